From an optimization exercise on the open Yosys and OpenROAD flow, aimed at small area; shortcuts taken in it are not production practice.
RTL that was checked went through simulation tests only; none was proved equivalent to the original.
The runs stand in the order in which they began. Some may have run side by side, so a run need not build on the results above it, and the first need not be the original design.
The series may have gaps, and a smaller design here may also do less where the tests do not look.
For runs 4, 5 and 10, only the layout was checked, not whether the RTL still works.
Power is estimated from default activity; no workload was simulated.

$ cat flow/design.v
module ButtonShaper(B_in, B_out, Clk, Rst);
    input B_in, Clk, Rst;
    output reg B_out;
    reg down, was_down;
    always @(posedge Clk)
        if (Rst == 0) begin
            down <= 0; was_down <= 0; B_out <= 0;
        end else begin
            down <= ~B_in;
            was_down <= down;
            B_out <= down & ~was_down;
        end
endmodule
module Authentication(clk, reset, gs, user_cred, submit, s_update, ucls);
    input clk, reset, submit;
    input [2:0] gs;
    input [7:0] user_cred;
    output reg [1:0] s_update;
    output reg [2:0] ucls;
    localparam Init = 2'd0, Compare = 2'd1, Next_id = 2'd2;
    reg [1:0] st;
    reg flag;
    reg [2:0] rom_a;
    wire [2:0] cls;
    ROM_Sim Credentials(user_cred, cls);
    wire [2:0] hit = (rom_a == 3'd0) ? 3'd1 : rom_a;
    always @(posedge clk)
        if (reset == 0) begin
            st <= Init; flag <= 0; rom_a <= 0; ucls <= 0; s_update <= 0;
        end else if (gs == 3'd0) begin
            case (st)
                Init:
                    if (submit) begin ucls <= cls; st <= Compare; end
                    else if (flag) st <= Compare;
                    else s_update <= 2'b00;
                Compare: begin
                    st <= Next_id;
                    if (ucls == hit) begin s_update <= 2'b01; flag <= 0; end
                    else if (rom_a == 3'd5) begin s_update <= 2'b10; flag <= 0; end
                    else flag <= 1;
                end
                Next_id: begin
                    st <= Init;
                    rom_a <= flag ? rom_a + 3'd1 : 3'd0;
                end
                default: ;
            endcase
        end
endmodule
module ROM_Sim(cred, cls);
    input  [7:0] cred;
    output reg [2:0] cls;
    always @(*)
        case (cred)
            8'hCC:   cls = 3'd1;
            8'h33:   cls = 3'd2;
            8'hD1:   cls = 3'd3;
            8'h4E:   cls = 3'd4;
            8'hFF:   cls = 3'd5;
            default: cls = 3'd0;
        endcase
endmodule
module GameController(s_auth, cur_time, s_results, clk, rst, timeout, gs, gs_prev);
    input [1:0] s_auth, s_results;
    input clk, rst, timeout;
    input [11:0] cur_time;
    output reg [2:0] gs, gs_prev;
    reg [1:0] counter;
    always @(posedge clk)
        if (rst == 0) begin
            gs <= 3'd0; gs_prev <= 3'd0;
        end else begin
            gs_prev <= gs;
            case (gs)
                3'd0, 3'd2:
                    case (s_auth)
                        2'b00: gs <= 3'd0;
                        2'b01: gs <= 3'd1;
                        2'b10: gs <= 3'd2;
                        default: ;
                    endcase
                3'd1, 3'd3:
                    if (cur_time == 12'd0) gs <= 3'd5;
                    else if (s_results == 2'b01) begin gs <= 3'd4; counter <= 0; end
                    else if (s_results == 2'b10) begin gs <= 3'd5; counter <= 0; end
                    else gs <= 3'd3;
                3'd4:
                    if (counter == 2'd3) gs <= 3'd3;
                    else if (timeout) counter <= counter + 2'd1;
                default: ;
            endcase
        end
endmodule
module OneSec_Timer(clk, reset, timeout);
    input clk, reset;
    output reg timeout;
    reg [9:0] cnt;
    always @(posedge clk)
        if (reset == 0) begin cnt <= 10'd1000; timeout <= 1'b0; end
        else if (cnt == 0) begin timeout <= 1'b1; cnt <= 10'd1000; end
        else begin cnt <= cnt - 10'd1; timeout <= 1'b0; end
endmodule
module Countdown(init_time, gs, sec_timer, reset, clk, value_three, value_two, value_one);
    input [2:0] gs;
    input sec_timer, reset, clk;
    input [11:0] init_time;
    output reg [3:0] value_three, value_two, value_one;
    reg state;
    wire in_game = (gs == 3'd3);
    always @(posedge clk)
        if (reset == 0) begin
            state <= 0; value_one <= 9; value_two <= 9; value_three <= 9;
        end else if (state == 0) begin
            if (in_game) begin
                state <= 1;
                value_one <= init_time[3:0]; value_two <= init_time[7:4]; value_three <= init_time[11:8];
            end else begin
                value_one <= 9; value_two <= 9; value_three <= 9;
            end
        end else begin
            if (sec_timer && in_game) begin
                if (value_one != 0) value_one <= value_one - 4'd1;
                else if (value_two != 0 || value_three != 0) begin
                    value_one <= 4'd9;
                    if (value_two == 0) begin value_three <= value_three - 4'd1; value_two <= 4'd9; end
                    else value_two <= value_two - 4'd1;
                end else state <= 0;
            end else if (gs == 3'd4 || gs == 3'd5) state <= 0;
        end
endmodule
module SevSegTimer(digit_reg, segment_output);
	input [3:0] digit_reg;
	output [6:0] segment_output;
	reg [6:0] segment_output;
	always@(digit_reg)
	begin
		case(digit_reg)
			4'b0000 : begin segment_output = 7'b1000000; end
			4'b0001 : begin segment_output = 7'b1111001; end
			4'b0010 : begin segment_output = 7'b0100100; end
			4'b0011 : begin segment_output = 7'b0110000; end
			4'b0100 : begin segment_output = 7'b0011001; end
			4'b0101 : begin segment_output = 7'b0010010; end
			4'b0110 : begin segment_output = 7'b0000010; end
			4'b0111 : begin segment_output = 7'b1111000; end
			4'b1000 : begin segment_output = 7'b0000000; end
			4'b1001 : begin segment_output = 7'b0011000; end
			default : begin segment_output = 7'b0100001; end
		endcase
	end
endmodule
module LFSR8bit(reset, clk, output_sequence);
    input reset, clk;
    output [7:0] output_sequence;
    reg [7:0] LFSR;
    reg top;
    always @(posedge clk) begin
        top <= LFSR[7];
        if (reset == 0) LFSR <= 8'hFF;
        else LFSR <= {LFSR[6:0], LFSR[1] ^ LFSR[2] ^ LFSR[3] ^ LFSR[7]};
    end
    assign output_sequence = {top, LFSR[7:1]};
endmodule
module SequenceKeyBuilder(gs, level_state, data_in, clk, rst, key, transmit);
    input [2:0] gs;
    input [1:0] level_state;
    input [7:0] data_in;
    input clk, rst;
    output reg [7:0] key;
    output reg transmit;
    always @(posedge clk)
        if (rst == 0) begin key <= 0; transmit <= 0; end
        else if (transmit) transmit <= 0;
        else if (gs == 3'd3 && level_state == 2'b11) begin key <= data_in; transmit <= 1; end
endmodule
module SequenceKeyGenerator(gs, level_state, lfsr, clk, rst, key, transmit);
    input [2:0] gs;
    input [1:0] level_state;
    input [7:0] lfsr;
    input clk, rst;
    output [7:0] key;
    output transmit;
    SequenceKeyBuilder SequenceKeyBuilder1(gs, level_state, lfsr, clk, rst, key, transmit);
endmodule
module SequenceVerifier(gs, key, valid_key, seq_in, verify, clk, rst, result);
    input [2:0] gs;
    input [7:0] key;
    input [1:0] seq_in;
    input valid_key, verify, clk, rst;
    output reg [1:0] result;
    localparam stage0 = 3'd0, stage1 = 3'd1, stage2 = 3'd2, stage3 = 3'd3,
               stage_fail = 3'd5, level_success = 3'd6;
    reg [2:0] level_stage;
    reg sv, tv;             
    reg [1:0] sc, tc;       
    reg [1:0] cnt;
    wire [1:0] n0 = key[1:0], n1 = key[3:2], n2 = key[5:4], n3 = key[7:6];
    reg [1:0] load, tgt;
    always @(*) begin
        case (level_stage)
            stage1:  load = n2;
            stage2:  load = n0;
            default: load = n3;
        endcase
        case (level_stage)
            stage1: tgt = sc ^ 2'd2;
            stage2: tgt = (sc == 2'd1) ? n2 : (sc == 2'd2) ? n1 : n3;
            default:
                case ({sc, cnt})
                    4'b00_00: tgt = n0; 4'b00_01: tgt = n1; 4'b00_10: tgt = n2; 4'b00_11: tgt = n3;
                    4'b01_00: tgt = n3; 4'b01_01: tgt = n2; 4'b01_10: tgt = n1; 4'b01_11: tgt = n0;
                    4'b10_00: tgt = n0; 4'b10_01: tgt = n3; 4'b10_10: tgt = n2; 4'b10_11: tgt = n1;
                    4'b11_00: tgt = n2; 4'b11_01: tgt = n1; 4'b11_10: tgt = n0; default: tgt = n3;
                endcase
        endcase
    end
    always @(posedge clk)
        if (rst == 0) begin
            level_stage <= stage0; result <= 2'b11;
            sv <= 0; tv <= 0; sc <= 0; tc <= 0; cnt <= 0;
        end else
            case (level_stage)
                stage0: begin
                    sv <= 0; tv <= 0; cnt <= 0;
                    if (gs == 3'd3) begin level_stage <= stage1; result <= 2'b11; end
                    else result <= 2'b00;
                end
                stage1, stage2, stage3: begin
                    if (valid_key) begin sv <= 1; sc <= load; end
                    if (sv) begin
                        tv <= 1; tc <= tgt;
                        if (verify) begin
                            if (tv && seq_in == tc) begin
                                if (cnt != 2'd3) begin cnt <= cnt + 2'd1; result <= 2'b00; end
                                else begin
                                    cnt <= 0; sv <= 0; tv <= 0;
                                    if (level_stage == stage3) begin level_stage <= level_success; result <= 2'b01; end
                                    else begin level_stage <= level_stage + 3'd1; result <= 2'b11; end
                                end
                            end else begin result <= 2'b10; level_stage <= stage_fail; end
                        end else result <= 2'b00;
                    end
                end
                level_success, stage_fail:
                    if (gs == 3'd0 || gs == 3'd3) begin level_stage <= stage0; result <= 2'b00; end
                    else if (gs == 3'd4) result <= (level_stage == level_success) ? 2'b01 : 2'b10;
                default: ;
            endcase
endmodule
module SSD_Sequence(key, gs, one_sec, button_move, button_next, clk, reset, sequence_out,
                    sevseg_1, sevseg_2, sevseg_3, sevseg_4);
    input [7:0] key;
    input [2:0] gs;
    input one_sec, button_move, button_next, clk, reset;
    output reg [1:0] sequence_out;
    output [6:0] sevseg_1, sevseg_2, sevseg_3, sevseg_4;
    localparam init = 3'd0, show2Sec = 3'd1, initialStart = 3'd2, firstSeg = 3'd3,
               secondSeg = 3'd4, thirdSeg = 3'd5, fourthSeg = 3'd6;
    reg [2:0] state;
    reg [1:0] visabity, wait_start;
    reg [3:0] on;
    reg [1:0] c1, c2, c3, c4;
    function [6:0] seg;
        input o;
        input [1:0] c;
        seg = {1'b1, ~(o & c == 2'd3), ~(o & c == 2'd3), ~(o & c == 2'd2),
               ~(o & c == 2'd1), ~(o & c == 2'd1), ~(o & c == 2'd0)};
    endfunction
    assign sevseg_1 = seg(on[0], c1);
    assign sevseg_2 = seg(on[1], c2);
    assign sevseg_3 = seg(on[2], c3);
    assign sevseg_4 = seg(on[3], c4);
    always @(posedge clk)
        if (reset == 0) begin
            on <= 4'b0000; visabity <= 0; wait_start <= 0; sequence_out <= 2'd0; state <= init;
        end else
            case (state)
                init: begin
                    on <= 4'b0000;
                    visabity <= 0;
                    if (gs == 3'd3) begin
                        if (wait_start == 3) state <= show2Sec;
                        else wait_start <= wait_start + 2'd1;
                    end
                end
                show2Sec: begin
                    if (visabity == 3) state <= initialStart;
                    else if (one_sec) visabity <= visabity + 2'd1;
                    on <= 4'b1111;
                    c1 <= key[1:0]; c2 <= key[3:2]; c3 <= key[5:4]; c4 <= key[7:6];
                end
                initialStart: begin
                    on <= 4'b1111;
                    c1 <= 0; c2 <= 0; c3 <= 0; c4 <= 0;
                    sequence_out <= 2'd0;
                    visabity <= 0; wait_start <= 0;
                    state <= firstSeg;
                end
                firstSeg:
                    if (button_next) state <= secondSeg;
                    else if (button_move) begin c4 <= c4 + 2'd1; sequence_out <= c4 + 2'd1; end
                secondSeg:
                    if (button_next) state <= thirdSeg;
                    else if (button_move) begin c3 <= c3 + 2'd1; sequence_out <= c3 + 2'd1; end
                thirdSeg:
                    if (button_next) state <= fourthSeg;
                    else if (button_move) begin c2 <= c2 + 2'd1; sequence_out <= c2 + 2'd1; end
                fourthSeg:
                    if (button_next) state <= init;
                    else if (button_move) begin c1 <= c1 + 2'd1; sequence_out <= c1 + 2'd1; end
                default: ;
            endcase
endmodule
module LCDController(clk, reset, gs_prev, ucls, level, lcd_on, lcd_en, lcd_flag);
    input clk, reset;
    input [2:0] gs_prev, ucls;
    input [7:0] level;
    output lcd_on, lcd_en;
    output reg [9:0] lcd_flag;
    reg [1:0] ph;      
    reg [5:0] step;    
    reg [2:0] cap;     
    always @(posedge clk)
        if (reset == 0) begin
            ph <= 2'd3; step <= 6'd63;
        end else begin
            ph <= ph + 2'd1;
            if (ph == 2'd3) begin
                step <= (step == 6'd41) ? 6'd6 : step + 6'd1;
                cap <= gs_prev;
            end
        end
    assign lcd_on = 1'b1;
    assign lcd_en = (ph != 2'd2);
    reg [127:0] l1, l2;
    reg [47:0] uname;
    reg [15:0] score;
    reg [7:0] ch;
    integer i;
    always @(*) begin
        case (ucls)
            3'd1: uname = "KAT   ";
            3'd2: uname = "SERGIO";
            3'd3: uname = "DANIEL";
            3'd4: uname = "RAFAEL";
            default: uname = "ERROR!";
        endcase
        case (level)
            8'd0: score = "00"; 8'd1: score = "01"; 8'd2: score = "02"; 8'd3: score = "03";
            8'd4: score = "04"; 8'd5: score = "05"; 8'd6: score = "06"; 8'd7: score = "07";
            8'd8: score = "08"; 8'd9: score = "09"; 8'd10: score = "10";
            default: score = "XX";
        endcase
        case (cap)
            3'd0: begin l1 = "   BOMB SQUAD   "; l2 = "ENTER CREDENTIAL"; end
            3'd1: begin l1 = " ACCESS GRANTED "; l2 = "    WELCOME!    "; end
            3'd2: begin l1 = "     ACCESS     "; l2 = "     DENIED     "; end
            3'd3: begin l1 = "BOMB ACTIVATED  "; l2 = {"OPERATIVE:", uname}; end
            3'd4: begin l1 = "BOMB DEACTIVATED"; l2 = "  SUCCESSFULLY  "; end
            default: begin l1 = " BOMB DETONATED "; l2 = {" YOUR SCORE: ", score, " "}; end
        endcase
        ch = 8'h00;
        for (i = 0; i < 16; i = i + 1) begin
            if (step == 6 + i)  ch = l1[8*(15-i) +: 8];
            if (step == 24 + i) ch = l2[8*(15-i) +: 8];
        end
        case (step)
            6'd0, 6'd1: lcd_flag = 10'b00_0011_1000;
            6'd2:       lcd_flag = 10'b00_0000_1000;
            6'd3:       lcd_flag = 10'b00_0000_0001;
            6'd4:       lcd_flag = 10'b00_0000_1100;
            6'd5:       lcd_flag = 10'b00_0000_0110;
            6'd22, 6'd23: lcd_flag = 10'b00_1100_0000;
            6'd40, 6'd41: lcd_flag = 10'b00_1000_0000;
            default:    lcd_flag = {2'b10, ch};
        endcase
    end
endmodule
module LEDDriver(clk, reset, gs, gs_prev, rnd, led_g, led_r);
    input clk, reset;
    input [2:0] gs, gs_prev;
    input [7:0] rnd;
    output reg [7:0] led_g;
    output reg [17:0] led_r;
    reg [21:0] counter;
    localparam C_45MS = 45, C_1SAN = 56;
    always @(posedge clk)
        if (reset == 0) begin
            led_g <= 0; led_r <= 0; counter <= 0;
        end else
            case (gs)
                3'd3: begin
                    led_g <= 0;
                    if (gs_prev != 3'd3) led_r <= 18'd1;
                    else if (counter == C_1SAN) begin counter <= 0; led_r <= {led_r[16:0], led_r[17]}; end
                    else counter <= counter + 22'd1;
                end
                3'd4: begin
                    led_r <= 0;
                    if (counter == C_45MS) begin counter <= 0; led_g <= rnd; end
                    else counter <= counter + 22'd1;
                end
                3'd5: begin
                    led_g <= 0;
                    if (counter == C_45MS) begin counter <= 0; led_r <= {rnd[4:1], rnd[7:1], rnd[7:1]}; end
                    else counter <= counter + 22'd1;
                end
                default: begin led_g <= 0; led_r <= 0; counter <= 0; end
            endcase
endmodule
module RAMController(ucls, gs_prev, clk, reset, level);
    input [2:0] ucls, gs_prev;
    input clk, reset;
    output reg [7:0] level;
    wire known = (ucls != 3'd0) && (ucls != 3'd5) && (ucls[2:1] != 2'b11);
    always @(posedge clk)
        if (reset == 0) level <= 0;
        else if (gs_prev == 3'd4 && known) level <= level + 8'd1;
endmodule
module RAM_sim;
endmodule
module TimeAssignment(game_level, value_three, value_two, value_one);
    input [7:0] game_level;
    output reg [3:0] value_three, value_two, value_one;
    always @(*)
        case (game_level)
            8'd0:  {value_three, value_two, value_one} = 12'h200;
            8'd1:  {value_three, value_two, value_one} = 12'h100;
            8'd2:  {value_three, value_two, value_one} = 12'h060;
            8'd3:  {value_three, value_two, value_one} = 12'h055;
            8'd4:  {value_three, value_two, value_one} = 12'h050;
            8'd5:  {value_three, value_two, value_one} = 12'h045;
            8'd6:  {value_three, value_two, value_one} = 12'h035;
            8'd7:  {value_three, value_two, value_one} = 12'h030;
            8'd8:  {value_three, value_two, value_one} = 12'h025;
            8'd9:  {value_three, value_two, value_one} = 12'h020;
            8'd10: {value_three, value_two, value_one} = 12'h015;
            default: {value_three, value_two, value_one} = 12'h010;
        endcase
endmodule
module BombSquad(user_cred, submit_button, rotate_button, verify_button, clk, rst,
                 timer_sevseg1, timer_sevseg2, timer_sevseg3,
                 puzzle_sevseg1, puzzle_sevseg2, puzzle_sevseg3, puzzle_sevseg4,
                 lcd_on, lcd_en, lcd_flag, led_g, led_r);
    input [7:0] user_cred;
    input submit_button, rotate_button, verify_button, clk, rst;
    output lcd_on, lcd_en;
    output [9:0] lcd_flag;
    output [6:0] puzzle_sevseg1, puzzle_sevseg2, puzzle_sevseg3, puzzle_sevseg4;
    output [6:0] timer_sevseg1, timer_sevseg2, timer_sevseg3;
    output [7:0] led_g;
    output [17:0] led_r;
    wire submit, rotate, verify;
    wire [1:0] s_auth, verifier_result;
    wire [2:0] ucls;            
    wire [2:0] gs, gs_prev;     
    wire one_sec;
    wire [3:0] cur_time3, cur_time2, cur_time1;
    wire [3:0] value_three, value_two, value_one;
    wire [7:0] lfsr_out;
    wire [7:0] key;             
    wire valid_key;
    wire [1:0] seq_in;          
    wire [7:0] level;
    ButtonShaper RotateButton(rotate_button, rotate, clk, rst);
    ButtonShaper VerifyButton(verify_button, verify, clk, rst);
    ButtonShaper SubmitButton(submit_button, submit, clk, rst);
    Authentication UserAuthentication(clk, rst, gs, user_cred, submit, s_auth, ucls);
    GameController MainGameController(s_auth, {cur_time3, cur_time2, cur_time1}, verifier_result,
                                      clk, rst, one_sec, gs, gs_prev);
    OneSec_Timer OneSecondTimer(clk, rst, one_sec);
    Countdown CountdownTimer({value_three, value_two, value_one}, gs, one_sec, rst, clk,
                             cur_time3, cur_time2, cur_time1);
    SevSegTimer SevSegTimer1(cur_time3, timer_sevseg3);
    SevSegTimer SevSegTimer2(cur_time2, timer_sevseg2);
    SevSegTimer SevSegTimer3(cur_time1, timer_sevseg1);
    LFSR8bit LFSR(rst, clk, lfsr_out);
    SequenceKeyGenerator PuzzleSequenceKeyGenerator(gs, verifier_result, lfsr_out, clk, rst, key, valid_key);
    SequenceVerifier UserSequenceVerifier(gs, key, valid_key, seq_in, verify, clk, rst, verifier_result);
    SSD_Sequence SSD_Sequence1(key, gs, one_sec, rotate, verify, clk, rst, seq_in,
                               puzzle_sevseg1, puzzle_sevseg2, puzzle_sevseg3, puzzle_sevseg4);
    RAMController RAMController1(ucls, gs_prev, clk, rst, level);
    TimeAssignment TimeAssignment1(level, value_three, value_two, value_one);
    LCDController LCDController1(clk, rst, gs_prev, ucls, level, lcd_on, lcd_en, lcd_flag);
    LEDDriver LEDDriver1(clk, rst, gs, gs_prev, lfsr_out, led_g, led_r);
endmodule
$ cat flow/run.sh
#!/bin/bash
# synth_recipe.tcl (not shown) runs the flow's synth.tcl, then flattens the netlist and writes it again
# the make line also repeats each setting of config.mk as NAME=value (left out here)
make -C /OpenROAD-flow-scripts/flow DESIGN_CONFIG=/design/flow/config.mk WORK_HOME=/design/flow/orfs CLKGATE_MAP_FILE= SYNTH_SCRIPT=/design/flow/synth_recipe.tcl finish
$ cat flow/config.mk
export PLATFORM = sky130hd
export DESIGN_NAME = BombSquad
export DESIGN_NICKNAME = BombSquad
export VERILOG_FILES = /design/flow/design.v
export SDC_FILE = /design/flow/constraint.sdc
export NUM_CORES = 4
export LEC_CHECK = 0
export CAP_MARGIN = 20
export CORE_MARGIN = 2
export CORE_UTILIZATION = 40
export SLEW_MARGIN = 20
$ cat flow/constraint.sdc
create_clock -name core_clock -period 10.0 [get_ports {clk}]
set_input_delay 2.0000 -clock core_clock [delete_from_list [all_inputs] [get_ports {clk}]]
set_output_delay 2.0000 -clock core_clock [all_outputs]
set_load 0.01 [all_outputs]
==> notes.md, run 1 <==
* Status: finished clean
* GRT Residual Overflow at 0
* Final Skew at 0.0263 ns
* Worst Path Arrival at 4.64 ns
* Antenna violation net count after detailed routing at 0
* Fillcell total at 3264
* Core Area at 0.0325 sq mm
* Ys async rst share at 0%
* # hold bufs at CTS at 0
* Vias in the first global route at 12400
* Mapped cell area at 0.0132 sq mm
* R2R Path Start: MainGameController.gs[0]
* Antenna diodes at 0
* Post-synth top area cell: dfxtp_1
* Main synth FF type: dfxtp_1
* Max Fclk at 151 MHz
* Cell Rows at 66
* WL final at 42.8 mm
* H-tree depth at 1
* Syn Area/Cell at 7.66 sq um
* Clk root buf: clkbuf_16
* Post-synth top area share at 28.6%
* Cts bufs inserted at 24
* Drt drc at 0
* Post-CTS Resized at 0
* Peak supply drop at 124 uV
* Worst-path maximum fanout at 24
* Number of flops mapped to enable cells by yosys at 13
* TritonCTS clock tree: built
* Setup TNS at 0 ns
* # setup viols final at 0
* Post-CTS Setup Bufs at 0
* Library cells used by synthesis at 97
* Clk latency of the worst-skew pair at 0.54 ns
* Half-perimeter wire length after placement at 30.6 mm
* HP Start: RotateButton.was_down
* Syn-to-layout area delta at 13.7%
* Starting Density at 40.7%
* Fin cells at 2197
* Detailed Routing Iterations Pass 1 at 5
* Register area share after synthesis at 31.5%
* Worst Setup Start Kind: flip-flop
* Minimum clock period at 6.64 ns
* Clock Pin Slew Worst Setup and Hold Paths at 0.06 ns
* #FFs+latches synth at 202
* Rel. slew slack at 31.6%
* Max-slew violation total from the final report at 0
* Fin crit share at 66.4%
* Routability congestion estimate at 0.971
* Leak at 0.00556 uW
* Register area at 0.00418 sq mm
* Largest net degree at the start of global routing at 73
* Area contributors post-synth: dfxtp_1, ha_1, nor2_1, nand2_1, a21oi_1
* Fin nets at 1831
* Die Height at 186 microns
* First-pass GRT wire length at 68.1 mm
* Clock Sinks at 202
* CP required at 8.00 ns
* Tightest Pin Transition at 1.02 ns
* Total placed cells including tap cells at 2157
* Synth warn at 15
* Layout cell share with drive strength beyond 1 at 5.30%
* Die width at 186 microns
* Commonest cells after routing, fill and taps aside: nor2_1, nand2_1, dfxtp_1, a21oi_1, o21ai_0
* Min-Delay Path Class: flip-flop to flip-flop
* Max cap viols at 0
* Most common cell after layout, fill and taps aside: nor2_1
* RSZ-0062 raised after global routing: false
* Critical path class: flip-flop to primary output
* Fin. Hold Viols at 0
* Multi-input combinational cell area at 0.00819 sq mm
* CP Capture Type: primary output
* Total die area at 0.0346 sq mm
* Clk buf depth at 3
* PD cells at 140 mW/mm^2
* Critical path origin: LCDController1.step[2]
* Drt first-iter violations at 1145
* Via count at 13000
* Max FFs per register at 22
* Port bufs at 93
* Top Ports at 100
* Detailed-route vias per instance at 5.91
* Initial antenna violation count at 0
* Avg WL per Cell at 19.5 microns
* GRT Total Usage at 24.6%
* Cell count after synthesis at 1728
-- critical path: stages (launching register included) --
cell and delay, ns:
dfxtp_1 0.88, nor2b_1 0.78, nand2_1 0.41, a221o_1 0.44, o2111ai_1 0.08, o211ai_1 0.15
a311oi_1 0.31, o2111ai_1 0.21, a41oi_1 0.27, clkdlybuf4s50_1 0.57
-- synth_stat cells (21+ instances only) --
cell type and instances:
inv_1 79, xnor2_1 23, nand2_1 195, nor2_1 204, nand4_1 23, mux2i_1 30
buf_2 22, buf_4 21, o21ai_0 108, nor4_1 24, clkbuf_1 70, a21oi_1 140
nor3_1 49, dfxtp_1 189, nand2b_1 28, a31oi_1 21, o211ai_1 24, ha_1 77
nand3_1 47
-- metal layers --
| metal | vias up | global-route usage [%] | wire, microns |
|---|---|---|---|
| met2 | 498 | 39.9 | 19300 |
| li1 | 6195 | - | - |
| met5 | - | 0 | 0 |
| met3 | 116 | 4.09 | 2870 |
| met4 | 0 | 10.2 | 1830 |
| met1 | 6167 | 32.5 | 18800 |
-- stage by stage --
step                utilization [%]  worst slack, ns  hold WS (ns)  total power [uW]  area [sq um]
floorplan                         -             5.49         0.367              1140         13300
global placement               43.8             3.93         0.374              1240         14200
detailed placement             43.8             3.97         0.381              1250         14200
CTS                            46.2             3.41         0.390              2130         15000
global route                   46.2             3.18         0.402              2200         15000
finish                         46.2             3.36         0.385              2110         15000
-- cells by family (layout without fill, tap and decap cells) --
kind of cell               Yosys count  in the layout  synth area share [%]
and+or+nand+nor                    691            691                  25.5
AOI/OAI and AO/OA                  480            480                  23.7
buffers and inverters              203            226                  6.74
DFF                                202            202                  31.5
adders and majority gates           77             77                  7.28
xor gates and xnor gates            41             41                  2.71
muxes                               32             32                  2.44
other                                2              6                0.0567
-- layout make-up --
class,instances,area share (%)
inverters,80,2.00
clock buffers,29,4.32
clock inverters,11,0.990
well taps,442,3.68
repair buffers,106,6.80
multi-input cells,1327,54.5
flip-flops and latches,202,27.8
-- final timing paths --
| check | end | slack (ns) | depth (start not counted) |
|---|---|---|---|
| worst max-delay path | lcd_flag[3] | 3.36 | 9 |
| worst max register to register | timer_sevseg2[5] | 6.70 | 11 |
| worst min register to register | RotateButton.B_out | 0.38 | 1 |
| worst min-delay path | RotateButton.B_out | 0.38 | 1 |
-- where the power goes --
group	internal, uW	leakage (uW)	switching [uW]
clock	518	0.000388	357
sequential	836	0.00165	48.7
combinational	122	0.00352	229
total	1480	0.00556	635
==> inputs of run 2 (changes only) <==
--- a/flow/design.v
+++ b/flow/design.v
@@ -49,16 +49,12 @@
 endmodule
 module ROM_Sim(cred, cls);
     input  [7:0] cred;
-    output reg [2:0] cls;
-    always @(*)
-        case (cred)
-            8'hCC:   cls = 3'd1;
-            8'h33:   cls = 3'd2;
-            8'hD1:   cls = 3'd3;
-            8'h4E:   cls = 3'd4;
-            8'hFF:   cls = 3'd5;
-            default: cls = 3'd0;
-        endcase
+    output [2:0] cls;
+    assign cls = (cred == 8'hCC) ? 3'd1 :
+                 (cred == 8'h33) ? 3'd2 :
+                 (cred == 8'hD1) ? 3'd3 :
+                 (cred == 8'h4E) ? 3'd4 :
+                 (cred == 8'hFF) ? 3'd5 : 3'd0;
 endmodule
 module GameController(s_auth, cur_time, s_results, clk, rst, timeout, gs, gs_prev);
     input [1:0] s_auth, s_results;
@@ -131,23 +127,17 @@
 module SevSegTimer(digit_reg, segment_output);
 	input [3:0] digit_reg;
 	output [6:0] segment_output;
-	reg [6:0] segment_output;
-	always@(digit_reg)
-	begin
-		case(digit_reg)
-			4'b0000 : begin segment_output = 7'b1000000; end
-			4'b0001 : begin segment_output = 7'b1111001; end
-			4'b0010 : begin segment_output = 7'b0100100; end
-			4'b0011 : begin segment_output = 7'b0110000; end
-			4'b0100 : begin segment_output = 7'b0011001; end
-			4'b0101 : begin segment_output = 7'b0010010; end
-			4'b0110 : begin segment_output = 7'b0000010; end
-			4'b0111 : begin segment_output = 7'b1111000; end
-			4'b1000 : begin segment_output = 7'b0000000; end
-			4'b1001 : begin segment_output = 7'b0011000; end
-			default : begin segment_output = 7'b0100001; end
-		endcase
-	end
+	assign segment_output =
+		(digit_reg == 4'd0) ? 7'b1000000 :
+		(digit_reg == 4'd1) ? 7'b1111001 :
+		(digit_reg == 4'd2) ? 7'b0100100 :
+		(digit_reg == 4'd3) ? 7'b0110000 :
+		(digit_reg == 4'd4) ? 7'b0011001 :
+		(digit_reg == 4'd5) ? 7'b0010010 :
+		(digit_reg == 4'd6) ? 7'b0000010 :
+		(digit_reg == 4'd7) ? 7'b1111000 :
+		(digit_reg == 4'd8) ? 7'b0000000 :
+		(digit_reg == 4'd9) ? 7'b0011000 : 7'b0100001;
 endmodule
 module LFSR8bit(reset, clk, output_sequence);
     input reset, clk;
@@ -318,16 +308,21 @@
     output lcd_on, lcd_en;
     output reg [9:0] lcd_flag;
     reg [1:0] ph;      
-    reg [5:0] step;    
+    reg init;          
+    reg [1:0] sec;     
+    reg [3:0] pos;     
     reg [2:0] cap;     
+    wire last = init ? (pos == 4'd5) : sec[0] ? (pos == 4'd1) : (pos == 4'd15);
     always @(posedge clk)
         if (reset == 0) begin
-            ph <= 2'd3; step <= 6'd63;
+            ph <= 2'd3; init <= 1; sec <= 2'd3; pos <= 4'd15;
         end else begin
             ph <= ph + 2'd1;
             if (ph == 2'd3) begin
-                step <= (step == 6'd41) ? 6'd6 : step + 6'd1;
                 cap <= gs_prev;
+                if (pos == 4'd15 && sec == 2'd3) pos <= 4'd0;    
+                else if (last) begin pos <= 4'd0; init <= 0; if (!init) sec <= sec + 2'd1; else sec <= 2'd0; end
+                else pos <= pos + 4'd1;
             end
         end
     assign lcd_on = 1'b1;
@@ -335,45 +330,34 @@
     reg [127:0] l1, l2;
     reg [47:0] uname;
     reg [15:0] score;
+    reg [127:0] ln;
     reg [7:0] ch;
-    integer i;
     always @(*) begin
-        case (ucls)
-            3'd1: uname = "KAT   ";
-            3'd2: uname = "SERGIO";
-            3'd3: uname = "DANIEL";
-            3'd4: uname = "RAFAEL";
-            default: uname = "ERROR!";
-        endcase
-        case (level)
-            8'd0: score = "00"; 8'd1: score = "01"; 8'd2: score = "02"; 8'd3: score = "03";
-            8'd4: score = "04"; 8'd5: score = "05"; 8'd6: score = "06"; 8'd7: score = "07";
-            8'd8: score = "08"; 8'd9: score = "09"; 8'd10: score = "10";
-            default: score = "XX";
-        endcase
-        case (cap)
-            3'd0: begin l1 = "   BOMB SQUAD   "; l2 = "ENTER CREDENTIAL"; end
-            3'd1: begin l1 = " ACCESS GRANTED "; l2 = "    WELCOME!    "; end
-            3'd2: begin l1 = "     ACCESS     "; l2 = "     DENIED     "; end
-            3'd3: begin l1 = "BOMB ACTIVATED  "; l2 = {"OPERATIVE:", uname}; end
-            3'd4: begin l1 = "BOMB DEACTIVATED"; l2 = "  SUCCESSFULLY  "; end
-            default: begin l1 = " BOMB DETONATED "; l2 = {" YOUR SCORE: ", score, " "}; end
-        endcase
-        ch = 8'h00;
-        for (i = 0; i < 16; i = i + 1) begin
-            if (step == 6 + i)  ch = l1[8*(15-i) +: 8];
-            if (step == 24 + i) ch = l2[8*(15-i) +: 8];
-        end
-        case (step)
-            6'd0, 6'd1: lcd_flag = 10'b00_0011_1000;
-            6'd2:       lcd_flag = 10'b00_0000_1000;
-            6'd3:       lcd_flag = 10'b00_0000_0001;
-            6'd4:       lcd_flag = 10'b00_0000_1100;
-            6'd5:       lcd_flag = 10'b00_0000_0110;
-            6'd22, 6'd23: lcd_flag = 10'b00_1100_0000;
-            6'd40, 6'd41: lcd_flag = 10'b00_1000_0000;
-            default:    lcd_flag = {2'b10, ch};
-        endcase
+        uname = (ucls == 3'd1) ? "KAT   " :
+                (ucls == 3'd2) ? "SERGIO" :
+                (ucls == 3'd3) ? "DANIEL" :
+                (ucls == 3'd4) ? "RAFAEL" : "ERROR!";
+        score = (level > 8'd10) ? "XX" :
+                (level == 8'd10) ? "10" : {"0", 4'h3, level[3:0]};
+        l1 = (cap == 3'd0) ? "   BOMB SQUAD   " :
+             (cap == 3'd1) ? " ACCESS GRANTED " :
+             (cap == 3'd2) ? "     ACCESS     " :
+             (cap == 3'd3) ? "BOMB ACTIVATED  " :
+             (cap == 3'd4) ? "BOMB DEACTIVATED" : " BOMB DETONATED ";
+        l2 = (cap == 3'd0) ? "ENTER CREDENTIAL" :
+             (cap == 3'd1) ? "    WELCOME!    " :
+             (cap == 3'd2) ? "     DENIED     " :
+             (cap == 3'd3) ? {"OPERATIVE:", uname} :
+             (cap == 3'd4) ? "  SUCCESSFULLY  " : {" YOUR SCORE: ", score, " "};
+        ln = sec[1] ? l2 : l1;
+        ch = ln[8*(15-pos) +: 8];
+        if (init)
+            lcd_flag = (pos[2:1] == 2'd0) ? 10'b00_0011_1000 :
+                       (pos == 4'd2) ? 10'b00_0000_1000 :
+                       (pos == 4'd3) ? 10'b00_0000_0001 :
+                       (pos == 4'd4) ? 10'b00_0000_1100 : 10'b00_0000_0110;
+        else if (sec[0]) lcd_flag = {3'b001, ~sec[1], 6'b000000};
+        else lcd_flag = {2'b10, ch};
     end
 endmodule
 module LEDDriver(clk, reset, gs, gs_prev, rnd, led_g, led_r);
@@ -420,23 +404,20 @@
 module RAM_sim;
 endmodule
 module TimeAssignment(game_level, value_three, value_two, value_one);
-    input [7:0] game_level;
-    output reg [3:0] value_three, value_two, value_one;
-    always @(*)
-        case (game_level)
-            8'd0:  {value_three, value_two, value_one} = 12'h200;
-            8'd1:  {value_three, value_two, value_one} = 12'h100;
-            8'd2:  {value_three, value_two, value_one} = 12'h060;
-            8'd3:  {value_three, value_two, value_one} = 12'h055;
-            8'd4:  {value_three, value_two, value_one} = 12'h050;
-            8'd5:  {value_three, value_two, value_one} = 12'h045;
-            8'd6:  {value_three, value_two, value_one} = 12'h035;
-            8'd7:  {value_three, value_two, value_one} = 12'h030;
-            8'd8:  {value_three, value_two, value_one} = 12'h025;
-            8'd9:  {value_three, value_two, value_one} = 12'h020;
-            8'd10: {value_three, value_two, value_one} = 12'h015;
-            default: {value_three, value_two, value_one} = 12'h010;
-        endcase
+	input [7:0] game_level;
+	output [3:0] value_three, value_two, value_one;
+	assign {value_three, value_two, value_one} =
+		(game_level == 8'd0)  ? 12'h200 :
+		(game_level == 8'd1)  ? 12'h100 :
+		(game_level == 8'd2)  ? 12'h060 :
+		(game_level == 8'd3)  ? 12'h055 :
+		(game_level == 8'd4)  ? 12'h050 :
+		(game_level == 8'd5)  ? 12'h045 :
+		(game_level == 8'd6)  ? 12'h035 :
+		(game_level == 8'd7)  ? 12'h030 :
+		(game_level == 8'd8)  ? 12'h025 :
+		(game_level == 8'd9)  ? 12'h020 :
+		(game_level == 8'd10) ? 12'h015 : 12'h010;
 endmodule
 module BombSquad(user_cred, submit_button, rotate_button, verify_button, clk, rst,
                  timer_sevseg1, timer_sevseg2, timer_sevseg3,
--- a/flow/config.mk
+++ b/flow/config.mk
@@ -5,6 +5,7 @@
 export SDC_FILE = /design/flow/constraint.sdc
 export NUM_CORES = 4
 export LEC_CHECK = 0
+export ABC_AREA = 1
 export CAP_MARGIN = 20
 export CORE_MARGIN = 2
 export CORE_UTILIZATION = 40
==> notes.md, run 2 <==
* Status: finished clean
* Clock Sinks at 169
* Fin. Hold Viols at 0
* Worst Path Arrival at 3.31 ns
* Cells on worst reg2reg path at 8
* Max FFs per register at 22
* Die Height at 172 microns
* Synth top cells by count: nand2_1, inv_1, nor2_1
* #FFs+latches synth at 169
* Clk buf depth at 2
* Starting Density at 40.6%
* Total placed cells including tap cells at 2185
* Peak supply drop at 102 uV
* Fin nets at 1900
* GRT Residual Overflow at 0
* Fin crit share at 53.1%
* Routability congestion estimate at 1.03
* H-tree depth at 4
* Cell Rows at 61
* Worst-path maximum fanout at 11
* Drt first-iter violations at 1036
* Antenna diodes at 0
* CP Capture Type: primary output
* Leak at 0.00587 uW
* Worst stage delay on the critical path at 0.57 ns
* Critical path class: flip-flop to primary output
* GRT Total Usage at 23.0%
* Half-perimeter wire length after placement at 24.9 mm
* Register area share after synthesis at 31.0%
* Worst reg-to-reg setup slack at 7.50 ns
* Most common cell after layout, fill and taps aside: nand2_1
* Setup TNS at 0 ns
* Tightest Pin Transition at 1.01 ns
* Syn Area/Cell at 6.43 sq um
* # setup viols final at 0
* Main synth FF type: dfxtp_1
* Worst Setup Start Kind: flip-flop
* Clk root buf: clkbuf_16
* TritonCTS clock tree: built
* Syn-to-layout area delta at 15.2%
* First-pass GRT wire length at 54.7 mm
* Chain of cells forming the critical path: inv_1, nand3_2, inv_1, nand2_1, nand3b_1, nand3_1, nand2_1, a21oi_1, nand2_1, nand2_1, nand2_1, nand2_1, clkdlybuf4s50_1
* RSZ-0062 raised after global routing: false
* Max cap viols at 0
* Initial antenna violation count at 0
* Avg WL per Cell at 15.2 microns
* Cell count after synthesis at 1761
* Mapped cell area at 0.0113 sq mm
* Number of flops mapped to enable cells by yosys at 13
* Clk latency of the worst-skew pair at 0.44 ns
* Area contributors post-synth: dfxtp_1, nand2_1, inv_1, nor2_1, ha_1
* Most frequent cell after synthesis: nand2_1
* WL final at 33.7 mm
* Max-slew violation total from the final report at 0
* Fin cells at 2217
* Vias in the first global route at 10700
* Library cells used by synthesis at 60
* Ys async rst share at 0%
* Detailed Routing Iterations Pass 1 at 5
* Synth warn at 12
* Clock Pin Slew Worst Setup and Hold Paths at 0.07 ns
* Core Area at 0.0279 sq mm
* Rel. slew slack at 32.9%
* Top Ports at 100
* Total die area at 0.0297 sq mm
* Slowest cell on the critical path: edfxtp_1
* Detailed-route vias per instance at 5.25
* Commonest cells after routing, fill and taps aside: nand2_1, inv_1, nor2_1, dfxtp_1, o21ai_0
* Via count at 11600
* Max Fclk at 188 MHz
* Minimum clock period at 5.31 ns
* Layout cell share with drive strength beyond 1 at 5.44%
* FF-to-FF End: LEDDriver1.counter[9]
* WHS at 0.385 ns
* Largest net degree at the start of global routing at 85
* R2R Path Start: MainGameController.gs[1]
* CP required at 8.00 ns
* Worst setup path endpoint: lcd_flag[2]
* Critical path origin: LCDController1.cap[2]
* Post-synth top area cell: dfxtp_1
* Cts bufs inserted at 17
* Post-CTS Resized at 0
* Min-Delay Path Class: flip-flop to flip-flop
* Die width at 172 microns
* Antenna violation net count after detailed routing at 0
* Most used cell, CP: nand2_1
* Post-synth top area share at 27.6%
* Final Skew at 0.0121 ns
* PD cells at 139 mW/mm^2
* Port bufs at 93
* # hold bufs at CTS at 0
* Drt drc at 0
* Post-CTS Setup Bufs at 0
-- run 2: changes by cell type in the layout (fill, tap and decap cells not counted), sizes merged, moves of 16 or more --
cell,previous run,this run
nand2,195,421
inv,83,260
nand3,47,109
nor2,204,248
dfxtp,189,156
mux2i,30,0
nand2b,28,0
a21oi,141,116
and2,21,1
xnor2,23,4
nor4,25,7
or3,17,0
ha,77,61
nor2b,16,0
-- run 2: cell families (layout without fill, tap and decap cells) --
logic type               count (synthesis)  count (layout)  share of synthesized area, %
flip-flops                             169             169                          31.0
buffers and inverters                  307             381                          11.1
adder cells (fa/ha/maj)                 61              61                          6.74
other                                    2               6                        0.0663
XOR/XNOR                                14              14                          1.08
AO/OA/AOI/OAI                          331             331                          16.5
AND/OR/NAND/NOR                        877             877                          33.5
-- run 2: worst min-delay path by stage --
stage | startpoint | end | slack, ns | cells after the start
6_report | RotateButton.was_down | RotateButton.B_out | 0.38 | 1
3_3_place_gp | RotateButton.was_down | RotateButton.B_out | 0.37 | 1
4_1_cts | RotateButton.was_down | RotateButton.B_out | 0.39 | 1
5_1_grt | LFSR.LFSR[7] | LFSR.top | 0.40 | 0
3_5_place_dp | VerifyButton.was_down | VerifyButton.B_out | 0.38 | 1
2_1_floorplan | RotateButton.was_down | RotateButton.B_out | 0.37 | 1
-- run 2: critical path, delay by kind of cell, from the launching register on --
family	cells	cell delay (ns)
DFF	1	0.57
AOI/OAI and AO/OA	1	0.14
and+or+nand+nor	9	1.04
buffers and inverters	3	1.11
-- run 2: stage by stage --
stage               utilization (%)  total power (uW)  worst slack (ns)  cell area, sq um
floorplan                         -              1050              6.36             11300
global placement               44.8              1170              5.15             12500
detailed placement             44.8              1160              5.24             12500
CTS                            46.8              1820              4.77             13000
global route                   46.8              1920              4.42             13000
finish                         46.8              1810              4.69             13000
-- run 2: report_power, final --
group          switching [uW]  leakage, uW  internal [uW]
logic                     279      0.00419            135
clock network             309     0.000289            344
registers                32.0      0.00139            712
total                     620      0.00587           1190
-- run 2: layer usage --
| metal | share of wire (%) | global-route usage, % | up-vias |
|---|---|---|---|
| met5 | 0 | 0 | - |
| li1 | - | - | 5856 |
| met4 | 2.7 | 8.22 | 0 |
| met2 | 43 | 35.9 | 409 |
| met3 | 6.0 | 3.85 | 73 |
| met1 | 48 | 32.0 | 5306 |
-- run 2: final cells by class --
class                      instances  area, sq um
fill                            2817        14800
multi-input combinational       1289         6570
sequential                       169         3510
timing repair buffer              99          971
inverter                         250          943
tap                              378          473
clock buffer                      19          453
clock inverter                    13          120
==> inputs of run 3 (changes only) <==
--- a/flow/config.mk
+++ b/flow/config.mk
@@ -8,5 +8,7 @@
 export ABC_AREA = 1
 export CAP_MARGIN = 20
 export CORE_MARGIN = 2
-export CORE_UTILIZATION = 40
+export CORE_UTILIZATION = 60
+export CTS_CLUSTER_DIAMETER = 100
+export CTS_CLUSTER_SIZE = 50
 export SLEW_MARGIN = 20
==> notes.md, run 3 <==
* Status: finished clean
* Worst stage delay on the critical path at 0.77 ns
* Area contributors post-synth: dfxtp_1, nand2_1, inv_1, nor2_1, ha_1
* Port bufs at 93
* Clk latency of the worst-skew pair at 0.44 ns
* Post-CTS Resized at 0
* Most common cell after layout, fill and taps aside: nand2_1
* TritonCTS clock tree: built
* RSZ-0062 raised after global routing: false
* Fin crit share at 54.2%
* Commonest cells after routing, fill and taps aside: nand2_1, inv_1, nor2_1, dfxtp_1, o21ai_0
* Cell Rows at 50
* CP required at 8.00 ns
* # hold bufs at CTS at 0
* Total die area at 0.0200 sq mm
* H-tree depth at 4
* Fin nets at 1899
* Slowest cell on the critical path: inv_1
* Worst Path Arrival at 3.42 ns
* Max-slew violation total from the final report at 0
* Routability congestion estimate at 1.09
* Drt first-iter violations at 1388
* Initial antenna violation count at 0
* Number of flops mapped to enable cells by yosys at 13
* First-pass GRT wire length at 53.6 mm
* GRT Residual Overflow at 0
* Syn-to-layout area delta at 13.6%
* Minimum clock period at 5.42 ns
* Half-perimeter wire length after placement at 24.0 mm
* Max FFs per register at 22
* Leak at 0.00586 uW
* Final core utilization at 69.2%
* CP Capture Type: primary output
* Largest net degree at the start of global routing at 58
* Post-synth top area share at 27.6%
* Clock Pin Slew Worst Setup and Hold Paths at 0.07 ns
* Min-Delay Path Class: flip-flop to flip-flop
* Finished layout cell area at 0.0129 sq mm
* Max Fclk at 184 MHz
* PD cells at 141 mW/mm^2
* Vias in the first global route at 11000
* # setup viols final at 0
* Critical path class: flip-flop to primary output
* Via count at 12100
* Synth warn at 12
* Cell count after synthesis at 1761
* Delay-heaviest family, CP: buffers and inverters
* Antenna diodes at 0
* Clock Sinks at 169
* Core Area at 0.0186 sq mm
* Cts bufs inserted at 17
* Die width at 141 microns
* Library cells used by synthesis at 60
* Clk buf depth at 2
* Ys async rst share at 0%
* Synth top cells by count: nand2_1, inv_1, nor2_1
* Total power at 1820 uW
* Rel. slew slack at 27.9%
* Max cap viols at 0
* Final Skew at 0.0167 ns
* Critical path buffer and inverter count at 2
* Detailed Routing Iterations Pass 1 at 7
* Chain of cells forming the critical path: inv_1, nor2_1, nand2_1, nand2_1, o21ai_0, o21ai_0, nand2_1, nand2_1, nor2_1, nand2_1, nand2_1, clkdlybuf4s50_1
* Antenna violation net count after detailed routing at 0
* Mapped cell area at 0.0113 sq mm
* WL final at 33.5 mm
* Fin. Hold Viols at 0
* #FFs+latches synth at 169
* Post-synth top area cell: dfxtp_1
* Drt drc at 0
* Main synth FF type: dfxtp_1
* Syn Area/Cell at 6.43 sq um
* Starting Density at 60.9%
* Worst-path maximum fanout at 30
* Setup TNS at 0 ns
* Area after DPL at 0.0123 sq mm
* Most used cell, CP: nand2_1
* Detailed-route vias per instance at 5.82
* Tightest Pin Transition at 1.08 ns
* Most frequent cell after synthesis: nand2_1
* Avg WL per Cell at 16.2 microns
* WHS at 0.386 ns
* Clk root buf: clkbuf_16
* Worst Setup Start Kind: flip-flop
* Post-CTS Setup Bufs at 0
* Die Height at 141 microns
* Register area share after synthesis at 31.0%
* Layout cell share with drive strength beyond 1 at 5.33%
* GRT Total Usage at 33.0%
* Top Ports at 100
* Peak supply drop at 186 uV
==> run 3: cell types whose count changed in the layout (fill, tap and decap cells not counted), moves of 2 or more <==
| cell | previous run | this run |
|---|---|---|
| inv_8 | 5 | 3 |
| inv_12 | 0 | 2 |
| inv_6 | 6 | 4 |
| clkbuf_8 | 2 | 0 |
| clkinv_4 | 1 | 3 |
==> run 3: routing by layer <==
metal | global-route usage, % | share of wire [%]
met3 | 6.04 | 8.5
met5 | 0 | 0
met4 | 11.6 | 2.9
met2 | 55.5 | 46
met1 | 42.7 | 43
==> run 3: through the flow <==
stage	setup WS, ns	cells
finish	4.58	2072
global route	4.50	2072
CTS	4.69	2072
detailed placement	5.16	2040
global placement	5.00	2040
floorplan	6.36	1765
==> run 3: cell type report <==
class,count,area [sq um]
multi-input cells,1289,6570
fillers,1597,5720
flip-flops and latches,169,3510
repair buffers,98,963
inverters,250,943
clock buffers,18,429
well taps,234,293
clock inverters,14,149
==> run 3: worst register-to-register path: cells and delay by family, from the launching register on <==
| kind | cells | cell delay, ns |
|---|---|---|
| and+or+nand+nor | 6 | 1.42 |
| buffers and inverters | 2 | 0.53 |
| DFF | 1 | 0.44 |
==> run 3: logic make-up after synthesis <==
family | Yosys count | synth area share [%]
flops | 169 | 31.0
other cells | 2 | 0.0663
simple gates | 877 | 33.5
xor+xnor | 14 | 1.08
buf+inv | 307 | 11.1
compound gates | 331 | 16.5
fa+ha+maj | 61 | 6.74
==> run 3: worst paths after layout <==
check                           slack (ns)                      from                      to  depth (start not counted)
worst min-delay path                  0.39     VerifyButton.was_down      VerifyButton.B_out                          1
worst min register to register        0.39     VerifyButton.was_down      VerifyButton.B_out                          1
worst max-delay path                  4.58     LCDController1.sec[1]             lcd_flag[3]                         12
worst max register to register        7.55  MainGameController.gs[1]  LEDDriver1.counter[10]                          8
==> run 3: power by group <==
part	internal [uW]	leakage, uW	switching (uW)	total (uW)
Clock	335	0.000281	317	652
Sequential	712	0.00139	33.5	746
Combinational	134	0.00418	285	419
Total	1180	0.00586	635	1820
--- run 4: outline of the changes from run 3 ---
flow/design.v: 467 -> 2948 lines; modules unchanged: 0
  BombSquad: edited, 46 -> 2948 lines, shown in part
  removed: ButtonShaper, Authentication, ROM_Sim, GameController, OneSec_Timer, Countdown, SevSegTimer, LFSR8bit, SequenceKeyBuilder, SequenceKeyGenerator, SequenceVerifier, SSD_Sequence, LCDController, LEDDriver, RAMController, RAM_sim, TimeAssignment
==> module BombSquad as of run 4, first 85 of 2948 lines <==
module BombSquad(user_cred, submit_button, rotate_button, verify_button, clk, rst, timer_sevseg1, timer_sevseg2, timer_sevseg3, puzzle_sevseg1, puzzle_sevseg2, puzzle_sevseg3, puzzle_sevseg4, lcd_on, lcd_en, lcd_flag, led_g, led_r);
  input [7:0] user_cred;
  wire [7:0] user_cred;
  input submit_button;
  wire submit_button;
  input rotate_button;
  wire rotate_button;
  input verify_button;
  wire verify_button;
  input clk;
  wire clk;
  input rst;
  wire rst;
  output [6:0] timer_sevseg1;
  wire [6:0] timer_sevseg1;
  output [6:0] timer_sevseg2;
  wire [6:0] timer_sevseg2;
  output [6:0] timer_sevseg3;
  wire [6:0] timer_sevseg3;
  output [6:0] puzzle_sevseg1;
  wire [6:0] puzzle_sevseg1;
  output [6:0] puzzle_sevseg2;
  wire [6:0] puzzle_sevseg2;
  output [6:0] puzzle_sevseg3;
  wire [6:0] puzzle_sevseg3;
  output [6:0] puzzle_sevseg4;
  wire [6:0] puzzle_sevseg4;
  output lcd_on;
  wire lcd_on;
  output lcd_en;
  wire lcd_en;
  output [9:0] lcd_flag;
  wire [9:0] lcd_flag;
  output [7:0] led_g;
  reg [7:0] led_g;
  output [17:0] led_r;
  reg [17:0] led_r;
  wire _0000_;
  wire _0001_;
  wire _0002_;
  wire _0003_;
  wire _0004_;
  wire _0005_;
  wire _0006_;
  wire _0007_;
  wire _0008_;
  wire _0009_;
  wire _0010_;
  wire _0011_;
  wire _0012_;
  wire _0013_;
  wire _0014_;
  wire _0015_;
  wire _0016_;
  wire _0017_;
  wire _0018_;
  wire _0019_;
  wire _0020_;
  wire _0021_;
  wire _0022_;
  wire _0023_;
  wire _0024_;
  wire _0025_;
  wire _0026_;
  wire _0027_;
  wire _0028_;
  wire _0029_;
  wire _0030_;
  wire _0031_;
  wire _0032_;
  wire _0033_;
  wire _0034_;
  wire _0035_;
  wire _0036_;
  wire _0037_;
  wire _0038_;
  wire _0039_;
  wire _0040_;
  wire _0041_;
  wire _0042_;
  wire _0043_;
  wire _0044_;
  wire _0045_;
  wire _0046_;
  wire _0047_;
--- a/flow/config.mk
+++ b/flow/config.mk
@@ -9,6 +9,5 @@
 export CAP_MARGIN = 20
 export CORE_MARGIN = 2
 export CORE_UTILIZATION = 60
-export CTS_CLUSTER_DIAMETER = 100
-export CTS_CLUSTER_SIZE = 50
+export CTS_BUF_LIST = sky130_fd_sc_hd__clkbuf_8
 export SLEW_MARGIN = 20
==> notes.md, run 4 <==
* Total power at 1900 uW
* # setup viols final at 0
* Tightest Pin Transition at 0.867 ns
* GRT Total Usage at 32.7%
* Mapped cell area at 0.00998 sq mm
* Multi-input combinational cell area at 0.00547 sq mm
* Cell count after synthesis at 1487
* Antenna diodes at 0
* Worst stage delay on the critical path at 0.81 ns
* Cell Rows at 47
* # hold bufs at CTS at 0
* Synth top cells by count: nand2_1, nor2_1, inv_1
* Pre-CTS WS at 4.70 ns
* Min-Delay Path Class: flip-flop to flip-flop
* Hold path endpoint: SSD_Sequence1.button_next
* Routability congestion estimate at 1.03
* Leak at 0.00512 uW
* Clock Sinks at 169
* Post-synth top area share at 31.3%
* Rel. slew slack at 40.7%
* CP Capture Type: primary output
* Clock Pin Slew Worst Setup and Hold Paths at 0.09 ns
* #FFs+latches synth at 169
* Register area share after synthesis at 35.2%
* Library cells used by synthesis at 53
* Initial antenna violation count at 0
* Main synth FF type: dfxtp_1
* Final WS setup at 4.03 ns
* Clk latency of the worst-skew pair at 0.48 ns
* Max FFs per register at 22
* Worst Path Arrival at 3.97 ns
* Critical path class: flip-flop to primary output
* Fin crit share at 59.7%
* WL final at 29.4 mm
* Avg WL per Cell at 16.4 microns
* Fin. Hold Viols at 0
* Number of flops mapped to enable cells by yosys at 13
* Hold path depth at 1
* Top Ports at 100
* Ys async rst share at 0%
* Synth warn at 1
* Starting Density at 60.8%
* Die width at 133 microns
* HP Start: VerifyButton.was_down
* Core Area at 0.0164 sq mm
* R2R Path Start: LEDDriver1.counter[0]
* RSZ-0062 raised after global routing: false
* Peak supply drop at 145 uV
* Most common cell after layout, fill and taps aside: nand2_1
* Worst reg-to-reg setup slack at 7.21 ns
* Worst Setup Start Kind: flip-flop
* FF-to-FF End: LEDDriver1.counter[21]
* H-tree depth at 4
* Post-CTS Resized at 0
* Chain of cells forming the critical path: clkinv_1, ha_1, nand2_1, inv_1, nor2_1, nand4_1, nand4_1, nand3_1, nand2_1, nand2_1, a21oi_1, clkdlybuf4s50_1
* Worst-path maximum fanout at 15
* Slowest cell on the critical path: dfxtp_1
* Drt first-iter violations at 1041
* Syn Area/Cell at 6.71 sq um
* Largest net degree at the start of global routing at 55
* Port bufs at 93
* Max cap viols at 0
* Cells on worst reg2reg path at 15
* Total die area at 0.0177 sq mm
* Commonest cells after routing, fill and taps aside: nand2_1, nor2_1, inv_1, dfxtp_1, o21ai_0
* Post-CTS Setup Bufs at 0
* Detailed Routing Iterations Pass 1 at 9
* TritonCTS clock tree: built
* Via count at 10500
* Clk root buf: clkbuf_8
* Detailed-route vias per instance at 5.90
* Most frequent cell after synthesis: nand2_1
* CP required at 8.00 ns
* Final Skew at 0.0186 ns
* Layout cell share with drive strength beyond 1 at 4.34%
* Fillcell total at 1352
* First-pass GRT wire length at 46.8 mm
* Most used cell, CP: nand2_1
* Max-slew violation total from the final report at 0
* Antenna violation net count after detailed routing at 0
* Cts bufs inserted at 17
* Syn-to-layout area delta at 13.3%
* Post-synth top area cell: dfxtp_1
* Status: finished clean
* Area contributors post-synth: dfxtp_1, nand2_1, nor2_1, inv_1, o21ai_0
* Total placed cells including tap cells at 1758
* PD cells at 168 mW/mm^2
* Drt drc at 0
* Setup TNS at 0 ns
* Die Height at 133 microns
* Clk buf depth at 2
* Minimum clock period at 5.97 ns
* Final core utilization at 68.9%
* Fin nets at 1618
* Half-perimeter wire length after placement at 22.0 mm
* Fin cells at 1788
* Register area at 0.00351 sq mm
* GRT Residual Overflow at 0
* Max Fclk at 168 MHz
* Vias in the first global route at 9861
## run 4: cell types whose count changed in the layout (fill, tap and decap cells not counted), moves of 6 or more
cell,change
ha_1,-13
o21a_1,+6
a31oi_1,-11
nor2_2,-18
clkbuf_8,+18
nand2_1,-113
o21ai_0,+14
nor2_1,-23
inv_1,-50
a211oi_1,-13
nand3_1,-18
clkbuf_16,-17
nor3_1,-12
## run 4: layout make-up
class | count | share of cell area [%]
clock buffers | 18 | 2.19
clock inverters | 12 | 0.852
inverters | 202 | 6.71
multi-input cells | 1072 | 48.4
flip-flops and latches | 169 | 31.1
well taps | 220 | 2.43
repair buffers | 95 | 8.32
## run 4: worst max-delay path by stage
stage | end | from | slack (ns)
after floorplan | lcd_flag[2] | LCDController1.pos[0] | 6.11
after global placement | lcd_flag[2] | LCDController1.sec[1] | 4.61
after detailed placement | lcd_flag[2] | LCDController1.pos[0] | 4.70
after CTS | lcd_flag[2] | LCDController1.pos[0] | 4.19
after global routing | lcd_flag[2] | LCDController1.pos[0] | 3.89
final | lcd_flag[2] | LCDController1.sec[1] | 4.03
## run 4: worst max-delay path, delay by kind of cell (launching register included)
family,cells,cell delay (ns)
buf+inv,3,1.22
simple gates,7,0.91
compound gates,1,0.16
fa+ha+maj,1,0.40
flops,1,0.81
## run 4: per-stage QoR
step / hold slack (ns) / instance area [sq um]
floorplan: 0.368 / 9990
global placement: 0.373 / 11000
detailed placement: 0.384 / 11000
CTS: 0.397 / 11300
global route: 0.420 / 11300
finish: 0.393 / 11300
## run 4: power breakdown
part	leakage (uW)	switching [uW]	total [uW]	internal, uW
clock network	0.000183	260	440	181
registers	0.00139	78.6	827	748
logic	0.00355	409	628	219
total	0.00512	747	1900	1150
## run 4: logic make-up after synthesis
kind of cell	Yosys count	synth area share (%)
XOR/XNOR	15	1.32
buffers and inverters	250	10.1
AO/OA/AOI/OAI	325	18.2
adder cells (fa/ha/maj)	48	6.02
AND/OR/NAND/NOR	678	29.1
other	2	0.0753
flip-flops	169	35.2
## run 4: layer usage
layer / vias up / global-route usage, % / routed length [microns]
met4: 0 / 15.8 / 1210
met1: 4792 / 40.9 / 12000
met5: - / 0 / 0
met2: 603 / 53.3 / 13400
li1: 5042 / - / -
met3: 104 / 7.39 / 2750
--- run 5: outline of the changes from run 4 ---
flow/design.v: 2948 -> 3047 lines; modules unchanged: 0
  BombSquad: edited, 2948 -> 3047 lines, shown in part
==> module BombSquad, changes in run 5, first 100 of 3266 lines <==
@@ -32,9 +32,9 @@
   output [9:0] lcd_flag;
   wire [9:0] lcd_flag;
   output [7:0] led_g;
-  reg [7:0] led_g;
+  wire [7:0] led_g;
   output [17:0] led_r;
-  reg [17:0] led_r;
+  wire [17:0] led_r;
   wire _0000_;
   wire _0001_;
   wire _0002_;
@@ -545,9 +545,9 @@
   wire _0507_;
   wire _0508_;
   wire _0509_;
-  wire _0510_;
+  wire [1:0] _0510_;
   wire [1:0] _0511_;
-  wire [1:0] _0512_;
+  wire _0512_;
   wire _0513_;
   wire _0514_;
   wire _0515_;
@@ -679,8 +679,8 @@
   wire _0641_;
   wire _0642_;
   wire _0643_;
-  wire [21:0] _0644_;
-  wire [17:0] _0645_;
+  wire _0644_;
+  wire _0645_;
   wire _0646_;
   wire _0647_;
   wire _0648_;
@@ -713,9 +713,9 @@
   wire _0675_;
   wire _0676_;
   wire _0677_;
-  wire _0678_;
-  wire _0679_;
-  wire _0680_;
+  wire [9:0] _0678_;
+  wire [7:0] _0679_;
+  wire [21:0] _0680_;
   wire _0681_;
   wire _0682_;
   wire _0683_;
@@ -729,9 +729,9 @@
   wire _0691_;
   wire _0692_;
   wire _0693_;
-  wire [1:0] _0694_;
-  wire [1:0] _0695_;
-  wire [2:0] _0696_;
+  wire _0694_;
+  wire _0695_;
+  wire _0696_;
   wire _0697_;
   wire _0698_;
   wire _0699_;
@@ -751,7 +751,7 @@
   wire _0713_;
   wire _0714_;
   wire _0715_;
-  wire [9:0] _0716_;
+  wire _0716_;
   wire _0717_;
   wire _0718_;
   wire _0719_;
@@ -764,9 +764,9 @@
   wire _0726_;
   wire _0727_;
   wire _0728_;
-  wire _0729_;
-  wire _0730_;
-  wire _0731_;
+  wire [1:0] _0729_;
+  wire [1:0] _0730_;
+  wire [2:0] _0731_;
   wire _0732_;
   wire _0733_;
   wire _0734_;
@@ -779,14 +779,14 @@
   wire _0741_;
   wire _0742_;
   wire _0743_;
-  wire [7:0] _0744_;
-  wire [7:0] _0745_;
+  wire _0744_;
+  wire _0745_;
   wire _0746_;
   wire _0747_;
   wire _0748_;
   wire _0749_;
   wire _0750_;
-  wire _0751_;
+  wire [9:0] _0751_;
   wire _0752_;
   wire _0753_;
removed: flow/run.sh
==> flow/flow/run.sh (new file) <==
#!/bin/bash
# Layout flow: the standard flow (standard synthesis, floorplan, power
# grid, placement, CTS, routing), with one change: the port buffers that
# global placement inserts on every input and output are the smallest
# buffer, sky130_fd_sc_hd__buf_1, instead of the cell buffer_ports picks
# by default.
set -euo pipefail
export BUFFER_PORTS_ARGS="-buffer_cell sky130_fd_sc_hd__buf_1"
bash standard.sh finish > standard_flow.log 2>&1
==> flow/standard.sh (new file) <==
#!/bin/bash
# synth_recipe.tcl (not shown) runs the flow's synth.tcl, then flattens the netlist and writes it again
# the make line also repeats each setting of config.mk as NAME=value (left out here)
make -C /OpenROAD-flow-scripts/flow DESIGN_CONFIG=/design/flow/config.mk WORK_HOME=/design/flow/orfs CLKGATE_MAP_FILE= SYNTH_SCRIPT=/design/flow/synth_recipe.tcl "${@:-finish}"
==> notes.md, run 5 <==
* Slowest cell on the critical path: dfxtp_1
* Fin crit share at 52.6%
* Switch share at 41.5%
* Post-CTS Setup Bufs at 0
* Minimum clock period at 5.26 ns
* HP Start: SubmitButton.was_down
* Max FFs per register at 22
* Post-CTS Resized at 0
* WHS at 0.383 ns
* Top Ports at 100
* Detailed Routing Iterations Pass 1 at 8
* Initial antenna violation count at 0
* #FFs+latches synth at 161
* Starting Density at 61.7%
* Critical path class: flip-flop to primary output
* Cell count after synthesis at 1572
* Leak at 0.00499 uW
* Fin nets at 1693
* Mapped cell area at 0.0103 sq mm
* Post-synth top area share at 28.8%
* Max Fclk at 190 MHz
* PD cells at 169 mW/mm^2
* Status: finished clean
* Cts bufs inserted at 17
* Clk latency of the worst-skew pair at 0.47 ns
* Worst stage delay on the critical path at 0.80 ns
* Synth top cells by count: nand2_1, nor2_1, inv_1
* Hold path endpoint: SubmitButton.B_out
* Clock Sinks at 161
* Syn Area/Cell at 6.53 sq um
* Rel. slew slack at 29.8%
* GRT Residual Overflow at 0
* Vias in the first global route at 9657
* Largest net degree at the start of global routing at 88
* Number of flops mapped to enable cells by yosys at 13
* Switching power total at 771 uW
* Clk root buf: clkbuf_8
* Fin. Hold Viols at 0
* Syn-to-layout area delta at 7.02%
* Max cap viols at 0
* Antenna violation net count after detailed routing at 0
* Tightest Pin Transition at 1.05 ns
* R2R Path Start: LEDDriver1.counter[0]
* # hold bufs at CTS at 0
* # setup viols final at 0
* Area contributors post-synth: dfxtp_1, nand2_1, nor2_1, inv_1, o21ai_0
* Library cells used by synthesis at 55
* First-pass GRT wire length at 46.4 mm
* Most used cell, CP: nand2_1
* Cells on worst reg2reg path at 18
* Ys async rst share at 0%
* Port bufs at 93
* Most frequent cell after synthesis: nand2_1
* Worst reg-to-reg setup slack at 7.13 ns
* Detailed-route vias per instance at 5.70
* Post-synth top area cell: dfxtp_1
* Drt first-iter violations at 961
* Avg WL per Cell at 15.4 microns
* Worst Setup Start Kind: flip-flop
* Fillcell total at 1520
* H-tree depth at 4
* Clk network pwr share at 25.4%
* Drt drc at 0
* Commonest cells after routing, fill and taps aside: nand2_1, nor2_1, inv_1, dfxtp_1, o21ai_0
* Hold path depth at 1
* Worst-path maximum fanout at 18
* RSZ-0062 raised after global routing: false
* Max-slew violation total from the final report at 0
* Comb pwr share at 31.8%
* Clk buf depth at 2
* Die width at 135 microns
* GRT Total Usage at 31.7%
* Via count at 10600
* WL final at 28.7 mm
* Antenna diodes at 0
* Cell Rows at 47
* Setup TNS at 0 ns
* Main synth FF type: dfxtp_1
* Routability congestion estimate at 1.01
* Share of power burned in registers at 42.8%
* CP required at 8.00 ns
* Clock Pin Slew Worst Setup and Hold Paths at 0.10 ns
* Worst Path Arrival at 3.26 ns
* Min-Delay Path Class: flip-flop to flip-flop
* Most common cell after layout, fill and taps aside: nand2_1
* Register area share after synthesis at 32.6%
* Layout cell share with drive strength beyond 1 at 6.38%
* Total die area at 0.0182 sq mm
* Die Height at 135 microns
* Pint at 1090 uW
* Chain of cells forming the critical path: inv_1, ha_1, inv_1, o21ai_0, o22ai_1, nand2_1, nand2_1, nand2_1, nand2_1, nand2_1, nand2_1, nand2_1, buf_1
* Peak supply drop at 141 uV
* Final Skew at 0.0146 ns
* TritonCTS clock tree: built
* FF-to-FF End: LEDDriver1.counter[21]
* CP Capture Type: primary output
* Half-perimeter wire length after placement at 21.6 mm
* Core Area at 0.0166 sq mm
* Synth warn at 1
## run 5: cell count changes after synthesis, moves of 8 or more
cell / change
a21oi_1: -8
nor2_1: +21
inv_1: +27
nand3_1: +15
nand2_1: +21
dfxtp_1: -8
inv_2: +9
buf_4: +10
## run 5: area by class of cell
class	count	area [sq um]	area share (%)
Multi-Input combinational cell	1118	5680	51.6
Tap cell	220	275	2.50
Clock buffer	17	234	2.13
Sequential cell	161	3350	30.5
Clock inverter	15	174	1.58
Inverter	240	908	8.26
Timing Repair Buffer	96	373	3.39
## run 5: power by group through the flow
stage	Sequential (uW)	Clock, uW	Combinational [uW]
finish	794	472	591
floorplan	777	0	452
global placement	803	0	568
CTS	793	479	576
detailed placement	807	0	572
global route	805	505	665
## run 5: per-layer routing
metal / up-vias / global-route usage (%) / share of wire (%)
li1: 5215 / - / -
met1: 4813 / 43.6 / 45
met2: 536 / 50.1 / 44
met3: 72 / 7.21 / 9.1
met4: 0 / 8.89 / 2.1
met5: - / 0 / 0
## run 5: critical path, delay by kind of cell, from the launching register on
kind	cells	cell delay (ns)
DFF	1	0.80
adders and majority gates	1	0.40
AOI/OAI and AO/OA	2	0.31
and+or+nand+nor	7	0.46
buffers and inverters	3	0.84
## run 5: how the worst max path moves through the flow
stage	start	end	slack (ns)	cells after the start
after floorplan	LCDController1.pos[1]	lcd_flag[6]	6.08	13
after global placement	LCDController1.pos[1]	lcd_flag[0]	5.33	13
after detailed placement	LCDController1.pos[1]	lcd_flag[0]	5.32	13
after CTS	LCDController1.pos[1]	lcd_flag[0]	4.81	13
after global routing	LCDController1.pos[1]	lcd_flag[0]	4.54	13
final	LCDController1.pos[1]	lcd_flag[0]	4.74	13
## run 5: per-stage QoR
| stage | setup WS (ns) | power (uW) | cell area, sq um | cells | utilization (%) |
|---|---|---|---|---|---|
| global route | 4.54 | 1980 | 11000 | 1867 | 66.1 |
| detailed placement | 5.32 | 1380 | 10600 | 1835 | 63.6 |
| floorplan | 6.08 | 1230 | 10300 | 1576 | - |
| global placement | 5.33 | 1370 | 10600 | 1835 | 63.6 |
| CTS | 4.81 | 1850 | 11000 | 1867 | 66.1 |
| finish | 4.74 | 1860 | 11000 | 1867 | 66.1 |
## run 5: kinds of logic (layout without fill, tap and decap cells)
| kind of cell | count (synthesis) | count (layout) | synth area share, % |
|---|---|---|---|
| flip-flops | 161 | 161 | 32.6 |
| AND/OR/NAND/NOR | 756 | 756 | 32.5 |
| buffers and inverters | 297 | 368 | 12.3 |
| other | 2 | 6 | 0.0731 |
| AO/OA/AOI/OAI | 300 | 300 | 16.1 |
| adder cells (fa/ha/maj) | 46 | 46 | 5.60 |
| XOR/XNOR | 10 | 10 | 0.853 |
--- run 6: outline of the changes from run 5 ---
flow/design.v: 3047 -> 3776 lines; modules unchanged: 0
  BombSquad: edited, 3047 -> 3776 lines, shown in part
==> module BombSquad as of run 6, first 79 of 3776 lines <==
module BombSquad(user_cred, submit_button, rotate_button, verify_button, clk, rst, timer_sevseg1, timer_sevseg2, timer_sevseg3, puzzle_sevseg1, puzzle_sevseg2, puzzle_sevseg3, puzzle_sevseg4, lcd_on, lcd_en, lcd_flag, led_g, led_r);
  input [7:0] user_cred;
  wire [7:0] user_cred;
  input submit_button;
  wire submit_button;
  input rotate_button;
  wire rotate_button;
  input verify_button;
  wire verify_button;
  input clk;
  wire clk;
  input rst;
  wire rst;
  output [6:0] timer_sevseg1;
  wire [6:0] timer_sevseg1;
  output [6:0] timer_sevseg2;
  wire [6:0] timer_sevseg2;
  output [6:0] timer_sevseg3;
  wire [6:0] timer_sevseg3;
  output [6:0] puzzle_sevseg1;
  wire [6:0] puzzle_sevseg1;
  output [6:0] puzzle_sevseg2;
  wire [6:0] puzzle_sevseg2;
  output [6:0] puzzle_sevseg3;
  wire [6:0] puzzle_sevseg3;
  output [6:0] puzzle_sevseg4;
  wire [6:0] puzzle_sevseg4;
  output lcd_on;
  wire lcd_on;
  output lcd_en;
  wire lcd_en;
  output [9:0] lcd_flag;
  wire [9:0] lcd_flag;
  output [7:0] led_g;
  wire [7:0] led_g;
  output [17:0] led_r;
  wire [17:0] led_r;
  wire pre_0000;
  wire pre_0001;
  wire pre_0002;
  wire pre_0003;
  wire pre_0004;
  wire pre_0005;
  wire pre_0006;
  wire pre_0007;
  wire pre_0008;
  wire pre_0009;
  wire pre_0010;
  wire pre_0011;
  wire pre_0012;
  wire pre_0013;
  wire pre_0014;
  wire pre_0015;
  wire pre_0016;
  wire pre_0017;
  wire pre_0018;
  wire pre_0019;
  wire pre_0020;
  wire pre_0021;
  wire pre_0022;
  wire pre_0023;
  wire pre_0024;
  wire pre_0025;
  wire pre_0026;
  wire pre_0027;
  wire pre_0028;
  wire pre_0029;
  wire pre_0030;
  wire pre_0031;
  wire pre_0032;
  wire pre_0033;
  wire pre_0034;
  wire pre_0035;
  wire pre_0036;
  wire pre_0037;
  wire pre_0038;
  wire pre_0039;
  wire pre_0040;
  wire pre_0041;
==> flow/flow/run.sh (replaced) <==
#!/bin/bash
# Layout flow: the standard flow (standard synthesis, floorplan, power
# grid, placement, CTS, routing) with two changes:
#  - the port buffers that global placement puts on every input and output
#    are the smallest buffer, sky130_fd_sc_hd__buf_1, instead of the cell
#    buffer_ports picks by default;
#  - clock tree synthesis runs with ORFS's usual arguments plus
#    -dont_use_dummy_load, so it adds no dummy load cells to the clock nets.
set -euo pipefail
export BUFFER_PORTS_ARGS="-buffer_cell sky130_fd_sc_hd__buf_1"
export CTS_ARGS="-sink_clustering_enable -repair_clock_nets -dont_use_dummy_load -buf_list sky130_fd_sc_hd__clkbuf_8"
bash standard.sh finish > standard_flow.log 2>&1
==> notes.md, run 6 <==
* Syn-to-layout area delta at 4.99%
* Main synth FF type: dfxtp_1
* Minimum clock period at 5.60 ns
* Layout cell share with drive strength beyond 1 at 6.41%
* Syn Area/Cell at 6.83 sq um
* Initial antenna violation count at 0
* Core Area at 0.0158 sq mm
* Critical path buffer and inverter count at 3
* Post-CTS Setup Bufs at 0
* Antenna diodes at 0
* Die width at 131 microns
* Clk latency of the worst-skew pair at 0.46 ns
* Drt first-iter violations at 1134
* Max cap viols at 0
* Post-synth top area share at 32.6%
* WHS at 0.356 ns
* Cts bufs inserted at 17
* # hold bufs at CTS at 0
* Setup TNS at 0 ns
* Worst Setup Start Kind: flip-flop
* Starting Density at 61.3%
* GRT Total Usage at 31.1%
* Tightest Pin Transition at 0.941 ns
* Leak at 0.00435 uW
* Detailed-route vias per instance at 5.84
* GRT Residual Overflow at 0
* Number of flops mapped to enable cells by yosys at 0
* Top sig layer: met4
* Share of power burned in registers at 39.5%
* Slowest cell on the critical path: dfxtp_1
* Register area share after synthesis at 32.6%
* Worst stage delay on the critical path at 0.94 ns
* Area contributors post-synth: dfxtp_1, nand2_1, inv_1, o21ai_0, nor2_1
* Clk network pwr share at 15.6%
* Clk root buf: clkbuf_8
* Rel. slew slack at 37.2%
* Worst Path Arrival at 3.60 ns
* Clock Pin Slew Worst Setup and Hold Paths at 0.08 ns
* RSZ-0062 raised after global routing: false
* Peak supply drop at 174 uV
* Via count at 9834
* Multi-input combinational cell area at 0.00535 sq mm
* TritonCTS clock tree: built
* Fillcell total at 1470
* First-pass GRT wire length at 44.3 mm
* Switch share at 46.2%
* H-tree depth at 4
* Avg WL per Cell at 16.1 microns
* Synth warn at 1
* Chain of cells forming the critical path: inv_1, ha_1, inv_1, nor3_1, nor3_1, nand3_1, o211ai_1, nand4_1, nand2_1, buf_1
* Largest net degree at the start of global routing at 38
* Top Ports at 100
* Cell count after synthesis at 1419
* Port bufs at 92
* Commonest cells after routing, fill and taps aside: nand2_1, inv_1, nor2_1, dfxtp_1, o21ai_0
* Ys async rst share at 0%
* Switching power total at 1030 uW
* #FFs+latches synth at 158
* Fin. Hold Viols at 0
* Half-perimeter wire length after placement at 20.3 mm
* Fin crit share at 56.0%
* Critical path class: flip-flop to primary output
* Synth top cells by count: nand2_1, inv_1, nor2_1
* CP required at 8.00 ns
* Delay-heaviest family, CP: buffers and inverters
* Met2 Routed Length at 12.5 mm
* Status: finished clean
* Most common cell after layout, fill and taps aside: nand2_1
* Die Height at 131 microns
* Pint at 1210 uW
* Detailed Routing Iterations Pass 1 at 8
* Routability congestion estimate at 1.02
* Cell Rows at 46
* PD cells at 220 mW/mm^2
* Drt drc at 0
* Final Skew at 0.0241 ns
* Post-CTS Resized at 0
* Post-synth top area cell: dfxtp_1
* Total die area at 0.0172 sq mm
* Antenna violation net count after detailed routing at 0
* Fin nets at 1529
* WL met3 at 1.99 mm
* Clk buf depth at 2
* Most frequent cell after synthesis: nand2_1
* Wl on met1 at 11.3 mm
* CP Capture Type: primary output
* Max Fclk at 179 MHz
* Library cells used by synthesis at 59
* Mapped cell area at 0.00970 sq mm
* Vias in the first global route at 9061
* WL final at 27.0 mm
* # setup viols final at 0
* Max-slew violation total from the final report at 0
* Register area at 0.00316 sq mm
* Comb pwr share at 44.9%
* Worst-path maximum fanout at 24
* Clock Sinks at 158
* Min-Delay Path Class: flip-flop to flip-flop
## run 6: changes by cell type after synthesis, moves of 9 or more
cell      change
nand2_1      -90
nor2_1       -59
nand3_1      -41
inv_1        -22
a31oi_1      +14
edfxtp_1     -13
nor2_2       +12
dfxtp_1      +10
o211ai_1     +10
a21oi_1       -9
nand4_1       -9
## run 6: logic make-up after synthesis
logic type | count (synthesis) | share of synthesized area [%]
other | 2 | 0.0774
buffers and inverters | 282 | 12.4
AND/OR/NAND/NOR | 560 | 25.9
XOR/XNOR | 5 | 0.452
adder cells (fa/ha/maj) | 47 | 6.06
flip-flops | 158 | 32.6
AO/OA/AOI/OAI | 365 | 22.4
## run 6: through the flow
step | util (%) | total power (uW) | area [sq um] | setup slack (ns) | cells
6_report | 64.3 | 2240 | 10200 | 4.40 | 1683
3_3_place_gp | 62.9 | 1870 | 9950 | 4.96 | 1666
5_1_grt | 64.3 | 2410 | 10200 | 4.24 | 1683
3_5_place_dp | 62.9 | 1860 | 9950 | 5.01 | 1666
2_1_floorplan | - | 1620 | 9720 | 5.91 | 1424
4_1_cts | 64.3 | 2220 | 10200 | 4.51 | 1683
## run 6: cell type report
| cell class | count | area share [%] |
|---|---|---|
| clock buffers | 17 | 2.30 |
| inverters | 215 | 7.95 |
| multi-input cells | 984 | 52.6 |
| flip-flops and latches | 158 | 31.1 |
| well taps | 216 | 2.65 |
| repair buffers | 93 | 3.48 |
## run 6: power groups by stage
stage | sequential (uW) | combinational, uW | clock (uW)
after floorplan | 817 | 800 | 0
after detailed placement | 897 | 966 | 0
final | 885 | 1010 | 351
after global routing | 904 | 1120 | 385
after global placement | 894 | 976 | 0
after CTS | 884 | 975 | 359
## run 6: worst paths after layout
kind | from | end | slack, ns | cells after the start
max | LCDController1.pos_0_ | lcd_flag[1] | 4.40 | 10
min | SubmitButton.down | SubmitButton.was_down | 0.36 | 0
max reg2reg | CountdownTimer.gs_2_ | LEDDriver1.counter_21_ | 6.94 | 20
min reg2reg | SubmitButton.down | SubmitButton.was_down | 0.36 | 0
## run 6: metal layers
metal  vias up  track usage, %
li1       4814               -
met1      4403            39.2
met2       491            51.5
met3       126            5.59
met4         0            15.5
met5         -               0
==> inputs of run 7 (changes only) <==
==> flow/run.sh (new file) <==
#!/bin/bash
# synth_recipe.tcl (not shown) runs the flow's synth.tcl, then flattens the netlist and writes it again
# the make line also repeats each setting of config.mk as NAME=value (left out here)
make -C /OpenROAD-flow-scripts/flow DESIGN_CONFIG=/design/flow/config.mk WORK_HOME=/design/flow/orfs CLKGATE_MAP_FILE= SYNTH_SCRIPT=/design/flow/synth_recipe.tcl finish
removed: flow/flow/run.sh
removed: flow/standard.sh
==> notes.md, run 7 <==
* Via count at 10000
* Antenna violation net count after detailed routing at 0
* Share of power burned in registers at 35.3%
* Largest net degree at the start of global routing at 38
* Met2 Usage GRT at 57.6%
* Register area share after synthesis at 32.6%
* # setup viols final at 0
* CP required at 8.00 ns
* Compound-Gate Fraction of Synth Area at 22.4%
* Fin crit share at 56.9%
* Post-Synth Adder-Cell Area at 6.06%
* Area after DPL at 0.0106 sq mm
* Main synth FF type: dfxtp_1
* Cells on worst reg2reg path at 21
* Status: finished clean
* Fin nets at 1533
* Most common cell after layout, fill and taps aside: nand2_1
* Final Skew at 0.0155 ns
* Mux cell area share after synthesis at 0%
* Tightest Pin Transition at 0.859 ns
* Commonest cells after routing, fill and taps aside: nand2_1, inv_1, nor2_1, dfxtp_1, o21ai_0
* Rel. slew slack at 42.5%
* Synth top cells by count: nand2_1, inv_1, nor2_1
* PD cells at 226 mW/mm^2
* Worst reg-to-reg setup slack at 7.03 ns
* Post-CTS Setup Bufs at 0
* Minimum clock period at 5.69 ns
* TritonCTS clock tree: built
* First-pass GRT wire length at 47.1 mm
* H-tree depth at 4
* Post-CTS Resized at 0
* Worst-path maximum fanout at 11
* Starting Density at 61.3%
* Die Height at 131 microns
* Worst Setup Start Kind: flip-flop
* Drt first-iter violations at 1066
* Peak supply drop at 198 uV
* Worst setup path endpoint: lcd_flag[3]
* Final WS setup at 4.31 ns
* Met1 global-route usage at 39.4%
* Switching power total at 1160 uW
* Clk latency of the worst-skew pair at 0.48 ns
* Setup TNS at 0 ns
* Antenna diodes at 0
* Layout cell share with drive strength beyond 1 at 7.54%
* Leak at 0.00468 uW
* R2R Path Start: CountdownTimer.gs_2_
* Main combinational cell family by area after synthesis: simple AND/OR/NAND/NOR gates
* CP Capture Type: primary output
* RSZ-0062 raised after global routing: false
* Detailed-route vias per instance at 5.90
* Total die area at 0.0172 sq mm
* Top Ports at 100
* Comb pwr share at 45.0%
* Cell count after synthesis at 1419
* Pint at 1320 uW
* Post-synth top area cell: dfxtp_1
* Cts bufs inserted at 17
* Max-slew violation total from the final report at 0
* Avg WL per Cell at 17.0 microns
* Clk buf depth at 2
* Detailed Routing Iterations Pass 1 at 6
* GRT Residual Overflow at 0
* Synth warn at 1
* Critical path class: flip-flop to primary output
* # hold bufs at CTS at 0
* Initial antenna violation count at 0
* Syn Area/Cell at 6.83 sq um
* Drt drc at 0
* FF-to-FF End: LEDDriver1.counter_19_
* Synth Area in Simple Gates at 25.9%
* Critical path origin: LCDController1.cap_1_
* Half-perimeter wire length after placement at 21.3 mm
* Clk network pwr share at 19.7%
* Busiest grt layer: met2
* Worst Path Arrival at 3.69 ns
* Port bufs at 92
* Post-synth top area share at 32.6%
* Grt met3 use at 6.13%
* Fin. Hold Viols at 0
* Clock Pin Slew Worst Setup and Hold Paths at 0.09 ns
* Clk root buf: clkbuf_8
* Vias in the first global route at 9559
* Routability congestion estimate at 1.07
* WL final at 29.0 mm
* Die width at 131 microns
* Cell Rows at 46
* Most frequent cell after synthesis: nand2_1
* Min-Delay Path Class: flip-flop to flip-flop
* Xor-xnor portion of the synthesized cell area at 0.452%
* Core Area at 0.0158 sq mm
* GRT Total Usage at 33.2%
* Switch share at 46.6%
* Pre-CTS WS at 4.89 ns
* Max cap viols at 0
* Area contributors post-synth: dfxtp_1, nand2_1, inv_1, o21ai_0, nor2_1
* Mapped cell area at 0.00970 sq mm
* Finished layout cell area at 0.0110 sq mm
* Clock Sinks at 158
* #FFs+latches synth at 158
* Syn-to-layout area delta at 13.0%
* Max Fclk at 176 MHz
* Ys async rst share at 0%
* Number of flops mapped to enable cells by yosys at 0
* Library cells used by synthesis at 59
[run 7: cell count changes in the layout (fill, tap and decap cells not counted), sizes merged]
cell           previous run  this run
clkinvlp                  0         2
clkinv                    2         8
inv                     213       220
buf                      92         5
clkbuf                   18        17
clkdlybuf4s50             0        92
[run 7: layout make-up]
class	count	area (sq um)
clock inverter	15	173
inverter	215	810
fill	1292	4870
tap	216	270
multi-input combinational	984	5350
timing repair buffer	97	958
clock buffer	17	234
sequential	158	3160
[run 7: critical path, stage by stage, from the launching register on]
cell and delay, ns:
dfxtp_1 0.61, inv_2 0.13, nand2_1 0.37, inv_1 0.30, nand2_1 0.32, nand2_1 0.08
inv_1 0.13, o2111ai_1 0.12, nand3_1 0.11, nand3_1 0.09, nand2_1 0.11, nand3_1 0.08
nand2_1 0.09, nand3_1 0.08, nand2_1 0.07, clkdlybuf4s50_1 0.53
[run 7: worst min-delay path by stage]
stage	from	end	slack, ns	cells after the start
floorplan	CountdownTimer.gs_2_	LCDController1.gs_prev_2_	0.33	0
global placement	SubmitButton.down	SubmitButton.was_down	0.33	0
detailed placement	SubmitButton.down	SubmitButton.was_down	0.34	0
CTS	SubmitButton.down	SubmitButton.was_down	0.36	0
global route	SubmitButton.down	SubmitButton.was_down	0.36	0
finish	SubmitButton.down	SubmitButton.was_down	0.35	0
[run 7: layer usage]
layer	up-vias	wire length [microns]
met4	0	1450
li1	4830	-
met2	519	13800
met5	-	0
met3	136	2210
met1	4560	11600
[run 7: cells by family (layout without fill, tap and decap cells)]
group | after synthesis | after routing
adders and majority gates | 47 | 47
buffers and inverters | 282 | 344
other | 2 | 7
AOI/OAI and AO/OA | 365 | 365
xor gates and xnor gates | 5 | 5
and+or+nand+nor | 560 | 560
DFF | 158 | 158
[run 7: metrics by stage]
stage	cells	utilization, %	hold WS, ns	power, uW
global placement	1670	66.7	0.333	1960
CTS	1702	69.2	0.356	2450
global route	1702	69.2	0.363	2630
floorplan	1424	-	0.326	1620
finish	1702	69.2	0.354	2480
detailed placement	1670	66.7	0.339	1960
[run 7: power groups by stage]
| stage | logic [uW] | registers, uW | clock network [uW] |
|---|---|---|---|
| 2_1_floorplan | 800 | 817 | 0 |
| 3_3_place_gp | 1080 | 881 | 0 |
| 3_5_place_dp | 1070 | 886 | 0 |
| 4_1_cts | 1090 | 873 | 488 |
| 5_1_grt | 1220 | 894 | 517 |
| 6_report | 1120 | 875 | 488 |
## Run 8: large edit since run 7, in outline
flow/design.v: 3776 -> 3692 lines; modules unchanged: 0
  BombSquad: edited, 3776 -> 3692 lines, shown in part
==> module BombSquad as of run 8, first 79 of 3692 lines <==
module BombSquad(user_cred, submit_button, rotate_button, verify_button, clk, rst, timer_sevseg1, timer_sevseg2, timer_sevseg3, puzzle_sevseg1, puzzle_sevseg2, puzzle_sevseg3, puzzle_sevseg4, lcd_on, lcd_en, lcd_flag, led_g, led_r);
  input [7:0] user_cred;
  wire [7:0] user_cred;
  input submit_button;
  wire submit_button;
  input rotate_button;
  wire rotate_button;
  input verify_button;
  wire verify_button;
  input clk;
  wire clk;
  input rst;
  wire rst;
  output [6:0] timer_sevseg1;
  wire [6:0] timer_sevseg1;
  output [6:0] timer_sevseg2;
  wire [6:0] timer_sevseg2;
  output [6:0] timer_sevseg3;
  wire [6:0] timer_sevseg3;
  output [6:0] puzzle_sevseg1;
  wire [6:0] puzzle_sevseg1;
  output [6:0] puzzle_sevseg2;
  wire [6:0] puzzle_sevseg2;
  output [6:0] puzzle_sevseg3;
  wire [6:0] puzzle_sevseg3;
  output [6:0] puzzle_sevseg4;
  wire [6:0] puzzle_sevseg4;
  output lcd_on;
  wire lcd_on;
  output lcd_en;
  wire lcd_en;
  output [9:0] lcd_flag;
  wire [9:0] lcd_flag;
  output [7:0] led_g;
  wire [7:0] led_g;
  output [17:0] led_r;
  wire [17:0] led_r;
  wire pre_0000;
  wire pre_0001;
  wire pre_0002;
  wire pre_0003;
  wire pre_0004;
  wire pre_0005;
  wire pre_0006;
  wire pre_0007;
  wire pre_0008;
  wire pre_0009;
  wire pre_0010;
  wire pre_0011;
  wire pre_0012;
  wire pre_0013;
  wire pre_0014;
  wire pre_0015;
  wire pre_0016;
  wire pre_0017;
  wire pre_0018;
  wire pre_0019;
  wire pre_0020;
  wire pre_0021;
  wire pre_0022;
  wire pre_0023;
  wire pre_0024;
  wire pre_0025;
  wire pre_0026;
  wire pre_0027;
  wire pre_0028;
  wire pre_0029;
  wire pre_0030;
  wire pre_0031;
  wire pre_0032;
  wire pre_0033;
  wire pre_0034;
  wire pre_0035;
  wire pre_0036;
  wire pre_0037;
  wire pre_0038;
  wire pre_0039;
  wire pre_0040;
  wire pre_0041;
removed: flow/run.sh
==> flow/flow/run.sh (new file) <==
#!/bin/bash
# Layout flow: the standard flow (standard synthesis, floorplan, power
# grid, placement, CTS, routing) with these changes:
#  - the port buffers that global placement puts on every input and output
#    are the smallest buffer, sky130_fd_sc_hd__buf_1, instead of the cell
#    buffer_ports picks by default;
#  - clock tree synthesis runs with ORFS's usual arguments plus
#    -dont_use_dummy_load, so it adds no dummy load cells to the clock nets;
#  - floorplan removes the buffers that synthesis's ABC mapping inserted
#    (REMOVE_ABC_BUFFERS), leaving buffering to the placement repair steps.
set -euo pipefail
export BUFFER_PORTS_ARGS="-buffer_cell sky130_fd_sc_hd__buf_1"
export REMOVE_ABC_BUFFERS=1
export CTS_ARGS="-sink_clustering_enable -repair_clock_nets -dont_use_dummy_load -buf_list sky130_fd_sc_hd__clkbuf_8"
bash standard.sh finish > standard_flow.log 2>&1
==> flow/standard.sh (new file) <==
#!/bin/bash
# synth_recipe.tcl (not shown) runs the flow's synth.tcl, then flattens the netlist and writes it again
# the make line also repeats each setting of config.mk as NAME=value (left out here)
make -C /OpenROAD-flow-scripts/flow DESIGN_CONFIG=/design/flow/config.mk WORK_HOME=/design/flow/orfs CLKGATE_MAP_FILE= SYNTH_SCRIPT=/design/flow/synth_recipe.tcl "${@:-finish}"
==> notes.md, run 8 <==
* Status: finished clean
* Area contributors post-synth: dfxtp_1, nand2_1, inv_1, ha_1, o21ai_0
* Finished layout cell area at 0.0101 sq mm
* Share of power burned in registers at 46.9%
* Number of flops mapped to enable cells by yosys at 0
* Max cap viols at 0
* Cell Rows at 46
* Synth Area in Simple Gates at 25.9%
* Vias in the first global route at 8799
* Min-Delay Path Class: flip-flop to flip-flop
* Xor-xnor portion of the synthesized cell area at 0.275%
* WL final at 26.3 mm
* Most frequent cell after synthesis: nand2_1
* Peak supply drop at 152 uV
* GRT Residual Overflow at 0
* Setup TNS at 0 ns
* CP Capture Type: primary output
* Pint at 984 uW
* Minimum clock period at 5.72 ns
* Register area share after synthesis at 32.7%
* Post-synth top area cell: dfxtp_1
* Detailed-route vias per instance at 5.78
* Post-Synth Adder-Cell Area at 7.33%
* Half-perimeter wire length after placement at 19.7 mm
* Syn Area/Cell at 6.78 sq um
* Synth warn at 1
* Mapped cell area at 0.00956 sq mm
* Synth top cells by count: nand2_1, inv_1, nor2_1
* Drt drc at 0
* PD cells at 159 mW/mm^2
* Total die area at 0.0170 sq mm
* Clk buf depth at 2
* Fillcell total at 1463
* # hold bufs at CTS at 0
* Register area at 0.00312 sq mm
* Commonest cells after routing, fill and taps aside: nand2_1, inv_1, nor2_1, dfxtp_1, o21ai_0
* Detailed Routing Iterations Pass 1 at 6
* Die width at 130 microns
* Fin nets at 1541
* TritonCTS clock tree: built
* # setup viols final at 0
* Die Height at 130 microns
* RSZ-0062 raised after global routing: false
* Leak at 0.00430 uW
* Port bufs at 92
* Via count at 9744
* Multi-input combinational cell area at 0.00526 sq mm
* Worst-path maximum fanout at 15
* Syn-to-layout area delta at 5.75%
* Switch share at 38.7%
* Main combinational cell family by area after synthesis: simple AND/OR/NAND/NOR gates
* Antenna diodes at 0
* Hold path depth at 0
* Clk latency of the worst-skew pair at 0.46 ns
* Cts bufs inserted at 17
* Total placed cells including tap cells at 1669
* Switching power total at 622 uW
* Clock Pin Slew Worst Setup and Hold Paths at 0.07 ns
* CP required at 8.00 ns
* Rel. slew slack at 42.8%
* Most common cell after layout, fill and taps aside: nand2_1
* Library cells used by synthesis at 53
* First-pass GRT wire length at 41.8 mm
* Comb pwr share at 31.1%
* GRT Total Usage at 30.8%
* Starting Density at 60.8%
* Compound-Gate Fraction of Synth Area at 21.2%
* Max-slew violation total from the final report at 0
* Max Fclk at 175 MHz
* Main synth FF type: dfxtp_1
* Cells on worst reg2reg path at 19
* Cell count after synthesis at 1411
* Post-CTS Setup Bufs at 0
* Critical path class: flip-flop to primary output
* Final Skew at 0.0495 ns
* Clk network pwr share at 22.0%
* Fin. Hold Viols at 0
* Core Area at 0.0157 sq mm
* Initial antenna violation count at 0
* Post-synth top area share at 32.7%
* #FFs+latches synth at 156
* Mux cell area share after synthesis at 0%
* Worst Path Arrival at 3.72 ns
* Area after DPL at 0.00988 sq mm
* Worst Setup Start Kind: flip-flop
* Top Ports at 100
* Antenna violation net count after detailed routing at 0
* Fin crit share at 57.2%
* Drt first-iter violations at 1014
* Post-CTS Resized at 0
* Routability congestion estimate at 1.10
* Ys async rst share at 0%
* Tightest Pin Transition at 0.855 ns
* Clock Sinks at 156
* Largest net degree at the start of global routing at 37
* Avg WL per Cell at 15.6 microns
* Clk root buf: clkbuf_8
* H-tree depth at 4
* Fin cells at 1686
* Layout cell share with drive strength beyond 1 at 3.67%
[run 8: changes by cell type after synthesis, moves of 5 or more]
cell      delta
buf_2        -8
o221ai_1     +6
inv_2       -11
o21ai_0      +6
nand4_1     +12
nor2_2      -15
o21ai_1      -7
a41oi_1      -5
nor3_1       -8
a32oi_1      -6
ha_1         +9
inv_1       +20
a31oi_1      -6
nand2_1     +22
[run 8: kinds of logic (layout without fill, tap and decap cells)]
group           count (synthesis)  count (layout)
buf+inv                       285             339
fa+ha+maj                      56              56
flops                         156             156
simple gates                  562             562
xor+xnor                        3               3
compound gates                347             347
other cells                     2               7
[run 8: power by group through the flow]
stage	Clock [uW]	Combinational (uW)	Sequential [uW]
floorplan	0	339	748
global placement	0	489	765
detailed placement	0	483	766
CTS	361	486	753
global route	383	554	763
finish	353	500	754
[run 8: final timing paths]
path	start	to	slack (ns)
worst max-delay path	LCDController1.cap_1_	lcd_flag[2]	4.28
worst min-delay path	RotateButton.down	RotateButton.was_down	0.35
worst max register to register	CountdownTimer.gs_2_	LEDDriver1.counter_21_	7.07
worst min register to register	RotateButton.down	RotateButton.was_down	0.35
[run 8: cell type report]
cell class,count,area share [%]
Tap cell,216,2.67
Inverter,225,8.35
Sequential cell,156,30.9
Timing Repair Buffer,97,3.79
Clock buffer,17,2.31
Multi-Input combinational cell,975,52.0
[run 8: critical path, cell delays in order (launching register included)]
cell	delay (ns)
dfxtp_1	0.49
inv_1	0.26
ha_1	0.49
clkinv_1	0.38
ha_1	0.38
inv_1	0.27
a21oi_1	0.14
a21oi_1	0.21
a2111oi_0	0.11
nor3_1	0.17
o2111ai_1	0.14
nand2_1	0.10
buf_1	0.15
[run 8: metal layers]
layer  global-route usage (%)  wire length (microns)  vias up  share of wire, %
met5                        0                      0        -                 0
met4                     16.1                   1180        0               4.5
met3                     5.90                   1890       96               7.2
met2                     50.2                  11900      473                45
met1                     39.0                  11200     4401                43
li1                         -                      -     4774                 -
[run 8: through the flow]
step	worst slack [ns]	utilization, %	power [uW]	hold slack (ns)
6_report	4.28	64.3	1610	0.354
5_1_grt	3.93	64.3	1700	0.362
4_1_cts	4.37	64.3	1600	0.355
3_5_place_dp	4.88	62.9	1250	0.340
3_3_place_gp	4.78	62.9	1250	0.333
2_1_floorplan	5.72	-	1090	0.331
==> inputs of run 9 (changes only) <==
--- a/flow/flow/run.sh
+++ b/flow/flow/run.sh
@@ -11,5 +11,5 @@
 set -euo pipefail
 export BUFFER_PORTS_ARGS="-buffer_cell sky130_fd_sc_hd__buf_1"
 export REMOVE_ABC_BUFFERS=1
-export CTS_ARGS="-sink_clustering_enable -repair_clock_nets -dont_use_dummy_load -buf_list sky130_fd_sc_hd__clkbuf_8"
+export CTS_ARGS="-sink_clustering_enable -repair_clock_nets -dont_use_dummy_load -buf_list sky130_fd_sc_hd__clkbuf_8 -sink_clustering_size 30 -sink_clustering_max_diameter 100"
 bash standard.sh finish > standard_flow.log 2>&1
==> notes.md, run 9 <==
* Main synth FF type: dfxtp_1
* Clk root buf: clkbuf_8
* Syn Area/Cell at 6.78 sq um
* Half-perimeter wire length after placement at 19.7 mm
* CP required at 8.00 ns
* Fillcell total at 1463
* Cell count after synthesis at 1411
* Detailed-route vias per instance at 5.78
* Clk buf depth at 2
* TritonCTS clock tree: built
* Cells on worst reg2reg path at 19
* Post-CTS Setup Bufs at 0
* Starting Density at 60.8%
* Main combinational cell family by area after synthesis: simple AND/OR/NAND/NOR gates
* Most common cell after layout, fill and taps aside: nand2_1
* Worst stage delay on the critical path at 0.49 ns
* Worst Path Arrival at 3.72 ns
* Slowest cell on the critical path: dfxtp_1
* Layout cell share with drive strength beyond 1 at 3.67%
* Fin crit share at 57.2%
* Port bufs at 92
* Min-Delay Path Class: flip-flop to flip-flop
* Core Area at 0.0157 sq mm
* PD cells at 159 mW/mm^2
* Clock Sinks at 156
* Xor-xnor portion of the synthesized cell area at 0.275%
* Number of flops mapped to enable cells by yosys at 0
* Minimum clock period at 5.72 ns
* Worst-path maximum fanout at 15
* Leak at 0.00430 uW
* Die width at 130 microns
* Most frequent cell after synthesis: nand2_1
* Fin cells at 1686
* Syn-to-layout area delta at 5.75%
* Vias in the first global route at 8799
* Commonest cells after routing, fill and taps aside: nand2_1, inv_1, nor2_1, dfxtp_1, o21ai_0
* Synth Area in Simple Gates at 25.9%
* Critical path class: flip-flop to primary output
* Routability congestion estimate at 1.10
* Peak supply drop at 152 uV
* Avg WL per Cell at 15.6 microns
* Setup TNS at 0 ns
* Post-synth top area cell: dfxtp_1
* Antenna violation net count after detailed routing at 0
* Area contributors post-synth: dfxtp_1, nand2_1, inv_1, ha_1, o21ai_0
* Total die area at 0.0170 sq mm
* Antenna diodes at 0
* Compound-Gate Fraction of Synth Area at 21.2%
* Max Fclk at 175 MHz
* Worst reg-to-reg setup slack at 7.07 ns
* Tightest Pin Transition at 0.855 ns
* Mux cell area share after synthesis at 0%
* Clk latency of the worst-skew pair at 0.46 ns
* Critical path origin: LCDController1.cap_1_
* Library cells used by synthesis at 53
* Max-slew violation total from the final report at 0
* Post-Synth Adder-Cell Area at 7.33%
* Drt drc at 0
* Ys async rst share at 0%
* Initial antenna violation count at 0
* R2R Path Start: CountdownTimer.gs_2_
* # hold bufs at CTS at 0
* GRT Total Usage at 30.8%
* Synth warn at 1
* Max cap viols at 0
* Register area share after synthesis at 32.7%
* Drt first-iter violations at 1014
* FF-to-FF End: LEDDriver1.counter_21_
* Cell Rows at 46
* Fin. Hold Viols at 0
* Post-synth top area share at 32.7%
* Rel. slew slack at 42.8%
* Via count at 9744
* Largest net degree at the start of global routing at 37
* #FFs+latches synth at 156
* # setup viols final at 0
* Mapped cell area at 0.00956 sq mm
* GRT Residual Overflow at 0
* Total placed cells including tap cells at 1669
* Total power at 1610 uW
* Clock Pin Slew Worst Setup and Hold Paths at 0.07 ns
* Synth top cells by count: nand2_1, inv_1, nor2_1
* Detailed Routing Iterations Pass 1 at 6
* Worst Setup Start Kind: flip-flop
* Final Skew at 0.0495 ns
* Status: finished clean
* Die Height at 130 microns
* Top Ports at 100
* RSZ-0062 raised after global routing: false
* WL final at 26.3 mm
* CP Capture Type: primary output
* Cts bufs inserted at 17
* Fin nets at 1541
* Post-CTS Resized at 0
* Chain of cells forming the critical path: inv_1, ha_1, clkinv_1, ha_1, inv_1, a21oi_1, a21oi_1, a2111oi_0, nor3_1, o2111ai_1, nand2_1, buf_1
* H-tree depth at 4
* First-pass GRT wire length at 41.8 mm
* WHS at 0.354 ns
* Worst setup path endpoint: lcd_flag[2]
==> run 9: final cells by class <==
cell class | instances | area (sq um) | share of cell area (%)
repair buffers | 97 | 383 | 3.79
inverters | 225 | 845 | 8.35
multi-input cells | 975 | 5260 | 52.0
clock buffers | 17 | 234 | 2.31
flip-flops and latches | 156 | 3120 | 30.9
well taps | 216 | 270 | 2.67
==> run 9: how the worst min path moves through the flow <==
stage | start | to | slack [ns] | cells past startpoint
2_1_floorplan | RotateButton.down | RotateButton.was_down | 0.33 | 0
3_3_place_gp | SubmitButton.down | SubmitButton.was_down | 0.33 | 0
3_5_place_dp | RotateButton.down | RotateButton.was_down | 0.34 | 0
4_1_cts | RotateButton.down | RotateButton.was_down | 0.35 | 0
5_1_grt | SubmitButton.down | SubmitButton.was_down | 0.36 | 0
6_report | RotateButton.down | RotateButton.was_down | 0.35 | 0
==> run 9: cells by family (layout without fill, tap and decap cells) <==
kind of cell    count (synthesis)  count (layout)
other cells                     2               7
simple gates                  562             562
fa+ha+maj                      56              56
flops                         156             156
buf+inv                       285             339
xor+xnor                        3               3
compound gates                347             347
==> run 9: report_power, final <==
part           switching (uW)  internal, uW
clock                     203           150
sequential               79.1           675
combinational             340           159
==> run 9: metrics by stage <==
stage                     setup slack, ns  util (%)  instance area (sq um)
after floorplan                      5.72         -                   9220
after global placement               4.78      62.9                   9880
after detailed placement             4.88      62.9                   9880
after CTS                            4.37      64.3                  10100
after global routing                 3.93      64.3                  10100
final                                4.28      64.3                  10100
==> run 9: critical path, delay by kind of cell (launching register included) <==
family / cells / cell delay, ns
DFF: 1 / 0.49
AOI/OAI and AO/OA: 4 / 0.60
and+or+nand+nor: 2 / 0.27
buffers and inverters: 4 / 1.06
adders and majority gates: 2 / 0.87
==> run 9: routing by layer <==
metal	global-route usage, %	wire length, microns	up-vias
met2	50.2	11900	473
li1	-	-	4774
met5	0	0	-
met4	16.1	1180	0
met3	5.90	1890	96
met1	39.0	11200	4401
==> run 10: too many edits to list; what changed since run 9 <==
flow/design.v: 3692 -> 3658 lines; modules unchanged: 0
  BombSquad: edited, 3692 -> 3658 lines, shown in part
==> module BombSquad, changes in run 10, first 59 of 1680 lines <==
@@ -1565,23 +1565,6 @@
   wire pre_1527;
   wire pre_1528;
   wire pre_1529;
-  wire pre_1530;
-  wire pre_1531;
-  wire pre_1532;
-  wire pre_1533;
-  wire pre_1534;
-  wire pre_1535;
-  wire pre_1536;
-  wire pre_1537;
-  wire pre_1538;
-  wire pre_1539;
-  wire pre_1540;
-  wire pre_1541;
-  wire pre_1542;
-  wire pre_1543;
-  wire pre_1544;
-  wire pre_1545;
-  wire pre_1546;
   reg \CountdownTimer.gs_0_ ;
   reg \CountdownTimer.gs_1_ ;
   reg \CountdownTimer.gs_2_ ;
@@ -1684,16 +1667,16 @@
   reg \MainGameController.s_auth_1_ ;
   wire \MainGameController.s_results_0_ ;
   wire \MainGameController.s_results_1_ ;
-  reg \OneSecondTimer.cnt_0_ ;
-  reg \OneSecondTimer.cnt_1_ ;
-  reg \OneSecondTimer.cnt_2_ ;
-  reg \OneSecondTimer.cnt_3_ ;
-  reg \OneSecondTimer.cnt_4_ ;
-  reg \OneSecondTimer.cnt_5_ ;
-  reg \OneSecondTimer.cnt_6_ ;
-  reg \OneSecondTimer.cnt_7_ ;
-  reg \OneSecondTimer.cnt_8_ ;
-  reg \OneSecondTimer.cnt_9_ ;
+  reg \OneSecondTimer.s_0_ ;
+  reg \OneSecondTimer.s_1_ ;
+  reg \OneSecondTimer.s_2_ ;
+  reg \OneSecondTimer.s_3_ ;
+  reg \OneSecondTimer.s_4_ ;
+  reg \OneSecondTimer.s_5_ ;
+  reg \OneSecondTimer.s_6_ ;
+  reg \OneSecondTimer.s_7_ ;
+  reg \OneSecondTimer.s_8_ ;
+  reg \OneSecondTimer.s_9_ ;
   reg \PuzzleSequenceKeyGenerator.SequenceKeyBuilder1.key_0_ ;
   reg \PuzzleSequenceKeyGenerator.SequenceKeyBuilder1.key_1_ ;
   reg \PuzzleSequenceKeyGenerator.SequenceKeyBuilder1.key_2_ ;
@@ -1868,34 +1851,6 @@
     \CountdownTimer.value_one_3_  <= pre_0008;
   always @(posedge clk)
     \CountdownTimer.state  <= pre_0009;
-  assign pre_0224 = 4'h4 >> { pre_0223, pre_0572 };
-  assign pre_0225 = 4'h8 >> { pre_0224, pre_0222 };
-  assign pre_0226 = 4'h1 >> { pre_0225, pre_0210 };
-  assign pre_0227 = 4'h4 >> { pre_0226, pre_0221 };
--- a/flow/flow/run.sh
+++ b/flow/flow/run.sh
@@ -11,5 +11,5 @@
 set -euo pipefail
 export BUFFER_PORTS_ARGS="-buffer_cell sky130_fd_sc_hd__buf_1"
 export REMOVE_ABC_BUFFERS=1
-export CTS_ARGS="-sink_clustering_enable -repair_clock_nets -dont_use_dummy_load -buf_list sky130_fd_sc_hd__clkbuf_8 -sink_clustering_size 30 -sink_clustering_max_diameter 100"
+export CTS_ARGS="-sink_clustering_enable -repair_clock_nets -dont_use_dummy_load -buf_list sky130_fd_sc_hd__clkbuf_8 -sink_clustering_size 64 -sink_clustering_max_diameter 300"
 bash standard.sh finish > standard_flow.log 2>&1
==> notes.md, run 10 <==
* Slowest cell on the critical path: dfxtp_1
* Xor-xnor portion of the synthesized cell area at 0.556%
* Status: finished clean
* WHS at 0.357 ns
* Core Area at 0.0153 sq mm
* Post-CTS Resized at 0
* Ys async rst share at 0%
* Register area at 0.00312 sq mm
* Mux cell area share after synthesis at 0%
* Main synth FF type: dfxtp_1
* Tightest Pin Transition at 1.01 ns
* Minimum clock period at 5.76 ns
* Compound-Gate Fraction of Synth Area at 20.8%
* H-tree depth at 4
* Clk buf depth at 2
* Worst stage delay on the critical path at 0.67 ns
* Max Fclk at 174 MHz
* Cell count after synthesis at 1409
* Drt first-iter violations at 1012
* Half-perimeter wire length after placement at 20.0 mm
* Total die area at 0.0168 sq mm
* Post-synth top area cell: dfxtp_1
* Fin crit share at 57.6%
* Mapped cell area at 0.00945 sq mm
* Most common cell after layout, fill and taps aside: nand2_1
* Post-Synth Adder-Cell Area at 6.22%
* WL final at 26.8 mm
* Number of flops mapped to enable cells by yosys at 0
* Most frequent cell after synthesis: nand2_1
* Cts bufs inserted at 17
* CP required at 8.00 ns
* CP Capture Type: primary output
* # setup viols final at 0
* Avg WL per Cell at 16.0 microns
* Max cap viols at 0
* Via count at 9699
* Syn-to-layout area delta at 5.49%
* Die Height at 130 microns
* GRT Residual Overflow at 0
* Synth Area in Simple Gates at 26.8%
* Final Skew at 0.0325 ns
* Die width at 130 microns
* Max-slew violation total from the final report at 0
* Starting Density at 61.7%
* Clock Sinks at 156
* Antenna diodes at 0
* TritonCTS clock tree: built
* Port bufs at 92
* Worst Setup Start Kind: flip-flop
* Top Ports at 100
* Syn Area/Cell at 6.71 sq um
* Cell Rows at 45
* Routability congestion estimate at 1.12
* Detailed Routing Iterations Pass 1 at 8
* PD cells at 160 mW/mm^2
* Worst-path maximum fanout at 15
* Peak supply drop at 150 uV
* Synth top cells by count: nand2_1, inv_1, nor2_1
* Min-Delay Path Class: flip-flop to flip-flop
* Area contributors post-synth: dfxtp_1, nand2_1, inv_1, nor2_1, o21ai_0
* Multi-input combinational cell area at 0.00517 sq mm
* Detailed-route vias per instance at 5.80
* First-pass GRT wire length at 42.7 mm
* Clk latency of the worst-skew pair at 0.47 ns
* Main combinational cell family by area after synthesis: simple AND/OR/NAND/NOR gates
* Fin nets at 1524
* Clk root buf: clkbuf_8
* Rel. slew slack at 32.3%
* Leak at 0.00431 uW
* Commonest cells after routing, fill and taps aside: nand2_1, inv_1, nor2_1, dfxtp_1, o21ai_0
* Initial antenna violation count at 0
* # hold bufs at CTS at 0
* Post-CTS Setup Bufs at 0
* RSZ-0062 raised after global routing: false
* Fin. Hold Viols at 0
* Chain of cells forming the critical path: inv_1, ha_1, inv_1, ha_1, inv_1, a21oi_1, a21oi_1, a2111oi_0, nor3_1, nand4_1, nand2_1, buf_1
* Fillcell total at 1380
* Critical path class: flip-flop to primary output
* Most used cell, CP: inv_1
* Vias in the first global route at 8701
* GRT Total Usage at 32.0%
* Library cells used by synthesis at 55
* Hold path depth at 0
* Clock Pin Slew Worst Setup and Hold Paths at 0.07 ns
* Post-synth top area share at 33.0%
* Antenna violation net count after detailed routing at 0
* Layout cell share with drive strength beyond 1 at 3.69%
* Synth warn at 1
* Drt drc at 0
* Cells on worst reg2reg path at 19
* #FFs+latches synth at 156
* Largest net degree at the start of global routing at 35
* Worst Path Arrival at 3.76 ns
* Setup TNS at 0 ns
* Register area share after synthesis at 33.0%
-- run 10: layer usage --
metal | wire (microns) | GRT usage [%] | up-vias
met1 | 11700 | 41.5 | 4381
met5 | 0 | 0 | -
met3 | 1990 | 6.40 | 79
met4 | 934 | 14.1 | 0
li1 | - | - | 4749
met2 | 12200 | 52.0 | 490
-- run 10: power by group --
group,internal (uW),switching (uW)
sequential,672,73.8
combinational,157,340
clock,150,204
total,979,618
-- run 10: path summary, 6_finish.rpt --
path / startpoint / to / slack (ns)
setup / recovery: LCDController1.cap_1_ / lcd_flag[2] / 4.24
setup reg to reg: CountdownTimer.gs_2_ / LEDDriver1.counter_21_ / 6.87
hold reg to reg: VerifyButton.down / VerifyButton.was_down / 0.36
hold / removal: VerifyButton.down / VerifyButton.was_down / 0.36
-- run 10: cell families (layout without fill, tap and decap cells) --
| family | count (synthesis) | after routing |
|---|---|---|
| xor+xnor | 6 | 6 |
| other cells | 2 | 7 |
| compound gates | 336 | 336 |
| fa+ha+maj | 47 | 47 |
| simple gates | 581 | 581 |
| buf+inv | 281 | 329 |
| flops | 156 | 156 |
-- run 10: area by class of cell --
type	count	area share [%]
inverter	217	8.17
clock buffer	17	2.35
timing repair buffer	95	3.69
multi-input combinational	977	51.8
tap	211	2.65
sequential	156	31.3
-- run 10: stage by stage --
| stage | std cells | cell area, sq um | power, uW | worst slack, ns | util (%) |
|---|---|---|---|---|---|
| finish | 1673 | 9970 | 1600 | 4.24 | 65.1 |
| global route | 1673 | 9970 | 1680 | 4.07 | 65.1 |
| CTS | 1673 | 9970 | 1580 | 4.34 | 65.1 |
| detailed placement | 1656 | 9740 | 1230 | 4.85 | 63.6 |
| global placement | 1656 | 9740 | 1240 | 4.74 | 63.6 |
| floorplan | 1350 | 9110 | 1080 | 5.72 | - |
-- run 10: critical path, delay by kind of cell (launching register included) --
kind | cells | cell delay, ns
and+or+nand+nor | 3 | 0.29
AOI/OAI and AO/OA | 3 | 0.76
DFF | 1 | 0.67
buffers and inverters | 4 | 0.81
adders and majority gates | 2 | 0.76
==> inputs of run 11 (changes only) <==
--- a/flow/design.v
+++ b/flow/design.v
@@ -1549,22 +1549,6 @@
   wire pre_1511;
   wire pre_1512;
   wire pre_1513;
-  wire pre_1514;
-  wire pre_1515;
-  wire pre_1516;
-  wire pre_1517;
-  wire pre_1518;
-  wire pre_1519;
-  wire pre_1520;
-  wire pre_1521;
-  wire pre_1522;
-  wire pre_1523;
-  wire pre_1524;
-  wire pre_1525;
-  wire pre_1526;
-  wire pre_1527;
-  wire pre_1528;
-  wire pre_1529;
   reg \CountdownTimer.gs_0_ ;
   reg \CountdownTimer.gs_1_ ;
   reg \CountdownTimer.gs_2_ ;
@@ -1851,219 +1835,6 @@
     \CountdownTimer.value_one_3_  <= pre_0008;
   always @(posedge clk)
     \CountdownTimer.state  <= pre_0009;
-  assign pre_0252 = 4'h2 >> { pre_0251, pre_0130 };
-  assign pre_0253 = 4'h4 >> { pre_0252, pre_0250 };
-  assign pre_0254 = 4'h1 >> { pre_0253, pre_0246 };
-  assign pre_0255 = 4'h4 >> { pre_0254, pre_0230 };
-  assign pre_0256 = 4'h2 >> { pre_0255, lcd_flag[9] };
-  assign lcd_flag[4] = 4'he >> { pre_0256, pre_0175 };
-  assign pre_0257 = 4'h8 >> { pre_0182, pre_0577 };
-  assign pre_0097 = 4'h1 >> { pre_0257, pre_0194 };
-  assign pre_0258 = 4'h8 >> { pre_0224, pre_0577 };
-  assign pre_0259 = 4'h1 >> { pre_0257, pre_0579 };
-  assign pre_0260 = 4'h4 >> { pre_0259, pre_0157 };
-  assign pre_0098 = 4'h4 >> { pre_0260, pre_0258 };
-  assign pre_0101 = 4'h7 >> { pre_0195, pre_0577 };
-  assign pre_0261 = 4'h4 >> { pre_0148, \LCDController1.level_3_  };
-  assign pre_0262 = 4'h8 >> { \LCDController1.level_1_ , \LCDController1.level_3_  };
-  assign pre_0263 = 4'h1 >> { \LCDController1.level_0_ , \LCDController1.level_2_  };
-  assign pre_0264 = 4'h8 >> { pre_0263, pre_0262 };
-  assign pre_0265 = 4'h8 >> { pre_0264, pre_0148 };
-  assign pre_0266 = 4'h2 >> { pre_0265, pre_0594 };
-  assign pre_0267 = 4'h4 >> { pre_0266, pre_0261 };
-  assign pre_0099 = 4'h2 >> { pre_0267, pre_0101 };
-  assign pre_0268 = 4'h2 >> { pre_0102, \LCDController1.sec_1_  };
-  assign pre_0269 = 4'h2 >> { pre_0268, pre_0156 };
-  assign pre_0270 = 4'h8 >> { pre_0596, \LCDController1.pos_1_  };
-  assign pre_0271 = 4'h8 >> { pre_0590, \LCDController1.pos_0_  };
-  assign pre_0272 = 4'h4 >> { \LCDController1.cap_0_ , \LCDController1.pos_0_  };
-  assign pre_0273 = 4'h1 >> { pre_0272, pre_0271 };
-  assign pre_0274 = 4'h2 >> { pre_0273, pre_0270 };
-  assign pre_0275 = 4'h8 >> { pre_0238, pre_0580 };
-  assign pre_0276 = 4'h2 >> { pre_0275, pre_0602 };
-  assign pre_0277 = 4'h4 >> { pre_0276, pre_0274 };
-  assign pre_0278 = 4'h8 >> { pre_0130, pre_0128 };
-  assign pre_0279 = 4'h4 >> { pre_0594, \LCDController1.sec_1_  };
-  assign pre_0280 = 4'h2 >> { pre_0279, pre_0278 };
-  assign pre_0281 = 4'h4 >> { pre_0125, \LCDController1.cap_2_  };
-  assign pre_0282 = 4'h1 >> { pre_0281, pre_0158 };
-  assign pre_0283 = 4'h4 >> { \LCDController1.cap_1_ , \LCDController1.pos_0_  };
-  assign pre_0284 = 4'h1 >> { pre_0283, pre_0582 };
-  assign pre_0285 = 4'h1 >> { pre_0284, pre_0282 };
-  assign pre_0286 = 4'h2 >> { \LCDController1.cap_1_ , \LCDController1.cap_0_  };
-  assign pre_0287 = 4'h8 >> { pre_0286, pre_0207 };
-  assign pre_0288 = 4'h4 >> { pre_0233, pre_0210 };
-  assign pre_0289 = 4'h4 >> { pre_0288, pre_0287 };
-  assign pre_0290 = 4'h4 >> { pre_0289, pre_0285 };
-  assign pre_0291 = 4'h2 >> { \LCDController1.cap_2_ , \LCDController1.cap_0_  };
-  assign pre_0292 = 4'h8 >> { pre_0291, \LCDController1.sec_1_  };
-  assign pre_0293 = 4'h2 >> { pre_0292, pre_0232 };
-  assign pre_0294 = 4'h4 >> { pre_0293, pre_0279 };
-  assign pre_0295 = 4'h8 >> { pre_0139, pre_0577 };
-  assign pre_0296 = 4'h8 >> { pre_0295, \LCDController1.sec_1_  };
-  assign pre_0297 = 4'h4 >> { pre_0193, pre_0120 };
-  assign pre_0298 = 4'h4 >> { pre_0297, pre_0296 };
-  assign pre_0299 = 4'h1 >> { pre_0294, pre_0290 };
-  assign pre_0300 = 4'h4 >> { pre_0299, pre_0298 };
-  assign pre_0301 = 4'h2 >> { pre_0300, pre_0609 };
-  assign pre_0302 = 4'h1 >> { pre_0594, pre_0580 };
-  assign pre_0303 = 4'h2 >> { pre_0302, pre_0247 };
-  assign pre_0304 = 4'h1 >> { pre_0595, \LCDController1.pos_1_  };
-  assign pre_0305 = 4'h1 >> { pre_0594, pre_0589 };
-  assign pre_0306 = 4'h1 >> { pre_0305, pre_0304 };
-  assign pre_0307 = 4'h8 >> { pre_0235, pre_0577 };
-  assign pre_0308 = 4'h2 >> { pre_0307, pre_0130 };
-  assign pre_0309 = 4'h4 >> { pre_0308, pre_0303 };
-  assign pre_0310 = 4'h4 >> { pre_0309, pre_0306 };
-  assign pre_0311 = 4'h2 >> { pre_0269, lcd_flag[9] };
-  assign pre_0312 = 4'h4 >> { pre_0311, pre_0280 };
-  assign pre_0313 = 4'h4 >> { pre_0312, pre_0277 };
-  assign pre_0314 = 4'h4 >> { pre_0313, pre_0310 };
-  assign pre_0315 = 4'h4 >> { pre_0314, pre_0301 };
-  assign pre_0316 = 4'h1 >> { \LCDController1.pos_0_ , \LCDController1.pos_3_  };
-  assign pre_0317 = 4'h8 >> { pre_0316, \LCDController1.init  };
-  assign pre_0318 = 4'h4 >> { pre_0317, pre_0218 };
-  assign pre_0319 = 4'h1 >> { pre_0318, pre_0175 };
-  assign lcd_flag[3] = 4'hb >> { pre_0319, pre_0315 };
-  assign pre_0320 = 4'h8 >> { \LCDController1.pos_1_ , \LCDController1.pos_3_  };
-  assign pre_0321 = 4'h1 >> { pre_0320, \LCDController1.pos_2_  };
-  assign pre_0322 = 4'h2 >> { pre_0321, \LCDController1.init  };
-  assign pre_0323 = 4'h4 >> { pre_0278, pre_0594 };
-  assign pre_0324 = 4'h4 >> { pre_0232, \LCDController1.cap_1_  };
-  assign pre_0325 = 4'h2 >> { pre_0324, pre_0281 };
-  assign pre_0326 = 4'h1 >> { pre_0222, pre_0121 };
-  assign pre_0327 = 4'h2 >> { pre_0326, pre_0232 };
-  assign pre_0328 = 4'h2 >> { pre_0194, pre_0128 };
-  assign pre_0329 = 4'h8 >> { pre_0328, pre_0101 };
-  assign pre_0330 = 4'h1 >> { pre_0329, pre_0327 };
-  assign pre_0331 = 4'h2 >> { pre_0325, pre_0609 };
-  assign pre_0332 = 4'h4 >> { pre_0331, pre_0330 };
-  assign pre_0333 = 4'h1 >> { pre_0332, pre_0323 };
-  assign pre_0334 = 4'h1 >> { pre_0333, pre_0159 };
-  assign pre_0335 = 4'h4 >> { pre_0302, \LCDController1.sec_1_  };
-  assign pre_0336 = 4'h1 >> { pre_0295, pre_0197 };
-  assign pre_0337 = 4'h4 >> { pre_0336, pre_0335 };
-  assign pre_0338 = 4'h2 >> { pre_0337, pre_0193 };
-  assign pre_0339 = 4'h4 >> { pre_0596, pre_0590 };
-  assign pre_0340 = 4'h4 >> { pre_0606, pre_0596 };
-  assign pre_0341 = 4'h2 >> { pre_0339, pre_0181 };
-  assign pre_0342 = 4'h4 >> { pre_0341, pre_0340 };
-  assign pre_0343 = 4'h1 >> { pre_0342, pre_0338 };
-  assign pre_0344 = 4'h2 >> { pre_0343, pre_0609 };
-  assign pre_0345 = 4'h8 >> { pre_0194, pre_0193 };
-  assign pre_0346 = 4'h4 >> { pre_0286, pre_0128 };
-  assign pre_0347 = 4'h2 >> { pre_0181, \LCDController1.cap_1_  };
-  assign pre_0348 = 4'h4 >> { pre_0347, pre_0272 };
-  assign pre_0349 = 4'h1 >> { pre_0348, pre_0346 };
-  assign pre_0350 = 4'h2 >> { pre_0349, pre_0596 };
-  assign pre_0351 = 4'h1 >> { pre_0231, \LCDController1.pos_0_  };
-  assign pre_0352 = 4'h2 >> { pre_0351, pre_0124 };
-  assign pre_0353 = 4'h1 >> { \LCDController1.cap_2_ , \LCDController1.pos_0_  };
-  assign pre_0354 = 4'h2 >> { pre_0579, \LCDController1.pos_1_  };
-  assign pre_0355 = 4'h4 >> { pre_0354, pre_0353 };
-  assign pre_0356 = 4'h4 >> { pre_0355, pre_0588 };
-  assign pre_0357 = 4'h1 >> { pre_0356, pre_0352 };
-  assign pre_0358 = 4'h1 >> { pre_0357, \LCDController1.sec_1_  };
-  assign pre_0359 = 4'h2 >> { pre_0345, pre_0602 };
-  assign pre_0360 = 4'h4 >> { pre_0359, pre_0350 };
-  assign pre_0361 = 4'h4 >> { pre_0360, pre_0358 };
-  assign pre_0362 = 4'h4 >> { pre_0186, pre_0123 };
-  assign pre_0363 = 4'h4 >> { pre_0130, pre_0128 };
-  assign pre_0364 = 4'h4 >> { pre_0363, pre_0362 };
-  assign pre_0365 = 4'h4 >> { pre_0364, pre_0306 };
-  assign pre_0366 = 4'h2 >> { pre_0120, pre_0579 };
-  assign pre_0367 = 4'h2 >> { pre_0223, pre_0577 };
-  assign pre_0368 = 4'h1 >> { pre_0366, pre_0125 };
-  assign pre_0369 = 4'h4 >> { pre_0368, pre_0279 };
-  assign pre_0370 = 4'h4 >> { pre_0369, pre_0367 };
-  assign pre_0371 = 4'h2 >> { pre_0370, pre_0181 };
-  assign pre_0372 = 4'h4 >> { pre_0207, pre_0184 };
-  assign pre_0373 = 4'h1 >> { pre_0372, pre_0145 };
-  assign pre_0374 = 4'h8 >> { pre_0152, pre_0594 };
-  assign pre_0375 = 4'h8 >> { pre_0374, \LCDController1.level_2_  };
-  assign pre_0376 = 4'h1 >> { pre_0375, pre_0373 };
-  assign pre_0377 = 4'h2 >> { pre_0376, pre_0137 };
-  assign pre_0378 = 4'h8 >> { pre_0223, pre_0577 };
-  assign pre_0379 = 4'h1 >> { pre_0378, pre_0605 };
-  assign pre_0380 = 4'h2 >> { pre_0379, pre_0232 };
-  assign pre_0381 = 4'h2 >> { pre_0371, pre_0156 };
-  assign pre_0382 = 4'h4 >> { pre_0381, pre_0380 };
-  assign pre_0383 = 4'h4 >> { pre_0382, pre_0377 };
-  assign pre_0384 = 4'h2 >> { pre_0365, lcd_flag[9] };
-  assign pre_0385 = 4'h4 >> { pre_0384, pre_0361 };
-  assign pre_0386 = 4'h4 >> { pre_0385, pre_0334 };
-  assign pre_0387 = 4'h4 >> { pre_0386, pre_0344 };
-  assign pre_0388 = 4'h4 >> { pre_0387, pre_0383 };
-  assign lcd_flag[2] = 4'he >> { pre_0388, pre_0322 };
-  assign pre_0389 = 4'h2 >> { pre_0577, \LCDController1.level_1_  };
-  assign pre_0390 = 4'h8 >> { pre_0389, pre_0261 };
-  assign pre_0391 = 4'h1 >> { pre_0390, pre_0258 };
-  assign pre_0100 = 4'he >> { pre_0391, pre_0194 };
-  assign pre_0392 = 4'h8 >> { pre_0351, pre_0177 };
-  assign pre_0393 = 4'h1 >> { pre_0283, pre_0158 };
-  assign pre_0394 = 4'h1 >> { pre_0393, \LCDController1.cap_2_  };
-  assign pre_0395 = 4'h2 >> { pre_0125, pre_0582 };
-  assign pre_0396 = 4'h4 >> { pre_0395, pre_0209 };
-  assign pre_0397 = 4'h1 >> { pre_0394, pre_0392 };
-  assign pre_0398 = 4'h4 >> { pre_0397, pre_0396 };
-  assign pre_0399 = 4'h1 >> { pre_0398, \LCDController1.pos_1_  };
-  assign pre_0400 = 4'h2 >> { pre_0291, pre_0177 };
-  assign pre_0401 = 4'h2 >> { pre_0336, \LCDController1.sec_1_  };
-  assign pre_0402 = 4'h2 >> { pre_0400, pre_0193 };
-  assign pre_0403 = 4'h4 >> { pre_0402, pre_0401 };
-  assign pre_0404 = 4'h4 >> { pre_0281, \LCDController1.cap_1_  };
-  assign pre_0405 = 4'h4 >> { pre_0128, pre_0122 };
-  assign pre_0406 = 4'h4 >> { pre_0405, pre_0404 };
-  assign pre_0407 = 4'h8 >> { pre_0406, pre_0226 };
-  assign pre_0408 = 4'h1 >> { pre_0403, pre_0399 };
-  assign pre_0409 = 4'h4 >> { pre_0408, pre_0407 };
-  assign pre_0410 = 4'h2 >> { pre_0409, pre_0609 };
-  assign pre_0411 = 4'h8 >> { \LCDController1.sec_1_ , \LCDController1.pos_1_  };
-  assign pre_0412 = 4'h4 >> { pre_0411, pre_0103 };
-  assign pre_0413 = 4'h4 >> { pre_0412, pre_0588 };
-  assign pre_0414 = 4'h8 >> { pre_0207, pre_0577 };
-  assign pre_0415 = 4'h8 >> { pre_0378, \LCDController1.sec_1_  };
-  assign pre_0416 = 4'h1 >> { pre_0415, pre_0414 };
-  assign pre_0417 = 4'h1 >> { pre_0139, \LCDController1.pos_1_  };
-  assign pre_0418 = 4'h4 >> { pre_0417, pre_0416 };
-  assign pre_0419 = 4'h2 >> { pre_0413, pre_0156 };
-  assign pre_0420 = 4'h4 >> { pre_0419, pre_0418 };
-  assign pre_0421 = 4'h2 >> { pre_0125, \LCDController1.pos_1_  };
-  assign pre_0422 = 4'h4 >> { pre_0421, pre_0143 };
-  assign pre_0423 = 4'h4 >> { pre_0281, \LCDController1.pos_1_  };
-  assign pre_0424 = 4'h8 >> { pre_0158, \LCDController1.cap_2_  };
-  assign pre_0425 = 4'h1 >> { pre_0424, pre_0423 };
-  assign pre_0426 = 4'h1 >> { pre_0425, \LCDController1.cap_1_  };
-  assign pre_0427 = 4'h2 >> { pre_0422, \LCDController1.pos_0_  };
-  assign pre_0428 = 4'h4 >> { pre_0427, pre_0426 };
-  assign pre_0429 = 4'h4 >> { \LCDController1.sec_1_ , \LCDController1.pos_1_  };
-  assign pre_0430 = 4'h4 >> { pre_0429, \LCDController1.cap_1_  };
-  assign pre_0431 = 4'h4 >> { pre_0594, pre_0583 };
-  assign pre_0432 = 4'h1 >> { pre_0430, pre_0584 };
-  assign pre_0433 = 4'h8 >> { pre_0432, pre_0202 };
-  assign pre_0434 = 4'h4 >> { pre_0433, pre_0431 };
-  assign pre_0435 = 4'h1 >> { pre_0434, pre_0428 };
-  assign pre_0436 = 4'h2 >> { pre_0435, pre_0602 };
-  assign pre_0437 = 4'h8 >> { pre_0120, pre_0579 };
-  assign pre_0438 = 4'h4 >> { pre_0437, \LCDController1.pos_1_  };
-  assign pre_0439 = 4'h2 >> { pre_0291, pre_0123 };
-  assign pre_0440 = 4'h1 >> { pre_0286, \LCDController1.pos_0_  };
-  assign pre_0441 = 4'h2 >> { pre_0440, pre_0583 };
-  assign pre_0442 = 4'h4 >> { pre_0441, pre_0439 };
-  assign pre_0443 = 4'h8 >> { pre_0209, pre_0193 };
-  assign pre_0444 = 4'h1 >> { pre_0597, pre_0589 };
-  assign pre_0445 = 4'h2 >> { pre_0444, pre_0232 };
-  assign pre_0446 = 4'h1 >> { pre_0291, pre_0193 };
-  assign pre_0447 = 4'h1 >> { pre_0233, \LCDController1.cap_2_  };
-  assign pre_0448 = 4'h2 >> { pre_0446, \LCDController1.cap_1_  };
-  assign pre_0449 = 4'h4 >> { pre_0448, pre_0447 };
-  assign pre_0450 = 4'h2 >> { pre_0443, pre_0130 };
-  assign pre_0451 = 4'h4 >> { pre_0450, pre_0438 };
-  assign pre_0452 = 4'h4 >> { pre_0451, pre_0442 };
-  assign pre_0453 = 4'h4 >> { pre_0452, pre_0449 };
-  assign pre_0454 = 4'h4 >> { pre_0453, pre_0445 };
-  assign pre_0455 = 4'h2 >> { pre_0454, lcd_flag[9] };
-  assign pre_0456 = 4'h4 >> { pre_0455, pre_0420 };
   assign pre_0457 = 4'h4 >> { pre_0456, pre_0436 };
   assign pre_0458 = 4'h4 >> { pre_0457, pre_0410 };
   assign pre_0459 = 4'h4 >> { pre_0181, \LCDController1.pos_3_  };
@@ -2374,6 +2145,219 @@
   assign pre_0249 = 4'h4 >> { pre_0159, \LCDController1.pos_0_  };
   assign pre_0250 = 4'h1 >> { pre_0249, pre_0248 };
   assign pre_0251 = 4'h4 >> { pre_0579, \LCDController1.pos_1_  };
+  assign pre_0252 = 4'h2 >> { pre_0251, pre_0130 };
+  assign pre_0253 = 4'h4 >> { pre_0252, pre_0250 };
+  assign pre_0254 = 4'h1 >> { pre_0253, pre_0246 };
+  assign pre_0255 = 4'h4 >> { pre_0254, pre_0230 };
+  assign pre_0256 = 4'h2 >> { pre_0255, lcd_flag[9] };
+  assign lcd_flag[4] = 4'he >> { pre_0256, pre_0175 };
+  assign pre_0257 = 4'h8 >> { pre_0182, pre_0577 };
+  assign pre_0097 = 4'h1 >> { pre_0257, pre_0194 };
+  assign pre_0258 = 4'h8 >> { pre_0224, pre_0577 };
+  assign pre_0259 = 4'h1 >> { pre_0257, pre_0579 };
+  assign pre_0260 = 4'h4 >> { pre_0259, pre_0157 };
+  assign pre_0098 = 4'h4 >> { pre_0260, pre_0258 };
+  assign pre_0101 = 4'h7 >> { pre_0195, pre_0577 };
+  assign pre_0261 = 4'h4 >> { pre_0148, \LCDController1.level_3_  };
+  assign pre_0262 = 4'h8 >> { \LCDController1.level_1_ , \LCDController1.level_3_  };
+  assign pre_0263 = 4'h1 >> { \LCDController1.level_0_ , \LCDController1.level_2_  };
+  assign pre_0264 = 4'h8 >> { pre_0263, pre_0262 };
+  assign pre_0265 = 4'h8 >> { pre_0264, pre_0148 };
+  assign pre_0266 = 4'h2 >> { pre_0265, pre_0594 };
+  assign pre_0267 = 4'h4 >> { pre_0266, pre_0261 };
+  assign pre_0099 = 4'h2 >> { pre_0267, pre_0101 };
+  assign pre_0268 = 4'h2 >> { pre_0102, \LCDController1.sec_1_  };
+  assign pre_0269 = 4'h2 >> { pre_0268, pre_0156 };
+  assign pre_0270 = 4'h8 >> { pre_0596, \LCDController1.pos_1_  };
+  assign pre_0271 = 4'h8 >> { pre_0590, \LCDController1.pos_0_  };
+  assign pre_0272 = 4'h4 >> { \LCDController1.cap_0_ , \LCDController1.pos_0_  };
+  assign pre_0273 = 4'h1 >> { pre_0272, pre_0271 };
+  assign pre_0274 = 4'h2 >> { pre_0273, pre_0270 };
+  assign pre_0275 = 4'h8 >> { pre_0238, pre_0580 };
+  assign pre_0276 = 4'h2 >> { pre_0275, pre_0602 };
+  assign pre_0277 = 4'h4 >> { pre_0276, pre_0274 };
+  assign pre_0278 = 4'h8 >> { pre_0130, pre_0128 };
+  assign pre_0279 = 4'h4 >> { pre_0594, \LCDController1.sec_1_  };
+  assign pre_0280 = 4'h2 >> { pre_0279, pre_0278 };
+  assign pre_0281 = 4'h4 >> { pre_0125, \LCDController1.cap_2_  };
+  assign pre_0282 = 4'h1 >> { pre_0281, pre_0158 };
+  assign pre_0283 = 4'h4 >> { \LCDController1.cap_1_ , \LCDController1.pos_0_  };
+  assign pre_0284 = 4'h1 >> { pre_0283, pre_0582 };
+  assign pre_0285 = 4'h1 >> { pre_0284, pre_0282 };
+  assign pre_0286 = 4'h2 >> { \LCDController1.cap_1_ , \LCDController1.cap_0_  };
+  assign pre_0287 = 4'h8 >> { pre_0286, pre_0207 };
+  assign pre_0288 = 4'h4 >> { pre_0233, pre_0210 };
+  assign pre_0289 = 4'h4 >> { pre_0288, pre_0287 };
+  assign pre_0290 = 4'h4 >> { pre_0289, pre_0285 };
+  assign pre_0291 = 4'h2 >> { \LCDController1.cap_2_ , \LCDController1.cap_0_  };
+  assign pre_0292 = 4'h8 >> { pre_0291, \LCDController1.sec_1_  };
+  assign pre_0293 = 4'h2 >> { pre_0292, pre_0232 };
+  assign pre_0294 = 4'h4 >> { pre_0293, pre_0279 };
+  assign pre_0295 = 4'h8 >> { pre_0139, pre_0577 };
+  assign pre_0296 = 4'h8 >> { pre_0295, \LCDController1.sec_1_  };
+  assign pre_0297 = 4'h4 >> { pre_0193, pre_0120 };
+  assign pre_0298 = 4'h4 >> { pre_0297, pre_0296 };
+  assign pre_0299 = 4'h1 >> { pre_0294, pre_0290 };
+  assign pre_0300 = 4'h4 >> { pre_0299, pre_0298 };
+  assign pre_0301 = 4'h2 >> { pre_0300, pre_0609 };
+  assign pre_0302 = 4'h1 >> { pre_0594, pre_0580 };
+  assign pre_0303 = 4'h2 >> { pre_0302, pre_0247 };
+  assign pre_0304 = 4'h1 >> { pre_0595, \LCDController1.pos_1_  };
+  assign pre_0305 = 4'h1 >> { pre_0594, pre_0589 };
+  assign pre_0306 = 4'h1 >> { pre_0305, pre_0304 };
+  assign pre_0307 = 4'h8 >> { pre_0235, pre_0577 };
+  assign pre_0308 = 4'h2 >> { pre_0307, pre_0130 };
+  assign pre_0309 = 4'h4 >> { pre_0308, pre_0303 };
+  assign pre_0310 = 4'h4 >> { pre_0309, pre_0306 };
+  assign pre_0311 = 4'h2 >> { pre_0269, lcd_flag[9] };
+  assign pre_0312 = 4'h4 >> { pre_0311, pre_0280 };
+  assign pre_0313 = 4'h4 >> { pre_0312, pre_0277 };
+  assign pre_0314 = 4'h4 >> { pre_0313, pre_0310 };
+  assign pre_0315 = 4'h4 >> { pre_0314, pre_0301 };
+  assign pre_0316 = 4'h1 >> { \LCDController1.pos_0_ , \LCDController1.pos_3_  };
+  assign pre_0317 = 4'h8 >> { pre_0316, \LCDController1.init  };
+  assign pre_0318 = 4'h4 >> { pre_0317, pre_0218 };
+  assign pre_0319 = 4'h1 >> { pre_0318, pre_0175 };
+  assign lcd_flag[3] = 4'hb >> { pre_0319, pre_0315 };
+  assign pre_0320 = 4'h8 >> { \LCDController1.pos_1_ , \LCDController1.pos_3_  };
+  assign pre_0321 = 4'h1 >> { pre_0320, \LCDController1.pos_2_  };
+  assign pre_0322 = 4'h2 >> { pre_0321, \LCDController1.init  };
+  assign pre_0323 = 4'h4 >> { pre_0278, pre_0594 };
+  assign pre_0324 = 4'h4 >> { pre_0232, \LCDController1.cap_1_  };
+  assign pre_0325 = 4'h2 >> { pre_0324, pre_0281 };
+  assign pre_0326 = 4'h1 >> { pre_0222, pre_0121 };
+  assign pre_0327 = 4'h2 >> { pre_0326, pre_0232 };
+  assign pre_0328 = 4'h2 >> { pre_0194, pre_0128 };
+  assign pre_0329 = 4'h8 >> { pre_0328, pre_0101 };
+  assign pre_0330 = 4'h1 >> { pre_0329, pre_0327 };
+  assign pre_0331 = 4'h2 >> { pre_0325, pre_0609 };
+  assign pre_0332 = 4'h4 >> { pre_0331, pre_0330 };
+  assign pre_0333 = 4'h1 >> { pre_0332, pre_0323 };
+  assign pre_0334 = 4'h1 >> { pre_0333, pre_0159 };
+  assign pre_0335 = 4'h4 >> { pre_0302, \LCDController1.sec_1_  };
+  assign pre_0336 = 4'h1 >> { pre_0295, pre_0197 };
+  assign pre_0337 = 4'h4 >> { pre_0336, pre_0335 };
+  assign pre_0338 = 4'h2 >> { pre_0337, pre_0193 };
+  assign pre_0339 = 4'h4 >> { pre_0596, pre_0590 };
+  assign pre_0340 = 4'h4 >> { pre_0606, pre_0596 };
+  assign pre_0341 = 4'h2 >> { pre_0339, pre_0181 };
+  assign pre_0342 = 4'h4 >> { pre_0341, pre_0340 };
+  assign pre_0343 = 4'h1 >> { pre_0342, pre_0338 };
+  assign pre_0344 = 4'h2 >> { pre_0343, pre_0609 };
+  assign pre_0345 = 4'h8 >> { pre_0194, pre_0193 };
+  assign pre_0346 = 4'h4 >> { pre_0286, pre_0128 };
+  assign pre_0347 = 4'h2 >> { pre_0181, \LCDController1.cap_1_  };
+  assign pre_0348 = 4'h4 >> { pre_0347, pre_0272 };
+  assign pre_0349 = 4'h1 >> { pre_0348, pre_0346 };
+  assign pre_0350 = 4'h2 >> { pre_0349, pre_0596 };
+  assign pre_0351 = 4'h1 >> { pre_0231, \LCDController1.pos_0_  };
+  assign pre_0352 = 4'h2 >> { pre_0351, pre_0124 };
+  assign pre_0353 = 4'h1 >> { \LCDController1.cap_2_ , \LCDController1.pos_0_  };
+  assign pre_0354 = 4'h2 >> { pre_0579, \LCDController1.pos_1_  };
+  assign pre_0355 = 4'h4 >> { pre_0354, pre_0353 };
+  assign pre_0356 = 4'h4 >> { pre_0355, pre_0588 };
+  assign pre_0357 = 4'h1 >> { pre_0356, pre_0352 };
+  assign pre_0358 = 4'h1 >> { pre_0357, \LCDController1.sec_1_  };
+  assign pre_0359 = 4'h2 >> { pre_0345, pre_0602 };
+  assign pre_0360 = 4'h4 >> { pre_0359, pre_0350 };
+  assign pre_0361 = 4'h4 >> { pre_0360, pre_0358 };
+  assign pre_0362 = 4'h4 >> { pre_0186, pre_0123 };
+  assign pre_0363 = 4'h4 >> { pre_0130, pre_0128 };
+  assign pre_0364 = 4'h4 >> { pre_0363, pre_0362 };
+  assign pre_0365 = 4'h4 >> { pre_0364, pre_0306 };
+  assign pre_0366 = 4'h2 >> { pre_0120, pre_0579 };
+  assign pre_0367 = 4'h2 >> { pre_0223, pre_0577 };
+  assign pre_0368 = 4'h1 >> { pre_0366, pre_0125 };
+  assign pre_0369 = 4'h4 >> { pre_0368, pre_0279 };
+  assign pre_0370 = 4'h4 >> { pre_0369, pre_0367 };
+  assign pre_0371 = 4'h2 >> { pre_0370, pre_0181 };
+  assign pre_0372 = 4'h4 >> { pre_0207, pre_0184 };
+  assign pre_0373 = 4'h1 >> { pre_0372, pre_0145 };
+  assign pre_0374 = 4'h8 >> { pre_0152, pre_0594 };
+  assign pre_0375 = 4'h8 >> { pre_0374, \LCDController1.level_2_  };
+  assign pre_0376 = 4'h1 >> { pre_0375, pre_0373 };
+  assign pre_0377 = 4'h2 >> { pre_0376, pre_0137 };
+  assign pre_0378 = 4'h8 >> { pre_0223, pre_0577 };
+  assign pre_0379 = 4'h1 >> { pre_0378, pre_0605 };
+  assign pre_0380 = 4'h2 >> { pre_0379, pre_0232 };
+  assign pre_0381 = 4'h2 >> { pre_0371, pre_0156 };
+  assign pre_0382 = 4'h4 >> { pre_0381, pre_0380 };
+  assign pre_0383 = 4'h4 >> { pre_0382, pre_0377 };
+  assign pre_0384 = 4'h2 >> { pre_0365, lcd_flag[9] };
+  assign pre_0385 = 4'h4 >> { pre_0384, pre_0361 };
+  assign pre_0386 = 4'h4 >> { pre_0385, pre_0334 };
+  assign pre_0387 = 4'h4 >> { pre_0386, pre_0344 };
+  assign pre_0388 = 4'h4 >> { pre_0387, pre_0383 };
+  assign lcd_flag[2] = 4'he >> { pre_0388, pre_0322 };
+  assign pre_0389 = 4'h2 >> { pre_0577, \LCDController1.level_1_  };
+  assign pre_0390 = 4'h8 >> { pre_0389, pre_0261 };
+  assign pre_0391 = 4'h1 >> { pre_0390, pre_0258 };
+  assign pre_0100 = 4'he >> { pre_0391, pre_0194 };
+  assign pre_0392 = 4'h8 >> { pre_0351, pre_0177 };
+  assign pre_0393 = 4'h1 >> { pre_0283, pre_0158 };
+  assign pre_0394 = 4'h1 >> { pre_0393, \LCDController1.cap_2_  };
+  assign pre_0395 = 4'h2 >> { pre_0125, pre_0582 };
+  assign pre_0396 = 4'h4 >> { pre_0395, pre_0209 };
+  assign pre_0397 = 4'h1 >> { pre_0394, pre_0392 };
+  assign pre_0398 = 4'h4 >> { pre_0397, pre_0396 };
+  assign pre_0399 = 4'h1 >> { pre_0398, \LCDController1.pos_1_  };
+  assign pre_0400 = 4'h2 >> { pre_0291, pre_0177 };
+  assign pre_0401 = 4'h2 >> { pre_0336, \LCDController1.sec_1_  };
+  assign pre_0402 = 4'h2 >> { pre_0400, pre_0193 };
+  assign pre_0403 = 4'h4 >> { pre_0402, pre_0401 };
+  assign pre_0404 = 4'h4 >> { pre_0281, \LCDController1.cap_1_  };
+  assign pre_0405 = 4'h4 >> { pre_0128, pre_0122 };
+  assign pre_0406 = 4'h4 >> { pre_0405, pre_0404 };
+  assign pre_0407 = 4'h8 >> { pre_0406, pre_0226 };
+  assign pre_0408 = 4'h1 >> { pre_0403, pre_0399 };
+  assign pre_0409 = 4'h4 >> { pre_0408, pre_0407 };
+  assign pre_0410 = 4'h2 >> { pre_0409, pre_0609 };
+  assign pre_0411 = 4'h8 >> { \LCDController1.sec_1_ , \LCDController1.pos_1_  };
+  assign pre_0412 = 4'h4 >> { pre_0411, pre_0103 };
+  assign pre_0413 = 4'h4 >> { pre_0412, pre_0588 };
+  assign pre_0414 = 4'h8 >> { pre_0207, pre_0577 };
+  assign pre_0415 = 4'h8 >> { pre_0378, \LCDController1.sec_1_  };
+  assign pre_0416 = 4'h1 >> { pre_0415, pre_0414 };
+  assign pre_0417 = 4'h1 >> { pre_0139, \LCDController1.pos_1_  };
+  assign pre_0418 = 4'h4 >> { pre_0417, pre_0416 };
+  assign pre_0419 = 4'h2 >> { pre_0413, pre_0156 };
+  assign pre_0420 = 4'h4 >> { pre_0419, pre_0418 };
+  assign pre_0421 = 4'h2 >> { pre_0125, \LCDController1.pos_1_  };
+  assign pre_0422 = 4'h4 >> { pre_0421, pre_0143 };
+  assign pre_0423 = 4'h4 >> { pre_0281, \LCDController1.pos_1_  };
+  assign pre_0424 = 4'h8 >> { pre_0158, \LCDController1.cap_2_  };
+  assign pre_0425 = 4'h1 >> { pre_0424, pre_0423 };
+  assign pre_0426 = 4'h1 >> { pre_0425, \LCDController1.cap_1_  };
+  assign pre_0427 = 4'h2 >> { pre_0422, \LCDController1.pos_0_  };
+  assign pre_0428 = 4'h4 >> { pre_0427, pre_0426 };
+  assign pre_0429 = 4'h4 >> { \LCDController1.sec_1_ , \LCDController1.pos_1_  };
+  assign pre_0430 = 4'h4 >> { pre_0429, \LCDController1.cap_1_  };
+  assign pre_0431 = 4'h4 >> { pre_0594, pre_0583 };
+  assign pre_0432 = 4'h1 >> { pre_0430, pre_0584 };
+  assign pre_0433 = 4'h8 >> { pre_0432, pre_0202 };
+  assign pre_0434 = 4'h4 >> { pre_0433, pre_0431 };
+  assign pre_0435 = 4'h1 >> { pre_0434, pre_0428 };
+  assign pre_0436 = 4'h2 >> { pre_0435, pre_0602 };
+  assign pre_0437 = 4'h8 >> { pre_0120, pre_0579 };
+  assign pre_0438 = 4'h4 >> { pre_0437, \LCDController1.pos_1_  };
+  assign pre_0439 = 4'h2 >> { pre_0291, pre_0123 };
+  assign pre_0440 = 4'h1 >> { pre_0286, \LCDController1.pos_0_  };
+  assign pre_0441 = 4'h2 >> { pre_0440, pre_0583 };
+  assign pre_0442 = 4'h4 >> { pre_0441, pre_0439 };
+  assign pre_0443 = 4'h8 >> { pre_0209, pre_0193 };
+  assign pre_0444 = 4'h1 >> { pre_0597, pre_0589 };
+  assign pre_0445 = 4'h2 >> { pre_0444, pre_0232 };
+  assign pre_0446 = 4'h1 >> { pre_0291, pre_0193 };
+  assign pre_0447 = 4'h1 >> { pre_0233, \LCDController1.cap_2_  };
+  assign pre_0448 = 4'h2 >> { pre_0446, \LCDController1.cap_1_  };
+  assign pre_0449 = 4'h4 >> { pre_0448, pre_0447 };
+  assign pre_0450 = 4'h2 >> { pre_0443, pre_0130 };
+  assign pre_0451 = 4'h4 >> { pre_0450, pre_0438 };
+  assign pre_0452 = 4'h4 >> { pre_0451, pre_0442 };
+  assign pre_0453 = 4'h4 >> { pre_0452, pre_0449 };
+  assign pre_0454 = 4'h4 >> { pre_0453, pre_0445 };
+  assign pre_0455 = 4'h2 >> { pre_0454, lcd_flag[9] };
+  assign pre_0456 = 4'h4 >> { pre_0455, pre_0420 };
   always @(posedge clk)
     \LCDController1.pos_0_  <= pre_0112;
   always @(posedge clk)
@@ -3451,200 +3435,184 @@
   assign pre_1362 = 4'h4 >> { pre_1361, user_cred[7] };
   assign pre_1363 = 4'h8 >> { pre_1362, pre_1355 };
   assign \UserAuthentication.Credentials.cls_2_  = 4'he >> { pre_1363, pre_1360 };
-  assign pre_1471 = 4'h4 >> { \UserSequenceVerifier.level_stage_2_ , \UserSequenceVerifier.level_stage_1_  };
-  assign pre_1472 = 4'h1 >> { \UserSequenceVerifier.level_stage_1_ , \UserSequenceVerifier.level_stage_0_  };
-  assign pre_1473 = 4'h1 >> { pre_1471, \UserSequenceVerifier.tv  };
-  assign pre_1474 = 4'h4 >> { pre_1473, pre_1472 };
-  assign pre_1475 = 4'h4 >> { \UserSequenceVerifier.tv , \UserSequenceVerifier.level_stage_1_  };
-  assign pre_1476 = 4'h4 >> { \UserSequenceVerifier.level_stage_2_ , \UserSequenceVerifier.level_stage_0_  };
-  assign pre_1477 = 4'h4 >> { pre_1476, pre_1475 };
-  assign \MainGameController.s_results_0_  = 4'he >> { pre_1477, pre_1474 };
-  assign pre_1478 = 4'h8 >> { pre_1471, \UserSequenceVerifier.level_stage_0_  };
-  assign pre_1479 = 4'h2 >> { pre_1478, \UserSequenceVerifier.tv  };
-  assign pre_1480 = 4'h2 >> { \UserSequenceVerifier.level_stage_2_ , \UserSequenceVerifier.level_stage_1_  };
-  assign pre_1481 = 4'h1 >> { pre_1471, \UserSequenceVerifier.level_stage_0_  };
-  assign pre_1482 = 4'h4 >> { pre_1481, pre_1480 };
-  assign \MainGameController.s_results_1_  = 4'h1 >> { pre_1482, pre_1479 };
-  assign pre_1483 = 4'h4 >> { rst, \UserSequenceVerifier.level_stage_2_  };
-  assign pre_1484 = 4'h8 >> { pre_1483, \UserSequenceVerifier.sv  };
-  assign pre_1485 = 4'h4 >> { pre_1484, pre_1472 };
+  assign pre_1456 = 4'h2 >> { \UserSequenceVerifier.level_stage_0_ , \UserSequenceVerifier.level_stage_2_  };
+  assign pre_1457 = 4'h4 >> { \UserSequenceVerifier.tv , \UserSequenceVerifier.level_stage_1_  };
+  assign pre_1458 = 4'h2 >> { pre_1457, pre_1456 };
+  assign pre_1459 = 4'h2 >> { \UserSequenceVerifier.level_stage_1_ , \UserSequenceVerifier.level_stage_2_  };
+  assign pre_1460 = 4'h1 >> { \UserSequenceVerifier.level_stage_1_ , \UserSequenceVerifier.level_stage_0_  };
+  assign pre_1461 = 4'h1 >> { pre_1460, \UserSequenceVerifier.tv  };
+  assign pre_1462 = 4'h4 >> { pre_1461, pre_1459 };
+  assign \MainGameController.s_results_0_  = 4'he >> { pre_1462, pre_1458 };
+  assign pre_1463 = 4'h4 >> { \UserSequenceVerifier.tv , \UserSequenceVerifier.level_stage_0_  };
+  assign pre_1464 = 4'h2 >> { pre_1463, pre_1459 };
+  assign pre_1465 = 4'h4 >> { pre_1461, pre_1456 };
+  assign \MainGameController.s_results_1_  = 4'he >> { pre_1465, pre_1464 };
+  assign pre_1466 = 4'h4 >> { rst, \UserSequenceVerifier.level_stage_2_  };
+  assign pre_1467 = 4'h8 >> { pre_1466, \PuzzleSequenceKeyGenerator.SequenceKeyBuilder1.transmit  };
+  assign pre_1468 = 4'h1 >> { pre_1467, \UserSequenceVerifier.sv  };
+  assign pre_1469 = 4'h8 >> { pre_1466, pre_1460 };
+  assign pre_1470 = 4'h8 >> { \UserSequenceVerifier.sv , \SSD_Sequence1.button_next  };
+  assign pre_1471 = 4'h1 >> { \SSD_Sequence1.sequence_out_1_ , \UserSequenceVerifier.tc_1_  };
+  assign pre_1472 = 4'h8 >> { \SSD_Sequence1.sequence_out_1_ , \UserSequenceVerifier.tc_1_  };
+  assign pre_1473 = 4'h1 >> { pre_1472, pre_1471 };
+  assign pre_1474 = 4'h1 >> { \SSD_Sequence1.sequence_out_0_ , \UserSequenceVerifier.tc_0_  };
+  assign pre_1475 = 4'h8 >> { \SSD_Sequence1.sequence_out_0_ , \UserSequenceVerifier.tc_0_  };
+  assign pre_1476 = 4'h1 >> { pre_1475, pre_1474 };
+  assign pre_1477 = 4'h2 >> { pre_1473, \UserSequenceVerifier.tv  };
+  assign pre_1478 = 4'h4 >> { pre_1477, pre_1476 };
+  assign pre_1479 = 4'h8 >> { pre_1470, pre_1466 };
+  assign pre_1480 = 4'h8 >> { pre_1479, pre_1478 };
+  assign pre_1481 = 4'h8 >> { pre_1480, \UserSequenceVerifier.cnt_0_  };
+  assign pre_1482 = 4'h8 >> { pre_1481, \UserSequenceVerifier.cnt_1_  };
+  assign pre_1483 = 4'h1 >> { pre_1482, pre_1469 };
+  assign pre_1364 = 4'h4 >> { pre_1483, pre_1468 };
+  assign pre_1484 = 4'h8 >> { pre_1466, \UserSequenceVerifier.sv  };
+  assign pre_1485 = 4'h4 >> { pre_1484, pre_1460 };
   assign pre_1486 = 4'h1 >> { pre_1485, \UserSequenceVerifier.tc_1_  };
-  assign pre_1487 = 4'h8 >> { \UserSequenceVerifier.level_stage_1_ , \UserSequenceVerifier.level_stage_0_  };
-  assign pre_1488 = 4'h4 >> { \UserSequenceVerifier.sc_1_ , \UserSequenceVerifier.sc_0_  };
-  assign pre_1489 = 4'h2 >> { \UserSequenceVerifier.sc_1_ , \UserSequenceVerifier.sc_0_  };
-  assign pre_1490 = 4'h1 >> { pre_1489, pre_1488 };
-  assign pre_1491 = 4'h1 >> { pre_1490, \UserSequenceVerifier.cnt_1_  };
-  assign pre_1492 = 4'h1 >> { pre_1489, \UserSequenceVerifier.cnt_0_  };
-  assign pre_1493 = 4'h2 >> { pre_1488, \UserSequenceVerifier.cnt_0_  };
-  assign pre_1494 = 4'h8 >> { pre_1493, \UserSequenceVerifier.cnt_1_  };
-  assign pre_1495 = 4'h1 >> { pre_1492, pre_1491 };
-  assign pre_1496 = 4'h4 >> { pre_1495, pre_1494 };
-  assign pre_1497 = 4'h8 >> { pre_1496, \PuzzleSequenceKeyGenerator.SequenceKeyBuilder1.key_3_  };
-  assign pre_1498 = 4'h2 >> { \UserSequenceVerifier.sc_1_ , \UserSequenceVerifier.cnt_0_  };
-  assign pre_1499 = 4'h4 >> { \UserSequenceVerifier.sc_1_ , \UserSequenceVerifier.cnt_0_  };
-  assign pre_1500 = 4'h1 >> { pre_1499, pre_1498 };
-  assign pre_1501 = 4'h2 >> { pre_1500, \UserSequenceVerifier.sc_0_  };
-  assign pre_1502 = 4'h1 >> { \UserSequenceVerifier.cnt_1_ , \PuzzleSequenceKeyGenerator.SequenceKeyBuilder1.key_5_  };
-  assign pre_1503 = 4'h4 >> { \UserSequenceVerifier.cnt_1_ , \PuzzleSequenceKeyGenerator.SequenceKeyBuilder1.key_1_  };
-  assign pre_1504 = 4'h1 >> { pre_1503, pre_1502 };
-  assign pre_1505 = 4'h8 >> { pre_1504, pre_1501 };
-  assign pre_1506 = 4'h4 >> { pre_1493, \UserSequenceVerifier.cnt_1_  };
-  assign pre_1507 = 4'h2 >> { pre_1490, \UserSequenceVerifier.cnt_1_  };
-  assign pre_1508 = 4'h1 >> { pre_1506, pre_1492 };
-  assign pre_1509 = 4'h4 >> { pre_1508, pre_1507 };
-  assign pre_1510 = 4'h8 >> { pre_1509, \PuzzleSequenceKeyGenerator.SequenceKeyBuilder1.key_7_  };
-  assign pre_1511 = 4'h4 >> { \UserSequenceVerifier.cnt_1_ , \PuzzleSequenceKeyGenerator.SequenceKeyBuilder1.key_5_  };
-  assign pre_1512 = 4'h1 >> { \UserSequenceVerifier.cnt_1_ , \PuzzleSequenceKeyGenerator.SequenceKeyBuilder1.key_1_  };
-  assign pre_1513 = 4'h1 >> { \UserSequenceVerifier.sc_0_ , \UserSequenceVerifier.cnt_0_  };
-  assign pre_1514 = 4'h1 >> { pre_1512, pre_1511 };
-  assign pre_1515 = 4'h8 >> { pre_1514, pre_1513 };
-  assign pre_1516 = 4'h1 >> { pre_1515, pre_1505 };
-  assign pre_1517 = 4'h4 >> { pre_1516, pre_1497 };
-  assign pre_1518 = 4'h4 >> { pre_1517, pre_1510 };
-  assign pre_1519 = 4'h2 >> { pre_1518, pre_1487 };
-  assign pre_1520 = 4'h1 >> { \UserSequenceVerifier.sc_1_ , \UserSequenceVerifier.level_stage_1_  };
-  assign pre_1521 = 4'h8 >> { pre_1489, \PuzzleSequenceKeyGenerator.SequenceKeyBuilder1.key_5_  };
-  assign pre_1522 = 4'h8 >> { pre_1488, \PuzzleSequenceKeyGenerator.SequenceKeyBuilder1.key_3_  };
-  assign pre_1523 = 4'h8 >> { pre_1490, \PuzzleSequenceKeyGenerator.SequenceKeyBuilder1.key_7_  };
-  assign pre_1524 = 4'h1 >> { pre_1522, pre_1521 };
-  assign pre_1525 = 4'h4 >> { pre_1524, pre_1523 };
-  assign pre_1526 = 4'h1 >> { pre_1525, \UserSequenceVerifier.level_stage_0_  };
-  assign pre_1527 = 4'h2 >> { pre_1520, pre_1485 };
-  assign pre_1375 = 4'h4 >> { pre_1527, pre_1526 };
-  assign pre_1376 = 4'h4 >> { pre_1375, pre_1519 };
-  assign pre_1364 = 4'h1 >> { pre_1376, pre_1486 };
-  assign pre_1377 = 4'h8 >> { pre_1483, \PuzzleSequenceKeyGenerator.SequenceKeyBuilder1.transmit  };
-  assign pre_1378 = 4'h4 >> { pre_1377, pre_1472 };
-  assign pre_1379 = 4'h2 >> { pre_1378, \UserSequenceVerifier.sc_0_  };
-  assign pre_1380 = 4'h2 >> { \UserSequenceVerifier.level_stage_1_ , \UserSequenceVerifier.level_stage_0_  };
-  assign pre_1381 = 4'h4 >> { pre_1380, \PuzzleSequenceKeyGenerator.SequenceKeyBuilder1.key_4_  };
-  assign pre_1382 = 4'h4 >> { pre_1487, \PuzzleSequenceKeyGenerator.SequenceKeyBuilder1.key_6_  };
-  assign pre_1383 = 4'h1 >> { \PuzzleSequenceKeyGenerator.SequenceKeyBuilder1.key_0_ , \UserSequenceVerifier.level_stage_0_  };
-  assign pre_1384 = 4'h1 >> { pre_1383, pre_1381 };
-  assign pre_1385 = 4'h4 >> { pre_1384, pre_1382 };
-  assign pre_1386 = 4'h8 >> { pre_1385, pre_1378 };
-  assign pre_1365 = 4'he >> { pre_1386, pre_1379 };
-  assign pre_1387 = 4'h4 >> { pre_1487, \PuzzleSequenceKeyGenerator.SequenceKeyBuilder1.key_7_  };
-  assign pre_1388 = 4'h4 >> { \UserSequenceVerifier.level_stage_1_ , \UserSequenceVerifier.level_stage_0_  };
-  assign pre_1389 = 4'h4 >> { pre_1388, \PuzzleSequenceKeyGenerator.SequenceKeyBuilder1.key_1_  };
-  assign pre_1390 = 4'h1 >> { \PuzzleSequenceKeyGenerator.SequenceKeyBuilder1.key_5_ , \UserSequenceVerifier.level_stage_1_  };
-  assign pre_1391 = 4'h1 >> { pre_1390, pre_1387 };
+  assign pre_1487 = 4'h8 >> { \UserSequenceVerifier.cnt_0_ , \UserSequenceVerifier.sc_1_  };
+  assign pre_1488 = 4'h2 >> { pre_1487, \PuzzleSequenceKeyGenerator.SequenceKeyBuilder1.key_5_  };
+  assign pre_1489 = 4'h8 >> { \UserSequenceVerifier.cnt_1_ , \UserSequenceVerifier.cnt_0_  };
+  assign pre_1490 = 4'h8 >> { pre_1489, \UserSequenceVerifier.sc_1_  };
+  assign pre_1491 = 4'h1 >> { pre_1487, \UserSequenceVerifier.cnt_1_  };
+  assign pre_1492 = 4'h2 >> { pre_1490, \UserSequenceVerifier.level_stage_0_  };
+  assign pre_1493 = 4'h4 >> { pre_1492, pre_1491 };
+  assign pre_1494 = 4'h4 >> { pre_1493, pre_1488 };
+  assign pre_1495 = 4'h2 >> { pre_1489, \UserSequenceVerifier.level_stage_0_  };
+  assign pre_1496 = 4'h1 >> { pre_1495, \UserSequenceVerifier.sc_1_  };
+  assign pre_1497 = 4'h1 >> { pre_1496, \UserSequenceVerifier.sc_0_  };
+  assign pre_1498 = 4'h4 >> { pre_1497, pre_1494 };
+  assign pre_1499 = 4'h2 >> { \UserSequenceVerifier.cnt_0_ , \UserSequenceVerifier.level_stage_0_  };
+  assign pre_1500 = 4'h4 >> { pre_1499, \UserSequenceVerifier.sc_1_  };
+  assign pre_1501 = 4'h2 >> { pre_1500, \PuzzleSequenceKeyGenerator.SequenceKeyBuilder1.key_5_  };
+  assign pre_1502 = 4'h2 >> { pre_1501, pre_1491 };
+  assign pre_1503 = 4'h8 >> { \UserSequenceVerifier.sc_0_ , \UserSequenceVerifier.level_stage_0_  };
+  assign pre_1504 = 4'h2 >> { \UserSequenceVerifier.sc_1_ , \UserSequenceVerifier.sc_0_  };
+  assign pre_1505 = 4'h8 >> { pre_1504, \PuzzleSequenceKeyGenerator.SequenceKeyBuilder1.key_5_  };
+  assign pre_1506 = 4'h1 >> { pre_1505, pre_1503 };
+  assign pre_1507 = 4'h1 >> { pre_1506, pre_1490 };
+  assign pre_1508 = 4'h4 >> { pre_1507, pre_1502 };
+  assign pre_1509 = 4'h4 >> { pre_1504, pre_1499 };
+  assign pre_1510 = 4'h2 >> { pre_1504, pre_1499 };
+  assign pre_1511 = 4'h1 >> { pre_1510, pre_1509 };
+  assign pre_1375 = 4'h8 >> { pre_1511, \PuzzleSequenceKeyGenerator.SequenceKeyBuilder1.key_7_  };
+  assign pre_1376 = 4'h1 >> { pre_1375, pre_1508 };
+  assign pre_1377 = 4'h4 >> { pre_1376, pre_1498 };
+  assign pre_1378 = 4'h2 >> { pre_1511, \PuzzleSequenceKeyGenerator.SequenceKeyBuilder1.key_1_  };
+  assign pre_1379 = 4'h2 >> { pre_1495, \UserSequenceVerifier.sc_1_  };
+  assign pre_1380 = 4'h1 >> { pre_1491, \UserSequenceVerifier.sc_0_  };
+  assign pre_1381 = 4'h2 >> { pre_1380, \UserSequenceVerifier.level_stage_0_  };
+  assign pre_1382 = 4'h1 >> { pre_1381, pre_1379 };
+  assign pre_1383 = 4'h2 >> { pre_1493, \UserSequenceVerifier.sc_0_  };
+  assign pre_1384 = 4'h1 >> { pre_1383, pre_1382 };
+  assign pre_1385 = 4'h8 >> { pre_1511, \PuzzleSequenceKeyGenerator.SequenceKeyBuilder1.key_3_  };
+  assign pre_1386 = 4'h1 >> { pre_1385, pre_1378 };
+  assign pre_1387 = 4'h8 >> { pre_1386, pre_1384 };
+  assign pre_1388 = 4'h2 >> { pre_1377, \UserSequenceVerifier.level_stage_1_  };
+  assign pre_1389 = 4'h4 >> { pre_1388, pre_1387 };
+  assign pre_1390 = 4'h1 >> { \UserSequenceVerifier.sc_1_ , \UserSequenceVerifier.level_stage_1_  };
+  assign pre_1391 = 4'h2 >> { pre_1390, pre_1485 };
   assign pre_1392 = 4'h4 >> { pre_1391, pre_1389 };
-  assign pre_1393 = 4'h2 >> { pre_1392, pre_1378 };
-  assign pre_1394 = 4'h1 >> { pre_1378, \UserSequenceVerifier.sc_1_  };
-  assign pre_1366 = 4'h1 >> { pre_1394, pre_1393 };
-  assign pre_1395 = 4'h8 >> { \UserSequenceVerifier.cnt_1_ , \UserSequenceVerifier.cnt_0_  };
-  assign pre_1396 = 4'h1 >> { \SSD_Sequence1.sequence_out_1_ , \UserSequenceVerifier.tc_1_  };
-  assign pre_1397 = 4'h8 >> { \SSD_Sequence1.sequence_out_1_ , \UserSequenceVerifier.tc_1_  };
+  assign pre_1365 = 4'h1 >> { pre_1392, pre_1486 };
+  assign pre_1393 = 4'h1 >> { pre_1481, \UserSequenceVerifier.cnt_1_  };
+  assign pre_1366 = 4'h2 >> { pre_1393, pre_1483 };
+  assign pre_1394 = 4'h2 >> { pre_1485, \UserSequenceVerifier.tc_0_  };
+  assign pre_1395 = 4'h1 >> { pre_1503, \UserSequenceVerifier.level_stage_1_  };
+  assign pre_1396 = 4'h4 >> { pre_1511, \PuzzleSequenceKeyGenerator.SequenceKeyBuilder1.key_6_  };
+  assign pre_1397 = 4'h1 >> { pre_1511, \PuzzleSequenceKeyGenerator.SequenceKeyBuilder1.key_4_  };
   assign pre_1398 = 4'h1 >> { pre_1397, pre_1396 };
-  assign pre_1399 = 4'h1 >> { \SSD_Sequence1.sequence_out_0_ , \UserSequenceVerifier.tc_0_  };
-  assign pre_1400 = 4'h8 >> { \SSD_Sequence1.sequence_out_0_ , \UserSequenceVerifier.tc_0_  };
-  assign pre_1401 = 4'h1 >> { pre_1400, pre_1399 };
-  assign pre_1402 = 4'h2 >> { pre_1398, \UserSequenceVerifier.tv  };
-  assign pre_1403 = 4'h4 >> { pre_1402, pre_1401 };
-  assign pre_1404 = 4'h4 >> { pre_1403, pre_1395 };
-  assign pre_1405 = 4'h8 >> { \SSD_Sequence1.button_next , \UserSequenceVerifier.sv  };
-  assign pre_1406 = 4'h1 >> { pre_1472, \UserSequenceVerifier.level_stage_2_  };
-  assign pre_1407 = 4'h8 >> { pre_1406, pre_1405 };
-  assign pre_1408 = 4'h4 >> { pre_1407, pre_1404 };
-  assign pre_1409 = 4'h4 >> { pre_1403, pre_1487 };
-  assign pre_1410 = 4'h2 >> { pre_1409, pre_1408 };
-  assign pre_1411 = 4'h8 >> { \CountdownTimer.gs_1_ , \CountdownTimer.gs_0_  };
-  assign pre_1412 = 4'h1 >> { \CountdownTimer.gs_1_ , \CountdownTimer.gs_0_  };
-  assign pre_1413 = 4'h1 >> { pre_1412, pre_1411 };
-  assign pre_1414 = 4'h1 >> { pre_1487, pre_1472 };
+  assign pre_1399 = 4'h4 >> { pre_1398, pre_1384 };
+  assign pre_1400 = 4'h1 >> { pre_1511, \PuzzleSequenceKeyGenerator.SequenceKeyBuilder1.key_0_  };
+  assign pre_1401 = 4'h4 >> { pre_1511, \PuzzleSequenceKeyGenerator.SequenceKeyBuilder1.key_2_  };
+  assign pre_1402 = 4'h1 >> { pre_1401, pre_1400 };
+  assign pre_1403 = 4'h8 >> { pre_1402, pre_1384 };
+  assign pre_1404 = 4'h2 >> { pre_1399, \UserSequenceVerifier.level_stage_1_  };
+  assign pre_1405 = 4'h4 >> { pre_1404, pre_1403 };
+  assign pre_1406 = 4'h2 >> { pre_1395, pre_1484 };
+  assign pre_1407 = 4'h4 >> { pre_1406, pre_1405 };
+  assign pre_1367 = 4'he >> { pre_1407, pre_1394 };
+  assign pre_1408 = 4'h4 >> { pre_1467, pre_1460 };
+  assign pre_1409 = 4'h2 >> { pre_1408, \UserSequenceVerifier.sc_0_  };
+  assign pre_1410 = 4'h1 >> { \PuzzleSequenceKeyGenerator.SequenceKeyBuilder1.key_0_ , \UserSequenceVerifier.level_stage_0_  };
+  assign pre_1411 = 4'h1 >> { \PuzzleSequenceKeyGenerator.SequenceKeyBuilder1.key_4_ , \UserSequenceVerifier.level_stage_1_  };
+  assign pre_1412 = 4'h8 >> { \UserSequenceVerifier.level_stage_1_ , \UserSequenceVerifier.level_stage_0_  };
+  assign pre_1413 = 4'h4 >> { pre_1412, \PuzzleSequenceKeyGenerator.SequenceKeyBuilder1.key_6_  };
+  assign pre_1414 = 4'h1 >> { pre_1411, pre_1410 };
   assign pre_1415 = 4'h4 >> { pre_1414, pre_1413 };
-  assign pre_1416 = 4'h4 >> { pre_1415, \CountdownTimer.gs_2_  };
-  assign pre_1417 = 4'h2 >> { pre_1416, \UserSequenceVerifier.level_stage_2_  };
-  assign pre_1418 = 4'h1 >> { pre_1417, pre_1410 };
-  assign pre_1367 = 4'h2 >> { pre_1418, rst };
-  assign pre_1419 = 4'h2 >> { pre_1415, \UserSequenceVerifier.level_stage_2_  };
-  assign pre_1420 = 4'h8 >> { pre_1411, pre_1472 };
-  assign pre_1421 = 4'h1 >> { pre_1420, \UserSequenceVerifier.level_stage_2_  };
-  assign pre_1422 = 4'h1 >> { pre_1421, \CountdownTimer.gs_2_  };
-  assign pre_1423 = 4'h4 >> { pre_1422, pre_1419 };
-  assign pre_1424 = 4'h1 >> { pre_1423, pre_1408 };
-  assign pre_1425 = 4'h8 >> { pre_1424, rst };
-  assign pre_1426 = 4'h8 >> { pre_1403, pre_1483 };
-  assign pre_1427 = 4'h1 >> { pre_1426, pre_1425 };
-  assign pre_1428 = 4'h2 >> { pre_1424, \UserSequenceVerifier.level_stage_0_  };
-  assign pre_1429 = 4'h1 >> { pre_1428, \UserSequenceVerifier.level_stage_1_  };
-  assign pre_1368 = 4'h1 >> { pre_1429, pre_1427 };
-  assign pre_1430 = 4'h1 >> { pre_1485, \UserSequenceVerifier.tc_0_  };
-  assign pre_1431 = 4'h8 >> { pre_1496, \PuzzleSequenceKeyGenerator.SequenceKeyBuilder1.key_2_  };
-  assign pre_1432 = 4'h8 >> { pre_1509, \PuzzleSequenceKeyGenerator.SequenceKeyBuilder1.key_6_  };
-  assign pre_1433 = 4'h1 >> { \PuzzleSequenceKeyGenerator.SequenceKeyBuilder1.key_4_ , \UserSequenceVerifier.cnt_1_  };
-  assign pre_1434 = 4'h2 >> { \PuzzleSequenceKeyGenerator.SequenceKeyBuilder1.key_0_ , \UserSequenceVerifier.cnt_1_  };
-  assign pre_1435 = 4'h1 >> { pre_1434, pre_1433 };
-  assign pre_1436 = 4'h8 >> { pre_1435, pre_1501 };
-  assign pre_1437 = 4'h2 >> { \PuzzleSequenceKeyGenerator.SequenceKeyBuilder1.key_4_ , \UserSequenceVerifier.cnt_1_  };
-  assign pre_1438 = 4'h1 >> { \PuzzleSequenceKeyGenerator.SequenceKeyBuilder1.key_0_ , \UserSequenceVerifier.cnt_1_  };
-  assign pre_1439 = 4'h2 >> { pre_1437, pre_1513 };
-  assign pre_1440 = 4'h4 >> { pre_1439, pre_1438 };
-  assign pre_1441 = 4'h1 >> { pre_1440, pre_1436 };
-  assign pre_1442 = 4'h4 >> { pre_1441, pre_1431 };
-  assign pre_1443 = 4'h4 >> { pre_1442, pre_1432 };
-  assign pre_1444 = 4'h1 >> { pre_1443, pre_1414 };
-  assign pre_1445 = 4'h8 >> { pre_1380, \UserSequenceVerifier.sc_0_  };
-  assign pre_1446 = 4'h8 >> { pre_1488, \PuzzleSequenceKeyGenerator.SequenceKeyBuilder1.key_2_  };
-  assign pre_1447 = 4'h8 >> { pre_1489, \PuzzleSequenceKeyGenerator.SequenceKeyBuilder1.key_4_  };
-  assign pre_1448 = 4'h8 >> { pre_1490, \PuzzleSequenceKeyGenerator.SequenceKeyBuilder1.key_6_  };
-  assign pre_1449 = 4'h1 >> { pre_1447, pre_1446 };
-  assign pre_1450 = 4'h4 >> { pre_1449, pre_1448 };
-  assign pre_1451 = 4'h1 >> { pre_1450, \UserSequenceVerifier.level_stage_0_  };
-  assign pre_1452 = 4'h2 >> { pre_1445, pre_1485 };
+  assign pre_1416 = 4'h8 >> { pre_1415, pre_1408 };
+  assign pre_1368 = 4'he >> { pre_1416, pre_1409 };
+  assign pre_1417 = 4'h1 >> { pre_1460, \UserSequenceVerifier.level_stage_2_  };
+  assign pre_1418 = 4'h8 >> { pre_1417, pre_1470 };
+  assign pre_1419 = 4'h4 >> { pre_1418, pre_1478 };
+  assign pre_1420 = 4'h2 >> { \CountdownTimer.gs_1_ , \CountdownTimer.gs_0_  };
+  assign pre_1421 = 4'h2 >> { \CountdownTimer.gs_1_ , \UserSequenceVerifier.level_stage_2_  };
+  assign pre_1422 = 4'h1 >> { pre_1421, \CountdownTimer.gs_0_  };
+  assign pre_1423 = 4'h1 >> { pre_1420, \CountdownTimer.gs_2_  };
+  assign pre_1424 = 4'h4 >> { pre_1423, pre_1417 };
+  assign pre_1425 = 4'h4 >> { pre_1424, pre_1422 };
+  assign pre_1426 = 4'h1 >> { pre_1425, pre_1419 };
+  assign pre_1427 = 4'h8 >> { pre_1418, pre_1489 };
+  assign pre_1428 = 4'h1 >> { pre_1427, \UserSequenceVerifier.level_stage_1_  };
+  assign pre_1429 = 4'h2 >> { pre_1428, pre_1426 };
+  assign pre_1430 = 4'h8 >> { pre_1412, \UserSequenceVerifier.level_stage_2_  };
+  assign pre_1431 = 4'h1 >> { pre_1430, pre_1429 };
+  assign pre_1369 = 4'h2 >> { pre_1431, rst };
+  assign pre_1432 = 4'h1 >> { pre_1480, \UserSequenceVerifier.cnt_0_  };
+  assign pre_1433 = 4'h1 >> { pre_1481, pre_1469 };
+  assign pre_1370 = 4'h4 >> { pre_1433, pre_1432 };
+  assign pre_1434 = 4'h2 >> { pre_1427, pre_1426 };
+  assign pre_1435 = 4'h4 >> { \UserSequenceVerifier.level_stage_0_ , \UserSequenceVerifier.level_stage_2_  };
+  assign pre_1436 = 4'h8 >> { pre_1435, pre_1478 };
+  assign pre_1437 = 4'h1 >> { pre_1436, pre_1459 };
+  assign pre_1438 = 4'h1 >> { pre_1437, pre_1434 };
+  assign pre_1439 = 4'h1 >> { pre_1434, \UserSequenceVerifier.level_stage_2_  };
+  assign pre_1440 = 4'h1 >> { pre_1439, \UserSequenceVerifier.level_stage_0_  };
+  assign pre_1441 = 4'h2 >> { pre_1438, rst };
+  assign pre_1371 = 4'h4 >> { pre_1441, pre_1440 };
+  assign pre_1442 = 4'h1 >> { pre_1426, pre_1460 };
+  assign pre_1443 = 4'h2 >> { pre_1442, \UserSequenceVerifier.level_stage_2_  };
+  assign pre_1444 = 4'h4 >> { pre_1417, pre_1478 };
+  assign pre_1445 = 4'h1 >> { pre_1444, pre_1412 };
+  assign pre_1446 = 4'h1 >> { pre_1445, pre_1434 };
+  assign pre_1447 = 4'h1 >> { pre_1446, pre_1443 };
+  assign pre_1372 = 4'h2 >> { pre_1447, rst };
+  assign pre_1448 = 4'h2 >> { pre_1408, \UserSequenceVerifier.sc_1_  };
+  assign pre_1449 = 4'h1 >> { \PuzzleSequenceKeyGenerator.SequenceKeyBuilder1.key_1_ , \UserSequenceVerifier.level_stage_0_  };
+  assign pre_1450 = 4'h1 >> { \PuzzleSequenceKeyGenerator.SequenceKeyBuilder1.key_5_ , \UserSequenceVerifier.level_stage_1_  };
+  assign pre_1451 = 4'h4 >> { pre_1412, \PuzzleSequenceKeyGenerator.SequenceKeyBuilder1.key_7_  };
+  assign pre_1452 = 4'h1 >> { pre_1450, pre_1449 };
   assign pre_1453 = 4'h4 >> { pre_1452, pre_1451 };
-  assign pre_1454 = 4'h4 >> { pre_1453, pre_1444 };
-  assign pre_1369 = 4'h1 >> { pre_1454, pre_1430 };
-  assign pre_1455 = 4'h8 >> { pre_1426, pre_1405 };
-  assign pre_1456 = 4'h8 >> { pre_1483, pre_1472 };
-  assign pre_1457 = 4'h1 >> { pre_1456, pre_1455 };
-  assign pre_1458 = 4'h1 >> { pre_1395, pre_1472 };
-  assign pre_1459 = 4'h1 >> { pre_1458, pre_1457 };
-  assign pre_1460 = 4'h1 >> { pre_1484, \UserSequenceVerifier.tv  };
-  assign pre_1370 = 4'h1 >> { pre_1460, pre_1459 };
-  assign pre_1461 = 4'h8 >> { pre_1403, \UserSequenceVerifier.level_stage_0_  };
-  assign pre_1462 = 4'h2 >> { pre_1461, pre_1483 };
-  assign pre_1463 = 4'h1 >> { pre_1462, pre_1425 };
-  assign pre_1464 = 4'h4 >> { pre_1424, \UserSequenceVerifier.level_stage_0_  };
-  assign pre_1371 = 4'h1 >> { pre_1464, pre_1463 };
-  assign pre_1465 = 4'h1 >> { pre_1377, \UserSequenceVerifier.sv  };
-  assign pre_1372 = 4'h1 >> { pre_1465, pre_1459 };
-  assign pre_1466 = 4'h8 >> { pre_1455, \UserSequenceVerifier.cnt_0_  };
-  assign pre_1467 = 4'h1 >> { pre_1466, \UserSequenceVerifier.cnt_1_  };
-  assign pre_1373 = 4'h1 >> { pre_1467, pre_1459 };
-  assign pre_1468 = 4'h4 >> { pre_1407, \UserSequenceVerifier.cnt_0_  };
-  assign pre_1469 = 4'h1 >> { pre_1468, pre_1457 };
-  assign pre_1470 = 4'h4 >> { pre_1457, \UserSequenceVerifier.cnt_0_  };
-  assign pre_1374 = 4'h1 >> { pre_1470, pre_1469 };
-  always @(posedge clk)
-    \UserSequenceVerifier.cnt_0_  <= pre_1374;
-  always @(posedge clk)
-    \UserSequenceVerifier.cnt_1_  <= pre_1373;
-  always @(posedge clk)
-    \UserSequenceVerifier.tc_0_  <= pre_1369;
-  always @(posedge clk)
-    \UserSequenceVerifier.tc_1_  <= pre_1364;
+  assign pre_1454 = 4'h8 >> { pre_1453, pre_1408 };
+  assign pre_1373 = 4'he >> { pre_1454, pre_1448 };
+  assign pre_1455 = 4'h1 >> { pre_1484, \UserSequenceVerifier.tv  };
+  assign pre_1374 = 4'h2 >> { pre_1455, pre_1483 };
   always @(posedge clk)
-    \UserSequenceVerifier.sc_0_  <= pre_1365;
+    \UserSequenceVerifier.cnt_0_  <= pre_1370;
   always @(posedge clk)
-    \UserSequenceVerifier.sc_1_  <= pre_1366;
+    \UserSequenceVerifier.cnt_1_  <= pre_1366;
   always @(posedge clk)
-    \UserSequenceVerifier.tv  <= pre_1370;
+    \UserSequenceVerifier.level_stage_0_  <= pre_1371;
   always @(posedge clk)
-    \UserSequenceVerifier.sv  <= pre_1372;
+    \UserSequenceVerifier.level_stage_1_  <= pre_1369;
   always @(posedge clk)
-    \UserSequenceVerifier.level_stage_0_  <= pre_1371;
+    \UserSequenceVerifier.level_stage_2_  <= pre_1372;
+  always @(posedge clk)
+    \UserSequenceVerifier.tv  <= pre_1374;
+  always @(posedge clk)
+    \UserSequenceVerifier.sv  <= pre_1364;
+  always @(posedge clk)
+    \UserSequenceVerifier.sc_0_  <= pre_1368;
+  always @(posedge clk)
+    \UserSequenceVerifier.sc_1_  <= pre_1373;
   always @(posedge clk)
-    \UserSequenceVerifier.level_stage_1_  <= pre_1368;
+    \UserSequenceVerifier.tc_0_  <= pre_1367;
   always @(posedge clk)
-    \UserSequenceVerifier.level_stage_2_  <= pre_1367;
-  assign pre_1528 = 4'h2 >> { \VerifyButton.was_down , \VerifyButton.down  };
-  assign pre_1529 = 4'h2 >> { verify_button, rst };
+    \UserSequenceVerifier.tc_1_  <= pre_1365;
+  assign pre_1512 = 4'h2 >> { \VerifyButton.was_down , \VerifyButton.down  };
+  assign pre_1513 = 4'h2 >> { verify_button, rst };
   always @(posedge clk)
-    \SSD_Sequence1.button_next  <= pre_1528;
+    \SSD_Sequence1.button_next  <= pre_1512;
   always @(posedge clk)
-    \VerifyButton.down  <= pre_1529;
+    \VerifyButton.down  <= pre_1513;
   always @(posedge clk)
     \VerifyButton.was_down  <= \VerifyButton.down ;
   assign led_r[17:8] = { \LEDDriver1.r_17_ , \LEDDriver1.r_16_ , \LEDDriver1.r_15_ , \LEDDriver1.r_14_ , \LEDDriver1.r_13_ , \LEDDriver1.r_12_ , \LEDDriver1.r_11_ , \LEDDriver1.r_10_ , \LEDDriver1.r_9_ , \LEDDriver1.r_8_  };
--- a/flow/flow/run.sh
+++ b/flow/flow/run.sh
@@ -11,5 +11,5 @@
 set -euo pipefail
 export BUFFER_PORTS_ARGS="-buffer_cell sky130_fd_sc_hd__buf_1"
 export REMOVE_ABC_BUFFERS=1
-export CTS_ARGS="-sink_clustering_enable -repair_clock_nets -dont_use_dummy_load -buf_list sky130_fd_sc_hd__clkbuf_8 -sink_clustering_size 64 -sink_clustering_max_diameter 300"
+export CTS_ARGS="-sink_clustering_enable -repair_clock_nets -dont_use_dummy_load -buf_list sky130_fd_sc_hd__clkbuf_8"
 bash standard.sh finish > standard_flow.log 2>&1
==> notes.md, run 11 <==
* Status: finished clean
* Avg WL per Cell at 15.6 microns
* Max cap viols at 0
* Vias in the first global route at 8659
* CP Capture Type: primary output
* Largest net degree at the start of global routing at 34
* Fin cells at 1685
* Switching power total at 589 uW
* Antenna violation net count after detailed routing at 0
* Pre-CTS WS at 4.93 ns
* Syn Area/Cell at 6.66 sq um
* Library cells used by synthesis at 54
* Initial antenna violation count at 0
* # setup viols final at 0
* Antenna diodes at 0
* R2R Path Start: CountdownTimer.gs_2_
* Total die area at 0.0167 sq mm
* Cell count after synthesis at 1416
* Post-CTS Setup Bufs at 0
* Half-perimeter wire length after placement at 19.9 mm
* Finished layout cell area at 0.00997 sq mm
* Fillcell total at 1428
* Top Ports at 100
* Synth warn at 1
* First-pass GRT wire length at 42.2 mm
* Max-slew violation total from the final report at 0
* H-tree depth at 4
* Worst Setup Start Kind: flip-flop
* Cell Rows at 45
* Mapped cell area at 0.00944 sq mm
* Port bufs at 92
* Fin crit share at 56.4%
* Worst-path maximum fanout at 14
* Post-synth top area cell: dfxtp_1
* Area after DPL at 0.00974 sq mm
* Syn-to-layout area delta at 5.67%
* Clk latency of the worst-skew pair at 0.46 ns
* # hold bufs at CTS at 0
* Max Fclk at 177 MHz
* GRT Total Usage at 31.4%
* Via count at 9718
* Fin. Hold Viols at 0
* Area contributors post-synth: dfxtp_1, nand2_1, inv_1, o21ai_0, nor2_1
* RSZ-0062 raised after global routing: false
* Comb pwr share at 30.6%
* Post-synth top area share at 33.1%
* Number of flops mapped to enable cells by yosys at 0
* Detailed-route vias per instance at 5.77
* Fin nets at 1528
* Clk network pwr share at 22.4%
* PD cells at 156 mW/mm^2
* Share of power burned in registers at 47.0%
* Final Skew at 0.0386 ns
* Detailed Routing Iterations Pass 1 at 6
* CP required at 8.00 ns
* Min-Delay Path Class: flip-flop to flip-flop
* Register area share after synthesis at 33.1%
* Die Height at 129 microns
* Routability congestion estimate at 1.02
* Peak supply drop at 162 uV
* Rel. slew slack at 45.1%
* Layout cell share with drive strength beyond 1 at 4.21%
* Total placed cells including tap cells at 1668
* Most frequent cell after synthesis: nand2_1
* Leak at 0.00424 uW
* Pint at 970 uW
* Register area at 0.00312 sq mm
* Minimum clock period at 5.64 ns
* Most common cell after layout, fill and taps aside: nand2_1
* Clock Pin Slew Worst Setup and Hold Paths at 0.10 ns
* Critical path origin: LCDController1.cap_1_
* Multi-input combinational cell area at 0.00517 sq mm
* GRT Residual Overflow at 0
* #FFs+latches synth at 156
* Clk root buf: clkbuf_8
* TritonCTS clock tree: built
* Tightest Pin Transition at 0.820 ns
* Setup TNS at 0 ns
* Critical path class: flip-flop to primary output
* Final core utilization at 65.4%
* Post-CTS Resized at 0
* Die width at 129 microns
* Switch share at 37.8%
* Core Area at 0.0153 sq mm
* Final WS setup at 4.36 ns
* HP Start: VerifyButton.down
* Drt drc at 0
* Clk buf depth at 2
* Main synth FF type: dfxtp_1
* Cts bufs inserted at 17
* WL final at 26.3 mm
* Starting Density at 61.8%
* Clock Sinks at 156
* Drt first-iter violations at 917
* Worst Path Arrival at 3.64 ns
* Synth top cells by count: nand2_1, inv_1, nor2_1
* Commonest cells after routing, fill and taps aside: nand2_1, inv_1, nor2_1, dfxtp_1, o21ai_0
* Ys async rst share at 0%
==> run 11: cell count changes after synthesis, moves of 4 or more <==
cell      delta
a31oi_1     -14
nand3_1     -10
nor2_1      -11
ha_1         -8
nand4_1      +6
clkbuf_1     -5
o22ai_1      +7
nor3_1       +5
inv_1        -9
nand2_1     +35
a221oi_1     +4
==> run 11: metal layers <==
metal	up-vias	GRT usage, %	wire, microns
met3	64	6.03	1960
met2	440	51.8	12200
met1	4435	40.6	11200
li1	4779	-	-
met5	-	0	0
met4	0	12.8	852
==> run 11: worst max-delay path, cell delays in order (launching register included) <==
cell and delay (ns):
dfxtp_1 0.63, ha_1 0.34, inv_1 0.11, nor2_1 0.64, inv_1 0.28, a21oi_1 0.33
o21ai_0 0.17, o211ai_1 0.21, nand4_1 0.15, a21oi_1 0.16, buf_1 0.17
==> run 11: power groups by stage <==
stage	logic, uW	clock network (uW)	registers [uW]
final	477	349	733
after CTS	464	355	733
after detailed placement	462	0	746
after global placement	467	0	745
after floorplan	322	0	736
after global routing	532	381	744
==> run 11: cells by family (layout without fill, tap and decap cells) <==
| kind of cell | after synthesis | count (layout) | share of synthesized area, % |
|---|---|---|---|
| AOI/OAI and AO/OA | 334 | 334 | 20.7 |
| xor gates and xnor gates | 4 | 4 | 0.371 |
| adders and majority gates | 39 | 39 | 5.17 |
| buffers and inverters | 273 | 326 | 12.3 |
| DFF | 156 | 156 | 33.1 |
| other | 2 | 7 | 0.0796 |
| and+or+nand+nor | 608 | 608 | 28.3 |
==> run 11: cell type report <==
cell class	instances	area share (%)
Multi-Input combinational cell	992	51.9
Sequential cell	156	31.3
Inverter	212	7.98
Timing Repair Buffer	97	3.84
Tap cell	211	2.65
Clock buffer	17	2.35
==> run 11: metrics by stage <==
step                      power, uW  hold WS (ns)
after global routing           1660         0.376
after floorplan                1060         0.331
after global placement         1210         0.334
after detailed placement       1210         0.350
after CTS                      1550         0.365
final                          1560         0.363
==> run 11: path summary, 6_finish.rpt <==
| check | end | slack (ns) | depth (start not counted) |
|---|---|---|---|
| hold / removal | VerifyButton.was_down | 0.36 | 0 |
| setup reg to reg | LEDDriver1.counter_21_ | 7.13 | 17 |
| hold reg to reg | VerifyButton.was_down | 0.36 | 0 |
| setup / recovery | lcd_flag[6] | 4.36 | 10 |
==> inputs of run 12 (changes only) <==
--- a/flow/flow/run.sh
+++ b/flow/flow/run.sh
@@ -11,5 +11,5 @@
 set -euo pipefail
 export BUFFER_PORTS_ARGS="-buffer_cell sky130_fd_sc_hd__buf_1"
 export REMOVE_ABC_BUFFERS=1
-export CTS_ARGS="-sink_clustering_enable -repair_clock_nets -dont_use_dummy_load -buf_list sky130_fd_sc_hd__clkbuf_8"
+export CTS_ARGS="-repair_clock_nets -dont_use_dummy_load -buf_list sky130_fd_sc_hd__clkbuf_8"
 bash standard.sh finish > standard_flow.log 2>&1
==> notes.md, run 12 <==
* Commonest cells after routing, fill and taps aside: nand2_1, inv_1, nor2_1, dfxtp_1, o21ai_0
* Die width at 129 microns
* Fin crit share at 56.4%
* Half-perimeter wire length after placement at 19.9 mm
* Post-synth top area cell: dfxtp_1
* Antenna diodes at 0
* Most common cell after layout, fill and taps aside: nand2_1
* Cells on worst reg2reg path at 17
* Library cells used by synthesis at 54
* Die Height at 129 microns
* Rel. slew slack at 45.1%
* CP Capture Type: primary output
* CP required at 8.00 ns
* Synth warn at 1
* Most frequent cell after synthesis: nand2_1
* Post-CTS Setup Bufs at 0
* Total die area at 0.0167 sq mm
* Worst Setup Start Kind: flip-flop
* Top Ports at 100
* Final WS setup at 4.36 ns
* #FFs+latches synth at 156
* Clk buf depth at 2
* Status: finished clean
* Synth top cells by count: nand2_1, inv_1, nor2_1
* Slowest cell on the critical path: nor2_1
* Detailed Routing Iterations Pass 1 at 6
* Max cap viols at 0
* HP Start: VerifyButton.down
* Critical path class: flip-flop to primary output
* Critical path origin: LCDController1.cap_1_
* Clock Pin Slew Worst Setup and Hold Paths at 0.10 ns
* Fin. Hold Viols at 0
* R2R Path Start: CountdownTimer.gs_2_
* Min-Delay Path Class: flip-flop to flip-flop
* Worst reg-to-reg setup slack at 7.13 ns
* Clock Sinks at 156
* Worst stage delay on the critical path at 0.64 ns
* FF-to-FF End: LEDDriver1.counter_21_
* Finished layout cell area at 0.00997 sq mm
* H-tree depth at 4
* Delay-heaviest family, CP: compound AO/OA/AOI/OAI gates
* Via count at 9718
* Critical path buffer and inverter count at 3
* Final Skew at 0.0386 ns
* Register area share after synthesis at 33.1%
* Starting Density at 61.8%
* Worst path depth at 10
* Vias in the first global route at 8659
* # setup viols final at 0
* First-pass GRT wire length at 42.2 mm
* Max-slew violation total from the final report at 0
* Drt drc at 0
* Leak at 0.00424 uW
* Pre-CTS WS at 4.93 ns
* Worst Path Arrival at 3.64 ns
* WL final at 26.3 mm
* Initial antenna violation count at 0
* Minimum clock period at 5.64 ns
* Post-synth top area share at 33.1%
* Port bufs at 92
* Cts bufs inserted at 17
* Clk root buf: clkbuf_8
* Area contributors post-synth: dfxtp_1, nand2_1, inv_1, o21ai_0, nor2_1
* Worst setup path endpoint: lcd_flag[6]
* Peak supply drop at 162 uV
* Cell Rows at 45
* Core Area at 0.0153 sq mm
* Tightest Pin Transition at 0.820 ns
* Cell count after synthesis at 1416
* Chain of cells forming the critical path: ha_1, inv_1, nor2_1, inv_1, a21oi_1, o21ai_0, o211ai_1, nand4_1, a21oi_1, buf_1
* Fin nets at 1528
* GRT Total Usage at 31.4%
* Syn-to-layout area delta at 5.67%
* Max Fclk at 177 MHz
* Ys async rst share at 0%
* Largest net degree at the start of global routing at 34
* RSZ-0062 raised after global routing: false
* Worst-path maximum fanout at 14
* Area after DPL at 0.00974 sq mm
* Antenna violation net count after detailed routing at 0
* TritonCTS clock tree: built
* Setup TNS at 0 ns
* Main synth FF type: dfxtp_1
* Syn Area/Cell at 6.66 sq um
* Layout cell share with drive strength beyond 1 at 4.21%
* PD cells at 156 mW/mm^2
* Drt first-iter violations at 917
* Post-CTS Resized at 0
* Detailed-route vias per instance at 5.77
* GRT Residual Overflow at 0
* Routability congestion estimate at 1.02
* Mapped cell area at 0.00944 sq mm
* Number of flops mapped to enable cells by yosys at 0
* # hold bufs at CTS at 0
* Avg WL per Cell at 15.6 microns
* Clk latency of the worst-skew pair at 0.46 ns
run 12: per-layer routing:
| metal | track usage [%] | part of all wire [%] | vias to the layer above |
|---|---|---|---|
| met5 | 0 | 0 | - |
| met4 | 12.8 | 3.2 | 0 |
| met3 | 6.03 | 7.5 | 64 |
| met2 | 51.8 | 47 | 440 |
| met1 | 40.6 | 43 | 4435 |
| li1 | - | - | 4779 |
run 12: final cells by class:
| type | count | area (sq um) |
|---|---|---|
| repair buffers | 97 | 383 |
| multi-input cells | 992 | 5170 |
| clock buffers | 17 | 234 |
| fillers | 1428 | 5290 |
| inverters | 212 | 796 |
| flip-flops and latches | 156 | 3120 |
| well taps | 211 | 264 |
run 12: logic make-up (layout without fill, tap and decap cells):
kind of cell / Yosys count / after routing / share of synthesized area [%]
AOI/OAI and AO/OA: 334 / 334 / 20.7
xor gates and xnor gates: 4 / 4 / 0.371
adders and majority gates: 39 / 39 / 5.17
buffers and inverters: 273 / 326 / 12.3
DFF: 156 / 156 / 33.1
other: 2 / 7 / 0.0796
and+or+nand+nor: 608 / 608 / 28.3
run 12: worst min-delay path by stage:
stage | end | slack [ns] | cells after the start
final | VerifyButton.was_down | 0.36 | 0
after global placement | SubmitButton.was_down | 0.33 | 0
after global routing | VerifyButton.was_down | 0.38 | 0
after detailed placement | VerifyButton.was_down | 0.35 | 0
after CTS | VerifyButton.was_down | 0.36 | 0
after floorplan | RotateButton.was_down | 0.33 | 0
run 12: per-stage QoR:
step	power, uW	instances	hold WS, ns	util [%]
final	1560	1685	0.363	65.4
after global routing	1660	1685	0.376	65.4
after CTS	1550	1685	0.365	65.4
after detailed placement	1210	1668	0.350	63.8
after global placement	1210	1668	0.334	63.8
after floorplan	1060	1360	0.331	-
run 12: where the power goes:
group / internal (uW) / switching, uW / leakage, uW
clock network: 150 / 199 / 0.000122
logic: 150 / 327 / 0.00285
registers: 670 / 62.4 / 0.00127
total: 970 / 589 / 0.00424
==> inputs of run 13 (changes only) <==
==> flow/flow/run.sh (replaced) <==
#!/bin/bash
# Layout flow: the standard flow (standard synthesis, floorplan, power
# grid, placement, CTS, routing) with these changes:
#  - after the standard synthesis, its combinational cells are re-mapped for
#    area by flow/remap.sh (Yosys + ABC); every flip-flop is kept exactly as
#    the standard synthesis made it (name, cell type, connections);
#  - the port buffers that global placement puts on every input and output
#    are the smallest buffer, sky130_fd_sc_hd__buf_1, instead of the cell
#    buffer_ports picks by default;
#  - floorplan removes buffers left from synthesis (REMOVE_ABC_BUFFERS),
#    leaving buffering to the placement repair steps;
#  - clock tree synthesis runs with ORFS's usual arguments plus
#    -dont_use_dummy_load, so it adds no dummy load cells to the clock nets.
# Each tool's output goes to a log file of its own in this folder.
set -euo pipefail
WORK=$(pwd)
ORFS_WORK=$(grep -o "WORK_HOME=[^ ]*" standard.sh | head -1 | cut -d= -f2- | tr -d "'")
R=$ORFS_WORK/results/$FLOW_PLATFORM/BombSquad/base
LIB=$FLOW_HOME/platforms/$FLOW_PLATFORM/lib/sky130_fd_sc_hd__tt_025C_1v80.lib
YOSYS=$FLOW_HOME/../tools/install/yosys/bin/yosys
[ -x "$YOSYS" ] || YOSYS=yosys
export BUFFER_PORTS_ARGS="-buffer_cell sky130_fd_sc_hd__buf_1"
export REMOVE_ABC_BUFFERS=1
export CTS_ARGS="-sink_clustering_enable -repair_clock_nets -dont_use_dummy_load -buf_list sky130_fd_sc_hd__clkbuf_8"
# 1. standard synthesis only
bash standard.sh "$R/1_2_yosys.v" > standard_synth.log 2>&1
# 2. area re-mapping of the combinational logic
cp "$R/1_2_yosys.v" "$R/1_2_yosys_standard.v"
bash flow/remap.sh "$R/1_2_yosys_standard.v" "$R/1_2_yosys_remapped.v" "$LIB" flow/amap.abc "$YOSYS" > remap.log 2>&1
cp "$R/1_2_yosys_remapped.v" "$R/1_2_yosys.v"
touch "$R/1_2_yosys.v" "$R/1_2_yosys.sdc"
# 3. the rest of the standard flow
bash standard.sh finish > standard_flow.log 2>&1
==> flow/flow/amap.abc (new file) <==
strash
dch -f
amap
topo
==> flow/flow/remap.sh (new file) <==
#!/bin/bash
# remap.sh IN.v OUT.v LIB ABCSCRIPT YOSYS
# Re-maps the combinational cells of the standard synthesis's netlist for
# area (ABC script amap.abc), keeping every flip-flop instance exactly as the
# standard synthesis made it: same instance name, cell type, connections and
# Q net name. The combinational cells are flattened into logic, mapped again
# to the platform's cells (minus DONT_USE_CELLS), constants get tie cells and
# pass-through nets buffers, as in ORFS's synthesis.
set -euo pipefail
IN=$1; OUT=$2; LIB=$3; SCR=$4; YOSYS=$5
FLOPS=$(grep -oE "sky130_fd_sc_hd__(s?e?df[a-z]+_[0-9]+)" "$IN" | sort -u | tr '\n' ' ')
DU=""
for c in probe_p_8 probec_p_8 lpflow_bleeder_1 lpflow_clkbufkapwr_1 lpflow_clkbufkapwr_16 lpflow_clkbufkapwr_2 lpflow_clkbufkapwr_4 lpflow_clkbufkapwr_8 lpflow_clkinvkapwr_1 lpflow_clkinvkapwr_16 lpflow_clkinvkapwr_2 lpflow_clkinvkapwr_4 lpflow_clkinvkapwr_8 lpflow_decapkapwr_12 lpflow_decapkapwr_3 lpflow_decapkapwr_4 lpflow_decapkapwr_6 lpflow_decapkapwr_8 lpflow_inputiso0n_1 lpflow_inputiso0p_1 lpflow_inputiso1n_1 lpflow_inputiso1p_1 lpflow_inputisolatch_1 lpflow_isobufsrc_1 lpflow_isobufsrc_16 lpflow_isobufsrc_2 lpflow_isobufsrc_4 lpflow_isobufsrc_8 lpflow_isobufsrckapwr_16 lpflow_lsbuf_lh_hl_isowell_tap_1 lpflow_lsbuf_lh_hl_isowell_tap_2 lpflow_lsbuf_lh_hl_isowell_tap_4 lpflow_lsbuf_lh_isowell_4 lpflow_lsbuf_lh_isowell_tap_1 lpflow_lsbuf_lh_isowell_tap_2 lpflow_lsbuf_lh_isowell_tap_4; do DU="$DU -dont_use sky130_fd_sc_hd__$c"; done
KEEP=""; for f in $FLOPS; do KEEP="$KEEP setattr -mod -set keep_hierarchy 1 $f; setattr -set keep 1 t:$f %x:+[Q,Q_N] t:$f %d;"; done
BB=""; for f in $FLOPS; do BB="$BB blackbox $f;"; done
"$YOSYS" -p "read_liberty -ignore_miss_func $LIB; read_verilog $IN; hierarchy -top BombSquad; $KEEP flatten; $BB opt -purge; abc -liberty $LIB $DU -script $SCR; opt_clean -purge; hilomap -singleton -hicell sky130_fd_sc_hd__conb_1 HI -locell sky130_fd_sc_hd__conb_1 LO; splitnets; insbuf -buf sky130_fd_sc_hd__buf_1 A X; opt_clean -purge; rename -hide w:_*; select BombSquad; write_verilog -noattr -noexpr -nohex -nodec -selected $OUT; tee -o $OUT.stat stat -liberty $LIB"
==> notes.md, run 13 <==
* Status: finished clean
* Syn Area/Cell at 6.74 sq um
* Worst Setup Start Kind: flip-flop
* Critical path buffer and inverter count at 4
* Clk latency of the worst-skew pair at 0.46 ns
* Final WS setup at 3.56 ns
* Leak at 0.00311 uW
* Core Area at 0.0138 sq mm
* Die Height at 122 microns
* Detailed Routing Iterations Pass 1 at 7
* Comb pwr share at 28.6%
* Min-Delay Path Class: flip-flop to flip-flop
* Delay-heaviest family, CP: simple AND/OR/NAND/NOR gates
* Fin nets at 1352
* H-tree depth at 4
* Switching power total at 541 uW
* Final Skew at 0.0274 ns
* WHS at 0.354 ns
* Routability congestion estimate at 1.08
* Via count at 9447
* Worst stage delay on the critical path at 0.58 ns
* Fin. Hold Viols at 0
* Pint at 946 uW
* Synth warn at 1
* Peak supply drop at 140 uV
* PD cells at 163 mW/mm^2
* Setup TNS at 0 ns
* Max cap viols at 0
* Most used cell, CP: nor2_1
* Max-slew violation total from the final report at 0
* Worst Path Arrival at 4.44 ns
* # setup viols final at 0
* CP Capture Type: primary output
* Antenna diodes at 0
* Cell count after synthesis at 1244
* Mapped cell area at 0.00838 sq mm
* Chain of cells forming the critical path: clkinv_1, nor2_1, clkinv_1, nor2_1, clkinv_1, nor3_1, nor2_1, a21oi_1, nor3_1, a21oi_1, nor2_1, nor4_1, a221oi_1, o21ai_0, buf_1
* Initial antenna violation count at 0
* Post-CTS Setup Bufs at 0
* Worst-path maximum fanout at 13
* Fillcell total at 1234
* Clk root buf: clkbuf_8
* RSZ-0062 raised after global routing: false
* Drt drc at 0
* Share of power burned in registers at 48.3%
* CP required at 8.00 ns
* Port bufs at 92
* Minimum clock period at 6.44 ns
* Clk buf depth at 2
* Cts bufs inserted at 17
* Pre-CTS WS at 4.17 ns
* TritonCTS clock tree: built
* Switch share at 36.4%
* Largest net degree at the start of global routing at 30
* Max Fclk at 155 MHz
* Die width at 122 microns
* Fin crit share at 64.4%
* Commonest cells after routing, fill and taps aside: nor2_1, clkinv_1, dfxtp_1, nand2_1, buf_1
* Vias in the first global route at 8671
* Cell Rows at 43
* Avg WL per Cell at 16.6 microns
* Slowest cell on the critical path: nor3_1
* Top Ports at 100
* Fin cells at 1517
* Critical path class: flip-flop to primary output
* Detailed-route vias per instance at 6.23
* Layout cell share with drive strength beyond 1 at 1.80%
* Clock Sinks at 156
* Starting Density at 60.8%
* First-pass GRT wire length at 41.5 mm
* Tightest Pin Transition at 0.945 ns
* Antenna violation net count after detailed routing at 0
* Half-perimeter wire length after placement at 18.8 mm
* Drt first-iter violations at 1065
* Total die area at 0.0149 sq mm
* Syn-to-layout area delta at 9.21%
* Total placed cells including tap cells at 1500
* Final core utilization at 66.5%
* Post-CTS Resized at 0
* GRT Total Usage at 34.6%
* Rel. slew slack at 36.7%
* Clk network pwr share at 23.1%
* # hold bufs at CTS at 0
* WL final at 25.1 mm
* Most common cell after layout, fill and taps aside: nor2_1
* Clock Pin Slew Worst Setup and Hold Paths at 0.06 ns
* GRT Residual Overflow at 0
[run 13: layer usage]
layer	routed length (microns)	global-route usage, %	vias to the layer above
met1	10300	43.2	4248
li1	-	-	4539
met5	0	0	-
met3	2320	7.72	107
met2	11500	56.6	553
met4	1010	16.4	0
[run 13: path summary, 6_finish.rpt]
| kind | slack [ns] | to | cells after the start | from |
|---|---|---|---|---|
| hold / removal | 0.35 | SubmitButton.was_down | 0 | SubmitButton.down |
| setup reg to reg | 4.88 | LEDDriver1.counter_21_ | 27 | CountdownTimer.gs_2_ |
| hold reg to reg | 0.35 | SubmitButton.was_down | 0 | SubmitButton.down |
| setup / recovery | 3.56 | lcd_flag[4] | 15 | LCDController1.cap_1_ |
[run 13: area by class of cell]
cell class | instances | area, sq um | share of cell area, %
clock buffers | 17 | 234 | 2.56
inverters | 166 | 623 | 6.81
multi-input cells | 900 | 4560 | 49.8
flip-flops and latches | 156 | 3120 | 34.1
well taps | 180 | 225 | 2.46
repair buffers | 98 | 390 | 4.27
[run 13: power groups by stage]
stage / combinational, uW / clock (uW) / sequential (uW)
global placement: 415 / 0 / 729
floorplan: 291 / 0 / 719
detailed placement: 407 / 0 / 731
global route: 466 / 374 / 727
finish: 425 / 344 / 719
CTS: 409 / 350 / 717
[run 13: metrics by stage]
step	instance area [sq um]	total power, uW
after global routing	9150	1570
after CTS	9150	1480
final	9150	1490
after global placement	8910	1140
after floorplan	8300	1010
after detailed placement	8910	1140
==> inputs of run 14 (changes only) <==
--- a/flow/flow/run.sh
+++ b/flow/flow/run.sh
@@ -21,7 +21,7 @@
 [ -x "$YOSYS" ] || YOSYS=yosys
 export BUFFER_PORTS_ARGS="-buffer_cell sky130_fd_sc_hd__buf_1"
 export REMOVE_ABC_BUFFERS=1
-export CTS_ARGS="-sink_clustering_enable -repair_clock_nets -dont_use_dummy_load -buf_list sky130_fd_sc_hd__clkbuf_8"
+export CTS_ARGS="-sink_clustering_enable -repair_clock_nets -dont_use_dummy_load -buf_list {sky130_fd_sc_hd__clkbuf_4 sky130_fd_sc_hd__clkbuf_8}"
 # 1. standard synthesis only
 bash standard.sh "$R/1_2_yosys.v" > standard_synth.log 2>&1
 # 2. area re-mapping of the combinational logic
==> notes.md, run 14 <==
* Commonest cells after routing, fill and taps aside: nor2_1, clkinv_1, dfxtp_1, nand2_1, buf_1
* Fin nets at 1352
* WL final at 25.1 mm
* Most used cell, CP: nor2_1
* RSZ-0062 raised after global routing: false
* Peak supply drop at 140 uV
* Total die area at 0.0149 sq mm
* Syn Area/Cell at 6.74 sq um
* Fin. Hold Viols at 0
* Pint at 946 uW
* Max cap viols at 0
* Setup TNS at 0 ns
* Clk latency of the worst-skew pair at 0.46 ns
* Minimum clock period at 6.44 ns
* Die Height at 122 microns
* Worst Setup Start Kind: flip-flop
* Worst stage delay on the critical path at 0.58 ns
* Clock Pin Slew Worst Setup and Hold Paths at 0.06 ns
* Die width at 122 microns
* Chain of cells forming the critical path: clkinv_1, nor2_1, clkinv_1, nor2_1, clkinv_1, nor3_1, nor2_1, a21oi_1, nor3_1, a21oi_1, nor2_1, nor4_1, a221oi_1, o21ai_0, buf_1
* Starting Density at 60.8%
* H-tree depth at 4
* Cts bufs inserted at 17
* Tightest Pin Transition at 0.945 ns
* Min-Delay Path Class: flip-flop to flip-flop
* Slowest cell on the critical path: nor3_1
* Rel. slew slack at 36.7%
* Delay-heaviest family, CP: simple AND/OR/NAND/NOR gates
* Drt first-iter violations at 1065
* Clk root buf: clkbuf_8
* Cells on worst reg2reg path at 27
* Drt drc at 0
* Worst Path Arrival at 4.44 ns
* Clk buf depth at 2
* Critical path buffer and inverter count at 4
* TritonCTS clock tree: built
* Core Area at 0.0138 sq mm
* Critical path class: flip-flop to primary output
* Switching power total at 541 uW
* Cell count after synthesis at 1244
* Max Fclk at 155 MHz
* First-pass GRT wire length at 41.5 mm
* Initial antenna violation count at 0
* Mapped cell area at 0.00838 sq mm
* Final Skew at 0.0274 ns
* CP Capture Type: primary output
* Avg WL per Cell at 16.6 microns
* Port bufs at 92
* GRT Residual Overflow at 0
* Fin crit share at 64.4%
* Clock Sinks at 156
* # hold bufs at CTS at 0
* Post-CTS Resized at 0
* Comb pwr share at 28.6%
* Total placed cells including tap cells at 1500
* Cell Rows at 43
* Fin cells at 1517
* Worst-path maximum fanout at 13
* GRT Total Usage at 34.6%
* Vias in the first global route at 8671
* Status: finished clean
* Most common cell after layout, fill and taps aside: nor2_1
* Detailed-route vias per instance at 6.23
* Largest net degree at the start of global routing at 30
* Antenna violation net count after detailed routing at 0
* Clk network pwr share at 23.1%
* Hold path depth at 0
* Leak at 0.00311 uW
* Top Ports at 100
* Layout cell share with drive strength beyond 1 at 1.80%
* Half-perimeter wire length after placement at 18.8 mm
* Antenna diodes at 0
* Via count at 9447
* Routability congestion estimate at 1.08
* CP required at 8.00 ns
* WHS at 0.354 ns
* Detailed Routing Iterations Pass 1 at 7
* Synth warn at 1
* Switch share at 36.4%
* PD cells at 163 mW/mm^2
* Syn-to-layout area delta at 9.21%
* Post-CTS Setup Bufs at 0
* Max-slew violation total from the final report at 0
* Share of power burned in registers at 48.3%
* # setup viols final at 0
* Worst path depth at 15
-- run 14: routing by layer --
layer	track usage (%)	wire (microns)	vias up
met1	43.2	10300	4248
met5	0	0	-
li1	-	-	4539
met4	16.4	1010	0
met3	7.72	2320	107
met2	56.6	11500	553
-- run 14: layout make-up --
cell class                      instances  area, sq um
Clock buffer                           17          234
Tap cell                              180          225
Inverter                              166          623
Timing Repair Buffer                   98          390
Multi-Input combinational cell        900         4560
Sequential cell                       156         3120
Fill cell                            1234         4620
-- run 14: power by group through the flow --
stage / combinational (uW) / sequential, uW / clock, uW
2_1_floorplan: 291 / 719 / 0
3_3_place_gp: 415 / 729 / 0
3_5_place_dp: 407 / 731 / 0
4_1_cts: 409 / 717 / 350
5_1_grt: 466 / 727 / 374
6_report: 425 / 719 / 344
-- run 14: worst paths after layout --
path                    startpoint                endpoint  slack [ns]
min reg2reg      SubmitButton.down   SubmitButton.was_down        0.35
max          LCDController1.cap_1_             lcd_flag[4]        3.56
max reg2reg   CountdownTimer.gs_2_  LEDDriver1.counter_21_        4.88
min              SubmitButton.down   SubmitButton.was_down        0.35
-- run 14: through the flow --
stage	utilization, %	worst slack, ns	area, sq um	power (uW)
4_1_cts	66.4	3.72	9150	1480
5_1_grt	66.5	3.06	9150	1570
3_5_place_dp	64.7	4.17	8910	1140
6_report	66.5	3.56	9150	1490
2_1_floorplan	-	5.05	8300	1010
3_3_place_gp	64.7	4.06	8910	1140
--- run 15: outline of the changes from run 14 ---
flow/design.v: 3626 -> 3520 lines; modules unchanged: 0
  BombSquad: edited, 3626 -> 3520 lines, shown in part
==> module BombSquad as of run 15, first 79 of 3520 lines <==
module BombSquad(user_cred, submit_button, rotate_button, verify_button, clk, rst, timer_sevseg1, timer_sevseg2, timer_sevseg3, puzzle_sevseg1, puzzle_sevseg2, puzzle_sevseg3, puzzle_sevseg4, lcd_on, lcd_en, lcd_flag, led_g, led_r);
  input [7:0] user_cred;
  wire [7:0] user_cred;
  input submit_button;
  wire submit_button;
  input rotate_button;
  wire rotate_button;
  input verify_button;
  wire verify_button;
  input clk;
  wire clk;
  input rst;
  wire rst;
  output [6:0] timer_sevseg1;
  wire [6:0] timer_sevseg1;
  output [6:0] timer_sevseg2;
  wire [6:0] timer_sevseg2;
  output [6:0] timer_sevseg3;
  wire [6:0] timer_sevseg3;
  output [6:0] puzzle_sevseg1;
  wire [6:0] puzzle_sevseg1;
  output [6:0] puzzle_sevseg2;
  wire [6:0] puzzle_sevseg2;
  output [6:0] puzzle_sevseg3;
  wire [6:0] puzzle_sevseg3;
  output [6:0] puzzle_sevseg4;
  wire [6:0] puzzle_sevseg4;
  output lcd_on;
  wire lcd_on;
  output lcd_en;
  wire lcd_en;
  output [9:0] lcd_flag;
  wire [9:0] lcd_flag;
  output [7:0] led_g;
  wire [7:0] led_g;
  output [17:0] led_r;
  wire [17:0] led_r;
  wire pre_0978;
  wire pre_0979;
  wire pre_0980;
  wire pre_0981;
  wire pre_0982;
  wire pre_0983;
  wire pre_0984;
  wire pre_0985;
  wire pre_0986;
  wire pre_0987;
  wire pre_0988;
  wire pre_0989;
  wire pre_0990;
  wire pre_0991;
  wire pre_0992;
  wire pre_0993;
  wire pre_0994;
  wire pre_0995;
  wire pre_0996;
  wire pre_0997;
  wire pre_0998;
  wire pre_0999;
  wire pre_1000;
  wire pre_1001;
  wire pre_1002;
  wire pre_1003;
  wire pre_1004;
  wire pre_1005;
  wire pre_1006;
  wire pre_1007;
  wire pre_1008;
  wire pre_1009;
  wire pre_1010;
  wire pre_1011;
  wire pre_1012;
  wire pre_1013;
  wire pre_1014;
  wire pre_1015;
  wire pre_1016;
  wire pre_1017;
  wire pre_1018;
  wire pre_1019;
--- a/flow/flow/run.sh
+++ b/flow/flow/run.sh
@@ -21,7 +21,7 @@
 [ -x "$YOSYS" ] || YOSYS=yosys
 export BUFFER_PORTS_ARGS="-buffer_cell sky130_fd_sc_hd__buf_1"
 export REMOVE_ABC_BUFFERS=1
-export CTS_ARGS="-sink_clustering_enable -repair_clock_nets -dont_use_dummy_load -buf_list {sky130_fd_sc_hd__clkbuf_4 sky130_fd_sc_hd__clkbuf_8}"
+export CTS_ARGS="-sink_clustering_enable -repair_clock_nets -dont_use_dummy_load -buf_list sky130_fd_sc_hd__clkbuf_8"
 # 1. standard synthesis only
 bash standard.sh "$R/1_2_yosys.v" > standard_synth.log 2>&1
 # 2. area re-mapping of the combinational logic
==> notes.md, run 15 <==
* Drt first-iter violations at 1042
* Total power at 1410 uW
* Hold path endpoint: RotateButton.was_down
* Pint at 910 uW
* Post-CTS Resized at 0
* Busiest grt layer: met2
* Mapped cell area at 0.00828 sq mm
* Peak supply drop at 152 uV
* Synth warn at 1
* Final core utilization at 68.0%
* Comb pwr share at 23.7%
* Cts bufs inserted at 17
* # setup viols final at 0
* Clock Sinks at 156
* Clk buf depth at 2
* Port bufs at 92
* Most common cell after layout, fill and taps aside: nor2_1
* Met2 Usage GRT at 65.8%
* # hold bufs at CTS at 0
* Clk network pwr share at 25.9%
* Leak at 0.00300 uW
* Worst Path Arrival at 4.69 ns
* TritonCTS clock tree: built
* Finished layout cell area at 0.00908 sq mm
* Rel. slew slack at 23.2%
* Initial antenna violation count at 0
* Antenna diodes at 0
* WHS at 0.347 ns
* PD cells at 156 mW/mm^2
* Starting Density at 62.1%
* Switch share at 35.7%
* Clock Pin Slew Worst Setup and Hold Paths at 0.08 ns
* GRT Residual Overflow at 0
* Fin. Hold Viols at 0
* Minimum clock period at 6.69 ns
* FF-to-FF End: LEDDriver1.counter_21_
* Most used cell, CP: clkinv_1
* Avg WL per Cell at 19.2 microns
* WL final at 28.2 mm
* Cell count after synthesis at 1196
* Post-CTS Setup Bufs at 0
* Syn-to-layout area delta at 9.58%
* Switching power total at 505 uW
* Drt drc at 0
* Critical path class: flip-flop to primary output
* Detailed Routing Iterations Pass 1 at 9
* Commonest cells after routing, fill and taps aside: nor2_1, clkinv_1, dfxtp_1, nand2_1, buf_1
* Clk latency of the worst-skew pair at 0.48 ns
* Setup TNS at 0 ns
* Worst reg-to-reg setup slack at 5.29 ns
* Status: finished clean
* Max-slew violation total from the final report at 0
* Hold path depth at 0
* Antenna violation net count after detailed routing at 0
* Slowest cell on the critical path: nor2_1
* Clk root buf: clkbuf_8
* Fin nets at 1308
* Layout cell share with drive strength beyond 1 at 2.09%
* GRT Total Usage at 38.6%
* Max Fclk at 150 MHz
* Share of power burned in registers at 50.4%
* Detailed-route vias per instance at 6.52
* H-tree depth at 4
* Routability congestion estimate at 1.09
* Top Ports at 100
* Area after DPL at 0.00884 sq mm
* Grt met3 use at 8.74%
* Min-Delay Path Class: flip-flop to flip-flop
* Max cap viols at 0
* Final Skew at 0.0237 ns
* RSZ-0062 raised after global routing: false
* Cells on worst reg2reg path at 26
* CP Capture Type: primary output
* Half-perimeter wire length after placement at 20.6 mm
* Worst stage delay on the critical path at 0.57 ns
* First-pass GRT wire length at 44.7 mm
* Fin crit share at 66.9%
* Worst-path maximum fanout at 10
* Worst Setup Start Kind: flip-flop
* Chain of cells forming the critical path: clkinv_1, nor2_1, clkinv_1, nor2_1, clkinv_1, nor2_1, nor3_1, a21oi_1, clkinv_1, nand2_1, o21ai_0, o211a_1, o41ai_1, o211a_1, buf_1
* R2R Path Start: CountdownTimer.gs_0_
* Tightest Pin Transition at 1.14 ns
* Die width at 122 microns
* Met1 global-route usage at 46.1%
* CP required at 8.00 ns
* Core Area at 0.0133 sq mm
* Via count at 9581
* Syn Area/Cell at 6.93 sq um
* HP Start: RotateButton.down
* Largest net degree at the start of global routing at 41
* Die Height at 122 microns
* Max FFs per register at 9
* Cell Rows at 42
* Total die area at 0.0148 sq mm
* Vias in the first global route at 8834
==> run 15: layout make-up <==
type,count,area [sq um]
clock buffer,17,234
fill,1107,4270
inverter,157,589
multi-input combinational,862,4500
sequential,156,3120
tap,176,220
timing repair buffer,101,413
==> run 15: stage by stage <==
step | cells | worst slack [ns]
after detailed placement | 1452 | 4.01
after global placement | 1452 | 4.01
after global routing | 1469 | 3.02
after floorplan | 1175 | 4.93
after CTS | 1469 | 3.51
final | 1469 | 3.31
==> run 15: worst max-delay path by stage <==
stage,start,slack (ns),to
global route,LCDController1.cap_1_,3.02,lcd_flag[6]
detailed placement,LCDController1.cap_1_,4.01,lcd_flag[6]
floorplan,LCDController1.sec_1_,4.93,lcd_flag[3]
CTS,LCDController1.cap_1_,3.51,lcd_flag[6]
finish,LCDController1.cap_1_,3.31,lcd_flag[6]
global placement,LCDController1.cap_1_,4.01,lcd_flag[3]
==> run 15: metal layers <==
metal  share of wire [%]  wire length (microns)
met1                  38                  10700
met2                  47                  13300
met3                 9.6                   2700
met4                 5.2                   1450
met5                   0                      0
==> run 15: critical path: cells and delay by family (launching register included) <==
kind	cells	cell delay, ns
compound gates	5	1.06
flops	1	0.56
simple gates	5	1.37
buf+inv	5	1.22
==> run 15: power groups by stage <==
stage          Combinational [uW]  Clock (uW)  Sequential [uW]
5_1_grt                       362         383              720
4_1_cts                       320         362              712
6_report                      335         366              714
3_3_place_gp                  323           0              724
3_5_place_dp                  318           0              726
2_1_floorplan                 215           0              716
## Run 16: large edit since run 15, in outline
flow/design.v: 3520 -> 3505 lines; modules unchanged: 0
  BombSquad: edited, 3520 -> 3505 lines, shown in part
==> module BombSquad, changes in run 16, first 76 of 3591 lines <==
@@ -35,28 +35,6 @@
   wire [7:0] led_g;
   output [17:0] led_r;
   wire [17:0] led_r;
-  wire pre_0978;
-  wire pre_0979;
-  wire pre_0980;
-  wire pre_0981;
-  wire pre_0982;
-  wire pre_0983;
-  wire pre_0984;
-  wire pre_0985;
-  wire pre_0986;
-  wire pre_0987;
-  wire pre_0988;
-  wire pre_0989;
-  wire pre_0990;
-  wire pre_0991;
-  wire pre_0992;
-  wire pre_0993;
-  wire pre_0994;
-  wire pre_0995;
-  wire pre_0996;
-  wire pre_0997;
-  wire pre_0998;
-  wire pre_0999;
   wire pre_1000;
   wire pre_1001;
   wire pre_1002;
@@ -1506,6 +1484,24 @@
   wire pre_2446;
   wire pre_2447;
   wire pre_2448;
+  wire pre_2449;
+  wire pre_2450;
+  wire pre_2451;
+  wire pre_2452;
+  wire pre_2453;
+  wire pre_2454;
+  wire pre_2455;
+  wire pre_2456;
+  wire pre_2457;
+  wire pre_2458;
+  wire pre_2459;
+  wire pre_2460;
+  wire pre_2461;
+  wire pre_2462;
+  wire pre_2463;
+  wire pre_2464;
+  wire pre_2465;
+  wire pre_2466;
   reg \CountdownTimer.gs_0_ ;
   reg \CountdownTimer.gs_1_ ;
   reg \CountdownTimer.gs_2_ ;
@@ -1526,7 +1522,6 @@
   reg \LCDController1.gs_prev_0_ ;
   reg \LCDController1.gs_prev_1_ ;
   reg \LCDController1.gs_prev[2]__n ;
-  reg \LCDController1.init ;
   reg \LCDController1.level_0_ ;
   reg \LCDController1.level_1_ ;
   reg \LCDController1.level_2_ ;
@@ -1598,7 +1593,6 @@
   reg \LFSR.LFSR_0_ ;
   reg \MainGameController.counter[0]__n ;
   reg \MainGameController.counter_1_ ;
-  reg \MainGameController.s_auth[0]__n ;
   reg \MainGameController.s_auth_1_ ;
   reg \OneSecondTimer.s_0_ ;
   reg \OneSecondTimer.s_1_ ;
@@ -1663,1854 +1657,1845 @@
   reg \UserSequenceVerifier.tv ;
   reg \VerifyButton.down ;
   reg \VerifyButton.was_down ;
-  wire pre_0977;
-  assign pre_1901 = 4'h1 >> { \LCDController1.gs_prev_0_ , \LCDController1.gs_prev_1_  };
==> notes.md, run 16 <==
* Cells on worst reg2reg path at 25
* Cell count after synthesis at 1190
* Drt drc at 0
* Via count at 9353
* Final WS setup at 3.39 ns
* Busiest grt layer: met2
* Min-Delay Path Class: flip-flop to flip-flop
* Fin. Hold Viols at 0
* Vias in the first global route at 8427
* Worst Path Arrival at 4.61 ns
* Drt first-iter violations at 1335
* Antenna diodes at 0
* Grt met3 use at 7.61%
* Post-CTS Setup Bufs at 0
* PD cells at 174 mW/mm^2
* GRT Total Usage at 36.2%
* Max Fclk at 151 MHz
* First-pass GRT wire length at 41.9 mm
* Die Height at 121 microns
* Avg WL per Cell at 18.2 microns
* Total die area at 0.0147 sq mm
* Total placed cells including tap cells at 1444
* RSZ-0062 raised after global routing: false
* CP Capture Type: primary output
* R2R Path Start: CountdownTimer.gs_2_
* Cts bufs inserted at 17
* Clk root buf: clkbuf_8
* # setup viols final at 0
* Max cap viols at 0
* Hold path endpoint: SubmitButton.was_down
* Mapped cell area at 0.00823 sq mm
* Clk latency of the worst-skew pair at 0.47 ns
* Chain of cells forming the critical path: clkinv_1, nor2_1, clkinv_1, nor2_1, clkinv_1, a2111oi_0, or3_1, nor4_1, nor3_1, buf_1
* H-tree depth at 4
* Commonest cells after routing, fill and taps aside: nor2_1, clkinv_1, dfxtp_1, nand2_1, buf_1
* Tightest Pin Transition at 0.932 ns
* Core Area at 0.0133 sq mm
* TritonCTS clock tree: built
* Worst Setup Start Kind: flip-flop
* WL final at 26.6 mm
* Rel. slew slack at 37.8%
* HP Start: SubmitButton.down
* Max-slew violation total from the final report at 0
* Hold path depth at 0
* Final Skew at 0.0221 ns
* Peak supply drop at 145 uV
* Status: finished clean
* Fin cells at 1461
* Slowest cell on the critical path: dfxtp_1
* Worst-path maximum fanout at 23
* Setup TNS at 0 ns
* Detailed Routing Iterations Pass 1 at 9
* Total power at 1560 uW
* Delay-heaviest family, CP: buffers and inverters
* Most common cell after layout, fill and taps aside: nor2_1
* Max FFs per register at 9
* Half-perimeter wire length after placement at 19.6 mm
* CP required at 8.00 ns
* Top Ports at 100
* Clock Pin Slew Worst Setup and Hold Paths at 0.06 ns
* Antenna violation net count after detailed routing at 0
* Largest net degree at the start of global routing at 34
* Fin crit share at 66.1%
* Routability congestion estimate at 1.10
* WHS at 0.343 ns
* Port bufs at 92
* Clk buf depth at 2
* Syn Area/Cell at 6.91 sq um
* Worst reg-to-reg setup slack at 5.39 ns
* Most used cell, CP: clkinv_1
* # hold bufs at CTS at 0
* Minimum clock period at 6.61 ns
* Detailed-route vias per instance at 6.40
* Initial antenna violation count at 0
* Leak at 0.00299 uW
* Met2 Usage GRT at 56.6%
* Pre-CTS WS at 4.18 ns
* Synth warn at 1
* Layout cell share with drive strength beyond 1 at 2.02%
* Met1 global-route usage at 47.8%
* Die width at 121 microns
* Syn-to-layout area delta at 9.52%
* GRT Residual Overflow at 0
* Fin nets at 1300
* FF-to-FF End: LEDDriver1.counter_21_
* Cell Rows at 42
* Worst stage delay on the critical path at 0.93 ns
* Post-CTS Resized at 0
* Critical path buffer and inverter count at 4
* Critical path class: flip-flop to primary output
* Starting Density at 61.9%
* Clock Sinks at 154
run 16: final cells by class:
type	instances	area, sq um
sequential	154	3080
multi-input combinational	844	4430
tap	176	220
fill	1119	4290
timing repair buffer	100	405
clock buffer	17	234
inverter	170	638
run 16: layer usage:
| layer | part of all wire [%] | wire length [microns] | up-vias |
|---|---|---|---|
| met5 | 0 | 0 | - |
| met4 | 4.4 | 1170 | 0 |
| met3 | 12 | 3080 | 128 |
| met2 | 43 | 11600 | 677 |
| met1 | 41 | 10800 | 4146 |
| li1 | - | - | 4402 |
run 16: metrics by stage:
step,instance area [sq um],util [%]
after floorplan,8140,-
after global placement,8780,66.0
after detailed placement,8780,66.0
after CTS,9010,67.8
after global routing,9010,67.8
final,9010,67.8
run 16: worst reg2reg max path, stage by stage, from the launching register on:
cell and delay, ns:
dfxtp_1 0.38, clkinv_1 0.18, nand3_1 0.43, nor2_1 0.13, nor2_1 0.19, nand2_1 0.12, nor2_1 0.18, nand2_1 0.11
nor2_1 0.20, nand2_1 0.13, nor2_1 0.18, nand2_1 0.11, nor2_1 0.21, nand2_1 0.11, nor2_1 0.19, nand2_1 0.11
nor2_1 0.21, nand2_1 0.11, nor2_1 0.20, and3_1 0.24, nand2_1 0.10, nor2_1 0.20, nand2_1 0.10, nor2_1 0.17
nor2_1 0.06, a211oi_1 0.17
run 16: where the power goes:
group          switching [uW]  internal (uW)
registers                64.2            666
clock network             206            150
logic                     338            139
run 16: worst max-delay path by stage:
stage / start / to / cells past startpoint
3_3_place_gp: LCDController1.sec_1_ / lcd_flag[3] / 13
6_report: LCDController1.sec_1_ / lcd_flag[3] / 10
4_1_cts: LCDController1.sec_1_ / lcd_flag[3] / 13
5_1_grt: LCDController1.sec_1_ / lcd_flag[4] / 12
2_1_floorplan: LCDController1.cap_0_ / lcd_flag[3] / 13
3_5_place_dp: LCDController1.sec_1_ / lcd_flag[3] / 13

[what the ideal ports hide]
The flow's constraints put no driver on any port. The routed layouts listed below were extracted and timed again, unchanged, in two steps. Step 1 assumes that a clkbuf_16 drives the clock port and a buf_2 every other input. Step 2 also shifts input and output timing later by t, the mid clock arrival at the registers, as if the neighbouring blocks saw the same clock. a / b / c = ideal ports / drivers / drivers and shift; a / b = the first two.
run	t (ns)	slack for setup (ns)	worst setup path at the end	worst register clock-pin slew, ns
run 1	0.579	3.357 / 3.307 / 3.886	register to output	0.06 / 0.06
run 2	0.480	4.689 / 4.641 / 5.121	register to output	0.08 / 0.08
run 3	0.475	4.576 / 4.530 / 5.005	register to output	0.08 / 0.08
run 4	0.510	4.035 / 3.993 / 4.503	register to output	0.10 / 0.10
run 5	0.502	4.736 / 4.696 / 5.198	register to output	0.11 / 0.11
run 6	0.486	4.401 / 4.361 / 4.847	register to output	0.08 / 0.08
run 7	0.511	4.312 / 4.271 / 4.782	register to output	0.11 / 0.11
run 8	0.471	4.282 / 4.243 / 4.714	register to output	0.10 / 0.10
run 9	0.471	4.282 / 4.243 / 4.714	register to output	0.10 / 0.10
run 10	0.496	4.244 / 4.204 / 4.700	register to output	0.09 / 0.09
run 11	0.475	4.360 / 4.319 / 4.794	register to output	0.10 / 0.10
run 12	0.475	4.360 / 4.319 / 4.794	register to output	0.10 / 0.10
run 13	0.483	3.555 / 3.516 / 3.999	register to output	0.08 / 0.08
run 14	0.483	3.555 / 3.516 / 3.999	register to output	0.08 / 0.08
run 15	0.508	3.313 / 3.273 / 3.781	register to output	0.09 / 0.09
run 16	0.492	3.388 / 3.351 / 3.844	register to output	0.08 / 0.08
After both steps every run listed still meets setup and hold.
